From an optimization exercise on the open Yosys and OpenROAD flow, aimed at small area; shortcuts taken in it are not production practice. At most, simulation tests tie the RTL to the original design; equivalence was not proved. Runs are listed by start time; runs that overlapped did not see each other's results, and the first one shown may already differ from the original design. Some runs may be left out. An edit can pass the tests and still lose a function that they never use. No functional check of the RTL was part of runs 4 to 8, 16 and 23.

### config.mk
export PLATFORM = sky130hd
export DESIGN_NAME = MatchingGame
export DESIGN_NICKNAME = MatchingGame
export VERILOG_FILES = /design/flow/design.v
export SDC_FILE = /design/flow/constraint.sdc
export NUM_CORES = 4
export LEC_CHECK = 0
export CAP_MARGIN = 20
export CORE_MARGIN = 2
export CORE_UTILIZATION = 40
export SLEW_MARGIN = 20
### design.v
`timescale 1ns / 1ps
module RNG(
    input clk,
    input changeNum,
	 input reset,
	 input seedReset,
    output reg [31:0] randNum
    );
reg [31:0] seed;
reg isSeeded;
always @ (posedge clk) begin
    if (seedReset) begin
        seed <= 1;
    end
    else
        seed <= seed + 1;
end
always @ (posedge clk) begin
	if(reset) begin
			isSeeded <= 0;
			randNum <= 1;
	end
	else if (changeNum) begin
		if(isSeeded == 0) begin
			randNum <= seed;
			isSeeded <= 1;
		end
		else begin
			randNum <= (16_807 * randNum) % 2_147_483_647;
		end
	end
end
endmodule
`timescale 1ns / 1ps
module MapGen(
    input clk,
	input reset,
	input seedReset,
	output reg finishedGen,
    output reg [4 * 4 * 3 - 1:0] logicMap
    );
reg randSig;
wire [31:0] randNum;
reg [3 - 1:0] colorVal;
RNG rng(.clk(clk), .changeNum(~randSig), .reset(reset), .seedReset(seedReset), .randNum(randNum));
reg [4:0] curIndex;
reg [3:0] indexCount [0:7];
always @ (posedge clk) begin
	if(reset) begin
		logicMap <= 0;
		finishedGen <= 0;
		randSig <= 0;
		curIndex <= 0;
		colorVal <= 0;
		indexCount[6] <= 4'b0010;
		indexCount[1] <= 4'b0010;
		indexCount[2] <= 4'b0010;
		indexCount[3] <= 4'b0010;
		indexCount[4] <= 4'b0100;
		indexCount[5] <= 4'b0100;
		indexCount[0] <= 4'b0000;
		indexCount[7] <= 4'b0000;
	end
	else begin
		randSig <= !randSig;
		if(randSig) begin
			colorVal <= randNum % 6 + 1;
			if(indexCount[colorVal] != 0) begin
				indexCount[colorVal] <= indexCount[colorVal] - 1;
				logicMap[(curIndex * 3)+: 3] <= colorVal;
				curIndex <= curIndex + 1;
			end
			else if (curIndex > 4 * 4 - 1) begin
				finishedGen <= 1;
			end
		end
	end
end
endmodule
`timescale 1ns / 1ps
module FSM(
    input clk,
	input reset,
	output reg mapReset,
    input btnU,
    input btnD,
    input btnL,
    input btnR,
    input btnS,
    input [4 * 4 * 3 - 1:0] inputMap,
	input finishedGen,
    output reg [4 * 4 * 3 - 1:0] logicMap,
    output reg [3:0] cursor,
    output reg [7:0] selected,
	output reg [1:0] selectedCount,
	output reg [4:0] removedCards
    );	
wire [8:0] clk_dv_inc;
reg [7:0] clk_dv;
assign clk_dv_inc = clk_dv + 1;
reg clk_en;
reg clk_en_d;
reg [2:0] step_L;
reg [2:0] step_R;
reg [2:0] step_U;
reg [2:0] step_D;
reg [2:0] step_S;
reg buttonL;
reg buttonR;
reg buttonU;
reg buttonD;
reg buttonS;
always @ (posedge clk) begin
	if (reset) begin
		clk_dv   <= 0;
		clk_en   <= 1'b0;
      clk_en_d <= 1'b0;
	end
	else begin
		clk_dv   <= clk_dv_inc[7:0];
		clk_en   <= clk_dv_inc[8];
		clk_en_d <= clk_en;
	end
end   
always @ (posedge clk) begin
	if(reset) begin
		step_L <= 3'b000;
		step_R <= 3'b000;
		step_U <= 3'b000;
		step_D <= 3'b000;
		step_S <= 3'b000;
	end
   else if (clk_en) begin
      step_L[2:0]  <= {btnL, step_L[2:1]};
		step_R[2:0]  <= {btnR, step_R[2:1]};
		step_U[2:0]  <= {btnU, step_U[2:1]};
		step_D[2:0]  <= {btnD, step_D[2:1]};
		step_S[2:0]  <= {btnS, step_S[2:1]};
   end
end
always @ (posedge clk) begin
	if (reset) begin
		buttonL <= 1'b0;
		buttonR <= 1'b0;
		buttonU <= 1'b0;
		buttonD <= 1'b0;
		buttonS <= 1'b0;
	end
	else begin
        buttonL <= ~step_L[0] & step_L[1] & clk_en_d;
		buttonR <= ~step_R[0] & step_R[1] & clk_en_d;
		buttonU <= ~step_U[0] & step_U[1] & clk_en_d;
		buttonD <= ~step_D[0] & step_D[1] & clk_en_d;
		buttonS <= ~step_S[0] & step_S[1] & clk_en_d;
	end
end
reg [3:0] cur_state;
reg [3:0] next_state;
reg [31:0] revealTimer;
always @ (posedge clk) begin
	if(reset) begin
		revealTimer <= 0;
		removedCards <= 0;
		selected <= 0;
		selectedCount <= 0;
		mapReset <= 0;
		cursor <= 0;
	end
	else begin
		case(cur_state)
			0: begin  
				if(finishedGen) begin
					logicMap <= inputMap;
					removedCards <= 0;
				end
			end
			1: begin  
				if(buttonU) begin
					cursor <= ((cursor - 4) + (4 * 4)) 
						% (4 * 4);
				end
				else if(buttonD) begin
					cursor <= (cursor + 4) % (4 * 4);
				end
				else if(buttonL) begin
					cursor <= (cursor / 4) * 4 + ((cursor - 1) % 4);
				end
				else if(buttonR) begin
					cursor <= (cursor / 4) * 4 + ((cursor + 1) % 4);
				end
			end
			2: begin  
				if(logicMap[(cursor * 3)+:3] == 3'b000 || 
						(cursor == selected[3:0] && selectedCount == 1))
					begin
					end
				else begin
					selected[(selectedCount * 4)+:4] <= cursor;
					selectedCount <= selectedCount + 1;
				end
			end
			3: begin  
				if(revealTimer == 40_000) begin
					revealTimer <= 0;
				end
				else begin
					revealTimer <= revealTimer + 1;
				end
			end
			4: begin  
				if(logicMap[(selected[3:0] * 3)+:3] == 
						logicMap[(selected[7:4] * 3)+:3]) begin
					logicMap[(selected[3:0] * 3)+:3] <= 3'b000;  
					logicMap[(selected[7:4] * 3)+:3] <= 3'b000;  
					selectedCount <= 0;
					removedCards <= removedCards + 2;
				end
				else begin
					selectedCount <= 0;
				end
			end
			5: begin  
				if(revealTimer == 400_000) begin
					revealTimer <= 0;
					mapReset <= 0;
				end
				else begin
					revealTimer <= revealTimer + 1;
					mapReset <= 1;
				end
			end
		endcase
	end
end
always @ (*) begin
	next_state = cur_state;
	case(cur_state)
	0: begin
		if(finishedGen)
			next_state = 1;
	end
	1: begin
		if(buttonS)
			next_state = 2;
	end
	2: begin
		if(logicMap[(cursor * 3)+:3] == 3'b000 || 
						(cursor == selected[3:0] && selectedCount == 1))
					next_state = 1;
		else if (selectedCount  == 0)
			next_state = 1;
		else if (selectedCount == 1)
			next_state = 3;
	end
	3: begin
		if(revealTimer == 40_000) 
			next_state = 4;
		else
			next_state = 3;
	end
	4: begin
		if(logicMap[(selected[3:0] * 3)+:3] == 
						logicMap[(selected[7:4] * 3)+:3]) begin
								next_state = (removedCards == 4 * 4 - 2) ? 5 : 1;
		end
		else
			next_state = 1;
	end
	5: begin
		if(revealTimer == 400_000) 
			next_state = 0;
		else
			next_state = 5;
	end
	endcase
end
always @(posedge clk) begin
	if(reset)
		cur_state <= 0;
	else
		cur_state <= next_state;
end
endmodule
`timescale 1ns / 1ps
module vga(
	 input wire clk,
	 input wire reset,
	 input wire [3:0] cursor,
	 input wire [7:0] selected,
	 input wire [1:0] selectedCount,
	 input wire [(3*4*4)-1:0] vid_mem,
    output reg [7:0] rgb,
    output wire hsync,
    output wire vsync
    );
	reg [1:0] pixel_clk;
	wire pixel_clk_en = (pixel_clk == 2'd3);
	always @ (posedge clk) begin
		if (reset)
			pixel_clk <= 0;
		else
			pixel_clk <= pixel_clk + 1;
	end
	reg [9:0] counter_x;
	reg [9:0] counter_y;
	wire [9:0] cursor_x = (cursor % 4)*60 + (((640 - (4 * 60)) / 2)) + (60 / 3);
	wire [9:0] cursor_y = (cursor / 4)*60 + (((480 - (4 * 60)) / 2)) + (60 / 3);
	wire [9:0] card1_x = (selected[3:0] % 4)*60 + (((640 - (4 * 60)) / 2));
	wire [9:0] card1_y = (selected[3:0] / 4)*60 + (((480 - (4 * 60)) / 2));
	wire [9:0] card2_x = (selected[7:4] % 4)*60 + (((640 - (4 * 60)) / 2));
	wire [9:0] card2_y = (selected[7:4] / 4)*60 + (((480 - (4 * 60)) / 2));
	assign hsync = ~(counter_x >= (640 + 16) &&
	                 counter_x < (640 + 16 + 96));
	assign vsync = ~(counter_y >= (480 + 10) &&
	                 counter_y < (480 + 10 + 2));
	reg [9:0] current_block_index;
	reg [2:0] current_vid_mem;
	always @ (posedge clk) begin
		if (reset) begin
			current_block_index <= 0;
			current_vid_mem <= 0;
			rgb <= 8'b00000000;
		end
		else if (pixel_clk_en) begin
		if (counter_x >= (((640 - (4 * 60)) / 2)) && counter_y >= (((480 - (4 * 60)) / 2)) &&
		    counter_x < (((640 - (4 * 60)) / 2)) + (4 * 60) && counter_y < (((480 - (4 * 60)) / 2)) + (4 * 60)) begin
			current_block_index <= ((counter_x-(((640 - (4 * 60)) / 2))+2) /60) + (((counter_y-(((480 - (4 * 60)) / 2)))/60)*4);
			current_vid_mem <= vid_mem[current_block_index * 3 +:3];
			if (counter_x == (((640 - (4 * 60)) / 2)) || counter_x == (((640 - (4 * 60)) / 2)) + (4 * 60) - 1 ||
				counter_y == (((480 - (4 * 60)) / 2)) || counter_y == (((480 - (4 * 60)) / 2)) + (4 * 60) - 1 ||
				counter_x == (((640 - (4 * 60)) / 2)) + 1 || counter_x == (((640 - (4 * 60)) / 2)) + (4 * 60) - 2
 ) begin
				rgb <= 8'b11111111;
			end
			else if (counter_x >= cursor_x && counter_y >= cursor_y &&
					 counter_x < cursor_x + (60 / 3) && counter_y < cursor_y + (60 / 3)) begin
				rgb <= 8'b11111111;
			end
			else if (selectedCount == 2'b01 &&
						counter_x >= card1_x && counter_y >= card1_y &&
						counter_x < card1_x + 60 && counter_y < card1_y + 60) begin
				case (current_vid_mem[2:0])
					3'b000: rgb <= 8'b00000000;
					3'b001: rgb <= 8'b11110000;
					3'b010: rgb <= 8'b00111111;
					3'b011: rgb <= 8'b11000111;
					3'b100: rgb <= 8'b00111000;
					3'b101: rgb <= 8'b00000111;
					3'b110: rgb <= 8'b11000000;
					3'b111: rgb <= 8'b00011111;
				endcase			
			end
			else if (selectedCount == 2'b10 &&
						((counter_x >= card1_x && counter_y >= card1_y &&
						counter_x < card1_x + 60 && counter_y < card1_y + 60)
						||
						(counter_x >= card2_x && counter_y >= card2_y &&
						counter_x < card2_x + 60 && counter_y < card2_y + 60))) begin
				case (current_vid_mem[2:0])
					3'b000: rgb <= 8'b00000000;
					3'b001: rgb <= 8'b11110000;
					3'b010: rgb <= 8'b00111111;
					3'b011: rgb <= 8'b11000111;
					3'b100: rgb <= 8'b00111000;
					3'b101: rgb <= 8'b00000111;
					3'b110: rgb <= 8'b11000000;
					3'b111: rgb <= 8'b00011111;
				endcase			
			end
			else begin
				if (current_vid_mem[2:0] == 3'b000)
					rgb <= 8'b00000000;
				else
					rgb <= 8'b10100100;
			end
		end else begin
			current_block_index <= 0;
			current_vid_mem <= 0;
			rgb <= 8'b00000000;
		end
		end
	end
	always @ (posedge clk) begin
		if (reset) begin
			counter_x <= 0;
			counter_y <= 0;
		end
		else if (pixel_clk_en) begin
		if (counter_x >= 640 + 16 + 96 + 48) begin
			counter_x <= 0;
			if (counter_y >= 480 + 10 + 2 + 33) begin
				counter_y <= 0;
			end else begin
				counter_y <= counter_y + 1;
			end
		end else begin
			counter_x <= counter_x + 1;
		end
		end
	end
endmodule
`timescale 1ns / 1ps
module SevenSeg(
    input clk,
	 input reset,
	 input [4:0] removedCards,
    output reg[7:0] C,   
    output reg[3:0] AN   
    );
reg [1:0] digit;
reg [5:0] value;
reg [15:0] clock;
wire clk_en = (clock == 16'hFFFF);
always @ (posedge clk)
	if (reset)
		clock <= 0;
	else
		clock <= clock + 1;
always @ (posedge clk) begin
	if (reset) begin
		digit <= 0;
		value <= 0;
		AN <= 4'b1111;
		C <= 8'b11111111;
	end
	else if (clk_en) begin
	digit <= digit + 1;
	if (removedCards == 5'b10000) begin
			case(digit)
			0: begin
				AN <= 4'b1011;
				C <= 8'b11000000;
			end
			1: begin
				AN <= 4'b1101;
				C <= 8'b10001000;
			end
			2: begin
				AN <= 4'b1110;
				C <= 8'b11000111;
			end
			3: begin
				AN <= 4'b0111;
				C <= 8'b11000010;
			end
		endcase
	end
	else begin
		case(digit)
			0: begin
				AN <= 4'b0111;
				value <= removedCards % 10;
				case(value)
					0: C <= 8'b11000000;
					1: C <= 8'b11111001;
					2: C <= 8'b10100100;
					3: C <= 8'b10110000;
					4: C <= 8'b10011001;
					5: C <= 8'b10010010;
					6: C <= 8'b10000010;
					7: C <= 8'b11111000;
					8: C <= 8'b10000000;
					9: C <= 8'b10010000;
				endcase
			end
			1: begin
				AN <= 4'b1011;
				value <= removedCards / 10;
				case(value)
					0: C <= 8'b11000000;
					1: C <= 8'b11111001;
					2: C <= 8'b10100100;
					3: C <= 8'b10110000;
					4: C <= 8'b10011001;
					5: C <= 8'b10010010;
					6: C <= 8'b10000010;
					7: C <= 8'b11111000;
					8: C <= 8'b10000000;
					9: C <= 8'b10010000;
				endcase
			end
			2: begin
				AN <= 4'b1101;
				C <= 8'b11111111;
			end
			3: begin
				AN <= 4'b1110;
				C <= 8'b11111111;
			end
		endcase
	end
	end
end
endmodule
`timescale 1ns / 1ps
module MatchingGame(
    input clk,
    input rst,
    input btnU,
    input btnD,
    input btnL,
    input btnR,
    input btnS,
	output [7:0] rgb,
	output hsync,
	output vsync,
	output [7:0] C,   
    output [3:0] AN   
    );
wire arst_i;
reg [1:0] arst_ff;
assign arst_i = rst;
wire reset;
assign reset = arst_ff[0];
always @ (posedge clk)
	if (arst_i)
		arst_ff <= 2'b11;
	else
		arst_ff <= {1'b0, arst_ff[1]}; 
wire mapReset;
wire resetSum;
assign resetSum = mapReset | rst;
wire [4 * 4 * 3 - 1:0] inputMap;
wire [4 * 4 * 3 - 1:0] logicMap;
wire finishedGen;
wire [3:0] cursor;
wire [7:0] selected;
wire [1:0] selectedCount;
wire [4:0] removedCards;
FSM fsm(.clk(clk), .reset(reset), .mapReset(mapReset), .btnU(btnU), .btnD(btnD), .btnL(btnL), .btnR(btnR), .btnS(btnS), .inputMap(inputMap), 
	.finishedGen(finishedGen), .logicMap(logicMap), .cursor(cursor), .selected(selected), .selectedCount(selectedCount), .removedCards(removedCards));
MapGen mapgen(.clk(clk), .reset(resetSum), .seedReset(rst), .finishedGen(finishedGen), .logicMap(inputMap));
vga VGA(.clk(clk), .reset(reset), .cursor(cursor), .vid_mem(logicMap), .rgb(rgb), .hsync(hsync), .vsync(vsync), 
	.selected(selected), .selectedCount(selectedCount));
SevenSeg sevenseg(.clk(clk), .reset(reset), .removedCards(removedCards), .C(C), .AN(AN));
endmodule
### run.sh
#!/bin/bash
# synth_recipe.tcl (not shown) runs the flow's synth.tcl, then flattens the netlist and writes it again
# the make line also repeats each setting of config.mk as NAME=value (left out here)
make -C /OpenROAD-flow-scripts/flow DESIGN_CONFIG=/design/flow/config.mk WORK_HOME=/design/flow/orfs CLKGATE_MAP_FILE= SYNTH_SCRIPT=/design/flow/synth_recipe.tcl finish
### constraint.sdc
create_clock -name core_clock -period 50.0 [get_ports {clk}]
set_input_delay 10.0000 -clock core_clock [delete_from_list [all_inputs] [get_ports {clk}]]
set_output_delay 10.0000 -clock core_clock [all_outputs]
set_load 0.01 [all_outputs]
==> run notes, run 1 <==
The run finished with no timing, DRC or antenna violations. The starting density of the core came out at 40.2%. The post-synthesis share of cell area spent on and, or, nand and nor gates is 29.1%. The cell type of the slowest stage on the worst timing path is sky130_fd_sc_hd__a2111oi_4.

The final layout contains 8658 nets. The DRC marker count from the first detailed-route iteration came out at 6454. The number of max-cap violations came out at 0. The sum of buffers and inverters on the critical path came out at 18. The count of boundary I/O pins came out at 29. The adder-cell area share of the yosys netlist is between 10% and 20%. The total global routing overflow is 0.

The count of vias placed by the detailed router is 64.6k. The compound-cell area share of the yosys netlist came out at around a quarter. Among all flip-flop cells after synthesis, the most frequent one is sky130_fd_sc_hd__dfxtp_1.

In the synthesized netlist, mux cells make up 4.89% of the area. Timing would allow up to 21.2 MHz. The tightest min-delay check is of the flop to flop type. The layout cell share with drive strength beyond 1 came out at under 10%. The H-tree level count is 2.

Global routing used 25.7% of the available tracks. The number of cell rows is 145. 0 antenna diodes ended up in the layout.

The number of distinct standard cells referenced by the synthesized netlist is around 150. In this run, synthesis produced a sequential element count of 370. The worst clock skew is 0.0400 ns. By area, the combinational part of the netlist is dominated by simple AND/OR/NAND/NOR gates.

The relative slew slack came out at 21.2%. The number of global-route vias before repair was 59.7k. The routed length per placed instance came out at 21.1 um.

The share of the clock period used by the worst path is between 90 and 100%. The remaining number of nets flagged by the antenna check after routing came out at 0. The wire length of the first global-routing pass is 337 mm. Setup total negative slack on the finished layout was measured at 0 ns. Data on the critical path arrives at its endpoint at between 40 and 50 ns. The chip height came out at 400 um. The library cells used most frequently in the layout, excluding fill and tap cells, are 894 x sky130_fd_sc_hd__nor2_1, 713 x sky130_fd_sc_hd__nand2_1, 585 x sky130_fd_sc_hd__xnor2_1. The area of the core came out at 0.156 sq mm. The via-per-instance ratio is 6.29. The final hold violation count came out at 0. Counting the buffers created by CTS gives 43.

After clock tree synthesis, the clock-pin slew on the worst setup and hold paths is 0.06 ns. The actual transition at the worst max-transition pin came out at about 1.2 ns. The die covers 0.160 sq mm. In this run the worst path has a maximum fanout of 22.

Hold repair after CTS inserted 0 buffers. The summed instance area of the synthesized netlist is 0.0626 sq mm. Clock tree synthesis selected as its root buffer the cell sky130_fd_sc_hd__clkbuf_16. The number of warnings issued by yosys is 6.

Broken down by cell family, the worst path's largest delay share belongs to simple AND/OR/NAND/NOR gates. The chip width is 400 um. The number of slew-limit violations in the final report came out at 0. The pin count of the biggest net entering global routing is 70. For this run, the register share of the synthesized area comes to a little over an eighth. The maximum root-to-sink buffer count is 3.

The final routed wirelength across all metal layers is 216 mm. For this run, the slowest stage of the critical path takes 0.71 ns. The category of the most critical setup path is flop to flop. TritonCTS built the clock tree. The detailed placer's ending HPWL is 170 mm.

The tightest hold margin is 0.404 ns. After technology mapping, the gate count stands at ~8.3k. The number of fill cells came out at 15.8k. The critical path required time came out at 50.48 ns. The first detailed-routing pass took 8 iterations.

The share of the core filled with cells in the final layout is 43.0%. The area share of the leading cell type in the synthesized netlist is roughly 9.3%. The worst setup path is captured at a flop. The leading cell type in the layout, fill and taps excluded is sky130_fd_sc_hd__nor2_1.

The number of cells on the worst reg-to-reg path is 135. The clock latency on the worst-skew pair came out at 0.61 ns. The weighted congestion reported at the end of routability-driven placement came out at around 0.96. The count of flip-flops with a built-in enable after synthesis came out at 80. The count of input and output buffers came out at 27.

The post-layout minimum cycle time is 47.27 ns. The fraction of registers with async set or reset after synthesis is 0%. The cell occurring most often along the worst timing path is sky130_fd_sc_hd__buf_4. Setup violations remaining at the end of the flow were counted as 0.

The DRC violations left came out at 0. STA classifies the critical path startpoint as a flop. The xor/xnor cell area share of the yosys netlist is 12.6%. Yosys attributes the largest share of cell area to sky130_fd_sc_hd__dfxtp_1 9.3%, sky130_fd_sc_hd__xnor2_1 8.3%, sky130_fd_sc_hd__ha_1 7.3%. The number of antenna violations at the first check in global routing was 1.

The depth of the critical timing path with buffers and inverters included came out at 135. The number of instances on the worst hold path is 1. In this run the mean area of a mapped cell was 7.56 sq um. The largest total area in the synthesized netlist belongs to sky130_fd_sc_hd__dfxtp_1. The sink count of the clock tree came out at 370.

The layout overhead on the synthesized area is 7.11%.
## timing repair
action,in CTS,in global routing
setup endpoints to repair,0,4
hold endpoints to repair,0,0
setup buffers,0,33
gates resized for setup,0,48
## cells in the mapped netlist, types with 60 or more instances
master                      instances
sky130_fd_sc_hd__nand4_1          154
sky130_fd_sc_hd__edfxtp_1          80
sky130_fd_sc_hd__clkbuf_1         223
sky130_fd_sc_hd__a21o_1            70
sky130_fd_sc_hd__nor2b_1           77
sky130_fd_sc_hd__nor3_1           323
sky130_fd_sc_hd__o31ai_1           61
sky130_fd_sc_hd__or2_2             60
sky130_fd_sc_hd__mux2i_1          140
sky130_fd_sc_hd__o2111ai_1         61
sky130_fd_sc_hd__inv_1            342
sky130_fd_sc_hd__and2_1           136
sky130_fd_sc_hd__nand2b_1          87
sky130_fd_sc_hd__and3_1           129
sky130_fd_sc_hd__nor4_1           131
sky130_fd_sc_hd__nor2_1           898
sky130_fd_sc_hd__fa_1             114
sky130_fd_sc_hd__nand2_1          714
sky130_fd_sc_hd__xor2_1           290
sky130_fd_sc_hd__dfxtp_1          290
sky130_fd_sc_hd__ha_1             365
sky130_fd_sc_hd__or3_1            112
sky130_fd_sc_hd__o21ai_0          269
sky130_fd_sc_hd__a211oi_1         124
sky130_fd_sc_hd__a21oi_1          394
sky130_fd_sc_hd__xnor2_1          594
sky130_fd_sc_hd__nand3_1          322
sky130_fd_sc_hd__a31oi_1          105
sky130_fd_sc_hd__buf_2             86
## per-layer routing
layer  wire (um)  GRT usage [%]  share of wire [%]  vias to the layer above
li1            -              -                  -                    30700
met1       97300           35.4                 45                    31100
met2       99100           42.3                 46                     2368
met3       12500           2.13                5.8                      387
met4        7200           8.22                3.3                        0
met5           0              0                  0                        -
## sequential cells by signal, summed over array words and instances, names as in the netlist, 10 cells and up, named ones only
name / cells
VGA.counter_y: 10
sevenseg.clock: 16
mapgen.rng.seed: 32
mapgen.indexCount: 32
mapgen.logicMap: 48
fsm.revealTimer: 32
fsm.logicMap: 48
VGA.counter_x: 10
mapgen.rng.randNum: 32
## cell type report
type | instances | area [sq um] | share of cell area [%]
multi-input cells | 7196 | 51800 | 77.3
inverters | 349 | 1310 | 1.96
clock buffers | 52 | 1160 | 1.73
repair buffers | 212 | 1680 | 2.50
flip-flops and latches | 370 | 8220 | 12.3
well taps | 2058 | 2570 | 3.84
clock inverters | 27 | 307 | 0.457
## metrics by stage
step / cell area (sq um) / setup slack (ns) / std cells
3_3_place_gp: 64900 / 1.65 / 10200
6_report: 67000 / 2.73 / 10300
4_1_cts: 66400 / 0.796 / 10200
2_1_floorplan: 62600 / 10.41 / 8285
3_5_place_dp: 65000 / 1.05 / 10200
5_1_grt: 67000 / -0.00110 / 10300
## worst reg2reg max path, delay by kind of cell, from the launching register on
family	cells	cell delay, ns
buffers and inverters	18	4.70
XOR/XNOR	11	2.77
AO/OA/AOI/OAI	49	18.31
flip-flops	1	0.62
multiplexers	5	1.72
adder cells (fa/ha/maj)	2	0.53
AND/OR/NAND/NOR	50	18.52
## cells by family (layout without fill, tap and decap cells)
group                      Yosys count  in the layout
AOI/OAI and AO/OA                 2063           2063
xor gates and xnor gates           891            891
adders and majority gates          494            494
buffers and inverters              719            640
DFF                                370            370
muxes                              233            233
other                                2              5
and+or+nand+nor                   3510           3510
## worst paths after layout
kind	start	end	slack, ns
setup / recovery	mapgen.rng.randNum[7]	flop	2.73
hold / removal	arst_ff[1]	arst_ff[0]	0.40
setup reg to reg	mapgen.rng.randNum[7]	flop	2.73
hold reg to reg	arst_ff[1]	arst_ff[0]	0.40
Power of run 1 is left out: the tool's default activity adds up to more than one toggle a clock period on the data nets, which glitch-free logic cannot reach.
==> run 2, diff against run 1 <==
==> design.v (replaced) <==
`timescale 1ns / 1ps
module RNG(
    input clk,
    input seedReset,
    input reset,
    input randSig,
    output reg [31:0] seed,
    output [2:0] color       
    );
always @ (posedge clk)
	if (seedReset)
		seed <= 32'd1;
	else
		seed <= seed + 32'd1;
reg [31:0] r;
reg isSeeded;
wire [31:0] m7   = {r[28:0], 3'b000} - r;
wire [31:0] m49  = {m7[28:0], 3'b000} - m7;
wire [31:0] m343 = {m49[28:0], 3'b000} - m49;
wire [31:0] s = {1'b0, m343[30:0]} + {31'd0, m343[31]};
wire [30:0] red = (s[30:0] == 31'h7FFFFFFF) ? 31'd0 : s[30:0];
wire [31:0] nxt = {1'b0, red[30:1], red[0] | s[31]};
always @ (posedge clk)
	if (randSig)
		r <= m49;
	else if (!isSeeded)
		r <= seed;
	else
		r <= nxt;
always @ (posedge clk)
	if (reset)
		isSeeded <= 1'b0;
	else if (!randSig)
		isSeeded <= 1'b1;
function [1:0] add3;
	input [1:0] a;
	input [1:0] b;
	reg [2:0] t;
	begin
		t = a + b;
		add3 = (t >= 3'd3) ? t - 3'd3 : t[1:0];
	end
endfunction
reg [1:0] m3;
integer i;
always @ (*) begin
	m3 = 2'd0;
	for (i = 0; i < 16; i = i + 1)
		m3 = add3(m3, (r[2*i +: 2] == 2'd3) ? 2'd0 : r[2*i +: 2]);
end
assign color = r[0] ? ((m3 == 2'd1) ? 3'd2 : (m3 == 2'd0) ? 3'd4 : 3'd6)
                    : ((m3 == 2'd0) ? 3'd1 : (m3 == 2'd2) ? 3'd3 : 3'd5);
endmodule
`timescale 1ns / 1ps
module MapGen(
    input clk,
	input reset,
	input [2:0] color,
	input [15:0] clr,
	output reg randSig,
	output reg finishedGen,
    output reg [47:0] logicMap
    );
reg [2:0] colorVal;
reg [1:0] c1, c2, c3, c6;
reg [2:0] c4, c5;
reg nz;
always @ (*)
	case (colorVal)
		3'd1: nz = |c1;
		3'd2: nz = |c2;
		3'd3: nz = |c3;
		3'd4: nz = |c4;
		3'd5: nz = |c5;
		3'd6: nz = |c6;
		default: nz = 1'b0;
	endcase
wire allzero = ~|{c1, c2, c3, c4, c5, c6};
wire place = randSig & nz;
always @ (posedge clk) begin
	if (reset) begin
		randSig <= 1'b0;
		finishedGen <= 1'b0;
		colorVal <= 3'd0;
		c1 <= 2'd2; c2 <= 2'd2; c3 <= 2'd2; c6 <= 2'd2;
		c4 <= 3'd4; c5 <= 3'd4;
	end
	else begin
		randSig <= !randSig;
		if (randSig) begin
			colorVal <= color;
			if (nz) begin
				case (colorVal)
					3'd1: c1 <= c1 - 2'd1;
					3'd2: c2 <= c2 - 2'd1;
					3'd3: c3 <= c3 - 2'd1;
					3'd4: c4 <= c4 - 3'd1;
					3'd5: c5 <= c5 - 3'd1;
					3'd6: c6 <= c6 - 2'd1;
					default: ;
				endcase
			end
			else if (allzero)
				finishedGen <= 1'b1;
		end
	end
end
integer k;
always @ (posedge clk) begin
	if (reset)
		logicMap <= 48'd0;
	else if (place)
		logicMap <= {colorVal, logicMap[47:3]};
	else
		for (k = 0; k < 16; k = k + 1)
			if (clr[k])
				logicMap[3*k +: 3] <= 3'd0;
end
endmodule
`timescale 1ns / 1ps
module FSM(
    input clk,
	input reset,
	input [7:0] tick,
    input btnU,
    input btnD,
    input btnL,
    input btnR,
    input btnS,
	input finishedGen,
	input [2:0] rd,             
	output reg mapReset,
	output [15:0] clr,          
	output reg [2:0] state,
    output reg [3:0] cursor,
	output reg [3:0] sel0,
	output reg [3:0] sel1,
	output reg s1,
	output reg [3:0] pairs      
    );
localparam [18:0] REVEAL_T = 19'h5337d;
localparam [18:0] FINISH_T = 19'h1f7e3;
reg clk_en;
reg [2:0] step_L, step_R, step_U, step_D, step_S;
always @ (posedge clk)
	clk_en <= ~reset & (tick == 8'd2);
always @ (posedge clk) begin
	if (reset) begin
		step_L <= 3'b000;
		step_R <= 3'b000;
		step_U <= 3'b000;
		step_D <= 3'b000;
		step_S <= 3'b000;
	end
	else if (clk_en) begin
		step_L <= {btnL, step_L[2:1]};
		step_R <= {btnR, step_R[2:1]};
		step_U <= {btnU, step_U[2:1]};
		step_D <= {btnD, step_D[2:1]};
		step_S <= {btnS, step_S[2:1]};
	end
end
wire bs = (tick == 8'd5);
wire buttonL = ~step_L[0] & step_L[1] & bs;
wire buttonR = ~step_R[0] & step_R[1] & bs;
wire buttonU = ~step_U[0] & step_U[1] & bs;
wire buttonD = ~step_D[0] & step_D[1] & bs;
wire buttonS = ~step_S[0] & step_S[1] & bs;
reg [18:0] timer;
wire [18:0] timer_n = {timer[17:0], ~(timer[18] ^ timer[17])};
wire t3 = (timer == REVEAL_T);
wire t5 = (timer == FINISH_T);
reg [2:0] col1;
reg mt;
wire invalid = (rd == 3'd0) | ((cursor == sel0) & s1);
always @ (posedge clk) begin
	if (reset) begin
		state <= 3'd0;
		timer <= 19'd0;
		pairs <= 4'd0;
		s1 <= 1'b0;
		cursor <= 4'd0;
		mapReset <= 1'b0;
	end
	else begin
		mapReset <= (state == 3'd5) & ~t5;
		timer <= (((state == 3'd3) & ~t3) | ((state == 3'd5) & ~t5)) ? timer_n : 19'd0;
		case (state)
			3'd0: if (finishedGen) begin
				pairs <= 4'd0;
				state <= 3'd1;
			end
			3'd1: begin
				if (buttonU)
					cursor <= cursor - 4'd4;
				else if (buttonD)
					cursor <= cursor + 4'd4;
				else if (buttonL)
					cursor <= {cursor[3:2], cursor[1:0] - 2'd1};
				else if (buttonR)
					cursor <= {cursor[3:2], cursor[1:0] + 2'd1};
				if (buttonS)
					state <= 3'd2;
			end
			3'd2: begin
				if (!invalid)
					s1 <= ~s1;
				state <= (!invalid && s1) ? 3'd3 : 3'd1;
			end
			3'd3: if (t3) state <= 3'd4;
			3'd4: begin
				if (mt)
					pairs <= pairs + 4'd1;
				state <= (mt && pairs == 4'd7) ? 3'd5 : 3'd1;
			end
			3'd5: if (t5) state <= 3'd0;
			default: ;
		endcase
	end
end
always @ (posedge clk)
	if (!reset && state == 3'd2 && !invalid) begin
		if (!s1) begin
			sel0 <= cursor;
			col1 <= rd;
		end
		else begin
			sel1 <= cursor;
			mt <= (rd == col1);
		end
	end
wire clrEn = (state == 3'd4) & mt;
assign clr = clrEn ? ((16'd1 << sel0) | (16'd1 << sel1)) : 16'd0;
endmodule
`timescale 1ns / 1ps
module vga(
	input wire clk,
	input wire reset,
	input wire [1:0] phase,
	input wire [3:0] cursor,
	input wire [3:0] sel0,
	input wire [3:0] sel1,
	input wire cnt1,
	input wire cnt2,
	input wire gate,           
	input wire [2:0] rd,
	output wire [3:0] idx,
    output reg [7:0] rgb,
    output wire hsync,
    output wire vsync
    );
	wire en   = (phase == 2'd2);
	wire samp = (phase == 2'd3);
	reg [3:0] qx, qy;
	reg [5:0] rx, ry;
	always @ (posedge clk) begin
		if (reset) begin
			qx <= 4'd0;
			rx <= 6'd40;
			qy <= 4'd2;
			ry <= 6'd0;
		end
		else if (en) begin
			if (qx == 4'd14) begin
				qx <= 4'd0;
				rx <= 6'd40;
				if (qy == 4'd10 && ry == 6'd45) begin
					qy <= 4'd2;
					ry <= 6'd0;
				end
				else if (ry == 6'd59) begin
					ry <= 6'd0;
					qy <= qy + 4'd1;
				end
				else
					ry <= ry + 6'd1;
			end
			else if (rx == 6'd59) begin
				rx <= 6'd0;
				qx <= qx + 4'd1;
			end
			else
				rx <= rx + 6'd1;
		end
	end
	assign hsync = ~((qx == 4'd11 && rx >= 6'd36) || qx == 4'd12 || (qx == 4'd13 && rx < 6'd12));
	assign vsync = ~(qy == 4'd10 && (ry == 6'd10 || ry == 6'd11));
	assign idx = {qy[1:0], qx[1:0]};
	reg [2:0] vid;
	always @ (posedge clk)
		if (samp)
			vid <= gate ? 3'd0 : rd;
	wire inb   = (qx[3:2] == 2'b01) && (qy[3:2] == 2'b01);
	wire edgeb = (qx == 4'd4 && rx < 6'd2) || (qx == 4'd7 && rx >= 6'd58) ||
	             (qy == 4'd4 && ry == 6'd0) || (qy == 4'd7 && ry == 6'd59);
	wire curs  = (qx[1:0] == cursor[1:0]) && (qy[1:0] == cursor[3:2]) &&
	             rx >= 6'd20 && rx < 6'd40 && ry >= 6'd20 && ry < 6'd40;
	wire card1 = (qx[1:0] == sel0[1:0]) && (qy[1:0] == sel0[3:2]);
	wire card2 = (qx[1:0] == sel1[1:0]) && (qy[1:0] == sel1[3:2]);
	wire showc = (cnt1 & card1) | (cnt2 & (card1 | card2));
	reg [3:0] code;
	always @ (posedge clk)
		if (reset)
			code <= 4'd0;
		else if (en) begin
			if (!inb)
				code <= 4'd0;
			else if (edgeb || curs)
				code <= 4'b1001;
			else if (showc)
				code <= {1'b0, vid};
			else if (vid == 3'd0)
				code <= 4'd0;
			else
				code <= 4'b1000;
		end
	always @ (*)
		if (code[3])
			rgb = code[0] ? 8'b11111111 : 8'b10100100;
		else
			case (code[2:0])
				3'b000: rgb = 8'b00000000;
				3'b001: rgb = 8'b11110000;
				3'b010: rgb = 8'b00111111;
				3'b011: rgb = 8'b11000111;
				3'b100: rgb = 8'b00111000;
				3'b101: rgb = 8'b00000111;
				3'b110: rgb = 8'b11000000;
				default: rgb = 8'b00011111;
			endcase
endmodule
`timescale 1ns / 1ps
module SevenSeg(
    input clk,
	input reset,
	input [17:0] tick,
	input [3:0] pairs,
    output reg [7:0] C,   
    output reg [3:0] AN   
    );
wire upd = (tick[15:0] == 16'd2);
wire [1:0] d = tick[17:16] - 2'd1;
wire goal = (pairs == 4'd8);
reg started, gl;
reg [1:0] dl;
reg [2:0] vcode, ccode;
always @ (posedge clk) begin
	if (reset) begin
		started <= 1'b0;
		vcode <= 3'd0;
	end
	else if (upd) begin
		started <= 1'b1;
		if (!goal && !d[1])
			vcode <= d[0] ? ((pairs >= 4'd5) ? 3'd5 : 3'd0)
			              : ((pairs >= 4'd5) ? pairs[2:0] - 3'd5 : pairs[2:0]);
	end
end
always @ (posedge clk)
	if (!reset && upd) begin
		gl <= goal;
		dl <= d;
		if (!goal && !d[1])
			ccode <= vcode;
	end
wire [1:0] an_d = gl ? dl + 2'd1 : dl;
always @ (*) begin
	if (!started) begin
		AN = 4'b1111;
		C = 8'b11111111;
	end
	else begin
		case (an_d)
			2'd0: AN = 4'b0111;
			2'd1: AN = 4'b1011;
			2'd2: AN = 4'b1101;
			default: AN = 4'b1110;
		endcase
		if (gl)
			case (dl)
				2'd0: C = 8'b11000000;
				2'd1: C = 8'b10001000;
				2'd2: C = 8'b11000111;
				default: C = 8'b11000010;
			endcase
		else if (dl[1])
			C = 8'b11111111;
		else
			case (ccode)
				3'd0: C = 8'b11000000;
				3'd1: C = 8'b10100100;
				3'd2: C = 8'b10011001;
				3'd3: C = 8'b10000010;
				3'd4: C = 8'b10000000;
				default: C = 8'b11111001;
			endcase
	end
end
endmodule
`timescale 1ns / 1ps
module MatchingGame(
    input clk,
    input rst,
    input btnU,
    input btnD,
    input btnL,
    input btnR,
    input btnS,
	output [7:0] rgb,
	output hsync,
	output vsync,
	output [7:0] C,   
    output [3:0] AN   
    );
reg [1:0] arst_ff;
wire reset = arst_ff[0];
always @ (posedge clk)
	if (rst)
		arst_ff <= 2'b11;
	else
		arst_ff <= {1'b0, arst_ff[1]};
wire mapReset;
wire resetSum = mapReset | rst;
wire [31:0] seed;
wire [2:0] color;
wire randSig;
wire finishedGen;
wire [47:0] map;
wire [15:0] clr;
wire [2:0] state;
wire [3:0] cursor, sel0, sel1;
wire s1;
wire [3:0] pairs;
wire [3:0] vgaIdx;
wire [3:0] idx = (state == 3'd2) ? cursor : vgaIdx;
wire [2:0] rd = map[idx * 3 +: 3];
reg gate_d;
always @ (posedge clk)
	gate_d <= (state == 3'd0);
RNG rng(.clk(clk), .seedReset(rst), .reset(resetSum), .randSig(randSig), .seed(seed), .color(color));
MapGen mapgen(.clk(clk), .reset(resetSum), .color(color), .clr(clr), .randSig(randSig),
	.finishedGen(finishedGen), .logicMap(map));
FSM fsm(.clk(clk), .reset(reset), .tick(seed[7:0]), .btnU(btnU), .btnD(btnD), .btnL(btnL), .btnR(btnR), .btnS(btnS),
	.finishedGen(finishedGen), .rd(rd), .mapReset(mapReset), .clr(clr), .state(state), .cursor(cursor),
	.sel0(sel0), .sel1(sel1), .s1(s1), .pairs(pairs));
vga VGA(.clk(clk), .reset(reset), .phase(seed[1:0]), .cursor(cursor), .sel0(sel0), .sel1(sel1),
	.cnt1(s1), .cnt2(state == 3'd3 || state == 3'd4), .gate(gate_d), .rd(rd), .idx(vgaIdx),
	.rgb(rgb), .hsync(hsync), .vsync(vsync));
SevenSeg sevenseg(.clk(clk), .reset(reset), .tick(seed[17:0]), .pairs(pairs), .C(C), .AN(AN));
endmodule
==> run 2 against run 1 <==
Wire length down 77%. Maximum frequency up 130%. Utilization up 1.2 points. Area after synthesis down 70%. Critical path type unchanged. Via count down 74%. Setup slack better by 26 ns. Die area down 70%. Critical path depth down 53.
==> run notes, run 2 <==
The highest layer touched by signal routing is met4. The wire length on met1 came out at 23.7 mm. The category of the most critical setup path is flop to flop. The final-layout setup total negative slack is 0 ns.

The cell sitting at the root of the clock tree is a sky130_fd_sc_hd__clkbuf_16. The weighted congestion reported at the end of routability-driven placement came out at 0.885. The cell type of the slowest stage on the worst timing path is sky130_fd_sc_hd__dfxtp_1.

The relative slew slack came out at 32.3%. Sorting the synthesized cells by area gives the leading types as sky130_fd_sc_hd__dfxtp_1 23%, sky130_fd_sc_hd__ha_1 9.9%, sky130_fd_sc_hd__nor2_1 5.5%. The biggest area consumer among synthesized cells is sky130_fd_sc_hd__dfxtp_1.

The core region is 0.0455 sq mm. The worst clock skew is around 0.023 ns. In the synthesized netlist the dominant register cell turns out to be sky130_fd_sc_hd__dfxtp_1.

Counting stages on the worst path, the most repeated cell is sky130_fd_sc_hd__ha_1. The pin count of the biggest net entering global routing is slightly below 70. The buffers inserted during post-CTS setup optimization is 0. The via-per-instance ratio came out at 5.76. The mux contribution to synthesized area is 1.55%. After the first detailed-routing iteration, the DRC count stood at approximately 1.2k. By instance count, the leading cell after synthesis is sky130_fd_sc_hd__nor2_1. The number of cell rows is 78.

The die footprint came out at between 0.04 and 0.05 sq mm. After synthesis the cells add up to 0.0185 sq mm. The count of vias placed by the detailed router is 16.8k. Summing the areas of all xor and xnor instances in the mapped netlist gives 8.85% of the synthesized area.

In the synthesized netlist, the cells that appear most often are 270 x sky130_fd_sc_hd__nor2_1, 210 x sky130_fd_sc_hd__dfxtp_1, 170 x sky130_fd_sc_hd__a21oi_1. The count of input and output buffers is 27. The number of warnings issued by yosys came out at 6.

The maximum clock frequency is 47.8 MHz. The net count of the finished layout is 2469. The post-CTS resize count is 0. The actual transition at the worst max-transition pin came out at 0.989 ns. Setup repair after global routing left no endpoint under its margin. Once placement finished, the instance area stood at 0.0191 sq mm.

The sequential area share after synthesis came out at between 20% and 30%. In this run the number of H-tree levels came out at 1. The compound-cell area share of the yosys netlist is 23.6%.

STA puts the critical path data required time at 50.51 ns. Wire segments on met3 add up to 2.32 mm in the final route. The remaining number of nets flagged by the antenna check after routing is 0. The adder-cell area share of the yosys netlist came out at between 10% and 20%. Counting flops and latches in the post-synthesis netlist gives 232. 0 antenna diodes ended up in the layout. The worst setup path is captured at a flop.

The DRC violations left came out at 0. The largest registers in the layout are mapgen.logicMap (48), rng.r (32), rng.seed (32). For this configuration, the core starts out at a cell density of 40.7%.

After synthesis, the largest family of logic cells by area is compound AO/OA/AOI/OAI gates. The mean post-synth cell area came out at just under 8 sq um. The number of max-cap violations came out at 0. The wire length of the first global-routing pass is 82.0 mm. The final routed wirelength across all metal layers is 50.4 mm.

The number of clock buffers inserted by TritonCTS is 28. The layout overhead on the synthesized area came out at 8.72%. The flip-flop count of the largest register after layout is 48. The final hold violation count is 0. Of the cells placed in the final design, the portion with a size suffix greater than 1 is 3.92%. At the later pin of the worst-skew pair, clock insertion delay measures approximately 0.58 ns. The first detailed-routing pass took 5 iterations. The path class of the tightest hold or removal check is flop to flop. TritonCTS built the clock tree. The worst path uses 41.8% of the clock period. The number of slew-limit violations in the final report came to 0. The run finished with no timing, DRC or antenna violations. Detailed routing placed a total of 22.9 mm of wire on met2. The maximum fanout encountered on the critical timing path is 20. The count of flip-flops with a built-in enable after synthesis came out at 22. Detailed placement ended at an HPWL of 38.5 mm. The finished cells cover 0.0201 sq mm.

Setup violations remaining at the end of the flow were counted as 0. The number of antenna violations at the first check in global routing came out at 1. The number of global-route vias before repair came to 16.0k.

Counting every sink on the clock net gives 232. In this design, the stage delay of the slowest critical-path cell is 0.75 ns. The maximum root-to-sink buffer count came out at 3. The routed length per placed instance is 17.2 um. The cell count after synthesis came out at 2353. From left edge to right edge, the die measures 219 um. The fraction of registers with async set or reset after synthesis came out at 0%.

The post-layout minimum cycle time is approximately 21 ns. The clock slew seen by the registers of the worst setup and hold paths is approximately 0.06 ns. At the worst endpoint, the arrival time is 21.43 ns. The worst setup path is launched from a flop. The count of boundary I/O pins came out at 29. More flip-flops sit in one register than any other, and that register is mapgen.logicMap. The leading cell type in the layout, fill and taps excluded is sky130_fd_sc_hd__nor2_1.

The post-synthesis share of cell area spent on and, or, nand and nor gates came out at between 20% and 30%. The area share of the leading cell type in the synthesized netlist came out at around 23%. The number of distinct standard cells referenced by the synthesized netlist is 88. The total global routing track utilization is 20.7%.

The top cell types in the final layout, fill and taps aside, are 269 x sky130_fd_sc_hd__nor2_1, 209 x sky130_fd_sc_hd__dfxtp_1, 170 x sky130_fd_sc_hd__a21oi_1. The chip height is 219 um. The number of hold buffers added after cts is 0. For this run the aggregate overflow at the end of global routing stands at 0.
==> run 2: cell count changes after synthesis, sizes merged, moves of 123 or more <==
cell | before | now
a21oi | 396 | 170
buf | 146 | 23
clkbuf | 223 | 98
ha | 365 | 146
inv | 346 | 143
nand2 | 717 | 161
nand3 | 325 | 50
nor2 | 900 | 270
nor3 | 339 | 59
nor4 | 151 | 14
o21ai | 326 | 88
xnor2 | 599 | 86
xor2 | 291 | 93
==> run 2: final timing paths <==
path | to | depth (start not counted) | start | slack [ns]
hold reg to reg | arst_ff[0] | 1 | arst_ff[1] | 0.43
setup reg to reg | mapgen.colorVal[1] | 82 | rng.r[2] | 29.08
hold / removal | arst_ff[0] | 1 | arst_ff[1] | 0.43
setup / recovery | mapgen.colorVal[1] | 82 | rng.r[2] | 29.08
==> run 2: stage by stage <==
step / hold slack [ns] / setup slack [ns] / utilization (%) / cells
3_5_place_dp: 0.417 / 29.02 / 42.1 / 2871
2_1_floorplan: 0.389 / 30.26 / - / 2353
5_1_grt: 0.434 / 27.64 / 44.2 / 2923
3_3_place_gp: 0.405 / 29.38 / 42.1 / 2871
4_1_cts: 0.431 / 28.97 / 44.2 / 2923
6_report: 0.434 / 29.08 / 44.2 / 2923
==> run 2: cell type report <==
class | count | area (sq um)
fill | 4542 | 25400
multi-input combinational | 1856 | 12600
sequential | 232 | 4870
tap | 600 | 751
clock buffer | 32 | 726
inverter | 144 | 541
timing repair buffer | 39 | 360
clock inverter | 20 | 250
==> run 2: routing by layer <==
| metal | track usage [%] | up-vias |
|---|---|---|
| li1 | - | 8397 |
| met1 | 28.2 | 8022 |
| met2 | 34.1 | 333 |
| met3 | 2.79 | 79 |
| met4 | 6.17 | 0 |
| met5 | 0 | - |
==> run 2: logic make-up (layout without fill, tap and decap cells) <==
logic type / count (synthesis) / count (layout)
and+or+nand+nor: 832 / 832
AOI/OAI and AO/OA: 652 / 652
buffers and inverters: 265 / 235
DFF: 232 / 232
xor gates and xnor gates: 182 / 182
adders and majority gates: 161 / 161
muxes: 28 / 28
other: 1 / 1
==> run 2: critical path: cells and delay by family (launching register included) <==
| family | cells | cell delay [ns] |
|---|---|---|
| flip-flops | 1 | 0.75 |
| adder cells (fa/ha/maj) | 45 | 12.30 |
| AO/OA/AOI/OAI | 16 | 2.40 |
| buffers and inverters | 1 | 0.22 |
| AND/OR/NAND/NOR | 20 | 5.17 |
Power of run 2 is left out for the same reason.
==> run 3, diff against run 2 <==
--- a/design.v
+++ b/design.v
@@ -16,6 +16,45 @@
 reg isSeeded;
-wire [31:0] m7   = {r[28:0], 3'b000} - r;
-wire [31:0] m49  = {m7[28:0], 3'b000} - m7;
-wire [31:0] m343 = {m49[28:0], 3'b000} - m49;
-wire [31:0] s = {1'b0, m343[30:0]} + {31'd0, m343[31]};
+function [31:0] add32;
+	input [31:0] a;
+	input [31:0] b;
+	reg c;
+	integer j;
+	begin
+		c = 1'b0;
+		for (j = 0; j < 32; j = j + 1) begin
+			add32[j] = a[j] ^ b[j] ^ c;
+			c = (a[j] & b[j]) | (c & (a[j] ^ b[j]));
+		end
+	end
+endfunction
+function [31:0] times7;
+	input [31:0] x;
+	reg c;
+	reg a;
+	reg b;
+	integer j;
+	begin
+		c = 1'b1;
+		for (j = 0; j < 32; j = j + 1) begin
+			a = (j >= 3) ? x[j-3] : 1'b0;
+			b = ~x[j];
+			times7[j] = a ^ b ^ c;
+			c = (a & b) | (c & (a ^ b));
+		end
+	end
+endfunction
+wire [31:0] m3r  = add32({r[30:0], 1'b0}, r);
+wire [31:0] m49  = add32({m3r[27:0], 4'b0000}, r);
+wire [31:0] m343 = times7(m49);
+reg [31:0] s;
+reg cc;
+integer j2;
+always @ (*) begin
+	cc = m343[31];
+	for (j2 = 0; j2 < 31; j2 = j2 + 1) begin
+		s[j2] = m343[j2] ^ cc;
+		cc = m343[j2] & cc;
+	end
+	s[31] = cc;
+end
 wire [30:0] red = (s[30:0] == 31'h7FFFFFFF) ? 31'd0 : s[30:0];
@@ -107,13 +146,11 @@
 end
-integer k;
-always @ (posedge clk) begin
-	if (reset)
-		logicMap <= 48'd0;
-	else if (place)
-		logicMap <= {colorVal, logicMap[47:3]};
-	else
-		for (k = 0; k < 16; k = k + 1)
-			if (clr[k])
-				logicMap[3*k +: 3] <= 3'd0;
-end
+genvar k;
+generate
+	for (k = 0; k < 16; k = k + 1) begin : card
+		wire keep = ~(place | clr[k]);
+		always @ (posedge clk)
+			logicMap[3*k +: 3] <= ({3{place}} & ((k == 15) ? colorVal : logicMap[3*k+3 +: 3]))
+			                    | ({3{keep}} & logicMap[3*k +: 3]);
+	end
+endgenerate
 endmodule
@@ -231,4 +268,8 @@
 	end
-wire clrEn = (state == 3'd4) & mt;
-assign clr = clrEn ? ((16'd1 << sel0) | (16'd1 << sel1)) : 16'd0;
+reg clr2;
+always @ (posedge clk)
+	clr2 <= ~reset & (state == 3'd4) & mt;
+wire clrEn = ((state == 3'd4) & mt) | clr2;
+wire [3:0] clrIdx = clr2 ? sel1 : sel0;
+assign clr = clrEn ? (16'd1 << clrIdx) : 16'd0;
 endmodule
==> run 3 against run 2 <==
Critical path type unchanged. Sequential cell count rose by 1. Still clean. Largest cell class unchanged. Maximum frequency rose by 0.77%. First-iteration DRC count fell by 48%. Sequential share of layout area rose by 5.4 points. Wire length fell by 36%.
==> run notes, run 3 <==
The run finished with no timing, DRC or antenna violations. The number of different library cells used by synthesis comes to 72. The detailed router finished its first iteration with 596 violations. The root buffer cell is sky130_fd_sc_hd__clkbuf_16. The number of clock buffers inserted by TritonCTS came out at 27.

The repair_antennas step left the layout with diodes totalling 0. Summing the sequential cell areas from Yosys gives 32.6% of the chip area. The total global routing overflow came out at 0. Entering global routing, the biggest net connects 71 pins. From synthesis to final layout, the design area changed by 10.4%. The number of global-route vias before repair was around 11k. The most frequently used cell type in the post-synthesis netlist is sky130_fd_sc_hd__dfxtp_1. In the post-synthesis netlist, the biggest area contributors are sky130_fd_sc_hd__dfxtp_1 28%, sky130_fd_sc_hd__fa_1 12%, sky130_fd_sc_hd__ha_1 10%. mapgen.logicMap holds more flip-flops than any other register. Counting instances, the worst hold path has a depth of 1. The detailed placer's ending HPWL is between 20 and 25 mm. The net count of the finished layout came out at around 1.8k. The launch point of the worst reg-to-reg path is rng.r[0]. The wire length of the first global-routing pass came out at 55.1 mm. The number of hold buffers added after cts is 0.

The number of cell rows is 71. The worst hold path begins at arst_ff[1]. The number of warnings issued by yosys is 6.

The endpoint arrival time on the critical path is 21.16 ns. The weighted congestion reported at the end of routability-driven placement came out at around 0.82. Setup repair after global routing left no endpoint under its margin. The critical path starts at rng.r[0]. The maximum root-to-sink buffer count came out at 3. The die is ~200 um wide.

The library cell used most frequently in the layout, excluding fill and tap cells, is sky130_fd_sc_hd__dfxtp_1. Counting instances in the post-synthesis netlist gives the leading cell types as 208 x sky130_fd_sc_hd__dfxtp_1, 158 x sky130_fd_sc_hd__nor2_1, 139 x sky130_fd_sc_hd__inv_1. The via-per-instance ratio is ~5.3.

The maximum fanout encountered on the critical timing path came out at 14. The count of flip-flops with a built-in enable after synthesis is 25. The clock reaches the later pin of the worst-skew pair after ~0.53 ns.

The worst setup path is launched from a flop. The storage element area came out at 0.00492 sq mm. The final-layout setup total negative slack is 0 ns.

The largest individual stage delay along the critical path comes from the cell sky130_fd_sc_hd__fa_1. Among the stages of the critical path, the cell type that occurs most often is sky130_fd_sc_hd__ha_1. The count of input and output buffers is 27. The class of the tightest hold or removal check is flop to flop.

The commonest register cell after synthesis is sky130_fd_sc_hd__dfxtp_1. For this configuration, the core starts out at a cell density of approximately two fifths. The synthesized design devotes to its leading area cell type between 20% and 30% of total area. Dividing the detail-routed wire length by the instance count gives 15.7 um. The largest registers in the layout are mapgen.logicMap (48), rng.r (32), rng.seed (32).

Grouping stages by cell kind, the critical path spends the most delay in adder cells. The category of the most critical setup path is flop to flop. The depth of the critical timing path with buffers and inverters included is between 70 and 80. The DRC violations left is 0. The sink count of the clock tree came out at 233. The CTS tree is yes. The final routed wirelength across all metal layers is 32.3 mm. The share of the clock period used by the worst path came out at 41.5%. The region available for standard cell placement spans ~0.037 sq mm. The buffers inserted during post-CTS setup optimization is 0. The worst clock skew is 0.0195 ns. Global routing consumed, over all layers together, 17.0% of the routing resources. The critical path required time is 50.40 ns. The mean post-synth cell area came out at 9.77 sq um.

Counting the fill cells in the layout gives 3604. The top cell types in the final layout, fill and taps aside, are 205 x sky130_fd_sc_hd__dfxtp_1, 158 x sky130_fd_sc_hd__nor2_1, 139 x sky130_fd_sc_hd__inv_1. The relative slew slack came out at 29.7%.

The cell count after synthesis is 1542. The H-tree level count is 1. The layout cell share with drive strength beyond 1 is under 10%. The fraction of registers with async set or reset after synthesis came out at 0%. 29 I/O pins were placed. The post-CTS resize count is 0.

STA classifies the critical path endpoint as a flop. The sum of buffers and inverters on the critical path is 6. The cell count of the worst reg-to-reg path came out at between 70 and 80. The clock slew seen by the registers of the worst setup and hold paths came out at 0.06 ns.

Once detail routing completed, the nets flagged for antenna violations numbered 0. The tightest hold margin is 0.412 ns. After synthesis the netlist holds a flip-flop and latch count of approximately 230.

The biggest area contributor in the post-synthesis netlist is sky130_fd_sc_hd__dfxtp_1. For this run, the top clock speed supported by timing is 48.2 MHz. The actual transition at the worst max-transition pin is 1.05 ns. The number of antenna violations at the first check in global routing is 0.

The chip height is 198 um. The die covers 0.0392 sq mm. The length of the first detailed-routing pass in iterations is 5.

The number of slew-limit violations in the final report came to 0. The largest stage delay on the critical path is 0.58 ns. The number of max-cap violations is 0.

The area occupied by multi-input gates is about 0.0093 sq mm. For the finished layout, the period the worst path requires is 20.76 ns. The register with the most flip-flops in the layout has 48 of them. The count of vias placed by the detailed router came out at 10.9k. Setup violations remaining at the end of the flow were counted as 0.

The final hold violation count came out at 0. The summed instance area of the synthesized netlist came out at 0.0151 sq mm.
[run 3: cell types whose count changed in the layout (fill, tap and decap cells not counted), sizes merged, moves of 48 or more]
| cell | previous run | this run |
|---|---|---|
| a21oi | 170 | 57 |
| nor2 | 270 | 158 |
| nand2 | 161 | 65 |
| fa | 15 | 94 |
| a22oi | 78 | 8 |
| xnor2 | 86 | 32 |
| a22o | 2 | 50 |
[run 3: layer usage]
layer	vias up	wire (um)	track usage, %
li1	5395	-	-
met1	5344	15200	22.7
met2	170	15400	29.6
met3	34	1210	2.01
met4	0	443	3.31
met5	-	0	0
[run 3: cell type report]
type	count	share of cell area [%]
flip-flops and latches	233	29.6
clock buffers	32	4.36
inverters	139	3.14
clock inverters	17	1.13
well taps	511	3.85
multi-input cells	1093	55.9
repair buffers	35	2.06
[run 3: worst paths after layout]
kind	endpoint	slack (ns)
worst min register to register	arst_ff[0]	0.41
worst max-delay path	rng.r[17]	29.24
worst max register to register	rng.r[17]	29.24
worst min-delay path	arst_ff[0]	0.41
[run 3: worst reg2reg max path, delay by kind of cell, from the launching register on]
family,cells,cell delay (ns)
AOI/OAI and AO/OA,3,0.67
xor gates and xnor gates,2,0.37
adders and majority gates,59,17.93
buffers and inverters,6,0.61
DFF,1,0.57
and+or+nand+nor,2,0.51
[run 3: kinds of logic (layout without fill, tap and decap cells)]
logic type                 after synthesis  count (layout)  share of synthesized area, %
DFF                                    233             233                          32.6
AOI/OAI and AO/OA                      283             283                          13.1
adders and majority gates              215             215                          22.6
xor gates and xnor gates                78              78                          4.54
buffers and inverters                  216             223                          5.76
and+or+nand+nor                        471             471                          16.4
other                                    1               1                        0.0249
muxes                                   45              45                          4.99
[run 3: metrics by stage]
step,instances,worst slack [ns],instance area [sq um],utilization (%)
after global routing,2060,28.30,16600,44.4
final,2060,29.24,16600,44.4
after CTS,2059,29.09,16600,44.4
after detailed placement,2010,29.14,15700,41.9
after floorplan,1542,30.37,15100,-
after global placement,2010,29.50,15700,41.9
Power of run 3 is left out for the same reason.
==> run 4, diff against run 3 <==
--- a/design.v
+++ b/design.v
@@ -6,3 +6,6 @@
     input randSig,
+    input tmode,
+    input [18:0] timerNext,
     output reg [31:0] seed,
+    output [18:0] timer,
     output [2:0] color       
@@ -63,7 +66,8 @@
 	if (randSig)
-		r <= m49;
+		r <= tmode ? {m49[31:19], timerNext} : m49;
 	else if (!isSeeded)
-		r <= seed;
+		r <= tmode ? {seed[31:19], timerNext} : seed;
 	else
-		r <= nxt;
+		r <= tmode ? {nxt[31:19], timerNext} : nxt;
+assign timer = r[18:0];
 always @ (posedge clk)
@@ -168,2 +172,5 @@
 	input [2:0] rd,             
+	input [18:0] timer,         
+	output tmode,               
+	output [18:0] timerNext,
 	output reg mapReset,
@@ -205,3 +212,3 @@
 wire buttonS = ~step_S[0] & step_S[1] & bs;
-reg [18:0] timer;
+assign tmode = ~reset & (state != 3'd0);
 wire [18:0] timer_n = {timer[17:0], ~(timer[18] ^ timer[17])};
@@ -211,2 +218,3 @@
 reg mt;
+assign timerNext = (((state == 3'd3) & ~t3) | ((state == 3'd5) & ~t5)) ? timer_n : 19'd0;
 wire invalid = (rd == 3'd0) | ((cursor == sel0) & s1);
@@ -215,3 +223,2 @@
 		state <= 3'd0;
-		timer <= 19'd0;
 		pairs <= 4'd0;
@@ -223,3 +230,2 @@
 		mapReset <= (state == 3'd5) & ~t5;
-		timer <= (((state == 3'd3) & ~t3) | ((state == 3'd5) & ~t5)) ? timer_n : 19'd0;
 		case (state)
@@ -480,3 +486,6 @@
 	gate_d <= (state == 3'd0);
-RNG rng(.clk(clk), .seedReset(rst), .reset(resetSum), .randSig(randSig), .seed(seed), .color(color));
+wire tmode;
+wire [18:0] timer, timerNext;
+RNG rng(.clk(clk), .seedReset(rst), .reset(resetSum), .randSig(randSig), .tmode(tmode), .timerNext(timerNext),
+	.seed(seed), .timer(timer), .color(color));
 MapGen mapgen(.clk(clk), .reset(resetSum), .color(color), .clr(clr), .randSig(randSig),
@@ -484,3 +493,3 @@
 FSM fsm(.clk(clk), .reset(reset), .tick(seed[7:0]), .btnU(btnU), .btnD(btnD), .btnL(btnL), .btnR(btnR), .btnS(btnS),
-	.finishedGen(finishedGen), .rd(rd), .mapReset(mapReset), .clr(clr), .state(state), .cursor(cursor),
+	.finishedGen(finishedGen), .rd(rd), .timer(timer), .tmode(tmode), .timerNext(timerNext), .mapReset(mapReset), .clr(clr), .state(state), .cursor(cursor),
 	.sel0(sel0), .sel1(sel1), .s1(s1), .pairs(pairs));
--- a/config.mk
+++ b/config.mk
@@ -9,3 +9,3 @@
 export CORE_MARGIN = 2
-export CORE_UTILIZATION = 40
+export CORE_UTILIZATION = 70
 export SLEW_MARGIN = 20
==> run 4 against run 3 <==
Still clean. Utilization grew 32 points. Sequential cell count shrank 19. Clock skew fell by 0.0037 ns. Area after synthesis decreased by 1.3%. Wire length up 2.5%. First-iteration DRC count increased by 12%. Setup slack got worse by 0.033 ns. Critical endpoint is now rng.r[14]. Highest routed layer unchanged.
==> run notes, run 4 <==
The maximum clock frequency is 48.1 MHz. The critical path required time came out at 50.37 ns. The wire length on met1 came out at 14.1 mm. The actual transition at the worst max-transition pin is 0.985 ns.

Row generation in the floorplan step produced 53 rows. Setup repair after global routing left no endpoint under its margin. The final hold violation count came out at 0. After synthesis, the cell types taking the most area are sky130_fd_sc_hd__dfxtp_1 25%, sky130_fd_sc_hd__fa_1 13%, sky130_fd_sc_hd__ha_1 11%. After routing, the total negative slack on setup checks comes to 0 ns. The critical path is of the flop to flop type. The number of hold buffers added after cts came out at 0.

The number of instances on the worst hold path came out at 1. The startpoint kind of the worst setup timing path is a flop. The number of distinct standard cells referenced by the synthesized netlist came out at 75.

The root buffer cell is sky130_fd_sc_hd__clkbuf_16. The cell count of the worst reg-to-reg path is 72. Summing the areas of all compound-gate instances in the mapped netlist gives between 10% and 20% of the synthesized area.

The remaining number of nets flagged by the antenna check after routing is 0. The highest routing layer actually used is met4. The detailed router finished its first iteration with 667 violations. The routed length per placed instance is between 15 and 20 um. The total global routing overflow is 0. The total global routing track utilization came out at 29.6%. The chip width came out at 150 um. The chip height came out at 150 um. The adder-cell area share of the yosys netlist came out at around a quarter. The cell count after synthesis is 1594. Ranked by flip-flop count, first place goes to mapgen.logicMap.

The relative slew slack is 33.9%. The sequential area share after synthesis is between 30 and 40%. The final routed wirelength across all metal layers is 33.1 mm. Routability-driven placement finished with a final weighted congestion of 0.897.

No sink is reached through more buffers than the 3 on the longest clock path. The fraction of registers with async set or reset after synthesis is 0%. The number of slew-limit violations in the final report is 0. The DRC violations left is 0. After synthesis, the largest family of logic cells by area is adder cells. In the final layout, the registers with the most flip-flops are mapgen.logicMap (48), rng.r (32), rng.seed (32). The mux contribution to synthesized area is 3.19%.

The cell occurring most often along the worst timing path is sky130_fd_sc_hd__ha_1. Entering global routing, the biggest net connects 70 pins. The run finished with no timing, DRC or antenna violations. The count of vias placed by the detailed router is 11.4k. In this run, CTS created clock tree buffers numbering 24.

The worst clock skew is 0.0158 ns. In the layout the commonest cells are 187 x sky130_fd_sc_hd__dfxtp_1, 174 x sky130_fd_sc_hd__nor2_1, 149 x sky130_fd_sc_hd__inv_1. The post-synthesis share of cell area spent on and, or, nand and nor gates is 16.7%. After clock tree synthesis, the clock-pin slew on the worst setup and hold paths is 0.06 ns.

The largest stage delay on the critical path came out at 0.59 ns. The biggest area consumer among synthesized cells is sky130_fd_sc_hd__dfxtp_1. The starting density of the core came out at just over 70%. The total length of routed met2 wires came out at 16.4 mm. The mean post-synth cell area is 9.32 sq um. The wire length of the first global-routing pass is ~54 mm. The count of boundary I/O pins came out at 29. The count of antenna diodes in the layout came out at 0.

The number of global-route vias before repair is 11.1k. The share of the clock period used by the worst path came out at 41.6%. The die footprint is 0.0224 sq mm. The area of the core is 0.0210 sq mm.

Using the TritonRoute via totals, the vias-per-cell ratio works out to 6.13. The summed instance area of the synthesized netlist is about 0.015 sq mm. Counting instances in the post-synthesis netlist gives the leading cell types as 189 x sky130_fd_sc_hd__dfxtp_1, 175 x sky130_fd_sc_hd__nor2_1, 149 x sky130_fd_sc_hd__inv_1. The count of final setup violators is 0. The endpoint arrival time on the critical path is 21.16 ns. The cell type of the slowest stage on the worst timing path is sky130_fd_sc_hd__fa_1. The number of max-cap violations came out at 0. The worst path needs 20.79 ns of the cycle, external delays included. The kind of capture point of the worst setup path is a flop. The length of the first detailed-routing pass in iterations came out at 5. The detailed placer's ending HPWL came out at 24.4 mm.

The count of input and output buffers is 27. The post-route netlist has 4.79% of its cells at a drive strength greater than 1. The tightest min-delay check is of the flop to flop type. The flip-flop count of the largest register after layout came out at 48.

The maximum fanout encountered on the critical timing path is 23. The clock net in this run drives a total of 214 sinks. CTS built an H-tree with a depth of 1.

The met3 routed wirelength is 1.39 mm. sky130_fd_sc_hd__dfxtp_1 is the most common cell in the netlist. The layout overhead on the synthesized area came out at 7.75%. The CTS tree is yes. After clock tree synthesis, the repair step resized 0 gates. The clock reaches the later pin of the worst-skew pair after just over 0.5 ns. The number of setup buffers added after CTS is 0. The leading cell type in the layout, fill and taps excluded is sky130_fd_sc_hd__dfxtp_1. Counting flops and latches in the post-synthesis netlist gives ~210. The commonest register cell after synthesis is sky130_fd_sc_hd__dfxtp_1.

The count of flip-flops with a built-in enable after synthesis came out at 25. The area share of the leading cell type in the synthesized netlist is between 20% and 30%. The number of warnings issued by yosys is 6.

The net count of the finished layout came out at between 1.5k and 2k. The xor/xnor cell area share of the yosys netlist came out at 4.78%. The number of antenna violations at the first check in global routing came to 0.
[run 4: kinds of logic after synthesis]
logic type | Yosys count
adder cells (fa/ha/maj) | 226
other | 1
multiplexers | 38
AND/OR/NAND/NOR | 490
AO/OA/AOI/OAI | 307
flip-flops | 214
buffers and inverters | 237
XOR/XNOR | 81
[run 4: stage by stage]
| step | setup slack, ns | util [%] | cell area [sq um] | hold slack, ns | instances |
|---|---|---|---|---|---|
| CTS | 28.79 | 76.2 | 16000 | 0.409 | 1861 |
| detailed placement | 28.84 | 72.5 | 15200 | 0.394 | 1817 |
| global route | 28.36 | 76.4 | 16000 | 0.438 | 1862 |
| floorplan | 30.48 | - | 14900 | 0.389 | 1594 |
| global placement | 29.12 | 72.5 | 15200 | 0.391 | 1817 |
| finish | 29.21 | 76.4 | 16000 | 0.409 | 1862 |
[run 4: layout make-up]
type,count,area [sq um]
Multi-Input combinational cell,1143,9410
Inverter,150,564
Sequential cell,214,4540
Clock buffer,31,668
Tap cell,275,344
Timing Repair Buffer,36,358
Fill cell,1515,4950
Clock inverter,13,125
[run 4: path summary, 6_finish.rpt]
check        slack, ns       start    endpoint
max              29.21    rng.r[0]   rng.r[14]
min               0.41  arst_ff[1]  arst_ff[0]
max reg2reg      29.21    rng.r[0]   rng.r[14]
min reg2reg       0.41  arst_ff[1]  arst_ff[0]
[run 4: critical path: cells and delay by family, from the launching register on]
kind | cells | cell delay [ns]
fa+ha+maj | 59 | 18.14
simple gates | 3 | 0.60
xor+xnor | 2 | 0.31
compound gates | 2 | 0.46
flops | 1 | 0.55
buf+inv | 6 | 0.60
[run 4: routing by layer]
layer / up-vias / global-route usage (%)
met3: 81 / 3.38
li1: 5527 / -
met4: 0 / 11.3
met5: - / 0
met1: 5491 / 37.9
met2: 311 / 51.6
Power of run 4 is left out for the same reason.
==> run 5, diff against run 4 <==
--- a/design.v
+++ b/design.v
@@ -12,10 +12,25 @@
     );
+function [1:0] add3;
+	input [1:0] a;
+	input [1:0] b;
+	reg [2:0] t;
+	begin
+		t = a + b;
+		add3 = (t >= 3'd6) ? t - 3'd6 : (t >= 3'd3) ? t - 3'd3 : t[1:0];
+	end
+endfunction
+reg [1:0] sig;
 always @ (posedge clk)
-	if (seedReset)
+	if (seedReset) begin
 		seed <= 32'd1;
-	else
+		sig <= 2'd1;
+	end
+	else begin
 		seed <= seed + 32'd1;
+		sig <= (sig == 2'd2) ? 2'd0 : sig + 2'd1;
+	end
 reg [31:0] r;
+reg [1:0] rho;               
 reg isSeeded;
-function [31:0] add32;
+function [32:0] add32;
 	input [31:0] a;
@@ -30,5 +45,6 @@
 		end
+		add32[32] = c;
 	end
 endfunction
-function [31:0] times7;
+function [32:0] times7;
 	input [31:0] x;
@@ -46,7 +62,8 @@
 		end
+		times7[32] = c;
 	end
 endfunction
-wire [31:0] m3r  = add32({r[30:0], 1'b0}, r);
-wire [31:0] m49  = add32({m3r[27:0], 4'b0000}, r);
-wire [31:0] m343 = times7(m49);
+wire [32:0] m3r  = add32({r[30:0], 1'b0}, r);
+wire [32:0] m49  = add32({m3r[27:0], 4'b0000}, r);
+wire [32:0] m343 = times7(m49[31:0]);
 reg [31:0] s;
@@ -62,11 +79,25 @@
 end
-wire [30:0] red = (s[30:0] == 31'h7FFFFFFF) ? 31'd0 : s[30:0];
+wire allOnes = (s[30:0] == 31'h7FFFFFFF);
+wire [30:0] red = allOnes ? 31'd0 : s[30:0];
 wire [31:0] nxt = {1'b0, red[30:1], red[0] | s[31]};
+wire [1:0] hx = add3(m3r[31:30], m3r[29:28]);    
+wire [1:0] neg49 = add3(add3(hx, {1'b0, r[31]}), {1'b0, m3r[32]} + {1'b0, m49[32]});
+wire [1:0] rho49 = add3(rho, (neg49 == 2'd0) ? 2'd0 : 2'd3 - neg49);
+wire [1:0] hh = add3({1'b0, m49[31]}, m49[30:29]);        
+wire k = allOnes | s[31];
+wire [1:0] neg343 = add3(add3(hh, {1'b0, m343[32]}), {1'b0, m343[31]} + {1'b0, k});
+wire [1:0] rhoNxt = add3(add3(rho49, 2'd1), (neg343 == 2'd0) ? 2'd0 : 2'd3 - neg343);
 always @ (posedge clk)
-	if (randSig)
-		r <= tmode ? {m49[31:19], timerNext} : m49;
-	else if (!isSeeded)
+	if (randSig) begin
+		r <= tmode ? {m49[31:19], timerNext} : m49[31:0];
+		rho <= rho49;
+	end
+	else if (!isSeeded) begin
 		r <= tmode ? {seed[31:19], timerNext} : seed;
-	else
+		rho <= sig;
+	end
+	else begin
 		r <= tmode ? {nxt[31:19], timerNext} : nxt;
+		rho <= rhoNxt;
+	end
 assign timer = r[18:0];
@@ -77,20 +108,4 @@
 		isSeeded <= 1'b1;
-function [1:0] add3;
-	input [1:0] a;
-	input [1:0] b;
-	reg [2:0] t;
-	begin
-		t = a + b;
-		add3 = (t >= 3'd3) ? t - 3'd3 : t[1:0];
-	end
-endfunction
-reg [1:0] m3;
-integer i;
-always @ (*) begin
-	m3 = 2'd0;
-	for (i = 0; i < 16; i = i + 1)
-		m3 = add3(m3, (r[2*i +: 2] == 2'd3) ? 2'd0 : r[2*i +: 2]);
-end
-assign color = r[0] ? ((m3 == 2'd1) ? 3'd2 : (m3 == 2'd0) ? 3'd4 : 3'd6)
-                    : ((m3 == 2'd0) ? 3'd1 : (m3 == 2'd2) ? 3'd3 : 3'd5);
+assign color = r[0] ? ((rho == 2'd1) ? 3'd2 : (rho == 2'd0) ? 3'd4 : 3'd6)
+                    : ((rho == 2'd0) ? 3'd1 : (rho == 2'd2) ? 3'd3 : 3'd5);
 endmodule
--- a/config.mk
+++ b/config.mk
@@ -10,2 +10,4 @@
 export CORE_UTILIZATION = 70
+export CTS_BUF_LIST = sky130_fd_sc_hd__clkbuf_4
+export CTS_CLUSTER_SIZE = 10
 export SLEW_MARGIN = 20
==> run 5 against run 4 <==
Still clean on timing, DRC and antenna. Area after synthesis down 1.2%. Global-route usage grew 0.68 points. Register-to-register slack got worse by 3.4 ns. Critical path depth increased by 9. Clock skew is 0.062 ns higher. Critical endpoint is now rng.rho[1].
==> run notes, run 5 <==
The register-to-register setup slack is between 20 and 30 ns. The final routed wirelength across all metal layers is roughly 33 mm. Setup repair after global routing left no endpoint under its margin. The sum of buffers and inverters on the critical path came out at 6. The number of clock buffers inserted by TritonCTS is just under 60.

The detailed placer's ending HPWL is 24.0 mm. The actual transition at the worst max-transition pin is 1.07 ns. Counting the fill cells in the layout gives 1454. For this run, the slowest stage of the critical path takes between 0.6 and 0.7 ns. The share of the clock period used by the worst path came out at 48.3%. The maximum fanout encountered on the critical timing path is 10. The number of slew-limit violations in the final report was 0. Of all cell types, the one taking the most synthesized area is sky130_fd_sc_hd__dfxtp_1.

The sink count of the clock tree is 218. The number of warnings issued by yosys came out at 6. The core region is a little over 0.02 sq mm. The leading cell type in the layout, fill and taps excluded is sky130_fd_sc_hd__dfxtp_1.

The commonest register cell after synthesis is sky130_fd_sc_hd__dfxtp_1. The class of the tightest hold or removal check is flop to flop. Across every metal layer, demand over resource in global routing totals 30.3%. The critical path required time came out at around 51 ns. Setup total negative slack on the finished layout was measured at 0 ns. For this block, the via count after detailed routing is roughly 12k. The cell type of the slowest stage on the worst timing path is sky130_fd_sc_hd__fa_1. The critical register-to-register path endpoint is rng.rho[1]. The floorplan step defined a die boundary enclosing 0.0221 sq mm. The area occupied by multi-input gates came out at 0.00906 sq mm. The netlist uses 72 different library cells.

The number of antenna violations at the first check in global routing came to 1. The register with the most flip-flops in the layout has 48 of them. The relative slew slack came out at 28.3%. The number of hold buffers added after cts came out at 0.

The chip height came out at 149 um. The remaining number of nets flagged by the antenna check after routing is 0. STA classifies the critical path endpoint as a flop. The category of the most critical setup path is flop to flop.

Leaving out fill and tap cells, the most frequent cells in the layout are 191 x sky130_fd_sc_hd__dfxtp_1, 170 x sky130_fd_sc_hd__inv_1, 157 x sky130_fd_sc_hd__nor2_1. The net count of the finished layout is 1757. The storage element area came out at 0.00462 sq mm.

The worst setup path is launched from a flop. The chip width came out at 149 um. Dividing the detail-routed wire length by the instance count gives 17.7 um. The startpoint identified for the worst hold timing path is arst_ff[1]. The register ranked first by flip-flop count is mapgen.logicMap. The length of the first detailed-routing pass in iterations came out at 5. The count of boundary I/O pins is 29. The cell occurring most often along the worst timing path is sky130_fd_sc_hd__ha_1. The layout cell share with drive strength beyond 1 is roughly a tenth. The fraction of registers with async set or reset after synthesis is 0%. The root buffer cell is sky130_fd_sc_hd__clkbuf_4.

The maximum clock frequency came out at 41.4 MHz. The cell area that synthesis handed to floorplanning was between 0.01 and 0.015 sq mm. The H-tree level count is 2. Subtracting the final worst setup slack from the clock period gives ~24 ns. The starting density of the core is 71.9%. The wire length of the first global-routing pass is 54.5 mm.

The endpoint arrival time on the critical path is between 20 and 25 ns. The largest registers in the layout are mapgen.logicMap (48), rng.r (32), rng.seed (32). The congestion estimate from routability-driven global placement came to 0.917. The clock slew seen by the registers of the worst setup and hold paths is 0.07 ns. The cell count of the worst reg-to-reg path came out at approximately 80. The buffers inserted during post-CTS setup optimization is 0. Gates resized during post-CTS repair numbered 0. The maximum root-to-sink buffer count is 3.

Sorting the synthesized cells by how often they occur yields 193 x sky130_fd_sc_hd__dfxtp_1, 170 x sky130_fd_sc_hd__inv_1, 157 x sky130_fd_sc_hd__nor2_1. The cell count after synthesis is 1537. Entering global routing, the biggest net connects 67 pins. Row generation in the floorplan step produced 52 rows.

For this run, design rule violations remaining after detail routing come to 0. For hold timing, the worst endpoint is arst_ff[0]. The flow ran to the end and the layout has no timing, DRC or antenna violations.

During placement, the flow inserted port buffers numbering 27. The post-synthesis sequential element count came out at 218. In the post-synthesis netlist, the biggest area contributors are sky130_fd_sc_hd__dfxtp_1 26%, sky130_fd_sc_hd__fa_1 13%, sky130_fd_sc_hd__ha_1 8.8%. The count of final setup violators is 0. The total global routing overflow came out at 0. In this run, the number of DRC markers left after iteration 0 of detailed routing was 717.

The via-per-instance ratio came out at 6.16. sky130_fd_sc_hd__dfxtp_1 is the most common cell in the netlist. The cell family contributing the most delay on the critical path is adder cells.

The number of instances on the worst hold path came out at 1. The CTS tree is yes. The number of global-route vias before repair is around 11k. Of the post-synthesis cell area, the dominant cell type holds a little over a quarter. The launch point of the worst reg-to-reg path is rng.r[0]. The mean post-synth cell area came out at 9.55 sq um. The count of flip-flops with a built-in enable after synthesis is 25. The final hold violation count was 0. The layout overhead on the synthesized area came out at 8.01%. The number of max-cap violations is 0.

The clock latency on the worst-skew pair came out at 0.73 ns. The worst clock skew is approximately 0.077 ns. For this run, the register share of the synthesized area comes to between 30% and 40%.
-- run 5: cell types whose count changed after synthesis, sizes merged, moves of 14 or more --
cell / delta
inv: +21
a221oi: +27
nand2: -14
nor2: -18
nand3: +15
mux4: +18
a311oi: -25
nor2b: -24
ha: -29
-- run 5: metal layers --
layer | up-vias | share of wire [%] | global-route usage [%]
met5 | - | 0 | 0
met4 | 0 | 3.2 | 11.6
met3 | 91 | 5.0 | 4.80
met2 | 353 | 51 | 53.5
met1 | 5602 | 41 | 37.4
li1 | 5462 | - | -
-- run 5: worst register-to-register path, delay by kind of cell (launching register included) --
| family | cells | cell delay (ns) |
|---|---|---|
| buffers and inverters | 6 | 0.46 |
| AOI/OAI and AO/OA | 7 | 1.20 |
| adders and majority gates | 65 | 21.05 |
| and+or+nand+nor | 3 | 0.78 |
| DFF | 1 | 0.56 |
-- run 5: kinds of logic after synthesis --
logic type / synth area share, %
buf+inv: 6.90
simple gates: 14.9
xor+xnor: 4.47
compound gates: 14.8
flops: 31.4
other cells: 0.0255
fa+ha+maj: 22.1
mux: 5.33
-- run 5: final cells by class --
type / count / area share [%]
inverters: 171 / 4.05
diodes: 1 / 0.0158
repair buffers: 39 / 2.27
multi-input cells: 1061 / 57.1
well taps: 270 / 2.13
clock buffers: 89 / 4.21
flip-flops and latches: 218 / 29.1
clock inverters: 20 / 1.07
-- run 5: stage by stage --
step,setup WS [ns],area [sq um],hold WS [ns],utilization [%],cells
5_1_grt,24.91,15900,0.433,77.6,1869
3_3_place_gp,26.70,15000,0.391,73.5,1759
2_1_floorplan,27.51,14700,0.389,-,1537
3_5_place_dp,26.04,15000,0.400,73.5,1759
4_1_cts,25.94,15900,0.415,77.6,1868
6_report,25.84,15900,0.410,77.6,1869
-- run 5: how the worst max path moves through the flow --
stage,startpoint,end,slack [ns],cells past startpoint
6_report,rng.r[0],rng.rho[1],25.84,81
5_1_grt,rng.r[0],rng.rho[1],24.91,81
4_1_cts,rng.r[0],rng.rho[1],25.94,81
3_5_place_dp,rng.r[0],rng.rho[1],26.04,81
3_3_place_gp,rng.r[0],rng.rho[1],26.70,81
2_1_floorplan,rng.r[0],rng.rho[1],27.51,81
Power of run 5 is left out for the same reason.
==> run 6, diff against run 5 <==
--- a/config.mk
+++ b/config.mk
@@ -10,4 +10,4 @@
 export CORE_UTILIZATION = 70
-export CTS_BUF_LIST = sky130_fd_sc_hd__clkbuf_4
-export CTS_CLUSTER_SIZE = 10
+export CTS_BUF_LIST = sky130_fd_sc_hd__clkbuf_8
+export CTS_CLUSTER_SIZE = 20
 export SLEW_MARGIN = 20
==> run 6 against run 5 <==
Critical path depth stayed put. Die area stayed put. Sequential share of layout area is 0.21 points higher. Largest cell class unchanged. Setup slack better by 0.081 ns. Still clean on timing, DRC and antenna. Sequential cell count stayed put. Area after synthesis stayed put. Critical path type unchanged. Register-to-register slack better by 0.08 ns.
==> run notes, run 6 <==
At the pin with the least slew margin, the transition time is 1.09 ns. By instance count, the cell type seen most on the critical path is sky130_fd_sc_hd__ha_1. The most critical setup path has its startpoint at rng.r[0].

The worst hold path begins at arst_ff[1]. The net count of the finished layout came out at 1737. After detailed routing, the average wire length per cell comes to 17.8 um. For this block, the initial DRC count from the detailed router was about 740. The wire length of the first global-routing pass is between 50 and 60 mm.

The post-layout minimum cycle time is 24.08 ns. The weighted congestion reported at the end of routability-driven placement is 0.917. The number of slew-limit violations in the final report is 0.

The buffers inserted during post-CTS setup optimization came out at 0. STA classifies the critical path endpoint as a flop. Counting buffers and inverters, the worst setup path is 81 cells deep. The post-route netlist has 6.55% of its cells at a drive strength greater than 1. The worst clock skew is 0.0313 ns. In this run the worst hold path is classified as flop to flop. The largest stage delay on the critical path is 0.62 ns.

Setup repair after global routing left no endpoint under its margin. The via-per-instance ratio is 6.21. The area share of the leading cell type in the synthesized netlist is 26.3%. The fraction of registers with async set or reset after synthesis came out at 0%. The final routed wirelength across all metal layers came out at 32.6 mm. The worst setup path is launched from a flop. The root buffer cell is sky130_fd_sc_hd__clkbuf_8.

The number of warnings issued by yosys came out at 6. The post-synthesis sequential element count is 218. By startpoint and endpoint, the worst setup path is classified as flop to flop. The count of final setup violators came out at 0.

The library cell used most frequently in the layout, excluding fill and tap cells, is sky130_fd_sc_hd__dfxtp_1. The tightest hold margin came out at 0.408 ns. The run finished with no timing, DRC or antenna violations. The compound-cell area share of the yosys netlist is 14.8%. The clock reaches the later pin of the worst-skew pair after 0.55 ns. Based on the critical path, the design can be clocked at up to 41.5 MHz. In the routed design, unresolved DRC markers number 0.

Measured in cells, the most critical reg-to-reg path has a length of 81. The number of gates resized after CTS was 0. The number of cell rows is 52.

The die footprint is roughly 0.022 sq mm. For this run, the total global-route usage over all layers was measured as 29.9%. The endpoint arrival time on the critical path is 24.49 ns. In this run the vertical extent of the chip is 149 um. The number of antenna violations at the first check in global routing is 0.

The tool flagged a number of max-cap violations equal to 0. The final hold violation count was 0. The summed instance area of the synthesized netlist came out at 0.0147 sq mm. The family with the most delay on the worst path is adder cells. The commonest register cell after synthesis is sky130_fd_sc_hd__dfxtp_1. The pin count of the biggest net entering global routing came out at 67.

The number of hold buffers added after cts came out at 0. Port buffering added 27 buffers. In the final layout, the registers with the most flip-flops are mapgen.logicMap (48), rng.r (32), rng.seed (32).

In this run, placement finished with an instance count of approximately 1.8k. In the finished design, the share of the clock period the worst path needs comes to around 48%. The mux contribution to synthesized area is 5.33%. The final-layout setup total negative slack came out at 0 ns. The clock net in this run drives a total of 218 sinks.

The startpoint identified for the worst register-to-register timing path is rng.r[0]. The sequential area share after synthesis is a little under a third. TritonCTS built the clock tree. The count of vias placed by the detailed router is 11.3k. Counting the buffers created by CTS gives 38. By area, the combinational part of the netlist is dominated by adder cells.

Yosys attributes the largest share of cell area to sky130_fd_sc_hd__dfxtp_1 26%, sky130_fd_sc_hd__fa_1 13%, sky130_fd_sc_hd__ha_1 8.8%. The starting density of the core came out at 71.9%. The relative slew slack is approximately 28%.

The register-to-register setup slack is 25.92 ns. The post-synthesis share of cell area spent on and, or, nand and nor gates is 14.9%. The register with the most flip-flops in the final layout is mapgen.logicMap. During I/O placement, the number of pins put on the boundary was 29. The clock slew seen by the registers of the worst setup and hold paths is 0.07 ns. The most common cell in the synthesized netlist is sky130_fd_sc_hd__dfxtp_1. The synthesized design spends more area on one cell type than any other, namely sky130_fd_sc_hd__dfxtp_1. The clock tree synthesis step divided the H-tree into 2 levels. The count of antenna diodes in the layout came out at 0. The xor/xnor cell area share of the yosys netlist came out at 4.47%. The sum of buffers and inverters on the critical path is 6. Ranked by instance count, the synthesized netlist is headed by 193 x sky130_fd_sc_hd__dfxtp_1, 170 x sky130_fd_sc_hd__inv_1, 157 x sky130_fd_sc_hd__nor2_1. The maximum root-to-sink buffer count came out at 3. Once detailed placement completed, the half-perimeter wirelength came to 24.0 mm. Of all nets on the critical path, the largest fanout is 10. The cell type of the slowest stage on the worst timing path is sky130_fd_sc_hd__fa_1. The cell count after synthesis came out at 1537. The number of global-route vias before repair is 11.2k.

The layout overhead on the synthesized area is 7.24%. The length of the first detailed-routing pass in iterations is 5. The number of non-filler instances in the completed layout is around 1.8k.

The number of distinct standard cells referenced by the synthesized netlist is slightly above 70. The area of the core is between 0.02 and 0.025 sq mm. Leaving out fill and tap cells, the most frequent cells in the layout are 191 x sky130_fd_sc_hd__dfxtp_1, 188 x sky130_fd_sc_hd__inv_1, 157 x sky130_fd_sc_hd__nor2_1. The mean post-synth cell area is 9.55 sq um. The flip-flop count of the largest register after layout is 48. For this run the aggregate overflow at the end of global routing stands at 0. The number of instances on the worst hold path is 1. The remaining number of nets flagged by the antenna check after routing came out at 0.

The critical path required time came out at 50.41 ns. The chip width came out at 149 um. The count of flip-flops with a built-in enable after synthesis is 25. The synthesized netlist devotes 22.1% of its cell area to adder and majority cells.
run 6: worst reg2reg max path: cells and delay by family (launching register included):
family | cells | cell delay (ns)
fa+ha+maj | 65 | 20.99
compound gates | 7 | 1.19
simple gates | 3 | 0.75
flops | 1 | 0.56
buf+inv | 6 | 0.44
run 6: worst paths after layout:
kind | end
worst min-delay path | arst_ff[0]
worst max register to register | rng.rho[1]
worst max-delay path | rng.rho[1]
worst min register to register | arst_ff[0]
run 6: area by class of cell:
cell class	instances	area [sq um]
Multi-Input combinational cell	1061	9060
Clock buffer	46	633
Fill cell	1439	4690
Sequential cell	218	4620
Clock inverter	22	93.8
Tap cell	270	338
Timing Repair Buffer	39	360
Inverter	171	642
run 6: cell families (layout without fill, tap and decap cells):
family | Yosys count | after routing
AND/OR/NAND/NOR | 433 | 433
AO/OA/AOI/OAI | 305 | 305
buffers and inverters | 258 | 278
flip-flops | 218 | 218
adder cells (fa/ha/maj) | 201 | 201
XOR/XNOR | 75 | 75
multiplexers | 46 | 46
other | 1 | 1
run 6: routing by layer:
layer,part of all wire (%),up-vias,global-route usage [%]
met5,0,-,0
met4,2.6,0,10.3
met3,4.4,70,4.10
met2,51,310,53.1
met1,42,5566,37.8
li1,-,5395,-
run 6: per-stage QoR:
stage	area, sq um	worst slack, ns	utilization [%]
after floorplan	14700	27.51	-
after global placement	15000	26.70	73.5
after detailed placement	15000	26.04	73.5
after CTS	15700	25.95	77.1
after global routing	15700	24.95	77.1
final	15700	25.92	77.1
Power of run 6 is left out for the same reason.
==> run 7, diff against run 6 <==
--- a/design.v
+++ b/design.v
@@ -191,3 +191,3 @@
 	output reg mapReset,
-	output [15:0] clr,          
+	output clrEn,               
 	output reg [2:0] state,
@@ -292,5 +292,3 @@
 	clr2 <= ~reset & (state == 3'd4) & mt;
-wire clrEn = ((state == 3'd4) & mt) | clr2;
-wire [3:0] clrIdx = clr2 ? sel1 : sel0;
-assign clr = clrEn ? (16'd1 << clrIdx) : 16'd0;
+assign clrEn = ((state == 3'd4) & mt) | clr2;
 endmodule
@@ -496,4 +494,20 @@
 wire [3:0] vgaIdx;
-wire [3:0] idx = (state == 3'd2) ? cursor : vgaIdx;
-wire [2:0] rd = map[idx * 3 +: 3];
+reg [3:0] idx;
+always @ (*)
+	case (seed[1:0])
+		2'd0: idx = sel0;
+		2'd1: idx = sel1;
+		2'd2: idx = cursor;
+		default: idx = vgaIdx;
+	endcase
+wire [15:0] dec = 16'd1 << idx;
+wire clrEn;
+assign clr = clrEn ? dec : 16'd0;
+reg [2:0] rd;
+integer k;
+always @ (*) begin
+	rd = 3'd0;
+	for (k = 0; k < 16; k = k + 1)
+		rd = rd | ({3{dec[k]}} & map[3*k +: 3]);
+end
 reg gate_d;
@@ -508,3 +522,3 @@
 FSM fsm(.clk(clk), .reset(reset), .tick(seed[7:0]), .btnU(btnU), .btnD(btnD), .btnL(btnL), .btnR(btnR), .btnS(btnS),
-	.finishedGen(finishedGen), .rd(rd), .timer(timer), .tmode(tmode), .timerNext(timerNext), .mapReset(mapReset), .clr(clr), .state(state), .cursor(cursor),
+	.finishedGen(finishedGen), .rd(rd), .timer(timer), .tmode(tmode), .timerNext(timerNext), .mapReset(mapReset), .clrEn(clrEn), .state(state), .cursor(cursor),
 	.sel0(sel0), .sel1(sel1), .s1(s1), .pairs(pairs));
--- a/config.mk
+++ b/config.mk
@@ -10,4 +10,5 @@
 export CORE_UTILIZATION = 70
-export CTS_BUF_LIST = sky130_fd_sc_hd__clkbuf_8
-export CTS_CLUSTER_SIZE = 20
+export CTS_BUF_LIST = sky130_fd_sc_hd__clkbuf_16
+export CTS_CLUSTER_DIAMETER = 120
+export CTS_CLUSTER_SIZE = 24
 export SLEW_MARGIN = 20
==> run 7 against run 6 <==
First-iteration DRC count down 5.8%. Cell count up 1.0%. Maximum frequency up 4.0%. Register-to-register slack better by 0.93 ns. Synthesized cell count up 4.0%. Sequential share of layout area up 1.1 points. Area after synthesis down 1.6%. Highest routed layer unchanged. Clock skew about the same. Worst hold slack better by 0.038 ns. Still clean.
==> run notes, run 7 <==
The endpoint arrival time on the critical path came out at 23.53 ns. The detailed placer's ending HPWL came out at between 20 and 25 mm. The weighted congestion reported at the end of routability-driven placement came out at 0.961. STA classifies the critical path startpoint as a flop.

Leaving out fill and tap cells, the most frequent cell in the layout is sky130_fd_sc_hd__dfxtp_1. The maximum fanout encountered on the critical timing path is 10. Wires add up to 31.0 mm.

The register ranked first by flip-flop count is mapgen.logicMap. The final hold violation count is 0. In this run the tightest slew margin relative to its limit is 34.2%. The routed layout has 11.2k vias. In this run the worst setup path terminates at rng.rho[1]. The kind of capture point of the worst setup path is a flop.

The run finished with no timing, DRC or antenna violations. The class of the tightest hold or removal check is flop to flop. The met3 layer usage reported by global route is between 4 and 5%.

The total global routing overflow came out at 0. The number of antenna violations at the first check in global routing is 0. The startpoint identified for the worst register-to-register timing path is rng.r[0]. Synthesis inferred 218 register bits.

Counting instances in the post-synthesis netlist gives the leading cell types as 193 x sky130_fd_sc_hd__dfxtp_1, 168 x sky130_fd_sc_hd__inv_1, 158 x sky130_fd_sc_hd__nor2_1. Ranked by total cell area, the synthesized netlist is headed by sky130_fd_sc_hd__dfxtp_1 27%, sky130_fd_sc_hd__fa_1 14%, sky130_fd_sc_hd__ha_1 9.0%. The number of fill cells came out at 1502.

Post-CTS repair changed the size of 0 cells. The number of cell rows is 52. The critical path launch point is rng.r[0].

Summed over all failing endpoints, the final setup total negative slack is 0 ns. The share of the clock period used by the worst path came out at 46.3%. The critical path required time is 50.38 ns.

The count of flip-flops with a built-in enable after synthesis came out at 25. CTS saw 218 sinks. The worst path in the final design needs a cycle of 23.15 ns, including I/O delays and setup. The count of antenna diodes in the layout came out at 0.

The mapped netlist covers 0.0145 sq mm. The critical register-to-register path endpoint is rng.rho[1]. The most congested layer reported by global routing is met2. In the routed layout, each cell is associated on average with a via count of 6.05. The cell count of the worst reg-to-reg path came out at 81.

The area share of the leading cell type in the synthesized netlist came out at about a quarter. The buffers inserted during post-CTS setup optimization is 0. The sequential area share after synthesis is 31.9%. The library cells used most frequently in the layout, excluding fill and tap cells, are 191 x sky130_fd_sc_hd__dfxtp_1, 173 x sky130_fd_sc_hd__inv_1, 158 x sky130_fd_sc_hd__nor2_1.

The chip width came out at about 150 um. The global-route track usage on met2 is 47.0%. The biggest area consumer among synthesized cells is sky130_fd_sc_hd__dfxtp_1.

The worst clock skew is 0.0311 ns. The fraction of registers with async set or reset after synthesis is 0%. The most frequently used cell type in the post-synthesis netlist is sky130_fd_sc_hd__dfxtp_1. Static timing analysis puts the maximum clock frequency at about 43 MHz.

Clock latency on the worst-skew pair, taken at its later pin, is roughly 0.50 ns. The layout overhead on the synthesized area is 4.98%. The DRC marker count from the first detailed-route iteration is roughly 700. The layout cell share with drive strength beyond 1 came out at 3.05%. The number of max-cap violations came out at 0. The starting density of the core came out at between 70% and 80%. The number of global-route vias before repair came out at about 11k. The clock passes through at most 3 buffers. Clock-pin slew was measured on the worst setup and hold paths at 0.10 ns. The register-to-register setup slack came out at about 27 ns. During synthesis, Yosys emitted a total of 6 warnings. The die footprint came out at between 0.02 and 0.025 sq mm. The net count of the finished layout is 1779. The commonest register cell after synthesis is sky130_fd_sc_hd__dfxtp_1. The cell occurring most often along the worst timing path is sky130_fd_sc_hd__ha_1. The chip height came out at 148 um. In the final routed layout, each cell accounts on average for about 17 um.

The count of boundary I/O pins is 29. The H-tree level count is 1. In the final layout, the registers with the most flip-flops are mapgen.logicMap (48), rng.r (32), rng.seed (32).

Input and output buffers added on the ports amount to 27. The length of the first detailed-routing pass in iterations is 5. The root buffer cell is sky130_fd_sc_hd__clkbuf_16. The pin count of the biggest net entering global routing came out at slightly below 70.

Setup repair after global routing left no endpoint under its margin. The DRC violations left is 0. The area of the core is 0.0202 sq mm. The cell count after synthesis came out at ~1.6k.

The slowest stage of the critical path belongs to the cell sky130_fd_sc_hd__edfxtp_1. The actual transition at the worst max-transition pin is 0.985 ns. The number of clock buffers added by TritonCTS is 13. The number of hold buffers added after CTS was 0. For met1 alone, demand over resource in global routing was 42.2%. The number of distinct standard cells referenced by the synthesized netlist is 75.

The category of the most critical setup path is flop to flop. The remaining number of nets flagged by the antenna check after routing is 0. The mean post-synth cell area is 9.04 sq um. The number of slew-limit violations in the final report came out at 0. The register with the most flip-flops in the layout has 48 of them. The largest single stage delay on the critical path is between 0.6 and 0.7 ns.

TritonCTS built the clock tree. Setup violations remaining at the end of the flow were counted as 0. The wire length of the first global-routing pass is 53.2 mm. The total global routing track utilization is 29.4%.
run 7: final cells by class:
cell class                      instances  area (sq um)  area share, %
Clock inverter                          8          52.6          0.346
Sequential cell                       218          4620           30.4
Tap cell                              270           338           2.23
Clock buffer                           13           325           2.14
Multi-Input combinational cell       1136          8890           58.6
Inverter                              169           634           4.18
Timing Repair Buffer                   32           308           2.03
run 7: per-layer routing:
layer,routed length (um),vias to the layer above,part of all wire [%]
met5,0,-,0
met4,604,0,2.0
met3,1960,51,6.3
met2,14200,343,46
met1,14200,5341,46
li1,-,5425,-
run 7: per-stage QoR:
step | hold slack [ns] | setup slack [ns] | instances | area (sq um) | util (%)
2_1_floorplan | 0.389 | 28.34 | 1598 | 14500 | -
3_3_place_gp | 0.392 | 27.46 | 1825 | 14800 | 73.1
3_5_place_dp | 0.422 | 27.01 | 1825 | 14800 | 73.1
4_1_cts | 0.453 | 26.92 | 1846 | 15200 | 75.0
5_1_grt | 0.459 | 25.70 | 1846 | 15200 | 75.0
6_report | 0.446 | 26.85 | 1846 | 15200 | 75.0
run 7: logic make-up (layout without fill, tap and decap cells):
kind of cell	after synthesis	in the layout	share of synthesized area, %
AO/OA/AOI/OAI	336	336	15.5
XOR/XNOR	79	79	4.79
adder cells (fa/ha/maj)	202	202	22.6
buffers and inverters	244	222	6.61
flip-flops	218	218	31.9
multiplexers	35	35	2.55
other	1	1	0.0259
AND/OR/NAND/NOR	483	483	16.0
run 7: how the worst min path moves through the flow:
stage	from	endpoint	slack, ns	cells after the start
after global placement	arst_ff[1]	arst_ff[0]	0.39	1
after CTS	sevenseg.vcode[0]	sevenseg.ccode[0]	0.45	0
after detailed placement	arst_ff[1]	arst_ff[0]	0.42	1
after floorplan	arst_ff[1]	arst_ff[0]	0.39	1
final	arst_ff[1]	arst_ff[0]	0.45	1
after global routing	sevenseg.vcode[0]	sevenseg.ccode[0]	0.46	0
run 7: critical path: cells and delay by family, from the launching register on:
kind | cells | cell delay (ns)
adder cells (fa/ha/maj) | 65 | 20.37
buffers and inverters | 5 | 0.45
AO/OA/AOI/OAI | 6 | 0.86
flip-flops | 1 | 0.63
AND/OR/NAND/NOR | 5 | 0.68
Power of run 7 is left out for the same reason.
==> run 8, diff against run 7 <==
--- a/config.mk
+++ b/config.mk
@@ -10,5 +10,5 @@
 export CORE_UTILIZATION = 70
-export CTS_BUF_LIST = sky130_fd_sc_hd__clkbuf_16
-export CTS_CLUSTER_DIAMETER = 120
-export CTS_CLUSTER_SIZE = 24
+export CTS_BUF_LIST = sky130_fd_sc_hd__clkbuf_8
+export CTS_CLUSTER_DIAMETER = 100
+export CTS_CLUSTER_SIZE = 12
 export SLEW_MARGIN = 20
==> run 8 against run 7 <==
Still clean. Design area down 0.12%. Synthesized cell count unchanged. Critical path depth is the same. Clock skew shrank 0.0080 ns. Setup slack improved by 0.037 ns. Worst hold slack got worse by 0.012 ns. Global-route usage about the same. Area after synthesis unchanged. Die area unchanged. Clock-buffer cell count is 9 higher. Maximum frequency grew 0.16%. Cell count up 0.70%. Largest cell class unchanged.
==> run notes, run 8 <==
The run finished with no timing, DRC or antenna violations. The pin count of the biggest net entering global routing came out at around 70. Setup repair after global routing left no endpoint under its margin. The register ranked first by flip-flop count is mapgen.logicMap. After floorplanning, the core was divided into 52 placement rows. The endpoint arrival time on the critical path is 23.53 ns. In this run the number of H-tree levels came out at 1. The largest stage delay on the critical path is 0.62 ns.

The number of slew-limit violations in the final report came out at 0. Timing would allow up to 43.3 MHz. The routed length per placed instance came out at ~17 um. The family with the most delay on the worst path is adder cells. The share of the core filled with cells in the final layout is approximately 75%. The library cells used most frequently in the layout, excluding fill and tap cells, are 191 x sky130_fd_sc_hd__dfxtp_1, 178 x sky130_fd_sc_hd__inv_1, 158 x sky130_fd_sc_hd__nor2_1. The share of the clock period used by the worst path is 46.2%.

In this run, synthesis produced a sequential element count of 218. The total global routing overflow came out at 0. The final hold violation count came out at 0. The register with the most flip-flops in the layout has 48 of them. The number of distinct standard cells referenced by the synthesized netlist is between 70 and 80. The highest routing layer actually used is met4. The count of vias placed by the detailed router is 11.2k. The tightest hold margin is 0.435 ns. The floorplan step defined a core boundary enclosing 0.0202 sq mm. Yosys attributes the largest share of cell area to sky130_fd_sc_hd__dfxtp_1 27%, sky130_fd_sc_hd__fa_1 14%, sky130_fd_sc_hd__ha_1 9.0%. The starting density of the core is 71.4%.

The summed instance area of the synthesized netlist came out at 0.0145 sq mm. The chip width came out at about 150 um. The die footprint is around 0.022 sq mm. The sink count of the clock tree is 218. In this run the tightest slew margin relative to its limit is 33.2%. The DRC marker count from the first detailed-route iteration is around 740. For this run, the leading register cell type out of synthesis is sky130_fd_sc_hd__dfxtp_1. The length of the first detailed-routing pass in iterations came out at 5.

The fraction of registers with async set or reset after synthesis came out at 0%. The clock passes through at most 3 buffers. The worst clock skew is around 0.023 ns.

The cell type of the slowest stage on the worst timing path is sky130_fd_sc_hd__edfxtp_1. Max-cap violations in this run came to 0. Yosys instantiated no cell more often than sky130_fd_sc_hd__dfxtp_1. The post-layout minimum cycle time is 23.11 ns. The chip height is 148 um.

The area share of the leading cell type in the synthesized netlist came out at a little over a quarter. The worst hold path belongs to the class flop to flop. For this run, the number of Yosys warnings is 6. The count of antenna diodes in the layout came out at 0.

The worst setup path is captured at a flop. The routed design uses 14.3 mm of met2 wire. Global routing consumed, over all layers together, a little under 30% of the routing resources. The wire length of the first global-routing pass is 53.1 mm. For the pin with the worst max-slew slack, the measured transition is 1.00 ns. The layout overhead on the synthesized area came out at 4.86%. Routability-driven placement finished with a final weighted congestion of 0.961. The DRC violations left is 0. The remaining number of nets flagged by the antenna check after routing came out at 0. After the flow finishes, the layout carries non-filler instances totaling 1859. The count of flip-flops with a built-in enable after synthesis is 25.

In this run the worst path has a maximum fanout of 10. The sum of buffers and inverters on the critical path came out at 5. Setup violations remaining at the end of the flow were counted as 0. Clock-pin slew was measured on the worst setup and hold paths at 0.09 ns. The number of hold buffers added after cts is 0. The startpoint kind of the worst setup timing path is a flop. The final layout contains 1788 nets. In the synthesized netlist, the cells that appear most often are 193 x sky130_fd_sc_hd__dfxtp_1, 168 x sky130_fd_sc_hd__inv_1, 158 x sky130_fd_sc_hd__nor2_1. The post-CTS resize count came out at 0. The routed design uses about 2.2 mm of met3 wire. Synthesis produced a netlist whose cell count is 1598. At the later pin of the worst-skew pair, clock insertion delay measures around 0.55 ns. The via-per-instance ratio is 6.02. The layout cell share with drive strength beyond 1 came out at 3.52%.

The CTS tree is yes. By startpoint and endpoint, the worst setup path is classified as flop to flop. In the final timing run, aggregate negative setup slack is 0 ns. The count of boundary I/O pins is 29. Leaving out fill and tap cells, the most frequent cell in the layout is sky130_fd_sc_hd__dfxtp_1. The number of antenna violations at the first check in global routing came to 0.

The number of global-route vias before repair came out at 10.8k. The critical path required time came out at around 50 ns. The final routed wirelength across all metal layers is roughly 31 mm.

In the final layout, the registers with the most flip-flops are mapgen.logicMap (48), rng.r (32), rng.seed (32). After synthesis, flip-flops and latches occupy about a third of the total area. The mean post-synth cell area is 9.04 sq um. The count of input and output buffers is 27. Buffers inserted during clock tree synthesis total 22. The detailed placer's ending HPWL came out at around 23 mm. The cell count after placement is about 1.8k. The biggest area contributor in the post-synthesis netlist is sky130_fd_sc_hd__dfxtp_1. The wire length on met1 came out at 14.2 mm.

The tree is rooted in a sky130_fd_sc_hd__clkbuf_8. The buffers inserted during post-CTS setup optimization came out at 0. Counting stages on the worst path, the most repeated cell is sky130_fd_sc_hd__ha_1.
[run 8: cell types whose count changed in the layout (fill, tap and decap cells not counted), sizes merged]
cell / change
clkbuf: +9
inv: +4
[run 8: path summary, 6_finish.rpt]
path / from / to / slack [ns] / depth (start not counted)
worst max register to register: rng.r[0] / rng.rho[1] / 26.89 / 81
worst min register to register: arst_ff[1] / arst_ff[0] / 0.43 / 1
worst max-delay path: rng.r[0] / rng.rho[1] / 26.89 / 81
worst min-delay path: arst_ff[1] / arst_ff[0] / 0.43 / 1
[run 8: cell families after synthesis]
| group | count (synthesis) | synth area share [%] |
|---|---|---|
| compound gates | 336 | 15.5 |
| xor+xnor | 79 | 4.79 |
| fa+ha+maj | 202 | 22.6 |
| buf+inv | 244 | 6.61 |
| flops | 218 | 31.9 |
| mux | 35 | 2.55 |
| other cells | 1 | 0.0259 |
| simple gates | 483 | 16.0 |
[run 8: metrics by stage]
step | instance area, sq um | setup slack, ns
after floorplan | 14500 | 28.34
after global placement | 14800 | 27.46
after detailed placement | 14800 | 27.01
after CTS | 15200 | 26.96
after global routing | 15200 | 25.79
final | 15200 | 26.89
[run 8: layout make-up]
type / instances / area (sq um)
flip-flops and latches: 218 / 4620
clock buffers: 22 / 303
fillers: 1529 / 5080
inverters: 169 / 634
well taps: 270 / 338
repair buffers: 32 / 308
multi-input cells: 1136 / 8890
clock inverters: 12 / 57.6
[run 8: per-layer routing]
| metal | GRT usage (%) | up-vias |
|---|---|---|
| met5 | 0 | - |
| met4 | 6.88 | 0 |
| met3 | 4.60 | 49 |
| met2 | 46.8 | 373 |
| met1 | 42.7 | 5327 |
| li1 | - | 5446 |
Power of run 8 is left out for the same reason.
==> run 9, diff against run 8 <==
--- a/design.v
+++ b/design.v
@@ -33,2 +33,3 @@
 reg [1:0] rho;               
+reg pend;
 reg isSeeded;
@@ -37,2 +38,3 @@
 	input [31:0] b;
+	input ci;
 	reg c;
@@ -40,3 +42,3 @@
 	begin
-		c = 1'b0;
+		c = ci;
 		for (j = 0; j < 32; j = j + 1) begin
@@ -50,2 +52,3 @@
 	input [31:0] x;
+	input p;
 	reg c;
@@ -57,3 +60,3 @@
 		for (j = 0; j < 32; j = j + 1) begin
-			a = (j >= 3) ? x[j-3] : 1'b0;
+			a = (j >= 3) ? x[j-3] : p;
 			b = ~x[j];
@@ -65,19 +68,9 @@
 endfunction
-wire [32:0] m3r  = add32({r[30:0], 1'b0}, r);
-wire [32:0] m49  = add32({m3r[27:0], 4'b0000}, r);
-wire [32:0] m343 = times7(m49[31:0]);
-reg [31:0] s;
-reg cc;
-integer j2;
-always @ (*) begin
-	cc = m343[31];
-	for (j2 = 0; j2 < 31; j2 = j2 + 1) begin
-		s[j2] = m343[j2] ^ cc;
-		cc = m343[j2] & cc;
-	end
-	s[31] = cc;
-end
-wire allOnes = (s[30:0] == 31'h7FFFFFFF);
-wire [30:0] red = allOnes ? 31'd0 : s[30:0];
-wire [31:0] nxt = {1'b0, red[30:1], red[0] | s[31]};
+wire [32:0] m3r  = add32({r[30:0], pend}, r, pend);
+wire [32:0] m49  = add32({m3r[27:0], {4{pend}}}, r, pend);
+wire [32:0] m343 = times7(m49[31:0], pend);
+wire bOnes = &m343[30:1];
+wire k = bOnes & (m343[0] | m343[31]);
+wire [31:0] nxt = k ? 32'd0 : {1'b0, m343[30:0]};
+wire nxtPend = k ? (m343[31] & m343[0]) : m343[31];
 wire [1:0] hx = add3(m3r[31:30], m3r[29:28]);    
@@ -86,3 +79,2 @@
 wire [1:0] hh = add3({1'b0, m49[31]}, m49[30:29]);        
-wire k = allOnes | s[31];
 wire [1:0] neg343 = add3(add3(hh, {1'b0, m343[32]}), {1'b0, m343[31]} + {1'b0, k});
@@ -97,2 +89,3 @@
 		rho <= sig;
+		pend <= 1'b0;
 	end
@@ -101,2 +94,3 @@
 		rho <= rhoNxt;
+		pend <= nxtPend;
 	end
@@ -108,3 +102,4 @@
 		isSeeded <= 1'b1;
-assign color = r[0] ? ((rho == 2'd1) ? 3'd2 : (rho == 2'd0) ? 3'd4 : 3'd6)
+wire par = r[0] ^ pend;
+assign color = par ? ((rho == 2'd1) ? 3'd2 : (rho == 2'd0) ? 3'd4 : 3'd6)
                     : ((rho == 2'd0) ? 3'd1 : (rho == 2'd2) ? 3'd3 : 3'd5);
==> run 9 against run 8 <==
Worst hold slack worse by 0.022 ns. Clock-buffer cell count is 1 higher. Register-to-register slack better by 0.71 ns. Critical path type unchanged. Design area is 3.0% lower.
==> run notes, run 9 <==
The detailed placer's ending HPWL came out at 22.1 mm. The count of vias placed by the detailed router is approximately 11k. The net count of the finished layout came out at 1689.

The wire length of the first global-routing pass came out at 50.7 mm. The number of slew-limit violations in the final report came out at 0. The count of antenna diodes in the layout came out at 0. The layout overhead on the synthesized area came out at 5.22%. The DRC marker count from the first detailed-route iteration came out at 790. TritonCTS built the clock tree. The final-layout setup total negative slack is 0 ns. Setup violations remaining at the end of the flow were counted as 0. The cell type of the slowest stage on the worst timing path is sky130_fd_sc_hd__fa_1. In the post-synthesis netlist, the biggest area contributors are sky130_fd_sc_hd__dfxtp_1 28%, sky130_fd_sc_hd__fa_1 15%, sky130_fd_sc_hd__ha_1 6.5%. The routed length per placed instance came out at 16.8 um. The post-layout minimum cycle time is 22.40 ns. The sequential area share after synthesis came out at between 30 and 40%.

The chip height came out at 145 um. In the layout the commonest cells are 196 x sky130_fd_sc_hd__dfxtp_1, 183 x sky130_fd_sc_hd__inv_1, 162 x sky130_fd_sc_hd__nor2_1. The tree is rooted in a sky130_fd_sc_hd__clkbuf_8.

The number of distinct standard cells referenced by the synthesized netlist came out at 77. The final hold violation count is 0. The die footprint came out at 0.0211 sq mm. The category of the most critical setup path is flop to flop. The remaining number of nets flagged by the antenna check after routing came out at 0. The commonest cells after synthesis are 197 x sky130_fd_sc_hd__dfxtp_1, 174 x sky130_fd_sc_hd__inv_1, 164 x sky130_fd_sc_hd__nor2_1. The library cell used most frequently in the layout, excluding fill and tap cells, is sky130_fd_sc_hd__dfxtp_1.

The starting density of the core came out at 71.6%. The core region is 0.0195 sq mm. The worst clock skew is 0.0188 ns. CTS built an H-tree with a depth of 1. The worst setup timing slack at the placement stage is 27.57 ns. The area share of the leading cell type in the synthesized netlist came out at 28.2%.

The count of boundary I/O pins came out at 29. The length of the first detailed-routing pass in iterations came out at 7. The number of hold buffers added after cts is 0.

The final routed wirelength across all metal layers is 29.9 mm. Setup repair after global routing left no endpoint under its margin. The worst hold path belongs to the class flop to flop. The final critical path takes up 44.8% of the cycle. For this run, the leading register cell type out of synthesis is sky130_fd_sc_hd__dfxtp_1. The cell count after synthesis is between 1.5k and 2k.

The register with the most flip-flops in the layout has between 40 and 50 of them. The worst setup path is captured at a flop. STA classifies the critical path startpoint as a flop. The sink count of the clock tree came out at 219.

The maximum fanout encountered on the critical timing path came out at 7. The cell count after placement came out at around 1.7k. The fraction of registers with async set or reset after synthesis is 0%. The register-to-register setup slack came out at 27.60 ns. For the worst-skew pair, the clock arrives at the later sink with an insertion delay of 0.54 ns. The cell area after layout came out at 0.0147 sq mm.

The most common cell in the synthesized netlist is sky130_fd_sc_hd__dfxtp_1. Synthesis inferred about 220 register bits. The clock slew seen by the registers of the worst setup and hold paths is 0.08 ns. mapgen.logicMap holds more flip-flops than any other register. The summed instance area of the synthesized netlist is around 0.014 sq mm.

The critical path required time came out at 50.42 ns. The DRC violations left came out at 0. Row generation in the floorplan step produced 51 rows.

The largest stage delay on the critical path is between 0.6 and 0.7 ns. The Yosys step of the flow raised 6 warnings. The worst-case setup margin in the final layout came out at 27.60 ns. The count of input and output buffers came out at 27.

The via-per-instance ratio came out at ~6. The post-CTS resize count is 0. The mean post-synth cell area came out at approximately 9.2 sq um. The number of antenna violations at the first check in global routing came out at 0. The total global routing overflow is 0. Counting stages on the worst path, the most repeated cell is sky130_fd_sc_hd__fa_1. The number of non-filler instances in the completed layout is 1780.

The flow ran to the end and the layout has no timing, DRC or antenna violations. The weighted congestion reported at the end of routability-driven placement came out at 0.887. The endpoint arrival time on the critical path came out at 22.82 ns. The biggest area consumer among synthesized cells is sky130_fd_sc_hd__dfxtp_1. The buffers inserted during post-CTS setup optimization came out at 0.

The number of global-route vias before repair is 10.3k. The maximum clock frequency is between 40 and 50 MHz. The instance area after placement is 0.0143 sq mm.

The pin count of the biggest net entering global routing is 71. The largest registers in the layout are mapgen.logicMap (48), rng.r (32), rng.seed (32). The number of max-cap violations came out at 0. The count of flip-flops with a built-in enable after synthesis came out at 22.

Measured along the x axis, the die boundary spans 145 um. The number of clock buffers inserted by TritonCTS is 22. The relative slew slack is around 28%.

The actual transition at the worst max-transition pin came out at around 1.1 ns. The layout cell share with drive strength beyond 1 is a little under 4%. The maximum root-to-sink buffer count is 3. Global routing consumed, over all layers together, 28.6% of the routing resources.
==> run 9: layout make-up <==
class                           count  area, sq um
Clock buffer                       23          317
Fill cell                        1538         4820
Timing Repair Buffer               36          338
Sequential cell                   219         4610
Multi-Input combinational cell   1051         8400
Clock inverter                     10         45.0
Inverter                          176          663
Tap cell                          265          332
==> run 9: per-stage QoR <==
stage          util [%]  hold slack [ns]
2_1_floorplan         -            0.389
3_3_place_gp       73.4            0.393
3_5_place_dp       73.4            0.397
4_1_cts            75.3            0.416
5_1_grt            75.3            0.430
6_report           75.3            0.412
==> run 9: path summary, 6_finish.rpt <==
path / startpoint / end / cells after the start
worst min register to register: arst_ff[1] / arst_ff[0] / 1
worst max-delay path: rng.r[0] / rng.rho[0] / 76
worst max register to register: rng.r[0] / rng.rho[0] / 76
worst min-delay path: arst_ff[1] / arst_ff[0] / 1
==> run 9: kinds of logic (layout without fill, tap and decap cells) <==
kind of cell	Yosys count	count (layout)	share of synthesized area, %
flip-flops	219	219	33.0
adder cells (fa/ha/maj)	176	176	21.3
multiplexers	39	39	2.88
AND/OR/NAND/NOR	449	449	15.4
AO/OA/AOI/OAI	308	308	15.6
other	1	1	0.0268
XOR/XNOR	78	78	4.89
buffers and inverters	252	245	7.04
==> run 9: per-layer routing <==
metal / global-route usage [%] / up-vias / part of all wire [%]
li1: - / 5201 / -
met4: 7.60 / 0 / 2.1
met1: 42.5 / 5213 / 46
met5: 0 / - / 0
met2: 44.6 / 401 / 45
met3: 3.40 / 52 / 6.9
==> run 9: critical path, delay by kind of cell, from the launching register on <==
family | cells | cell delay, ns
multiplexers | 2 | 0.55
AND/OR/NAND/NOR | 6 | 0.54
buffers and inverters | 13 | 1.14
adder cells (fa/ha/maj) | 46 | 18.22
AO/OA/AOI/OAI | 9 | 1.47
flip-flops | 1 | 0.36
Power of run 9 is left out for the same reason.
==> run 10, diff against run 9 <==
--- a/config.mk
+++ b/config.mk
@@ -7,2 +7,3 @@
 export LEC_CHECK = 0
+export ABC_AREA = 1
 export CAP_MARGIN = 20
==> run 10 against run 9 <==
Still clean on timing, DRC and antenna. Cell count increased by 15%. Via count increased by 7.7%. First-iteration DRC count decreased by 0.76%. Synthesized cell count increased by 16%. Wire length increased by 5.3%. Sequential cell count unchanged. Largest cell class unchanged.
==> run notes, run 10 <==
The post-layout minimum cycle time is roughly 22 ns. The mean post-synth cell area came out at 8.06 sq um. Buffers inserted to repair hold after CTS numbered 0. The fraction of registers with async set or reset after synthesis is 0%. The post-CTS resize count came out at 0. The sink count of the clock tree came out at 219. After synthesis, the cell types taking the most area are sky130_fd_sc_hd__dfxtp_1 28%, sky130_fd_sc_hd__fa_1 15%, sky130_fd_sc_hd__inv_1 9.0%.

The number of global-route vias before repair was 11.7k. The number of clock buffers inserted by TritonCTS came out at 22. The worst setup path is launched from a flop. The clock slew seen by the registers of the worst setup and hold paths is approximately 0.09 ns. The worst setup path is of the flop to flop kind.

The final routed wirelength across all metal layers is 31.5 mm. The area share of the leading cell type in the synthesized netlist is between 20% and 30%. The chip width came out at 146 um. The final hold violation count is 0. The largest stage delay on the critical path is 0.57 ns. Post-CTS timing repair inserted 0 buffers for setup. The number of placed instances, taps included, is approximately 2k.

The pre-antenna-repair detailed-routing pass consisted of 5 iterations. The chip height is about 150 um. The count of flip-flops with a built-in enable after synthesis is 22. The top cell types in the final layout, fill and taps aside, are 346 x sky130_fd_sc_hd__inv_1, 252 x sky130_fd_sc_hd__nand2_1, 197 x sky130_fd_sc_hd__dfxtp_1. The net count of the finished layout came out at 1947. By count the netlist is led by 339 x sky130_fd_sc_hd__inv_1, 252 x sky130_fd_sc_hd__nand2_1, 197 x sky130_fd_sc_hd__dfxtp_1.

The leading cell type in the layout, fill and taps excluded is sky130_fd_sc_hd__inv_1. The first global-routing pass estimated 54.1 mm of wire. The layout cell share with drive strength beyond 1 came out at 4.29%. In this run the cell area of the synthesized design comes to 0.0142 sq mm. In this run the critical register-to-register path is launched from rng.r[0].

The tightest min-delay check is of the flop to flop type. The area of the core came out at 0.0200 sq mm. Dividing the detail-routed wire length by the instance count gives 15.4 um. Once detailed placement completed, the half-perimeter wirelength came to 23.7 mm. Synthesis handed over a netlist of about 1.8k instances.

The H-tree level count came out at 1. The largest individual stage delay along the critical path comes from the cell sky130_fd_sc_hd__fa_1. The die covers 0.0214 sq mm. The sum of buffers and inverters on the critical path came out at 13.

The cell count of the worst reg-to-reg path came out at 80. The DRC violations left came out at 0. The maximum root-to-sink buffer count came out at 3.

The critical path crosses 80 cells after its start point. STA classifies the critical path endpoint as a flop. The most frequently used cell type in the post-synthesis netlist is sky130_fd_sc_hd__inv_1. The critical path required time came out at 50.43 ns. Setup total negative slack on the finished layout was measured at 0 ns. The number of slew-limit violations in the final report is 0. The sequential area share after synthesis came out at 32.4%. The total global routing track utilization is a little under a third. The worst hold path endpoint is arst_ff[0].

The root buffer cell chosen for the clock tree is sky130_fd_sc_hd__clkbuf_8. The biggest area consumer among synthesized cells is sky130_fd_sc_hd__dfxtp_1. In this run the critical register-to-register path is captured at rng.rho[0]. The count of final setup violators came out at 0. The relative slew slack is around 27%.

The number of non-filler instances in the completed layout came out at around 2.0k. Compared with the post-synthesis result, the final layout area differs by 5.46%. Counting instances, the worst hold path has a depth of 1. Setup repair after global routing left no endpoint under its margin. The largest registers in the layout are mapgen.logicMap (48), rng.r (32), rng.seed (32). The number of antenna diodes in the final layout is 0. Of all nets on the critical path, the largest fanout is 6. The count of input and output buffers came out at 27. The register with the most flip-flops in the final layout is mapgen.logicMap. The synthesized design contains 219 register bits. The number of antenna violations at the first check in global routing came out at 0. STA puts the critical path data arrival time at between 20 and 25 ns. The setup check on the worst reg-to-reg path leaves a slack of 27.80 ns. The Yosys step of the flow raised 6 warnings. The worst clock skew came out at about 0.024 ns.

The number of distinct standard cells referenced by the synthesized netlist is 59. For this run, the top clock speed supported by timing is about 45 MHz. The clock latency on the worst-skew pair came out at 0.55 ns. The actual transition at the worst max-transition pin came out at roughly 1.1 ns. Fill cells in the final layout number 1621. The via-per-instance ratio came out at 5.73. The weighted congestion reported at the end of routability-driven placement is 0.882. The worst hold path begins at arst_ff[1]. The most used flip-flop cell after synthesis is sky130_fd_sc_hd__dfxtp_1. The starting density of the core is between 70% and 80%.

The cell occurring most often along the worst timing path is sky130_fd_sc_hd__fa_1. The number of max-cap violations is 0. The pin count of the biggest net entering global routing is 67.

The count of vias placed by the detailed router came out at 11.7k. The DRC marker count from the first detailed-route iteration came out at 784. The flow ran to the end and the layout has no timing, DRC or antenna violations. The count of boundary I/O pins is 29. The flip-flop count of the largest register after layout is 48. The share of the clock period used by the worst path is 44.4%.

The remaining number of nets flagged by the antenna check after routing came out at 0. TritonCTS built the clock tree. The total global routing overflow is 0. The number of cell rows came out at 52. The family with the most delay on the worst path is adder cells.
[run 10: kinds of logic (layout without fill, tap and decap cells)]
kind of cell / Yosys count / in the layout / share of synthesized area [%]
other: 1 / 1 / 0.0264
buffers and inverters: 403 / 412 / 11.1
adder cells (fa/ha/maj): 176 / 176 / 21.0
multiplexers: 2 / 2 / 0.141
AO/OA/AOI/OAI: 330 / 330 / 13.9
XOR/XNOR: 36 / 36 / 2.22
AND/OR/NAND/NOR: 596 / 596 / 19.2
flip-flops: 219 / 219 / 32.4
[run 10: how the worst max path moves through the flow]
stage	startpoint	end	slack (ns)
finish	rng.r[0]	rng.rho[0]	27.80
floorplan	rng.r[0]	rng.rho[0]	29.05
global placement	rng.r[0]	rng.rho[0]	28.59
detailed placement	rng.r[0]	rng.rho[0]	27.71
CTS	rng.r[0]	rng.rho[0]	27.68
global route	rng.r[0]	rng.rho[0]	26.50
[run 10: final cells by class]
class | count | area [sq um] | share of cell area, %
Inverter | 344 | 1290 | 8.62
Sequential cell | 219 | 4600 | 30.7
Clock inverter | 8 | 35.0 | 0.234
Multi-Input combinational cell | 1141 | 8040 | 53.7
Timing Repair Buffer | 36 | 338 | 2.26
Clock buffer | 24 | 330 | 2.21
Tap cell | 270 | 338 | 2.26
[run 10: routing by layer]
layer  track usage, %  wire, um
met1             38.8     13500
met2             52.6     15400
met3             3.75      1520
met4             10.8      1050
met5                0         0
[run 10: stage by stage]
step	setup WS (ns)	hold WS (ns)	area [sq um]	utilization, %
CTS	27.68	0.432	15000	74.7
detailed placement	27.71	0.413	14600	72.9
global route	26.50	0.442	15000	74.7
global placement	28.59	0.391	14600	72.9
finish	27.80	0.421	15000	74.7
floorplan	29.05	0.389	14200	-
Power of run 10 is left out for the same reason.
==> run 11, diff against run 10 <==
==> flow/run.sh (new file) <==
#!/bin/bash
# Standard layout, with the port buffers made from the smallest buffer cell.
set -euo pipefail
export BUFFER_PORTS_ARGS="-buffer_cell sky130_fd_sc_hd__buf_1"
bash standard.sh > standard.log 2>&1
==> standard.sh (new file) <==
#!/bin/bash
# synth_recipe.tcl (not shown) runs the flow's synth.tcl, then flattens the netlist and writes it again
# the make line also repeats each setting of config.mk as NAME=value (left out here)
make -C /OpenROAD-flow-scripts/flow DESIGN_CONFIG=/design/flow/config.mk WORK_HOME=/design/flow/orfs CLKGATE_MAP_FILE= SYNTH_SCRIPT=/design/flow/synth_recipe.tcl "${@:-finish}"
removed: run.sh
==> run 11 against run 10 <==
Utilization fell by 0.91 points. Worst hold slack improved by 0.0036 ns. Setup slack improved by 0.084 ns. Cell count barely moved. Critical path depth did not move. Synthesized cell count did not move. Largest cell class unchanged. Highest routed layer unchanged.
==> run notes, run 11 <==
The flow ran to the end and the layout has no timing, DRC or antenna violations. TritonCTS built the clock tree. The remaining number of nets flagged by the antenna check after routing is 0. The number of non-filler instances in the completed layout came out at between 2k and 2.5k. The count of input and output buffers came out at 27. The number of warnings issued by yosys is 6.

The largest registers in the layout are mapgen.logicMap (48), rng.r (32), rng.seed (32). The repair_antennas step left the layout with diodes totalling 0. The H-tree level count came out at 1. The chip width is 146 um. The largest stage delay on the critical path came out at 0.58 ns. The class of the tightest hold or removal check is flop to flop. sky130_fd_sc_hd__dfxtp_1 takes more of the synthesized area than any other cell. The count of flip-flops with a built-in enable after synthesis came out at 22. The smallest clock period supported by the final layout is computed as 22.12 ns.

The area of the core came out at around 0.02 sq mm. Of all nets on the critical path, the largest fanout is 6. The total global routing track utilization is 29.5%. Compared with the post-synthesis result, the final layout area differs by 4.18%. Summed over all nets, the half-perimeter wirelength after detailed placement is 23.2 mm. The chip height is around 150 um. The maximum root-to-sink buffer count came out at 3. The clock slew seen by the registers of the worst setup and hold paths came out at 0.09 ns. The sequential area share after synthesis is 32.4%. The number of instances on the worst hold path is 0. After synthesis, the netlist uses 59 different library cells. After routing the design area is 0.0148 sq mm. The category of the most critical setup path is flop to flop. The DRC marker count from the first detailed-route iteration came out at 718. The worst setup path is captured at a flop. Clock tree synthesis selected as its root buffer the cell sky130_fd_sc_hd__clkbuf_8. The die covers approximately 0.021 sq mm. CTS saw ~220 sinks. Summed over its instances, the top area cell type makes up about 28% of the synthesized netlist area.

The pin count of the biggest net entering global routing is 67. The routed length per placed instance came out at 15.2 um. The final critical path takes up between 40% and 50% of the cycle. The count of final setup violators came out at 0. Measured on the finished design, the core utilization comes to 73.8%. The endpoint arrival time on the critical path came out at 22.57 ns.

The first detailed-routing pass ran for 5 iterations. The number of clock buffers inserted by TritonCTS came out at 22. The cell count of the worst reg-to-reg path came out at 80.

The number of global-route vias before repair is 11.6k. The commonest register cell after synthesis is sky130_fd_sc_hd__dfxtp_1. The buffers inserted during post-CTS setup optimization came out at 0. The startpoint kind of the worst setup timing path is a flop. By instance count, the leading cell after synthesis is sky130_fd_sc_hd__inv_1. The count of boundary I/O pins is 29. The worst pin sits at a relative slew slack of 27.4%. The final routed wirelength across all metal layers is between 30 and 40 mm. For flop-to-flop paths, the worst setup slack is 27.88 ns. The number of fill cells came out at 1599. Counting stages on the worst path, the most repeated cell is sky130_fd_sc_hd__fa_1.

Ranked by total cell area, the synthesized netlist is headed by sky130_fd_sc_hd__dfxtp_1 28%, sky130_fd_sc_hd__fa_1 15%, sky130_fd_sc_hd__inv_1 9.0%. Of the cells placed in the final design, the portion with a size suffix greater than 1 is 4.29%. After detailed routing, the number of vias per cell comes to 5.67.

The number of hold buffers added after cts came out at 0. By count the netlist is led by 339 x sky130_fd_sc_hd__inv_1, 252 x sky130_fd_sc_hd__nand2_1, 197 x sky130_fd_sc_hd__dfxtp_1. The count of vias placed by the detailed router is approximately 12k. The net count of the finished layout is about 1.9k. The synthesized netlist occupies a cell area of approximately 0.014 sq mm. The number of cell rows came out at 52.

The number of slew-limit violations in the final report is 0. The critical path required time is around 50 ns. The first global-routing pass estimated about 53 mm of wire. The register with the most flip-flops in the layout has 48 of them.

Across the run, the number of max-cap violations was 0. At the pin with the least slew margin, the transition time is 1.09 ns. The maximum clock frequency came out at 45.2 MHz. The fraction of registers with async set or reset after synthesis came out at 0%. Counting flops per register, the top entry is mapgen.logicMap. Post-CTS repair changed the size of 0 cells. The number of antenna violations at the first check in global routing came out at 0. The weighted congestion reported at the end of routability-driven placement came out at 0.858. The cell count after synthesis is approximately 1.8k. Among all stages on the critical path, the largest delay is contributed by sky130_fd_sc_hd__fa_1.

The final hold violation count is 0. The mean post-synth cell area came out at approximately 8.1 sq um. The worst clock skew is 0.0295 ns. Setup repair after global routing left no endpoint under its margin. The initial utilization of the core area, before any placement, comes to 70.9%. The final-layout setup total negative slack came out at 0 ns. At the later pin of the worst-skew pair, clock insertion delay measures ~0.55 ns. The instance area after placement is 0.0144 sq mm. The post-synthesis sequential element count is between 200 and 250.

The DRC violations left came out at 0. The top cell types in the final layout, fill and taps aside, are 347 x sky130_fd_sc_hd__inv_1, 252 x sky130_fd_sc_hd__nand2_1, 197 x sky130_fd_sc_hd__dfxtp_1. Leaving out fill and tap cells, the most frequent cell in the layout is sky130_fd_sc_hd__inv_1.

Including well taps, the total number of placed cells is 2011. The total global routing overflow is 0.
run 11: layout make-up:
| type | instances | area [sq um] | share of cell area [%] |
|---|---|---|---|
| multi-input cells | 1141 | 8030 | 54.3 |
| well taps | 270 | 338 | 2.28 |
| flip-flops and latches | 219 | 4600 | 31.1 |
| inverters | 344 | 1290 | 8.73 |
| repair buffers | 37 | 176 | 1.19 |
| clock inverters | 10 | 50.0 | 0.338 |
| clock buffers | 22 | 303 | 2.05 |
run 11: through the flow:
stage | hold slack (ns) | setup WS (ns)
2_1_floorplan | 0.389 | 29.05
3_3_place_gp | 0.391 | 28.58
3_5_place_dp | 0.409 | 27.82
4_1_cts | 0.425 | 27.81
5_1_grt | 0.433 | 26.59
6_report | 0.425 | 27.88
run 11: final timing paths:
check	start	end
max	rng.r[0]	rng.rho[0]
max reg2reg	rng.r[0]	rng.rho[0]
min	sevenseg.vcode[0]	sevenseg.ccode[0]
min reg2reg	sevenseg.vcode[0]	sevenseg.ccode[0]
run 11: per-layer routing:
metal	routed length [um]	vias to the layer above	GRT usage [%]
li1	-	5763	-
met1	13600	5468	38.0
met2	15300	295	52.5
met3	1400	49	3.56
met4	675	0	8.79
met5	0	-	0
run 11: critical path, delay by kind of cell (launching register included):
kind / cells / cell delay, ns
AO/OA/AOI/OAI: 10 / 1.79
XOR/XNOR: 3 / 0.44
adder cells (fa/ha/maj): 47 / 17.57
buffers and inverters: 13 / 1.18
flip-flops: 1 / 0.38
AND/OR/NAND/NOR: 7 / 0.66
run 11: cells by family (layout without fill, tap and decap cells):
logic type      count (synthesis)  count (layout)  synth area share [%]
simple gates                  596             596                  19.2
buf+inv                       403             413                  11.1
compound gates                330             330                  13.9
flops                         219             219                  32.4
fa+ha+maj                     176             176                  21.0
xor+xnor                       36              36                  2.22
mux                             2               2                 0.141
other cells                     1               1                0.0264
Power of run 11 is left out for the same reason.
==> run 12, diff against run 11 <==
==> flow/run.sh (replaced) <==
#!/bin/bash
# The standard layout, with two changes to how it is made:
#  - the port buffers are the smallest buffer cell;
#  - after floorplanning, every logic cell that synthesis gave a stronger drive
#    than it needs is put back to the smallest cell of its kind (the design has
#    lots of slack); placement's own repair then resizes whatever still needs it.
set -euo pipefail
export BUFFER_PORTS_ARGS="-buffer_cell sky130_fd_sc_hd__buf_1"
bash standard.sh floorplan > standard_floorplan.log 2>&1
openroad -no_init -exit flow/downsize.tcl > downsize.log 2>&1
bash standard.sh > standard.log 2>&1
==> flow/downsize.tcl (new file) <==
# Swap each logic cell for the smallest cell of the same kind (same function and
# pins, drive strength _0/_1/_2), in the floorplan database, before placement.
set odb_file orfs/results/sky130hd/MatchingGame/base/2_floorplan.odb
read_db $odb_file
set db [ord::get_db]
set block [ord::get_db_block]
set n 0
set saved 0
foreach inst [$block getInsts] {
  set m [$inst getMaster]
  set name [$m getName]
  if {![regexp {^(sky130_fd_sc_hd__[a-z0-9]+)_([0-9]+)$} $name -> base drive]} { continue }
  if {[regexp {clk|dly|tap|fill|decap|conb|df|dl|sdf|probe|lpflow|diode} $base]} { continue }
  set bestM $m
  set bestA [expr {[$m getWidth] * [$m getHeight]}]
  set a0 $bestA
  foreach d {0 1 2} {
    set c [$db findMaster ${base}_$d]
    if {$c eq "NULL" || $c eq ""} { continue }
    set a [expr {[$c getWidth] * [$c getHeight]}]
    if {$a < $bestA} {
      set bestM $c
      set bestA $a
    }
  }
  if {$bestM ne $m} {
    $inst swapMaster $bestM
    incr n
    set saved [expr {$saved + $a0 - $bestA}]
  }
}
puts "downsized $n instances, [expr {$saved / 1e6}] um2"
write_db $odb_file
==> run 12 against run 11 <==
Design area down 0.90%. Non-clock buffer count unchanged. Critical path depth unchanged. Clock skew up 0.0071 ns. Via count up 0.32%. Clock-buffer cell count unchanged. Sequential cell count unchanged. Utilization down 0.67 points. First-iteration DRC count down 2.6%. Still clean on timing, DRC and antenna. Setup slack worse by 0.020 ns. Synthesized cell count unchanged. Maximum frequency about the same.
==> run notes, run 12 <==
The fraction of registers with async set or reset after synthesis came out at 0%. The wire length of the first global-routing pass came out at about 54 mm. The critical path is of the flop to flop type. The layout cell share with drive strength beyond 1 came out at ~2.6%.

Ranked by total cell area, the synthesized netlist is headed by sky130_fd_sc_hd__dfxtp_1 28%, sky130_fd_sc_hd__fa_1 15%, sky130_fd_sc_hd__inv_1 9.0%. The path with the worst hold slack has its endpoint at sevenseg.ccode[0]. The count of vias placed by the detailed router is 11.6k. The register with the most flip-flops in the layout has 48 of them. The floorplan step defined a die boundary enclosing 0.0214 sq mm. The cell occurring most often along the worst timing path is sky130_fd_sc_hd__fa_1.

The post-CTS resize count is 0. The final-layout setup total negative slack came out at 0 ns. By instance count, the leading cell after synthesis is sky130_fd_sc_hd__inv_1.

The post-synthesis sequential element count came out at between 200 and 250. The number of instances on the worst hold path came out at 0. In this run the vertical extent of the chip is 146 um. The initial utilization of the core area, before any placement, comes to 70.9%. For the pin with the worst max-slew slack, the measured transition is between 1 and 1.5 ns.

In the final routed layout, each cell accounts on average for 15.4 um. The flow ran to the end and the layout has no timing, DRC or antenna violations. Entering global routing, the biggest net connects 67 pins. The post-layout minimum cycle time came out at roughly 22 ns. The final hold violation count came out at 0.

The count of final setup violators is 0. The leading cell type in the layout, fill and taps excluded is sky130_fd_sc_hd__inv_1. The total global routing track utilization is 30.3%. The length of the first detailed-routing pass in iterations is 5. The summed instance area of the synthesized netlist came out at 0.0142 sq mm. The detail route stage leaves a number of antenna-violating nets equal to 0. The commonest cells after synthesis are 339 x sky130_fd_sc_hd__inv_1, 252 x sky130_fd_sc_hd__nand2_1, 197 x sky130_fd_sc_hd__dfxtp_1. The kind of capture point of the worst setup path is a flop. The count of input and output buffers came out at 27. The count of boundary I/O pins came out at 29. The worst clock skew came out at around 0.037 ns.

The number of max-cap violations came out at 0. 0 antenna diodes ended up in the layout. The CTS tree is yes. The final routed wirelength across all metal layers is 31.4 mm. The largest stage delay on the critical path came out at 0.57 ns.

The top cell types in the final layout, fill and taps aside, are 348 x sky130_fd_sc_hd__inv_1, 255 x sky130_fd_sc_hd__nand2_1, 197 x sky130_fd_sc_hd__dfxtp_1. The maximum root-to-sink buffer count is 3. The total global routing overflow is 0. For the worst-skew pair, the clock arrives at the later sink with an insertion delay of 0.56 ns. The H-tree level count is 1. The sink count of the clock tree came out at 219.

The number of slew-limit violations in the final report is 0. The clock slew seen by the registers of the worst setup and hold paths is 0.09 ns. The finished cells cover 0.0147 sq mm. The DRC marker count from the first detailed-route iteration is 699. Setup repair after global routing left no endpoint under its margin. The endpoint identified for the worst register-to-register timing path is rng.rho[0]. For the worst setup path, the data required time is 50.44 ns. The startpoint identified for the worst hold timing path is sevenseg.vcode[0]. Dividing the synthesized area by the synthesized cell count gives 8.06 sq um. The sequential area share after synthesis came out at 32.4%.

The relative slew slack came out at 27.8%. The tightest min-delay check is of the flop to flop type. The number of clock buffers inserted by TritonCTS came out at 22. The count of flip-flops with a built-in enable after synthesis is 22. The number of distinct standard cells referenced by the synthesized netlist came out at 59. The register ranked first by flip-flop count is mapgen.logicMap. The number of global-route vias before repair is 11.6k.

The weighted congestion reported at the end of routability-driven placement is 0.882. After detailed routing, the number of remaining DRC violations is 0. The commonest register cell after synthesis is sky130_fd_sc_hd__dfxtp_1.

Counting cells, the worst reg-to-reg path comes to 80. The endpoint arrival time on the critical path is 22.58 ns. The area of the core came out at 0.0200 sq mm. The layout overhead on the synthesized area came out at 3.24%. The register-to-register setup slack came out at 27.86 ns. The number of setup buffers added after CTS is 0.

The cell count after synthesis came out at 1763. Of all cell types, the one taking the most synthesized area is sky130_fd_sc_hd__dfxtp_1. For this design, the slowest cell found on the critical path is sky130_fd_sc_hd__fa_1.

The maximum clock frequency is 45.2 MHz. The area share of the leading cell type in the synthesized netlist came out at ~28%. The die is 146 um wide.

The share of the clock period used by the worst path is 44.3%. The number of warnings issued by yosys came out at 6. The net count of the finished layout is 1948.

The root buffer cell chosen for the clock tree is sky130_fd_sc_hd__clkbuf_8. The maximum fanout encountered on the critical timing path is 6. The launch point of the worst reg-to-reg path is rng.r[0]. The via-per-instance ratio came out at roughly 5.7. The number of cell rows came out at 52.

The tightest hold margin came out at 0.438 ns. In this run, post-CTS hold repair placed 0 buffers. In the final layout, the registers with the most flip-flops are mapgen.logicMap (48), rng.r (32), rng.seed (32). The detailed placer's ending HPWL is 23.5 mm. The number of antenna violations at the first check in global routing was 0. The instance area after placement came out at 0.0143 sq mm. The worst setup path is launched from a flop.
run 12: kinds of logic (layout without fill, tap and decap cells):
family / Yosys count / after routing / synth area share (%)
buf+inv: 403 / 414 / 11.1
other cells: 1 / 1 / 0.0264
xor+xnor: 36 / 36 / 2.22
compound gates: 330 / 330 / 13.9
mux: 2 / 2 / 0.141
flops: 219 / 219 / 32.4
fa+ha+maj: 176 / 176 / 21.0
simple gates: 596 / 596 / 19.2
run 12: through the flow:
| stage | util, % | setup slack (ns) | instances |
|---|---|---|---|
| finish | 73.2 | 27.86 | 2044 |
| detailed placement | 71.4 | 27.74 | 2011 |
| global route | 73.2 | 26.45 | 2044 |
| global placement | 71.4 | 28.58 | 2011 |
| floorplan | - | 29.05 | 1763 |
| CTS | 73.2 | 27.73 | 2044 |
run 12: metal layers:
layer | track usage [%] | vias up | routed length, um
met5 | 0 | - | 0
met4 | 8.45 | 0 | 815
met3 | 3.81 | 64 | 1660
met2 | 54.0 | 337 | 15600
met1 | 38.9 | 5435 | 13400
li1 | - | 5776 | -
run 12: worst max path at each step:
| stage | slack (ns) | cells after the start | from | endpoint |
|---|---|---|---|---|
| after detailed placement | 27.74 | 80 | rng.r[0] | rng.rho[0] |
| after floorplan | 29.05 | 79 | rng.r[0] | rng.rho[0] |
| after CTS | 27.73 | 80 | rng.r[0] | rng.rho[0] |
| final | 27.86 | 80 | rng.r[0] | rng.rho[0] |
| after global routing | 26.45 | 80 | rng.r[0] | rng.rho[0] |
| after global placement | 28.58 | 79 | rng.r[0] | rng.rho[0] |
run 12: critical path: cells and delay by family, from the launching register on:
| kind | cells | cell delay [ns] |
|---|---|---|
| adder cells (fa/ha/maj) | 47 | 17.59 |
| AO/OA/AOI/OAI | 10 | 1.80 |
| buffers and inverters | 13 | 1.18 |
| AND/OR/NAND/NOR | 7 | 0.63 |
| XOR/XNOR | 3 | 0.43 |
| flip-flops | 1 | 0.38 |
run 12: layout make-up:
class	instances	area (sq um)
inverters	344	1290
multi-input cells	1141	7900
clock buffers	22	303
well taps	270	338
flip-flops and latches	219	4600
clock inverters	11	53.8
fillers	1664	5380
repair buffers	37	176
Power of run 12 is left out for the same reason.
==> run 13, diff against run 12 <==
--- a/config.mk
+++ b/config.mk
@@ -7,4 +7,3 @@
 export LEC_CHECK = 0
-export ABC_AREA = 1
-export CAP_MARGIN = 20
+export CAP_MARGIN = 0
 export CORE_MARGIN = 2
@@ -14,2 +13,2 @@
 export CTS_CLUSTER_SIZE = 12
-export SLEW_MARGIN = 20
+export SLEW_MARGIN = 0
==> run 13 against run 12 <==
Still clean. Wire length decreased by 4.2%. Design area down 1.0%. Clock-buffer cell count is 1 higher. First-iteration DRC count up 29%. Sequential cell count unchanged. Non-clock buffer count grew 1. Setup slack worse by 0.21 ns. Synthesized cell count fell by 14%. Clock skew fell by 0.020 ns. Global-route usage shrank 1.4 points. Critical path type unchanged. Critical endpoint unchanged. Largest cell class unchanged.
==> run notes, run 13 <==
The run finished with no timing, DRC or antenna violations. Relative to the synthesized area, the layout overhead comes to 3.84%. The worst setup path is captured at a flop. More flip-flops sit in one register than any other, and that register is mapgen.logicMap. Clock skew on the completed layout was measured at 0.0169 ns. The mean post-synth cell area is between 9 and 10 sq um. The area share of the leading cell type in the synthesized netlist came out at 28.2%.

The die is 145 um wide. The chip height came out at roughly 150 um. The most frequently used cell type in the post-synthesis netlist is sky130_fd_sc_hd__dfxtp_1. In this run the worst hold path is classified as flop to flop. The biggest area consumer among synthesized cells is sky130_fd_sc_hd__dfxtp_1.

By startpoint and endpoint, the worst setup path is classified as flop to flop. After synthesis, the most frequently instantiated cells are 197 x sky130_fd_sc_hd__dfxtp_1, 174 x sky130_fd_sc_hd__inv_1, 164 x sky130_fd_sc_hd__nor2_1. Setup repair after global routing left no endpoint under its margin. The layout cell share with drive strength beyond 1 is 3.43%. For this run, the number of Yosys warnings is 6. The buffers inserted during post-CTS setup optimization is 0. CTS built an H-tree with a depth of 1. The count of antenna diodes in the layout came out at 0. STA puts the critical path data required time at a little over 50 ns.

The worst setup timing slack at the placement stage is 27.57 ns. The clock latency on the worst-skew pair is 0.54 ns. The die footprint is ~0.021 sq mm. The launch point of the worst reg-to-reg path is rng.r[0]. Across the whole layout, storage elements account for ~0.0046 sq mm. The number of slew-limit violations in the final report is 0. The critical register-to-register path endpoint is rng.rho[0].

The count of flip-flops with a built-in enable after synthesis is 22. STA classifies the critical path startpoint as a flop. The core region is ~0.020 sq mm. At the end of routability-driven placement, the weighted congestion stood at 0.903. Clock tree synthesis found a total of 219 sinks. The DRC marker count from the first detailed-route iteration came out at 900. The wire length of the first global-routing pass came out at 51.3 mm. The relative slew slack is 20.4%. TritonCTS built the clock tree. After detailed routing, the number of remaining DRC violations is 0. In this run, synthesis produced a sequential element count of 219. Summed over all layers, the global routing overflow is 0. After synthesis, flip-flops and latches occupy roughly a third of the total area. The placed instances occupy a cell area of 0.0142 sq mm. Summing all multi-input logic gate instances after layout gives 0.00837 sq mm. The most critical setup path has its startpoint at rng.r[0]. In the finished design, the share of the clock period the worst path needs comes to 44.7%.

Of all flip-flops after synthesis, the portion carrying an async set or reset was 0%. Summed over all layers, the routed wires come to 30.1 mm. Clock-pin slew was measured on the worst setup and hold paths at 0.10 ns. The maximum fanout encountered on the critical timing path is 7. The pin count of the biggest net entering global routing is 71. The number of antenna violations at the first check in global routing came out at 0.

The number of clock buffers added by TritonCTS is 22. Setup violations remaining at the end of the flow were counted as 0. The post-CTS resize count is 0. For the worst setup path, the data arrival time is 22.77 ns.

The count of input and output buffers is 27. The routed length per placed instance came out at around 17 um. The length of the first detailed-routing pass in iterations came out at 7. The number of global-route vias before repair came out at 10.5k.

The count of boundary I/O pins is 29. The most numerous cell type found on the critical path is sky130_fd_sc_hd__fa_1. The routed design could run at a clock period as short as between 20 and 25 ns. The count of vias placed by the detailed router came out at 10.8k.

At the end of the flow the core is filled with cells to 74.3%. The register with the most flip-flops in the layout has 48 of them. In the routed layout, each cell is associated on average with a via count of 6.07. Leaving out fill and tap cells, the most frequent cell in the layout is sky130_fd_sc_hd__dfxtp_1. Once routing completed, OpenROAD measured the worst setup slack at around 28 ns. The root buffer cell is sky130_fd_sc_hd__clkbuf_8. The maximum root-to-sink buffer count is 3. The number of max-cap violations came out at 0.

In the final layout, the registers with the most flip-flops are mapgen.logicMap (48), rng.r (32), rng.seed (32). The detail route stage leaves a number of antenna-violating nets equal to 0. The detailed placer's ending HPWL is ~22 mm. The maximum clock frequency is 44.7 MHz.

The filler cells instantiated in the layout total between 1.5k and 2k. Row generation in the floorplan step produced 51 rows. The actual transition at the worst max-transition pin is roughly 1.2 ns. For the worst flop-to-flop path, the logic depth is 76. The number of distinct standard cells referenced by the synthesized netlist came out at 77. The starting density of the core came out at 71.6%. The register-to-register setup slack came out at 27.65 ns. Summing all non-filler instances in the final layout gives an area of between 0.01 and 0.015 sq mm.

In the post-synthesis netlist, the biggest area contributors are sky130_fd_sc_hd__dfxtp_1 28%, sky130_fd_sc_hd__fa_1 15%, sky130_fd_sc_hd__ha_1 6.5%. The final hold violation count came out at 0. The total global routing track utilization is approximately 29%. Counting every instance in the synthesized netlist gives 1522. The commonest register cell after synthesis is sky130_fd_sc_hd__dfxtp_1.

The most critical setup path has its endpoint at rng.rho[0]. The mapped netlist covers 0.0140 sq mm. The number of hold buffers added after cts is 0. The largest stage delay on the critical path is between 0.6 and 0.7 ns.

The cell type of the slowest stage on the worst timing path is sky130_fd_sc_hd__fa_1. The net count of the finished layout is 1691. The library cells used most frequently in the layout, excluding fill and tap cells, are 196 x sky130_fd_sc_hd__dfxtp_1, 183 x sky130_fd_sc_hd__inv_1, 163 x sky130_fd_sc_hd__nor2_1. The final-layout setup total negative slack is 0 ns.
## run 13: cell count changes after synthesis, sizes merged, moves of 26 or more
| cell | change |
|---|---|
| mux2i | +30 |
| a22o | +49 |
| nand3 | -32 |
| o21ai | -60 |
| inv | -165 |
| nand4 | -37 |
| nand2 | -166 |
| xnor2 | +26 |
| a21oi | -30 |
| o221ai | -28 |
## run 13: layout make-up
type,count,area share (%)
clock buffers,23,2.18
clock inverters,9,0.285
inverters,176,4.55
multi-input cells,1051,57.7
flip-flops and latches,219,31.7
well taps,265,2.29
repair buffers,38,1.27
## run 13: kinds of logic (layout without fill, tap and decap cells)
family / count (synthesis) / count (layout) / synth area share, %
AO/OA/AOI/OAI: 308 / 308 / 15.6
adder cells (fa/ha/maj): 176 / 176 / 21.3
buffers and inverters: 252 / 246 / 7.04
flip-flops: 219 / 219 / 33.0
multiplexers: 39 / 39 / 2.88
other: 1 / 1 / 0.0268
XOR/XNOR: 78 / 78 / 4.89
AND/OR/NAND/NOR: 449 / 449 / 15.4
## run 13: worst max-delay path: cells and delay by family, from the launching register on
family          cells  cell delay, ns
compound gates      9            1.42
fa+ha+maj          46           18.18
buf+inv            13            1.18
flops               1            0.37
mux                 2            0.54
simple gates        6            0.53
## run 13: routing by layer
layer	vias to the layer above	global-route usage [%]	part of all wire (%)
li1	5213	-	-
met1	5208	42.3	47
met2	342	46.1	46
met3	42	3.96	5.7
met4	0	6.37	1.9
met5	-	0	0
## run 13: stage by stage
stage / cells / hold slack [ns]
3_3_place_gp: 1749 / 0.391
6_report: 1781 / 0.414
2_1_floorplan: 1522 / 0.389
3_5_place_dp: 1749 / 0.395
4_1_cts: 1781 / 0.414
5_1_grt: 1781 / 0.439
## run 13: how the worst min path moves through the flow
stage | to | from | cells after the start | slack, ns
after floorplan | arst_ff[0] | arst_ff[1] | 1 | 0.39
after global placement | arst_ff[0] | arst_ff[1] | 1 | 0.39
after detailed placement | arst_ff[0] | arst_ff[1] | 1 | 0.39
after CTS | arst_ff[0] | arst_ff[1] | 1 | 0.41
after global routing | arst_ff[0] | arst_ff[1] | 1 | 0.44
final | arst_ff[0] | arst_ff[1] | 1 | 0.41
Power of run 13 is left out for the same reason.
==> run 14, diff against run 13 <==
--- a/config.mk
+++ b/config.mk
@@ -7,3 +7,3 @@
 export LEC_CHECK = 0
-export CAP_MARGIN = 0
+export CAP_MARGIN = 20
 export CORE_MARGIN = 2
@@ -13,2 +13,2 @@
 export CTS_CLUSTER_SIZE = 12
-export SLEW_MARGIN = 0
+export SLEW_MARGIN = 20
==> run 14 against run 13 <==
Area after synthesis is the same. Critical path depth shrank 1. Synthesized cell count is the same. Cell count is the same. Setup slack lost 0.021 ns. Maximum frequency is essentially flat. Sequential cell count is the same. Wire length shrank 0.22%. Critical endpoint unchanged. Highest routed layer unchanged.
==> run notes, run 14 <==
The run finished with no timing, DRC or antenna violations. Yosys attributes the largest share of cell area to sky130_fd_sc_hd__dfxtp_1 28%, sky130_fd_sc_hd__fa_1 15%, sky130_fd_sc_hd__ha_1 6.5%. The DRC marker count from the first detailed-route iteration came out at 942. The clock latency on the worst-skew pair is around 0.54 ns.

For this run the aggregate overflow at the end of global routing stands at 0. The count of input and output buffers came out at 27. The category of the most critical setup path is flop to flop.

The wire length of the first global-routing pass came out at 51.7 mm. Global routing used 46.2% of the available met2 tracks. The path class of the tightest hold or removal check is flop to flop. The number of clock buffers inserted by TritonCTS is 22. The post-CTS resize count is 0. The length of the first detailed-routing pass in iterations came out at 8. The share of the clock period used by the worst path is between 40 and 50%.

At the end of routability-driven placement, the weighted congestion stood at approximately 0.9. Yosys mapped the design onto 77 distinct sky130hd cell types. Compared with the post-synthesis result, the final layout area differs by 3.84%.

For this design, the slowest cell found on the critical path is sky130_fd_sc_hd__fa_1. The launch point of the worst reg-to-reg path is rng.r[0]. The remaining number of nets flagged by the antenna check after routing is 0. The die footprint came out at 0.0211 sq mm. The starting density of the core is 71.6%. In this run the clock root is driven by a sky130_fd_sc_hd__clkbuf_8.

Among all flip-flop cells after synthesis, the most frequent one is sky130_fd_sc_hd__dfxtp_1. Of all flip-flops after synthesis, the portion carrying an async set or reset was 0%. The CTS tree is yes. The final routed wirelength across all metal layers came out at roughly 30 mm. Measured along the y axis, the die boundary spans 145 um. The number of slew-limit violations in the final report is 0. In the layout the commonest cells are 196 x sky130_fd_sc_hd__dfxtp_1, 183 x sky130_fd_sc_hd__inv_1, 163 x sky130_fd_sc_hd__nor2_1. The sink count of the clock tree came out at 219. The number of antenna violations at the first check in global routing is 0. For the final database, setup skew stands at 0.0226 ns. The startpoint identified for the worst hold timing path is arst_ff[1].

Adding up every negative setup slack in the final design gives 0 ns. The count of boundary I/O pins came out at 29. The count of final setup violators came out at 0. The sequential area share after synthesis is 33.0%. The via-per-instance ratio is 6.08. The number of warnings issued by yosys came out at 6. The detailed placer's ending HPWL is ~22 mm. The die is 145 um wide.

The H-tree level count is 1. Leaving out fill and tap cells, the most frequent cell in the layout is sky130_fd_sc_hd__dfxtp_1. The count of antenna diodes in the layout is 0. The total global routing track utilization is between 20 and 30%. The flip-flop count of the largest register after layout came out at 48.

The met3 layer usage reported by global route is 3.99%. The net count of the finished layout came out at 1691. The critical path required time is 50.41 ns.

In this run the most used layer during global routing was met2. The relative slew slack came out at 27.4%. In this design, the critical path's most frequently occurring cell is sky130_fd_sc_hd__fa_1. At the pin with the least slew margin, the transition time is around 1.1 ns. The number of fill cells is 1531. The summed instance area of the synthesized netlist is about 0.014 sq mm.

The post-synthesis sequential element count is between 200 and 250. The clock passes through at most 3 buffers. The met1 capacity usage during global routing came out at 42.5%. The buffers inserted during post-CTS setup optimization came out at 0. After detailed routing, the number of remaining DRC violations is 0. In the post-synthesis netlist, the cell with the most instances is sky130_fd_sc_hd__dfxtp_1.

By count the netlist is led by 197 x sky130_fd_sc_hd__dfxtp_1, 174 x sky130_fd_sc_hd__inv_1, 164 x sky130_fd_sc_hd__nor2_1. Max-cap violations in this run came to 0. The number of global-route vias before repair is 10.6k. The cell count after synthesis is 1522.

Of all cell types, the one taking the most synthesized area is sky130_fd_sc_hd__dfxtp_1. The count of vias placed by the detailed router came out at 10.8k. Setup repair after global routing left no endpoint under its margin. The number of cell rows came out at 51. The area of the core came out at approximately 0.020 sq mm. The synthesized design contains 22 enable-type register cells. The post-layout minimum cycle time is around 22 ns. For this run, the top clock speed supported by timing is 44.7 MHz. The layout cell share with drive strength beyond 1 is approximately 3.4%. The number of hold buffers added after cts came out at 0. The register with the most flip-flops in the final layout is mapgen.logicMap. The endpoint arrival time on the critical path is between 20 and 25 ns. The routed length per placed instance is 16.9 um.

The largest stage delay on the critical path came out at around 0.65 ns. The final hold violation count came out at 0. The most critical setup path has its startpoint at rng.r[0]. The area share of the leading cell type in the synthesized netlist came out at approximately 28%. STA classifies the critical path startpoint as a flop. In this run the worst path has a maximum fanout of 7.

After clock tree synthesis, the clock-pin slew on the worst setup and hold paths is 0.09 ns. Entering global routing, the biggest net connects 71 pins. The worst setup path is captured at a flop. The mean post-synth cell area came out at 9.18 sq um. The largest registers in the layout are mapgen.logicMap (48), rng.r (32), rng.seed (32).
-- run 14: cell families (layout without fill, tap and decap cells) --
| kind of cell | Yosys count | after routing | share of synthesized area (%) |
|---|---|---|---|
| adder cells (fa/ha/maj) | 176 | 176 | 21.3 |
| multiplexers | 39 | 39 | 2.88 |
| other | 1 | 1 | 0.0268 |
| buffers and inverters | 252 | 246 | 7.04 |
| flip-flops | 219 | 219 | 33.0 |
| AO/OA/AOI/OAI | 308 | 308 | 15.6 |
| AND/OR/NAND/NOR | 449 | 449 | 15.4 |
| XOR/XNOR | 78 | 78 | 4.89 |
-- run 14: area by class of cell --
cell class                 instances  area, sq um  share of cell area (%)
clock buffer                      23          317                    2.18
clock inverter                     9         41.3                   0.285
inverter                         176          661                    4.55
multi-input combinational       1051         8370                    57.7
sequential                       219         4610                    31.7
tap                              265          332                    2.29
timing repair buffer              38          184                    1.27
-- run 14: per-layer routing --
layer / up-vias / share of wire (%) / wire (um)
met5: - / 0 / 0
met4: 0 / 2.0 / 602
met3: 50 / 5.8 / 1730
met2: 352 / 46 / 13800
met1: 5216 / 46 / 14000
li1: 5205 / - / -
-- run 14: worst paths after layout --
check                                   to  slack, ns  cells past startpoint
worst max-delay path            rng.rho[0]      27.63                     75
worst min-delay path            arst_ff[0]       0.41                      1
worst max register to register  rng.rho[0]      27.63                     75
worst min register to register  arst_ff[0]       0.41                      1
-- run 14: critical path: cells and delay by family, from the launching register on --
| family | cells | cell delay [ns] |
|---|---|---|
| AOI/OAI and AO/OA | 9 | 1.43 |
| muxes | 2 | 0.54 |
| buffers and inverters | 12 | 1.14 |
| adders and majority gates | 45 | 18.03 |
| DFF | 1 | 0.37 |
| and+or+nand+nor | 7 | 0.77 |
-- run 14: per-stage QoR --
stage / setup slack [ns] / hold slack [ns] / util [%] / cell area (sq um) / std cells
after global placement: 28.24 / 0.391 / 72.5 / 14200 / 1749
after floorplan: 28.76 / 0.389 / - / 14000 / 1522
after detailed placement: 27.60 / 0.395 / 72.5 / 14200 / 1749
after CTS: 27.53 / 0.414 / 74.3 / 14500 / 1781
after global routing: 26.36 / 0.439 / 74.3 / 14500 / 1781
final: 27.63 / 0.414 / 74.3 / 14500 / 1781
Power of run 14 is left out for the same reason.
==> run 15, diff against run 14 <==
--- a/config.mk
+++ b/config.mk
@@ -9,3 +9,3 @@
 export CORE_MARGIN = 2
-export CORE_UTILIZATION = 70
+export CORE_UTILIZATION = 85
 export CTS_BUF_LIST = sky130_fd_sc_hd__clkbuf_8
==> run 15 against run 14 <==
Critical path type unchanged. Sequential cell count did not move. Design area fell by 0.40%. Global-route usage rose by 11 points. Critical endpoint unchanged. Register-to-register slack got worse by 0.50 ns. Critical path depth rose by 2. Clock skew rose by 0.0035 ns.
==> run notes, run 15 <==
The final-layout setup total negative slack came out at 0 ns. Compared with the post-synthesis result, the final layout area differs by 3.43%. The net count of the finished layout came out at 1691. The count of vias placed by the detailed router is between 10k and 15k. Setup violations remaining at the end of the flow were counted as 0. Ranked by flip-flop count, first place goes to mapgen.logicMap.

0 antenna diodes ended up in the layout. During synthesis, Yosys emitted a total of 6 warnings. The die is 132 um wide. The buffers inserted during post-CTS setup optimization came out at 0. Counting instances in the post-synthesis netlist gives the leading cell types as 197 x sky130_fd_sc_hd__dfxtp_1, 174 x sky130_fd_sc_hd__inv_1, 164 x sky130_fd_sc_hd__nor2_1. The layout cell share with drive strength beyond 1 is 3.36%.

The largest registers in the layout are mapgen.logicMap (48), rng.r (32), rng.seed (32). The critical path required time came out at 50.41 ns. The final hold violation count is 0.

The number of hold buffers added after cts came out at 0. The kind of capture point of the worst setup path is a flop. The DRC marker count from the first detailed-route iteration is between 1.5k and 2k. The clock reaches the later pin of the worst-skew pair after 0.54 ns. The clock slew seen by the registers of the worst setup and hold paths is 0.09 ns. The relative slew slack came out at 20.4%.

The remaining number of nets flagged by the antenna check after routing is 0. The DRC violations left is 0. The post-layout minimum cycle time came out at 22.88 ns.

The total global routing track utilization is between 40% and 50%. The met3 routed wirelength is between 3 and 4 mm. For the worst setup path, the data arrival time is 23.29 ns.

The worst clock skew is ~0.026 ns. In this design, the critical path's most frequently occurring cell is sky130_fd_sc_hd__fa_1. The sink count of the clock tree is 219. The maximum fanout encountered on the critical timing path is 7. The synthesized design contains between 200 and 250 register bits. The detailed placer's ending HPWL came out at between 20 and 25 mm.

The largest stage delay on the critical path came out at between 0.6 and 0.7 ns. The number of distinct standard cells referenced by the synthesized netlist is 77. The run finished with no timing, DRC or antenna violations. After detailed routing, the wire length on met1 is 13.2 mm. On the critical path the largest part of the delay comes from adder cells. The highest routing layer actually used is met4. At the end of routability-driven placement, the weighted congestion stood at 0.959.

The fraction of registers with async set or reset after synthesis came out at 0%. Setup repair after global routing left no endpoint under its margin. The actual transition at the worst max-transition pin is 1.18 ns.

The path class of the tightest hold or removal check is flop to flop. The number of slew-limit violations in the final report came out at 0. Leaving out fill and tap cells, the most frequent cells in the layout are 196 x sky130_fd_sc_hd__dfxtp_1, 185 x sky130_fd_sc_hd__inv_1, 163 x sky130_fd_sc_hd__nor2_1. The pin count of the biggest net entering global routing is 54. The summed instance area of the synthesized netlist is ~0.014 sq mm. The sequential area share after synthesis came out at 33.0%. The category of the most critical setup path is flop to flop.

The biggest area contributor in the post-synthesis netlist is sky130_fd_sc_hd__dfxtp_1. The via-per-instance ratio is 6.84. The number of max-cap violations is 0.

The most frequently used cell type in the post-synthesis netlist is sky130_fd_sc_hd__dfxtp_1. The cell count after synthesis is between 1.5k and 2k. The total overflow left after global routing is 0.

STA classifies the critical path startpoint as a flop. The routed length per placed instance came out at 20.1 um. The total length of routed met2 wires is 16.4 mm. The final routed wirelength across all metal layers came out at 34.9 mm.

The mean post-synth cell area is around 9 sq um. The chip height came out at 132 um. The share of the clock period used by the worst path is 45.8%. In the post-synthesis netlist, the biggest area contributors are sky130_fd_sc_hd__dfxtp_1 28%, sky130_fd_sc_hd__fa_1 15%, sky130_fd_sc_hd__ha_1 6.5%. The wire length of the first global-routing pass is 57.7 mm. The number of clock buffers inserted by TritonCTS is 22. The die footprint is around 0.017 sq mm. In the synthesized netlist the dominant register cell turns out to be sky130_fd_sc_hd__dfxtp_1.

The number of global-route vias before repair is roughly 12k. The count of input and output buffers came out at 27. The count of flip-flops with a built-in enable after synthesis came out at 22.

The starting density of the core is 87.3%. The number of cell rows came out at 46. The CTS tree is yes. On the critical path, the stage with the largest delay is an instance of sky130_fd_sc_hd__fa_1. The number of fill cells is 707. The maximum root-to-sink buffer count is 3. The flip-flop count of the largest register after layout is 48. In this run, post-CTS repair resized a total of 0 instances. The share of the core filled with cells in the final layout came out at roughly nine tenths. The area of the core came out at 0.0160 sq mm. The H-tree level count came out at 1.

The leading cell type in the layout, fill and taps excluded is sky130_fd_sc_hd__dfxtp_1. The maximum clock frequency came out at 43.7 MHz. After synthesis, the largest area contributor takes up 28.2% of total cell area. The count of boundary I/O pins came out at 29.

The length of the first detailed-routing pass in iterations is 10. The number of antenna violations at the first check in global routing is 0. The sum of buffers and inverters on the critical path is 13.

CTS placed an instance of sky130_fd_sc_hd__clkbuf_8 at the clock tree root.
==> run 15: cell counts after synthesis <==
Identical to the previous run, type by type.
==> run 15: worst paths after layout <==
kind / endpoint / depth (start not counted) / start / slack [ns]
worst max register to register: rng.rho[0] / 77 / rng.r[0] / 27.12
worst min-delay path: arst_ff[0] / 1 / arst_ff[1] / 0.41
worst min register to register: arst_ff[0] / 1 / arst_ff[1] / 0.41
worst max-delay path: rng.rho[0] / 77 / rng.r[0] / 27.12
==> run 15: metrics by stage <==
step	instances	hold WS (ns)	area, sq um	worst slack, ns
after global placement	1700	0.393	14100	28.28
after CTS	1734	0.412	14500	27.21
after detailed placement	1700	0.393	14100	27.35
final	1734	0.413	14500	27.12
after floorplan	1522	0.389	14000	28.76
after global routing	1734	0.432	14500	26.10
==> run 15: area by class of cell <==
cell class / instances / area, sq um / area share (%)
multi-input cells: 1051 / 8370 / 57.9
clock inverters: 11 / 48.8 / 0.338
inverters: 176 / 661 / 4.57
repair buffers: 38 / 184 / 1.27
flip-flops and latches: 219 / 4610 / 31.9
clock buffers: 23 / 317 / 2.19
well taps: 216 / 270 / 1.87
==> run 15: worst register-to-register path, delay by kind of cell (launching register included) <==
family | cells | cell delay [ns]
fa+ha+maj | 46 | 18.49
simple gates | 6 | 0.61
compound gates | 10 | 1.52
flops | 1 | 0.37
mux | 2 | 0.57
buf+inv | 13 | 1.18
==> run 15: logic make-up (layout without fill, tap and decap cells) <==
group | after synthesis | after routing | synth area share (%)
compound gates | 308 | 308 | 15.6
xor+xnor | 78 | 78 | 4.89
fa+ha+maj | 176 | 176 | 21.3
buf+inv | 252 | 248 | 7.04
flops | 219 | 219 | 33.0
mux | 39 | 39 | 2.88
other cells | 1 | 1 | 0.0268
simple gates | 449 | 449 | 15.4
==> run 15: layer usage <==
metal  global-route usage (%)  up-vias
met5                        0        -
met4                     18.5        0
met3                     7.65      211
met2                     66.0      877
met1                     51.9     5549
li1                         -     5220
Power of run 15 is left out for the same reason.
==> run 16, diff against run 15 <==
--- a/design.v
+++ b/design.v
@@ -310,2 +310,7 @@
 	reg [5:0] rx, ry;
+	wire lineEnd = qx[3] & qx[2] & qx[1];                         
+	wire rxLast  = rx[5] & rx[4] & rx[3] & rx[1] & rx[0];          
+	wire ryLast  = ry[5] & ry[4] & ry[3] & ry[1] & ry[0];          
+	wire qy10    = qy[3] & qy[1];                                  
+	wire frameEnd = qy10 & ry[5] & ry[3] & ry[2] & ry[0];          
 	always @ (posedge clk) begin
@@ -318,6 +323,6 @@
 		else if (en) begin
-			if (qx == 4'd14) begin
+			if (lineEnd) begin
 				qx <= 4'd0;
 				rx <= 6'd40;
-				if (qy == 4'd10 && ry == 6'd45) begin
+				if (frameEnd) begin
 					qy <= 4'd2;
@@ -325,3 +330,3 @@
 				end
-				else if (ry == 6'd59) begin
+				else if (ryLast) begin
 					ry <= 6'd0;
@@ -332,3 +337,3 @@
 			end
-			else if (rx == 6'd59) begin
+			else if (rxLast) begin
 				rx <= 6'd0;
@@ -341,3 +346,3 @@
 	assign hsync = ~((qx == 4'd11 && rx >= 6'd36) || qx == 4'd12 || (qx == 4'd13 && rx < 6'd12));
-	assign vsync = ~(qy == 4'd10 && (ry == 6'd10 || ry == 6'd11));
+	assign vsync = ~(qy10 && ry[5:1] == 5'b00101);
 	assign idx = {qy[1:0], qx[1:0]};
@@ -348,4 +353,4 @@
 	wire inb   = (qx[3:2] == 2'b01) && (qy[3:2] == 2'b01);
-	wire edgeb = (qx == 4'd4 && rx < 6'd2) || (qx == 4'd7 && rx >= 6'd58) ||
-	             (qy == 4'd4 && ry == 6'd0) || (qy == 4'd7 && ry == 6'd59);
+	wire edgeb = (qx[1:0] == 2'd0 && rx[5:1] == 5'd0) || (qx[1:0] == 2'd3 && rx[5:1] == 5'b11101) ||
+	             (qy[1:0] == 2'd0 && ry == 6'd0) || (qy[1:0] == 2'd3 && ryLast);
 	wire curs  = (qx[1:0] == cursor[1:0]) && (qy[1:0] == cursor[3:2]) &&
@@ -396,7 +401,16 @@
 wire upd = (tick[15:0] == 16'd2);
-wire [1:0] d = tick[17:16] - 2'd1;
+wire [1:0] t = tick[17:16];
 wire goal = (pairs == 4'd8);
 reg started, gl;
-reg [1:0] dl;
+reg [1:0] tl;               
 reg [2:0] vcode, ccode;
+reg [2:0] mod10;            
+always @ (*)
+	case (pairs[2:0])
+		3'd5: mod10 = 3'd0;
+		3'd6: mod10 = 3'd1;
+		3'd7: mod10 = 3'd2;
+		default: mod10 = pairs[2:0];
+	endcase
+wire low = (t == 2'd1) || (t == 2'd2);     
 always @ (posedge clk) begin
@@ -408,5 +422,4 @@
 		started <= 1'b1;
-		if (!goal && !d[1])
-			vcode <= d[0] ? ((pairs >= 4'd5) ? 3'd5 : 3'd0)
-			              : ((pairs >= 4'd5) ? pairs[2:0] - 3'd5 : pairs[2:0]);
+		if (!goal && low)
+			vcode <= (t == 2'd2) ? ((pairs >= 4'd5) ? 3'd5 : 3'd0) : mod10;
 	end
@@ -416,7 +429,6 @@
 		gl <= goal;
-		dl <= d;
-		if (!goal && !d[1])
+		tl <= t;
+		if (!goal && low)
 			ccode <= vcode;
 	end
-wire [1:0] an_d = gl ? dl + 2'd1 : dl;
 always @ (*) begin
@@ -427,16 +439,16 @@
 	else begin
-		case (an_d)
-			2'd0: AN = 4'b0111;
-			2'd1: AN = 4'b1011;
-			2'd2: AN = 4'b1101;
-			default: AN = 4'b1110;
+		case ({gl, tl})
+			3'b001, 3'b100: AN = 4'b0111;
+			3'b010, 3'b101: AN = 4'b1011;
+			3'b011, 3'b110: AN = 4'b1101;
+			default:        AN = 4'b1110;
 		endcase
 		if (gl)
-			case (dl)
-				2'd0: C = 8'b11000000;
-				2'd1: C = 8'b10001000;
-				2'd2: C = 8'b11000111;
+			case (tl)
+				2'd1: C = 8'b11000000;
+				2'd2: C = 8'b10001000;
+				2'd3: C = 8'b11000111;
 				default: C = 8'b11000010;
 			endcase
-		else if (dl[1])
+		else if (tl == 2'd3 || tl == 2'd0)
 			C = 8'b11111111;
--- a/config.mk
+++ b/config.mk
@@ -9,3 +9,3 @@
 export CORE_MARGIN = 2
-export CORE_UTILIZATION = 85
+export CORE_UTILIZATION = 70
 export CTS_BUF_LIST = sky130_fd_sc_hd__clkbuf_8
==> run 16 against run 15 <==
Critical path depth decreased by 3. Wire length decreased by 14%. Sequential share of layout area decreased by 0.22 points. Maximum frequency increased by 15%. Die area increased by 21%.
==> run notes, run 16 <==
The flow ran to the end and the layout has no timing, DRC or antenna violations. The length of the first detailed-routing pass in iterations came out at 6. The largest registers in the layout are mapgen.logicMap (48), rng.r (32), rng.seed (32). The total global routing overflow came out at 0. For this block, the via count after detailed routing is between 10k and 15k. The number of global-route vias before repair is 10.4k.

After layout, the minimum clock period comes to 19.97 ns. The clock latency on the worst-skew pair is around 0.56 ns. The fraction of registers with async set or reset after synthesis came out at 0%. For this run, the leading register cell type out of synthesis is sky130_fd_sc_hd__dfxtp_1.

Summed over all instances, the cell type with the most area after synthesis is sky130_fd_sc_hd__dfxtp_1. The summed instance area of the synthesized netlist came out at 0.0140 sq mm. The cell occurring most often along the worst timing path is sky130_fd_sc_hd__fa_1. The post-CTS resize count is 0.

The cell count after synthesis is 1528. The detailed placer's ending HPWL came out at 22.0 mm. The area share of the leading cell type in the synthesized netlist is 28.1%. For the worst setup path, the data required time is 50.43 ns.

The maximum root-to-sink buffer count is 3. The worst clock skew is 0.0285 ns. The number of warnings issued by yosys is 6. 29 I/O pins were placed. The wire length of the first global-routing pass came out at 50.7 mm. STA classifies the critical path startpoint as a flop. The pin count of the biggest net entering global routing came out at 69. The number of antenna violations at the first check in global routing is 0. The area of the core came out at 0.0195 sq mm. The maximum clock frequency came out at 50.1 MHz.

The critical path is of the flop to flop type. The net count of the finished layout is approximately 1.7k. Data on the critical path arrives at its endpoint at 20.41 ns. The share of the clock period used by the worst path is between 30% and 40%.

The largest individual stage delay along the critical path comes from the cell sky130_fd_sc_hd__fa_1. The final-layout setup total negative slack is 0 ns. In the post-synthesis netlist, the cell with the most instances is sky130_fd_sc_hd__dfxtp_1. The layout cell share with drive strength beyond 1 is 3.15%. Sequential elements use 32.9% of the synthesized area. The final layout contains routed wiring with a total length of 30.1 mm. CTS built an H-tree with a depth of 1. Measured along the y axis, the die boundary spans between 100 and 150 um. CTS saw 219 sinks. The worst setup path is captured at a flop. The leading cell type in the layout, fill and taps excluded is sky130_fd_sc_hd__dfxtp_1. Yosys mapped a number of flops with a built-in enable equal to 22. The remaining number of nets flagged by the antenna check after routing came out at 0.

The clock slew seen by the registers of the worst setup and hold paths is 0.09 ns. The relative slew slack is 36.3%. The top cell types in the final layout, fill and taps aside, are 195 x sky130_fd_sc_hd__dfxtp_1, 187 x sky130_fd_sc_hd__inv_1, 129 x sky130_fd_sc_hd__nor2_1. The layout overhead on the synthesized area came out at 3.87%.

The commonest cells after synthesis are 197 x sky130_fd_sc_hd__dfxtp_1, 178 x sky130_fd_sc_hd__inv_1, 130 x sky130_fd_sc_hd__nor2_1. In the global route stage, overall resource usage came out at 28.5%. The number of max-cap violations came out at 0.

The number of slew-limit violations in the final report was 0. The filler cells instantiated in the layout total 1453. Setup repair after global routing left no endpoint under its margin.

The number of distinct standard cells referenced by the synthesized netlist came out at 72. The final hold violation count is 0. In the routed design, unresolved DRC markers number 0.

Buffers inserted during clock tree synthesis total 22. The weighted congestion reported at the end of routability-driven placement came out at roughly 0.87. The buffers inserted during post-CTS setup optimization came out at 0.

The class of the tightest hold or removal check is flop to flop. Clock tree synthesis selected as its root buffer the cell sky130_fd_sc_hd__clkbuf_8. Sorting the synthesized cells by area gives the leading types as sky130_fd_sc_hd__dfxtp_1 28%, sky130_fd_sc_hd__fa_1 15%, sky130_fd_sc_hd__ha_1 6.9%. After detailed routing, the average wire length per cell comes to 16.8 um.

For this block, the initial DRC count from the detailed router was 1017. The register with the most flip-flops in the layout has 48 of them. On the final layout, the worst hold slack is between 0.4 and 0.5 ns. The via-per-instance ratio is roughly 6.1. The post-synthesis sequential element count is 219. TritonCTS built the clock tree. The number of hold buffers added after cts came out at 0. The mean post-synth cell area is 9.17 sq um. Setup violations remaining at the end of the flow were counted as 0. The largest single stage delay on the critical path is 0.62 ns.

The die covers about 0.021 sq mm. The actual transition at the worst max-transition pin came out at 0.956 ns. The number of antenna diodes in the final layout is 0. The starting density of the core came out at 71.8%. The die is 145 um wide. The number of cell rows is 51. The count of input and output buffers is 27. The maximum fanout encountered on the critical timing path is 6. mapgen.logicMap holds more flip-flops than any other register.
-- run 16: path summary, 6_finish.rpt --
path	to	cells after the start	from	slack [ns]
worst min-delay path	arst_ff[0]	1	arst_ff[1]	0.42
worst min register to register	arst_ff[0]	1	arst_ff[1]	0.42
worst max register to register	rng.rho[1]	74	rng.r[0]	30.03
worst max-delay path	rng.rho[1]	74	rng.r[0]	30.03
-- run 16: through the flow --
step                      util, %  instance area (sq um)  setup WS, ns  cells
after floorplan                 -                  14000         31.33   1528
after global placement       72.6                  14200         30.83   1753
after detailed placement     72.6                  14200         30.14   1753
after CTS                    74.4                  14500         30.12   1786
after global routing         74.5                  14600         29.05   1787
final                        74.5                  14600         30.03   1787
-- run 16: cell families after synthesis --
logic type                 share of synthesized area [%]
and+or+nand+nor                                     15.1
AOI/OAI and AO/OA                                   16.3
buffers and inverters                               6.98
DFF                                                 32.9
adders and majority gates                           21.6
xor gates and xnor gates                            4.25
muxes                                               2.91
other                                             0.0268
-- run 16: cell type report --
class / instances / area (sq um) / share of cell area [%]
Multi-Input combinational cell: 1056 / 8410 / 57.8
Timing Repair Buffer: 36 / 181 / 1.25
Tap cell: 265 / 332 / 2.28
Sequential cell: 219 / 4610 / 31.7
Inverter: 178 / 668 / 4.59
Clock buffer: 22 / 303 / 2.08
Clock inverter: 11 / 51.3 / 0.352
-- run 16: worst max-delay path: cells and delay by family, from the launching register on --
kind	cells	cell delay [ns]
flops	1	0.37
buf+inv	11	0.97
simple gates	6	0.55
mux	1	0.14
compound gates	10	1.61
fa+ha+maj	46	16.22
-- run 16: routing by layer --
metal / part of all wire, % / wire length (um) / vias up / GRT usage (%)
li1: - / - / 5264 / -
met1: 47 / 14200 / 5300 / 42.9
met2: 44 / 13200 / 354 / 43.3
met3: 6.8 / 2040 / 48 / 4.48
met4: 2.1 / 646 / 0 / 7.79
met5: 0 / 0 / - / 0
Power of run 16 is left out for the same reason.
==> run 17, diff against run 16 <==
--- a/design.v
+++ b/design.v
@@ -50,2 +50,17 @@
 endfunction
+function [28:0] add28;
+	input [27:0] a;
+	input [27:0] b;
+	input ci;
+	reg c;
+	integer j;
+	begin
+		c = ci;
+		for (j = 0; j < 28; j = j + 1) begin
+			add28[j] = a[j] ^ b[j] ^ c;
+			c = (a[j] & b[j]) | (c & (a[j] ^ b[j]));
+		end
+		add28[28] = c;
+	end
+endfunction
 function [32:0] times7;
@@ -68,3 +83,3 @@
 endfunction
-wire [32:0] m3r  = add32({r[30:0], pend}, r, pend);
+wire [28:0] m3r  = add28({r[26:0], pend}, r[27:0], pend);
 wire [32:0] m49  = add32({m3r[27:0], {4{pend}}}, r, pend);
@@ -75,4 +90,3 @@
 wire nxtPend = k ? (m343[31] & m343[0]) : m343[31];
-wire [1:0] hx = add3(m3r[31:30], m3r[29:28]);    
-wire [1:0] neg49 = add3(add3(hx, {1'b0, r[31]}), {1'b0, m3r[32]} + {1'b0, m49[32]});
+wire [1:0] neg49 = add3({1'b0, r[27]}, {1'b0, m3r[28]} + {1'b0, m49[32]});
 wire [1:0] rho49 = add3(rho, (neg49 == 2'd0) ? 2'd0 : 2'd3 - neg49);
@@ -310,7 +324,2 @@
 	reg [5:0] rx, ry;
-	wire lineEnd = qx[3] & qx[2] & qx[1];                         
-	wire rxLast  = rx[5] & rx[4] & rx[3] & rx[1] & rx[0];          
-	wire ryLast  = ry[5] & ry[4] & ry[3] & ry[1] & ry[0];          
-	wire qy10    = qy[3] & qy[1];                                  
-	wire frameEnd = qy10 & ry[5] & ry[3] & ry[2] & ry[0];          
 	always @ (posedge clk) begin
@@ -323,6 +332,6 @@
 		else if (en) begin
-			if (lineEnd) begin
+			if (qx == 4'd14) begin
 				qx <= 4'd0;
 				rx <= 6'd40;
-				if (frameEnd) begin
+				if (qy == 4'd10 && ry == 6'd45) begin
 					qy <= 4'd2;
@@ -330,3 +339,3 @@
 				end
-				else if (ryLast) begin
+				else if (ry == 6'd59) begin
 					ry <= 6'd0;
@@ -337,3 +346,3 @@
 			end
-			else if (rxLast) begin
+			else if (rx == 6'd59) begin
 				rx <= 6'd0;
@@ -346,3 +355,3 @@
 	assign hsync = ~((qx == 4'd11 && rx >= 6'd36) || qx == 4'd12 || (qx == 4'd13 && rx < 6'd12));
-	assign vsync = ~(qy10 && ry[5:1] == 5'b00101);
+	assign vsync = ~(qy == 4'd10 && (ry == 6'd10 || ry == 6'd11));
 	assign idx = {qy[1:0], qx[1:0]};
@@ -353,4 +362,4 @@
 	wire inb   = (qx[3:2] == 2'b01) && (qy[3:2] == 2'b01);
-	wire edgeb = (qx[1:0] == 2'd0 && rx[5:1] == 5'd0) || (qx[1:0] == 2'd3 && rx[5:1] == 5'b11101) ||
-	             (qy[1:0] == 2'd0 && ry == 6'd0) || (qy[1:0] == 2'd3 && ryLast);
+	wire edgeb = (qx == 4'd4 && rx < 6'd2) || (qx == 4'd7 && rx >= 6'd58) ||
+	             (qy == 4'd4 && ry == 6'd0) || (qy == 4'd7 && ry == 6'd59);
 	wire curs  = (qx[1:0] == cursor[1:0]) && (qy[1:0] == cursor[3:2]) &&
@@ -401,16 +410,7 @@
 wire upd = (tick[15:0] == 16'd2);
-wire [1:0] t = tick[17:16];
+wire [1:0] d = tick[17:16] - 2'd1;
 wire goal = (pairs == 4'd8);
 reg started, gl;
-reg [1:0] tl;               
+reg [1:0] dl;
 reg [2:0] vcode, ccode;
-reg [2:0] mod10;            
-always @ (*)
-	case (pairs[2:0])
-		3'd5: mod10 = 3'd0;
-		3'd6: mod10 = 3'd1;
-		3'd7: mod10 = 3'd2;
-		default: mod10 = pairs[2:0];
-	endcase
-wire low = (t == 2'd1) || (t == 2'd2);     
 always @ (posedge clk) begin
@@ -422,4 +422,5 @@
 		started <= 1'b1;
-		if (!goal && low)
-			vcode <= (t == 2'd2) ? ((pairs >= 4'd5) ? 3'd5 : 3'd0) : mod10;
+		if (!goal && !d[1])
+			vcode <= d[0] ? ((pairs >= 4'd5) ? 3'd5 : 3'd0)
+			              : ((pairs >= 4'd5) ? pairs[2:0] - 3'd5 : pairs[2:0]);
 	end
@@ -429,6 +430,7 @@
 		gl <= goal;
-		tl <= t;
-		if (!goal && low)
+		dl <= d;
+		if (!goal && !d[1])
 			ccode <= vcode;
 	end
+wire [1:0] an_d = gl ? dl + 2'd1 : dl;
 always @ (*) begin
@@ -439,16 +441,16 @@
 	else begin
-		case ({gl, tl})
-			3'b001, 3'b100: AN = 4'b0111;
-			3'b010, 3'b101: AN = 4'b1011;
-			3'b011, 3'b110: AN = 4'b1101;
-			default:        AN = 4'b1110;
+		case (an_d)
+			2'd0: AN = 4'b0111;
+			2'd1: AN = 4'b1011;
+			2'd2: AN = 4'b1101;
+			default: AN = 4'b1110;
 		endcase
 		if (gl)
-			case (tl)
-				2'd1: C = 8'b11000000;
-				2'd2: C = 8'b10001000;
-				2'd3: C = 8'b11000111;
+			case (dl)
+				2'd0: C = 8'b11000000;
+				2'd1: C = 8'b10001000;
+				2'd2: C = 8'b11000111;
 				default: C = 8'b11000010;
 			endcase
-		else if (tl == 2'd3 || tl == 2'd0)
+		else if (dl[1])
 			C = 8'b11111111;
==> run 17 against run 16 <==
Still clean on timing, DRC and antenna. Via count shrank 3.9%. Setup slack improved by 0.32 ns. Non-clock buffer count up 3. Wire length is 2.9% lower. Global-route usage decreased by 0.053 points. Register-to-register slack better by 0.32 ns. Clock skew is 0.0032 ns lower. Area after synthesis is 1.6% lower. Maximum frequency is 1.6% higher. Synthesized cell count decreased by 1.2%. Largest cell class unchanged.
==> run notes, run 17 <==
The layout cell share with drive strength beyond 1 is 3.47%. The endpoint arrival time on the critical path is 20.07 ns. The remaining number of nets flagged by the antenna check after routing is 0. The actual transition at the worst max-transition pin is 1.06 ns. The count of flip-flops with a built-in enable after synthesis is 22.

The layout overhead on the synthesized area came out at 3.52%. The mean post-synth cell area is 9.13 sq um. The cell count after synthesis is 1510. The area share of the leading cell type in the synthesized netlist came out at 28.6%. The count of boundary I/O pins came out at 29. The number of hold buffers added after cts came out at 0. The routed design could run at a clock period as short as 19.65 ns.

The final hold violation count came out at 0. The count of vias placed by the detailed router came out at 10.5k. The register with the most flip-flops in the layout has 48 of them. The run finished with no timing, DRC or antenna violations. The summed instance area of the synthesized netlist came out at between 0.01 and 0.015 sq mm. The most frequently used cell type in the post-synthesis netlist is sky130_fd_sc_hd__dfxtp_1.

From bottom edge to top edge, the die measures around 140 um. The congestion estimate from routability-driven global placement came to 0.875. The number of setup buffers added after CTS is 0. The root buffer cell is sky130_fd_sc_hd__clkbuf_8. The number of cell rows is 51.

The total global routing track utilization is 28.5%. By area the synthesized netlist is led by sky130_fd_sc_hd__dfxtp_1 29%, sky130_fd_sc_hd__fa_1 14%, sky130_fd_sc_hd__ha_1 6.0%. The count of antenna diodes in the layout is 0. In this design, the stage delay of the slowest critical-path cell is 0.65 ns. For this run, asynchronously set or reset flops after synthesis account for 0%.

The maximum fanout encountered on the critical timing path is 6. Dividing the detail-routed wire length by the instance count gives 16.5 um. In this run the number of H-tree levels came out at 1. Setup violations remaining at the end of the flow were counted as 0. TritonCTS built the clock tree. By count the netlist is led by 197 x sky130_fd_sc_hd__dfxtp_1, 160 x sky130_fd_sc_hd__nor2_1, 156 x sky130_fd_sc_hd__inv_1.

The maximum clock frequency is 50.9 MHz. The final-layout setup total negative slack is 0 ns. The starting density of the core is between 70% and 80%. The clock slew seen by the registers of the worst setup and hold paths is about 0.09 ns. The relative slew slack came out at 29.5%.

The tool flagged a number of max-cap violations equal to 0. The biggest area consumer among synthesized cells is sky130_fd_sc_hd__dfxtp_1. Setup repair after global routing left no endpoint under its margin. At the later pin of the worst-skew pair, clock insertion delay measures between 0.5 and 0.6 ns. The number of slew-limit violations in the final report was 0.

The detailed placer's ending HPWL is 21.5 mm. Of the available clock period, the critical path in the final layout requires 39.3%. The DRC marker count from the first detailed-route iteration came out at 725.

The worst clock skew came out at 0.0252 ns. In the routed design, unresolved DRC markers number 0. The share of the core filled with cells in the final layout is ~74%. The sink count of the clock tree came out at 219. The pin count of the biggest net entering global routing is 70.

The post-CTS resize count is 0. The post-synthesis sequential element count is 219. The cell occurring most often along the worst timing path is sky130_fd_sc_hd__fa_1. The largest registers in the layout are mapgen.logicMap (48), rng.r (32), rng.seed (32). The routed design has just under 30 mm of wire. The die covers 0.0208 sq mm. STA classifies the critical path endpoint as a flop.

mapgen.logicMap holds more flip-flops than any other register. The number of warnings issued by yosys is 6. The count of input and output buffers came out at 27. Clock tree synthesis inserted a total of 22 buffers. The leading cell type in the layout, fill and taps excluded is sky130_fd_sc_hd__dfxtp_1. The number of distinct standard cells referenced by the synthesized netlist came out at 79. Dividing the detail-routed via count by the number of cells gives 5.97. STA classifies the critical path startpoint as a flop. The length of the first detailed-routing pass in iterations is 9. At the end of the flow, the number of nets in the layout was 1659. The number of antenna violations at the first check in global routing came to 0. The commonest register cell after synthesis is sky130_fd_sc_hd__dfxtp_1.

The cell type of the slowest stage on the worst timing path is sky130_fd_sc_hd__fa_1. The sequential area share after synthesis came out at 33.4%. Summed over all layers, the global routing overflow is 0. The category of the most critical setup path is flop to flop. Leaving out fill and tap cells, the most frequent cells in the layout are 195 x sky130_fd_sc_hd__dfxtp_1, 164 x sky130_fd_sc_hd__inv_1, 158 x sky130_fd_sc_hd__nor2_1. The chip width came out at 144 um. The critical path required time is 50.42 ns. The clock passes through at most 3 buffers. The number of global-route vias before repair came out at 9980. The area of the core is 0.0194 sq mm. The wire length of the first global-routing pass came out at 48.5 mm. The class of the tightest hold or removal check is flop to flop.
[run 17: final cells by class]
cell class,instances,area (sq um)
multi-input combinational,1053,8200
clock inverter,9,41.3
fill,1524,5130
inverter,157,589
sequential,219,4610
tap,265,332
clock buffer,23,317
timing repair buffer,39,189
[run 17: path summary, 6_finish.rpt]
| path | end | from | slack [ns] | cells after the start |
|---|---|---|---|---|
| min | arst_ff[0] | arst_ff[1] | 0.41 | 1 |
| max reg2reg | rng.rho[1] | rng.r[0] | 30.35 | 67 |
| max | rng.rho[1] | rng.r[0] | 30.35 | 67 |
| min reg2reg | arst_ff[0] | arst_ff[1] | 0.41 | 1 |
[run 17: cells by family (layout without fill, tap and decap cells)]
family | count (synthesis) | count (layout) | synth area share (%)
compound gates | 300 | 300 | 15.6
simple gates | 483 | 483 | 17.1
buf+inv | 238 | 228 | 6.93
flops | 219 | 219 | 33.4
mux | 34 | 34 | 2.49
fa+ha+maj | 160 | 160 | 19.6
xor+xnor | 75 | 75 | 4.77
other cells | 1 | 1 | 0.0272
[run 17: worst max-delay path, delay by kind of cell, from the launching register on]
kind	cells	cell delay, ns
compound gates	11	1.43
xor+xnor	1	0.32
fa+ha+maj	40	15.83
buf+inv	8	0.79
flops	1	0.43
mux	1	0.08
simple gates	6	0.64
[run 17: through the flow]
| stage | hold slack, ns | setup WS, ns | instances | area, sq um |
|---|---|---|---|---|
| CTS | 0.413 | 30.35 | 1764 | 14300 |
| global placement | 0.390 | 30.98 | 1732 | 13900 |
| detailed placement | 0.394 | 30.40 | 1732 | 13900 |
| floorplan | 0.389 | 31.54 | 1510 | 13800 |
| finish | 0.413 | 30.35 | 1765 | 14300 |
| global route | 0.437 | 29.22 | 1765 | 14300 |
[run 17: per-layer routing]
metal | track usage [%] | vias to the layer above | part of all wire [%]
met5 | 0 | - | 0
met4 | 7.87 | 0 | 2.2
met3 | 3.84 | 49 | 4.9
met2 | 47.8 | 287 | 48
met1 | 39.1 | 5042 | 45
li1 | - | 5161 | -
Power of run 17 is left out for the same reason.
==> run 18, diff against run 17 <==
--- a/config.mk
+++ b/config.mk
@@ -11,4 +11,4 @@
 export CTS_BUF_LIST = sky130_fd_sc_hd__clkbuf_8
-export CTS_CLUSTER_DIAMETER = 100
-export CTS_CLUSTER_SIZE = 12
+export CTS_CLUSTER_DIAMETER = 110
+export CTS_CLUSTER_SIZE = 14
 export SLEW_MARGIN = 20
==> run 18 against run 17 <==
Still clean. Synthesized cell count is the same. Wire length is 0.31% lower. Global-route usage down 0.17 points. Setup slack improved by 0.0023 ns. Critical path depth stayed put. First-iteration DRC count is 8.0% lower. Maximum frequency about the same. Non-clock buffer count unchanged. Utilization is 0.25 points lower. Design area shrank 0.33%. Critical path type unchanged. Highest routed layer unchanged.
==> run notes, run 18 <==
In the routed design, unresolved DRC markers number 0. The count of antenna diodes in the layout is 0. The die footprint is 0.0208 sq mm. The first global-routing pass estimated 48.2 mm of wire. The cell area after layout came out at 0.0142 sq mm.

Counting instances, the worst hold path has a depth of 1. Setup repair after global routing left no endpoint under its margin. The number of cell rows came out at 51. The relative slew slack came out at 30.2%. The number of fill cells came out at 1542. The flip-flop count of the largest register after layout came out at 48. The count of nets left with antenna violations once routing finished came out at 0. The number of distinct standard cells referenced by the synthesized netlist is 79. The DRC marker count from the first detailed-route iteration came out at approximately 670. By count the netlist is led by 197 x sky130_fd_sc_hd__dfxtp_1, 160 x sky130_fd_sc_hd__nor2_1, 156 x sky130_fd_sc_hd__inv_1. The worst-case setup margin in the final layout came out at 30.35 ns. The final routed wirelength across all metal layers is approximately 29 mm. The chip width came out at 144 um. The instance area after placement came out at 0.0139 sq mm. The run finished with no timing, DRC or antenna violations.

The area share of the leading cell type in the synthesized netlist came out at 28.6%. In the layout the commonest cells are 195 x sky130_fd_sc_hd__dfxtp_1, 165 x sky130_fd_sc_hd__inv_1, 158 x sky130_fd_sc_hd__nor2_1. The number of antenna violations at the first check in global routing is 0. Sorting the synthesized cells by area gives the leading types as sky130_fd_sc_hd__dfxtp_1 29%, sky130_fd_sc_hd__fa_1 14%, sky130_fd_sc_hd__ha_1 6.0%. The endpoint arrival time on the critical path is about 20 ns. The tightest hold margin came out at 0.415 ns. The final-layout setup total negative slack is 0 ns.

The maximum clock frequency is 50.9 MHz. The mean post-synth cell area is between 9 and 10 sq um. The count of boundary I/O pins is 29. The worst register-to-register path has a setup slack of ~30 ns.

The layout cell share with drive strength beyond 1 came out at under 10%. For this design, the CTS-stage hold fixing added 0 buffers. The path class of the tightest hold or removal check is flop to flop. For this run the aggregate overflow at the end of global routing stands at 0. The via-per-instance ratio came out at between 5 and 6. The number of max-cap violations is 0.

The detailed placer's ending HPWL came out at 21.5 mm. The clock slew seen by the registers of the worst setup and hold paths came out at 0.10 ns. For the final database, setup skew stands at 0.0144 ns.

The final hold violation count is 0. Of the synthesized area, sequential elements account for 33.4%. The count of flip-flops with a built-in enable after synthesis came out at 22. The net count of the finished layout came out at 1656.

At the worst endpoint, the required time is 50.40 ns. The detailed router placed 10.5k vias in this run. The most numerous cell type found on the critical path is sky130_fd_sc_hd__fa_1. The maximum fanout encountered on the critical timing path is 6.

Dividing the detail-routed wire length by the instance count gives 16.5 um. The post-layout minimum cycle time is 19.65 ns. TritonCTS built the clock tree.

For the worst-skew pair, the clock arrives at the later sink with an insertion delay of 0.53 ns. The actual transition at the worst max-transition pin came out at between 1 and 1.5 ns. The count of final setup violators is 0.

Counting every instance in the synthesized netlist gives 1510. The most used flip-flop cell after synthesis is sky130_fd_sc_hd__dfxtp_1. The sink count of the clock tree is 219. The summed instance area of the synthesized netlist is 0.0138 sq mm. The share of the clock period used by the worst path is a little under 40%. The number of warnings issued by yosys came out at 6. The first TritonRoute pass finished after 6 iterations.

In this run the most critical hold path is launched from arst_ff[1]. The launch point of the worst reg-to-reg path is rng.r[0]. The worst setup path is launched from a flop. The post-synthesis sequential element count came out at 219. The number of global-route vias before repair came out at 9943. Of all flip-flops after synthesis, the portion carrying an async set or reset was 0%. The post-CTS resize count came out at 0.

The total global routing track utilization is 28.3%. The count of input and output buffers is 27. The chip height is 144 um. The largest registers in the layout are mapgen.logicMap (48), rng.r (32), rng.seed (32). The worst setup path is of the flop to flop kind. sky130_fd_sc_hd__dfxtp_1 is the most common cell in the netlist.

Leaving out fill and tap cells, the most frequent cell in the layout is sky130_fd_sc_hd__dfxtp_1. The number of clock buffers inserted by TritonCTS is 19. The starting density of the core is 71.1%. The congestion estimate from routability-driven global placement came to 0.875. The number of slew-limit violations in the final report came to 0. The maximum root-to-sink buffer count came out at 3. The worst setup timing slack at the placement stage came out at about 30 ns. The register ranked first by flip-flop count is mapgen.logicMap. The largest total area in the synthesized netlist belongs to sky130_fd_sc_hd__dfxtp_1. For hold timing, the worst endpoint is arst_ff[0].

Among all stages on the critical path, the largest delay is contributed by sky130_fd_sc_hd__fa_1. The tree is rooted in a sky130_fd_sc_hd__clkbuf_8. STA classifies the critical path endpoint as a flop. The pin count of the biggest net entering global routing is 70.

The largest stage delay on the critical path came out at ~0.65 ns. The endpoint identified for the worst register-to-register timing path is rng.rho[1]. The area of the core is between 0.015 and 0.02 sq mm. The cell count of the worst reg-to-reg path came out at 67. The H-tree level count is 1. The layout overhead on the synthesized area came out at 3.18%. The buffers inserted during post-CTS setup optimization came out at 0.
-- run 18: changes by cell type in the layout (fill, tap and decap cells not counted), sizes merged --
cell and delta:
clkbuf -4, clkinvlp +2
-- run 18: layout make-up --
class / count / area, sq um / area share, %
multi-input combinational: 1053 / 8200 / 57.6
sequential: 219 / 4610 / 32.4
inverter: 157 / 589 / 4.14
tap: 265 / 332 / 2.33
clock buffer: 19 / 262 / 1.84
timing repair buffer: 39 / 189 / 1.33
clock inverter: 11 / 48.8 / 0.343
-- run 18: cells by family (layout without fill, tap and decap cells) --
group | count (synthesis) | after routing | synth area share (%)
flip-flops | 219 | 219 | 33.4
XOR/XNOR | 75 | 75 | 4.77
adder cells (fa/ha/maj) | 160 | 160 | 19.6
buffers and inverters | 238 | 226 | 6.93
multiplexers | 34 | 34 | 2.49
AND/OR/NAND/NOR | 483 | 483 | 17.1
AO/OA/AOI/OAI | 300 | 300 | 15.6
other | 1 | 1 | 0.0272
-- run 18: worst max path at each step --
stage | start | endpoint | slack (ns) | cells past startpoint
after global placement | rng.r[0] | rng.rho[1] | 30.98 | 65
after detailed placement | rng.r[0] | rng.rho[1] | 30.40 | 68
after floorplan | rng.r[0] | rng.rho[1] | 31.54 | 65
after CTS | rng.r[0] | rng.rho[1] | 30.34 | 67
final | rng.r[0] | rng.rho[1] | 30.35 | 67
after global routing | rng.r[0] | rng.rho[1] | 29.22 | 68
-- run 18: routing by layer --
metal | global-route usage (%) | vias to the layer above | wire [um]
met2 | 47.6 | 247 | 14000
met5 | 0 | - | 0
li1 | - | 5160 | -
met4 | 7.10 | 0 | 589
met3 | 3.58 | 47 | 1270
met1 | 39.2 | 5058 | 13300
-- run 18: metrics by stage --
stage                     std cells  util [%]
after floorplan                1510         -
after global routing           1763      73.3
final                          1763      73.3
after detailed placement       1732      71.7
after global placement         1732      71.7
after CTS                      1762      73.3
-- run 18: critical path: cells and delay by family, from the launching register on --
kind | cells | cell delay [ns]
buffers and inverters | 8 | 0.78
and+or+nand+nor | 6 | 0.64
AOI/OAI and AO/OA | 11 | 1.41
adders and majority gates | 40 | 15.82
xor gates and xnor gates | 1 | 0.32
muxes | 1 | 0.08
DFF | 1 | 0.44
Power of run 18 is left out for the same reason.
==> run 19, diff against run 18 <==
--- a/config.mk
+++ b/config.mk
@@ -13,2 +13,3 @@
 export CTS_CLUSTER_SIZE = 14
+export GPL_TIMING_DRIVEN = 0
 export SLEW_MARGIN = 20
==> run 19 against run 18 <==
First-iteration DRC count increased by 25%. Register-to-register slack got worse by 0.09 ns. Synthesized cell count stayed put. Highest routed layer unchanged. Clock skew rose by 0.012 ns. Design area up 1.4%. Wire length increased by 6.0%. Non-clock buffer count rose by 69. Utilization up 1.0 points. Setup slack lost 0.094 ns.
==> run notes, run 19 <==
The run finished with no timing, DRC or antenna violations. After detailed routing, the number of vias per cell comes to 5.99. The count of flip-flops with a built-in enable after synthesis is 22.

The mean post-synth cell area is 9.13 sq um. The number of cell rows is 51. The area occupied by multi-input gates is 0.00819 sq mm. The cell count after synthesis came out at between 1.5k and 2k. Yosys printed 6 warnings. The total global routing overflow came out at 0. Setup violations remaining at the end of the flow were counted as 0. The endpoint arrival time on the critical path came out at 20.17 ns.

After detailed routing, the total wire length is about 30 mm. The area growth from synthesis to layout is 4.63%. The number of gates resized after CTS was 0. The number of fill cells came out at 1527. The detailed placer's ending HPWL came out at about 23 mm. Entering global routing, the biggest net connects 16 pins. The largest registers in the layout are mapgen.logicMap (48), rng.r (32), rng.seed (32). The actual transition at the worst max-transition pin came out at 1.09 ns.

The starting density of the core came out at 71.1%. The commonest register cell after synthesis is sky130_fd_sc_hd__dfxtp_1. In the final design database the tool counted 1725 nets. Among the stages of the critical path, the cell type that occurs most often is sky130_fd_sc_hd__fa_1. The die covers 0.0208 sq mm. The first detailed-routing pass ran for 7 iterations.

The maximum fanout encountered on the critical timing path came out at 6. The commonest cells after synthesis are 197 x sky130_fd_sc_hd__dfxtp_1, 160 x sky130_fd_sc_hd__nor2_1, 156 x sky130_fd_sc_hd__inv_1. The area share of the leading cell type in the synthesized netlist is 28.6%. The number of slew-limit violations in the final report is 0.

Ranked by total cell area, the synthesized netlist is headed by sky130_fd_sc_hd__dfxtp_1 29%, sky130_fd_sc_hd__fa_1 14%, sky130_fd_sc_hd__ha_1 6.0%. The library cells used most frequently in the layout, excluding fill and tap cells, are 197 x sky130_fd_sc_hd__dfxtp_1, 164 x sky130_fd_sc_hd__inv_1, 160 x sky130_fd_sc_hd__nor2_1. Setup repair after global routing left no endpoint under its margin.

For the final database, setup skew stands at 0.0265 ns. The largest individual stage delay along the critical path comes from the cell sky130_fd_sc_hd__fa_1. Buffers added to address setup during post-CTS repair amount to 0. The maximum clock frequency is 50.6 MHz. The post-synthesis sequential element count is between 200 and 250. The summed instance area of the synthesized netlist came out at 0.0138 sq mm. Max-cap violations in this run came to 0. The H-tree level count is 1. The critical path is of the flop to flop type.

The sequential area share after synthesis came out at between 30% and 40%. The number of hold buffers added after cts is 0. STA puts the critical path data required time at 50.43 ns.

The count of input and output buffers came out at 27. The number of distinct standard cells referenced by the synthesized netlist is 79. The count of boundary I/O pins came out at 29. The number of antenna violations at the first check in global routing is 0.

STA classifies the critical path endpoint as a flop. The register-to-register setup slack is ~30 ns. The library cell used most frequently in the layout, excluding fill and tap cells, is sky130_fd_sc_hd__dfxtp_1. After clock tree synthesis, the clock-pin slew on the worst setup and hold paths is roughly 0.10 ns. The chip height is between 100 and 150 um.

The DRC marker count from the first detailed-route iteration is 835. The share of the clock period used by the worst path is 39.5%. The count of vias placed by the detailed router is ~11k.

The final hold violation count is 0. The number of global-route vias before repair is 10.2k. The count of nets left with antenna violations once routing finished came out at 0. The chip width is 144 um. The repair_antennas step left the layout with diodes totalling 0.

Subtracting the final worst setup slack from the clock period gives just under 20 ns. The relative slew slack is between 20% and 30%. The class of the tightest hold or removal check is flop to flop. The fraction of registers with async set or reset after synthesis is 0%. The largest stage delay on the critical path came out at 0.50 ns. The DRC violations left is 0.

STA classifies the critical path startpoint as a flop. The wire length of the first global-routing pass is 49.6 mm. The clock drives 219 sinks. The most frequently used cell type in the post-synthesis netlist is sky130_fd_sc_hd__dfxtp_1. TritonCTS built the clock tree. The root buffer cell is sky130_fd_sc_hd__clkbuf_8. The total global routing track utilization is about 30%.

After routing, the total negative slack on setup checks comes to 0 ns. The area of the core is 0.0194 sq mm. The maximum root-to-sink buffer count is 3. Routability-driven placement finished with a final weighted congestion of 0.942. The register with the most flip-flops in the final layout is mapgen.logicMap. The storage element area is 0.00460 sq mm.

The post-route netlist has between 2 and 2.5% of its cells at a drive strength greater than 1. The biggest area consumer among synthesized cells is sky130_fd_sc_hd__dfxtp_1. The later pin in the worst-skew pair is clocked with a latency of 0.55 ns. The register with the most flip-flops in the layout has 48 of them.

Counting the buffers created by CTS gives 19. After detailed routing, the average wire length per cell comes to 16.9 um.
run 19: cell counts after synthesis:
Identical to the previous run, type by type.
run 19: critical path: cells and delay by family, from the launching register on:
family,cells,cell delay (ns)
buffers and inverters,8,0.83
adders and majority gates,42,15.84
DFF,1,0.48
and+or+nand+nor,5,0.59
xor gates and xnor gates,1,0.33
muxes,1,0.08
AOI/OAI and AO/OA,10,1.46
run 19: cell families (layout without fill, tap and decap cells):
family	count (synthesis)	in the layout	synth area share [%]
AO/OA/AOI/OAI	300	300	15.6
XOR/XNOR	75	75	4.77
adder cells (fa/ha/maj)	160	160	19.6
buffers and inverters	238	294	6.93
flip-flops	219	219	33.4
multiplexers	34	34	2.49
other	1	1	0.0272
AND/OR/NAND/NOR	483	483	17.1
run 19: routing by layer:
| metal | global-route usage [%] | wire, um |
|---|---|---|
| met5 | 0 | 0 |
| met4 | 9.20 | 927 |
| met3 | 2.88 | 1310 |
| met2 | 51.0 | 15100 |
| met1 | 40.2 | 13500 |
run 19: path summary, 6_finish.rpt:
| path | start | end | depth (start not counted) |
|---|---|---|---|
| max | rng.r[0] | rng.rho[1] | 67 |
| min | arst_ff[1] | arst_ff[0] | 1 |
| max reg2reg | rng.r[0] | rng.rho[1] | 67 |
| min reg2reg | arst_ff[1] | arst_ff[0] | 1 |
run 19: metrics by stage:
stage | cell area (sq um) | cells | util, % | setup slack (ns) | hold slack (ns)
2_1_floorplan | 13800 | 1510 | - | 31.54 | 0.389
3_3_place_gp | 14100 | 1802 | 72.7 | 30.58 | 0.402
3_5_place_dp | 14100 | 1802 | 72.8 | 30.26 | 0.397
4_1_cts | 14400 | 1831 | 74.3 | 30.24 | 0.418
5_1_grt | 14400 | 1831 | 74.3 | 29.17 | 0.442
6_report | 14400 | 1831 | 74.3 | 30.26 | 0.417
run 19: cell type report:
| type | instances | area share [%] |
|---|---|---|
| flip-flops and latches | 219 | 31.9 |
| inverters | 157 | 4.09 |
| repair buffers | 27 | 0.703 |
| clock buffers | 19 | 1.81 |
| plain buffers | 81 | 2.11 |
| clock inverters | 10 | 0.312 |
| multi-input cells | 1053 | 56.8 |
| well taps | 265 | 2.30 |
Power of run 19 is left out for the same reason.
==> run 20, diff against run 19 <==
--- a/config.mk
+++ b/config.mk
@@ -10,6 +10,5 @@
 export CORE_UTILIZATION = 70
-export CTS_BUF_LIST = sky130_fd_sc_hd__clkbuf_8
-export CTS_CLUSTER_DIAMETER = 110
-export CTS_CLUSTER_SIZE = 14
-export GPL_TIMING_DRIVEN = 0
+export CTS_BUF_LIST = sky130_fd_sc_hd__clkbuf_16
+export CTS_CLUSTER_DIAMETER = 130
+export CTS_CLUSTER_SIZE = 28
 export SLEW_MARGIN = 20
==> run 20 against run 19 <==
Still clean. Critical path depth unchanged. Die area stayed put. Sequential share of layout area is 0.50 points higher. Maximum frequency is 0.61% higher. Critical path type unchanged.
==> run notes, run 20 <==
The run finished with no timing, DRC or antenna violations. In this run the worst path has a maximum fanout of 6. The chip height is 144 um. Dividing the final minimum period by the clock period gives 39.2%. Among all flip-flop cells after synthesis, the most frequent one is sky130_fd_sc_hd__dfxtp_1. The actual transition at the worst max-transition pin came out at between 1 and 1.5 ns.

The library cells used most frequently in the layout, excluding fill and tap cells, are 195 x sky130_fd_sc_hd__dfxtp_1, 160 x sky130_fd_sc_hd__inv_1, 158 x sky130_fd_sc_hd__nor2_1. The CTS tree is yes. The finished cells cover 0.0142 sq mm. The number of cell rows came out at 51. In this run the worst hold path is classified as flop to flop. The DRC marker count from the first detailed-route iteration is 755.

The clock latency on the worst-skew pair came out at roughly 0.47 ns. The remaining number of nets flagged by the antenna check after routing is 0. Among all stages on the critical path, the largest delay is contributed by sky130_fd_sc_hd__fa_1. The chip width came out at 144 um. The flip-flop count of the largest register after layout is 48. The number of global-route vias before repair is 9928. The biggest area contributor in the post-synthesis netlist is sky130_fd_sc_hd__dfxtp_1. By count the netlist is led by 197 x sky130_fd_sc_hd__dfxtp_1, 160 x sky130_fd_sc_hd__nor2_1, 156 x sky130_fd_sc_hd__inv_1. The leading cell type in the layout, fill and taps excluded is sky130_fd_sc_hd__dfxtp_1. The pin count of the biggest net entering global routing is 70. The maximum clock frequency came out at 51.0 MHz. The wire length of the first global-routing pass is between 40 and 50 mm. The layout has about 1.5k filler cells. The area of the core came out at about 0.019 sq mm.

In this design, the critical path's most frequently occurring cell is sky130_fd_sc_hd__fa_1. The die footprint is 0.0208 sq mm. The final hold violation count came to 0. The fraction of registers with async set or reset after synthesis came out at 0%.

The final routed wirelength across all metal layers came out at 28.9 mm. The number of gates resized after CTS was 0. After legalization and detailed placement, the total HPWL measured 21.5 mm. In the post-synthesis netlist, the biggest area contributors are sky130_fd_sc_hd__dfxtp_1 29%, sky130_fd_sc_hd__fa_1 14%, sky130_fd_sc_hd__ha_1 6.0%.

The buffers inserted during post-CTS setup optimization is 0. The count of input and output buffers is 27. More flip-flops sit in one register than any other, and that register is mapgen.logicMap. The smallest clock period supported by the final layout is computed as 19.62 ns. CTS saw 219 sinks. The largest registers in the layout are mapgen.logicMap (48), rng.r (32), rng.seed (32). Setup violations remaining at the end of the flow were counted as 0.

The number of distinct standard cells referenced by the synthesized netlist is between 70 and 80. The count of boundary I/O pins is 29. After detailed routing, the number of vias per cell comes to 5.98. The DRC violations left came out at 0. The relative slew slack is between 30% and 40%.

Setup repair after global routing left no endpoint under its margin. The storage element area came out at 0.00461 sq mm. For this run, the slowest stage of the critical path takes 0.64 ns. The worst setup path is captured at a flop. The final layout contains around 1.6k nets. The total global routing track utilization is between 20% and 30%.

The critical path required time came out at between 50 and 60 ns. The count of flip-flops with a built-in enable after synthesis is 22. The starting density of the core is between 70 and 80%.

The instance area after placement is 0.0139 sq mm. The number of slew-limit violations in the final report came out at 0. The routed length per placed instance came out at about 17 um. The area occupied by multi-input gates is 0.00820 sq mm. Of the cells placed in the final design, the portion with a size suffix greater than 1 is 2.70%. 0 antenna diodes ended up in the layout. Summed over all failing endpoints, the final setup total negative slack is 0 ns. In this run the mean area of a mapped cell was a little over 9 sq um. The count of vias placed by the detailed router came out at approximately 10k.

The layout overhead on the synthesized area came out at 3.09%. The cell count after synthesis came out at 1510. The setup path with the least slack is of type flop to flop.

In this run the deepest clock path goes through 3 buffers. The endpoint arrival time on the critical path is 19.98 ns. The number of hold buffers added after cts came out at 0.

Clock tree synthesis selected as its root buffer the cell sky130_fd_sc_hd__clkbuf_16. The startpoint kind of the worst setup timing path is a flop. The weighted congestion reported at the end of routability-driven placement is between 0.8 and 0.9. In this run the number of H-tree levels came out at 1.

The sequential area share after synthesis came out at ~33%. The share of synthesized area in the top cell type comes to 28.6%. The post-synthesis sequential element count is 219. Global routing finished with a remaining overflow of 0. The number of clock buffers inserted by TritonCTS came out at 11. During synthesis, Yosys emitted a total of 6 warnings.

The summed instance area of the synthesized netlist is approximately 0.014 sq mm. The number of max-cap violations came out at 0. The number of antenna violations at the first check in global routing is 0.

For this run, the detailed router's first-pass iteration total came to 8. Yosys instantiated no cell more often than sky130_fd_sc_hd__dfxtp_1. The clock slew seen by the registers of the worst setup and hold paths is 0.11 ns. The worst clock skew is 0.0123 ns.
-- run 20: cell counts after synthesis --
No cell type changed its count.
-- run 20: worst paths after layout --
check | startpoint | end | slack, ns | cells past startpoint
worst max-delay path | rng.r[0] | rng.rho[1] | 30.38 | 67
worst min-delay path | arst_ff[1] | arst_ff[0] | 0.42 | 1
worst max register to register | rng.r[0] | rng.rho[1] | 30.38 | 67
worst min register to register | arst_ff[1] | arst_ff[0] | 0.42 | 1
-- run 20: cell families (layout without fill, tap and decap cells) --
group / after synthesis / count (layout) / synth area share (%)
simple gates: 483 / 483 / 17.1
compound gates: 300 / 300 / 15.6
buf+inv: 238 / 212 / 6.93
flops: 219 / 219 / 33.4
fa+ha+maj: 160 / 160 / 19.6
xor+xnor: 75 / 75 / 4.77
mux: 34 / 34 / 2.49
other cells: 1 / 1 / 0.0272
-- run 20: cell type report --
| type | instances | area share, % |
|---|---|---|
| multi-input cells | 1053 | 57.7 |
| flip-flops and latches | 219 | 32.4 |
| inverters | 157 | 4.15 |
| well taps | 265 | 2.33 |
| clock buffers | 11 | 1.94 |
| repair buffers | 39 | 1.33 |
| clock inverters | 5 | 0.158 |
-- run 20: stage by stage --
step | std cells | utilization [%] | hold slack [ns] | setup slack [ns]
after floorplan | 1510 | - | 0.389 | 31.54
after global placement | 1732 | 71.7 | 0.390 | 30.98
after detailed placement | 1732 | 71.7 | 0.394 | 30.40
after CTS | 1748 | 73.2 | 0.419 | 30.35
after global routing | 1749 | 73.3 | 0.443 | 29.23
final | 1749 | 73.3 | 0.418 | 30.38
-- run 20: worst max-delay path: cells and delay by family (launching register included) --
kind,cells,cell delay (ns)
AOI/OAI and AO/OA,11,1.42
xor gates and xnor gates,1,0.32
adders and majority gates,40,15.82
buffers and inverters,8,0.79
DFF,1,0.45
muxes,1,0.08
and+or+nand+nor,6,0.64
-- run 20: per-layer routing --
metal	vias up	wire length (um)	track usage, %
met3	44	1250	3.34
met5	-	0	0
met2	276	13900	48.2
met4	0	629	7.05
li1	5141	-	-
met1	5001	13200	39.2
Power of run 20 is left out for the same reason.
==> run 21, diff against run 20 <==
--- a/config.mk
+++ b/config.mk
@@ -10,5 +10,5 @@
 export CORE_UTILIZATION = 70
-export CTS_BUF_LIST = sky130_fd_sc_hd__clkbuf_16
-export CTS_CLUSTER_DIAMETER = 130
-export CTS_CLUSTER_SIZE = 28
+export CTS_BUF_LIST = sky130_fd_sc_hd__clkbuf_8
+export CTS_CLUSTER_DIAMETER = 110
+export CTS_CLUSTER_SIZE = 16
 export SLEW_MARGIN = 20
==> run 21 against run 20 <==
Still clean on timing, DRC and antenna. Clock-buffer cell count up 6. First-iteration DRC count down 6.0%. Cell count up 0.57%. Sequential share of layout area up 0.051 points. Wire length up 0.52%. Via count up 1.1%. Design area down 0.16%. Non-clock buffer count unchanged. Utilization down 0.12 points. Die area unchanged.
==> run notes, run 21 <==
The flow ran to the end and the layout has no timing, DRC or antenna violations. The die footprint is 0.0208 sq mm. The area share of the leading cell type in the synthesized netlist came out at about 29%.

The post-CTS resize count came out at 0. The final-layout setup total negative slack came out at 0 ns. The commonest cells after synthesis are 197 x sky130_fd_sc_hd__dfxtp_1, 160 x sky130_fd_sc_hd__nor2_1, 156 x sky130_fd_sc_hd__inv_1. The class of the tightest hold or removal check is flop to flop. In the post-synthesis netlist, the cell with the most instances is sky130_fd_sc_hd__dfxtp_1. Sorting the synthesized cells by area gives the leading types as sky130_fd_sc_hd__dfxtp_1 29%, sky130_fd_sc_hd__fa_1 14%, sky130_fd_sc_hd__ha_1 6.0%.

In the layout the commonest cells are 195 x sky130_fd_sc_hd__dfxtp_1, 163 x sky130_fd_sc_hd__inv_1, 158 x sky130_fd_sc_hd__nor2_1. The mean post-synth cell area is 9.13 sq um. Data on the critical path arrives at its endpoint at about 20 ns. The post-route netlist has 3.15% of its cells at a drive strength greater than 1. After clock tree synthesis, the setup repair step added 0 buffers. The largest individual stage delay along the critical path comes from the cell sky130_fd_sc_hd__fa_1.

The worst setup path is captured at a flop. Counting stages on the worst path, the most repeated cell is sky130_fd_sc_hd__fa_1. The total global routing overflow came out at 0.

The register with the most flip-flops in the layout has 48 of them. The count of flip-flops with a built-in enable after synthesis is 22. The post-layout minimum cycle time came out at 19.65 ns. The worst clock skew came out at 0.0355 ns. More flip-flops sit in one register than any other, and that register is mapgen.logicMap. The via-per-instance ratio is roughly 6. The number of slew-limit violations in the final report is 0. The number of global-route vias before repair was 9999. The count of input and output buffers is 27.

The final hold violation count was 0. The count of final setup violators came out at 0. The largest registers in the layout are mapgen.logicMap (48), rng.r (32), rng.seed (32).

The sink count of the clock tree came out at 219. The DRC violations left is 0. For this run, asynchronously set or reset flops after synthesis account for 0%.

After synthesis the netlist holds a flip-flop and latch count of about 220. The cell count after synthesis came out at 1510. The H-tree level count came out at 1. The category of the most critical setup path is flop to flop. For this block, the via count after detailed routing is 10.6k. The number of hold buffers added after CTS was 0. The Yosys step of the flow raised 6 warnings. The starting density of the core is 71.1%. The number of antenna violations at the first check in global routing came out at 0. After synthesis, the netlist uses 79 different library cells. Summed over all nets, the half-perimeter wirelength after detailed placement is 21.5 mm.

Row generation in the floorplan step produced 51 rows. STA classifies the critical path startpoint as a flop. Setup repair after global routing left no endpoint under its margin. The CTS tree is yes.

The relative slew slack is 31.3%. Global routing used 28.4% of the available tracks across all layers. The first global-routing pass estimated about 48 mm of wire. The pin count of the biggest net entering global routing is 70. The final routed wirelength across all metal layers came out at 29.1 mm.

The critical path required time came out at around 50 ns. The DRC marker count from the first detailed-route iteration is 710. The count of antenna diodes in the layout is 0.

The clock passes through at most 3 buffers. In the synthesized netlist the dominant register cell turns out to be sky130_fd_sc_hd__dfxtp_1. The clock slew seen by the registers of the worst setup and hold paths is approximately 0.11 ns. For the worst-skew pair, the clock arrives at the later sink with an insertion delay of 0.54 ns.

After synthesis the cells add up to 0.0138 sq mm. The number of max-cap violations came out at 0. The actual transition at the worst max-transition pin is 1.03 ns.

The net count of the finished layout came out at roughly 1.7k. In the final routed layout, each cell accounts on average for roughly 17 um. The largest stage delay on the critical path is between 0.5 and 0.6 ns.

The maximum clock frequency is 50.9 MHz. The pre-antenna-repair detailed-routing pass consisted of 7 iterations. The area of the core came out at 0.0194 sq mm. The synthesized design spends more area on one cell type than any other, namely sky130_fd_sc_hd__dfxtp_1. The tree is rooted in a sky130_fd_sc_hd__clkbuf_8. Fill cells in the final layout number 1546.

The maximum fanout encountered on the critical timing path is 6. The number of clock buffers inserted by TritonCTS came out at 17. The sequential area share after synthesis is 33.4%.

The floorplan step set the die width to 144 um. The library cell used most frequently in the layout, excluding fill and tap cells, is sky130_fd_sc_hd__dfxtp_1. The layout overhead on the synthesized area is 2.92%.

The detail route stage leaves a number of antenna-violating nets equal to 0. Measured along the y axis, the die boundary spans 144 um. The worst path uses 39.3% of the clock period. The weighted congestion reported at the end of routability-driven placement came out at 0.875. In this run the count of I/O pins placed on the die edge is 29.
## run 21: area by class of cell
class / instances / area (sq um) / share of cell area [%]
clock inverter: 9 / 41.3 / 0.291
inverter: 157 / 589 / 4.15
clock buffer: 17 / 234 / 1.65
multi-input combinational: 1053 / 8200 / 57.8
sequential: 219 / 4610 / 32.5
tap: 265 / 332 / 2.34
timing repair buffer: 39 / 189 / 1.33
## run 21: final timing paths
kind	startpoint	endpoint	cells past startpoint	slack, ns
hold / removal	arst_ff[1]	arst_ff[0]	1	0.41
setup / recovery	rng.r[0]	rng.rho[1]	68	30.35
hold reg to reg	arst_ff[1]	arst_ff[0]	1	0.41
setup reg to reg	rng.r[0]	rng.rho[1]	68	30.35
## run 21: kinds of logic after synthesis
group | share of synthesized area [%]
fa+ha+maj | 19.6
simple gates | 17.1
xor+xnor | 4.77
flops | 33.4
other cells | 0.0272
compound gates | 15.6
buf+inv | 6.93
mux | 2.49
## run 21: through the flow
stage          instance area [sq um]  hold slack, ns  worst slack [ns]  cells  utilization (%)
2_1_floorplan                  13800           0.389             31.54   1510                -
3_3_place_gp                   13900           0.390             30.98   1732             71.7
3_5_place_dp                   13900           0.394             30.40   1732             71.7
4_1_cts                        14200           0.415             30.38   1758             73.1
5_1_grt                        14200           0.438             29.24   1759             73.1
6_report                       14200           0.412             30.35   1759             73.1
## run 21: metal layers
metal,global-route usage (%),routed length (um)
met5,0,0
met4,8.28,649
met3,3.21,1280
met2,47.6,13900
met1,39.2,13200
## run 21: critical path, delay by kind of cell, from the launching register on
| family | cells | cell delay [ns] |
|---|---|---|
| simple gates | 7 | 0.74 |
| fa+ha+maj | 42 | 15.76 |
| xor+xnor | 1 | 0.32 |
| mux | 1 | 0.15 |
| buf+inv | 7 | 0.65 |
| flops | 1 | 0.44 |
| compound gates | 10 | 1.50 |
Power of run 21 is left out for the same reason.
==> run 22, diff against run 21 <==
--- a/design.v
+++ b/design.v
@@ -22,2 +22,12 @@
 reg [1:0] sig;
+reg [31:0] seedInc;
+reg sc;
+integer i1;
+always @ (*) begin
+	sc = 1'b1;
+	for (i1 = 0; i1 < 32; i1 = i1 + 1) begin
+		seedInc[i1] = seed[i1] ^ sc;
+		sc = seed[i1] & sc;
+	end
+end
 always @ (posedge clk)
@@ -28,3 +38,3 @@
 	else begin
-		seed <= seed + 32'd1;
+		seed <= seedInc;
 		sig <= (sig == 2'd2) ? 2'd0 : sig + 2'd1;
--- a/config.mk
+++ b/config.mk
@@ -10,5 +10,5 @@
 export CORE_UTILIZATION = 70
-export CTS_BUF_LIST = sky130_fd_sc_hd__clkbuf_8
-export CTS_CLUSTER_DIAMETER = 110
-export CTS_CLUSTER_SIZE = 16
+export CTS_BUF_LIST = sky130_fd_sc_hd__clkbuf_16
+export CTS_CLUSTER_DIAMETER = 130
+export CTS_CLUSTER_SIZE = 28
 export SLEW_MARGIN = 20
==> run 22 against run 21 <==
Still clean on timing, DRC and antenna. Design area fell by 1.0%. Global-route usage fell by 0.76 points. Via count down 5.2%. Non-clock buffer count down 1. Worst hold slack gained 0.0087 ns. Highest routed layer unchanged.
==> run notes, run 22 <==
The run finished with no timing, DRC or antenna violations. The number of antenna violations at the first check in global routing is 0. The number of slew-limit violations in the final report is 0. After synthesis, the netlist uses 83 different library cells. Before CTS, the worst setup slack after placement is 31.91 ns. The number of global-route vias before repair came out at between 9k and 10k.

The number of max-cap violations is 0. The first detailed-routing pass took 6 iterations. The largest stage delay on the critical path came out at 0.50 ns. Adding up every negative setup slack in the final design gives 0 ns. Routability-driven placement finished with a final weighted congestion of about 0.91. Sorting the synthesized cells by how often they occur yields 197 x sky130_fd_sc_hd__dfxtp_1, 152 x sky130_fd_sc_hd__inv_1, 122 x sky130_fd_sc_hd__nor2_1.

The worst clock skew came out at 0.0115 ns. The post-CTS resize count came out at 0. The register with the most flip-flops in the layout has between 40 and 50 of them.

TritonCTS built the clock tree. The tree is rooted in a sky130_fd_sc_hd__clkbuf_16. The final routed wirelength across all metal layers came out at roughly 28 mm. The actual transition at the worst max-transition pin came out at 0.960 ns. The number of clock buffers inserted by TritonCTS is 11. The die footprint came out at 0.0207 sq mm. The layout overhead on the synthesized area came out at 2.61%.

Registers take approximately 0.0046 sq mm. Setup repair after global routing left no endpoint under its margin. After synthesis the netlist holds a flip-flop and latch count of roughly 220. The maximum fanout encountered on the critical timing path is 6. The cell type of the slowest stage on the worst timing path is sky130_fd_sc_hd__fa_1.

The buffers inserted during post-CTS setup optimization came out at 0. In this run the worst hold path is classified as flop to flop. The detailed placer's ending HPWL is ~21 mm. Grouping stages by cell kind, the critical path spends the most delay in adder cells. After clock tree synthesis, the clock-pin slew on the worst setup and hold paths is around 0.1 ns. Entering global routing, the biggest net connects 68 pins. The count of flip-flops with a built-in enable after synthesis is 22.

The worst setup path is of the flop to flop kind. In this design, the critical path's most frequently occurring cell is sky130_fd_sc_hd__fa_1. Once routing completed, OpenROAD measured the worst setup slack at 31.83 ns.

The maximum root-to-sink buffer count came out at 3. The share of the clock period used by the worst path is 36.3%. The count of antenna diodes in the layout came out at 0. The area share of the leading cell type in the synthesized netlist came out at 28.8%.

The top cell types in the final layout, fill and taps aside, are 195 x sky130_fd_sc_hd__dfxtp_1, 157 x sky130_fd_sc_hd__inv_1, 123 x sky130_fd_sc_hd__nor2_1. The maximum clock frequency came out at 55.0 MHz. The wire length of the first global-routing pass is about 46 mm. The count of final setup violators came out at 0. The DRC marker count from the first detailed-route iteration is ~600. The number of cell rows is 51.

The H-tree level count came out at 1. The endpoint arrival time on the critical path is between 15 and 20 ns. In the post-synthesis netlist, the cell with the most instances is sky130_fd_sc_hd__dfxtp_1.

The post-layout minimum cycle time came out at 18.17 ns. The leading cell type in the layout, fill and taps excluded is sky130_fd_sc_hd__dfxtp_1. The final hold violation count is 0.

The mean post-synth cell area is roughly 9.5 sq um. Port buffering added 27 buffers. The sink count of the clock tree came out at ~220. The startpoint kind of the worst setup timing path is a flop. The fraction of registers with async set or reset after synthesis is 0%.

The number of hold buffers added after cts came out at 0. The sum of buffers and inverters on the critical path came out at 8. Dividing the detail-routed wire length by the instance count gives between 15 and 20 um. The area of the core came out at 0.0193 sq mm. The critical path required time is 50.34 ns.

The number of warnings issued by yosys is 6. The chip height is 144 um. The total global routing track utilization is 27.6%.

Cells with a size suffix above 1 make up approximately 2.9% of the layout. Global routing finished with a remaining overflow of 0. The DRC violations left came out at 0.

The multi-input combinational cells in the finished layout cover a total of between 0.008 and 0.009 sq mm. By area the synthesized netlist is led by sky130_fd_sc_hd__dfxtp_1 29%, sky130_fd_sc_hd__fa_1 14%, sky130_fd_sc_hd__ha_1 8.7%. For this block, the via count after detailed routing is 10.0k.

The clock latency on the worst-skew pair is 0.46 ns. The number of fill cells came out at about 1.5k. The remaining number of nets flagged by the antenna check after routing is 0.

Of the synthesized area, sequential elements account for 33.6%. In the synthesized netlist the dominant register cell turns out to be sky130_fd_sc_hd__dfxtp_1. The starting density of the core came out at just over 70%.

Using the TritonRoute via totals, the vias-per-cell ratio works out to 5.97. The count of boundary I/O pins is 29. The net count of the finished layout is 1608. The register ranked first by flip-flop count is mapgen.logicMap. The largest registers in the layout are mapgen.logicMap (48), rng.r (32), rng.seed (32). The worst setup path is captured at a flop.

Headroom to the max-slew limit came out at 35.9%. The synthesized design spends more area on one cell type than any other, namely sky130_fd_sc_hd__dfxtp_1. The chip width is between 100 and 150 um. The summed instance area of the synthesized netlist is between 0.01 and 0.015 sq mm.

The cell count after synthesis is 1436.
[run 22: changes by cell type in the layout (fill, tap and decap cells not counted), moves of 6 or more]
cell,change
sky130_fd_sc_hd__and3_1,-13
sky130_fd_sc_hd__nor2_1,-35
sky130_fd_sc_hd__nand3_1,-13
sky130_fd_sc_hd__xor2_1,-20
sky130_fd_sc_hd__clkbuf_8,-17
sky130_fd_sc_hd__clkbuf_16,+11
sky130_fd_sc_hd__nand2_1,-15
sky130_fd_sc_hd__a31oi_1,+10
sky130_fd_sc_hd__nor2b_1,+23
sky130_fd_sc_hd__inv_1,-6
sky130_fd_sc_hd__mux2i_1,+6
sky130_fd_sc_hd__a21oi_1,-10
sky130_fd_sc_hd__ha_1,+29
sky130_fd_sc_hd__nor3_1,+7
[run 22: through the flow]
stage	hold WS, ns	cells	util, %	cell area [sq um]
detailed placement	0.397	1664	71.1	13700
global placement	0.392	1664	71.1	13700
finish	0.420	1681	72.6	14000
CTS	0.423	1681	72.6	14000
floorplan	0.389	1436	-	13700
global route	0.451	1681	72.6	14000
[run 22: cell type report]
cell class | instances | area share, %
Timing Repair Buffer | 38 | 1.31
Tap cell | 265 | 2.36
Clock inverter | 6 | 0.187
Inverter | 155 | 4.14
Multi-Input combinational cell | 987 | 57.2
Clock buffer | 11 | 1.96
Sequential cell | 219 | 32.8
[run 22: cell families after synthesis]
kind of cell               count (synthesis)  synth area share, %
adders and majority gates                189                 22.4
DFF                                      219                 33.6
buffers and inverters                    230                 6.76
other                                      1               0.0274
xor gates and xnor gates                  51                 3.26
and+or+nand+nor                          418                 15.2
muxes                                     45                 3.38
AOI/OAI and AO/OA                        283                 15.2
[run 22: per-layer routing]
layer,track usage [%],wire [um],vias up
met3,3.57,1250,45
met1,35.7,12300,4833
met5,0,0,-
met2,49.0,14000,244
met4,7.59,641,0
li1,-,-,4907
[run 22: final timing paths]
check / from / endpoint / slack [ns] / cells past startpoint
worst max register to register: rng.r[0] / rng.rho[1] / 31.83 / 69
worst min-delay path: arst_ff[1] / arst_ff[0] / 0.42 / 1
worst min register to register: arst_ff[1] / arst_ff[0] / 0.42 / 1
worst max-delay path: rng.r[0] / rng.rho[1] / 31.83 / 69
[run 22: worst register-to-register path, delay by kind of cell, from the launching register on]
kind	cells	cell delay [ns]
AND/OR/NAND/NOR	7	0.71
buffers and inverters	8	0.74
AO/OA/AOI/OAI	9	1.51
adder cells (fa/ha/maj)	42	13.97
XOR/XNOR	2	0.56
multiplexers	1	0.16
flip-flops	1	0.44
Power of run 22 is left out for the same reason.
==> run 23, diff against run 22 <==
--- a/design.v
+++ b/design.v
@@ -334,2 +334,26 @@
 	reg [5:0] rx, ry;
+	function [5:0] inc6;
+		input [5:0] v;
+		reg c;
+		integer j;
+		begin
+			c = 1'b1;
+			for (j = 0; j < 6; j = j + 1) begin
+				inc6[j] = v[j] ^ c;
+				c = v[j] & c;
+			end
+		end
+	endfunction
+	function [3:0] inc4;
+		input [3:0] v;
+		reg c;
+		integer j;
+		begin
+			c = 1'b1;
+			for (j = 0; j < 4; j = j + 1) begin
+				inc4[j] = v[j] ^ c;
+				c = v[j] & c;
+			end
+		end
+	endfunction
 	always @ (posedge clk) begin
@@ -351,6 +375,6 @@
 					ry <= 6'd0;
-					qy <= qy + 4'd1;
+					qy <= inc4(qy);
 				end
 				else
-					ry <= ry + 6'd1;
+					ry <= inc6(ry);
 			end
@@ -358,6 +382,6 @@
 				rx <= 6'd0;
-				qx <= qx + 4'd1;
+				qx <= inc4(qx);
 			end
 			else
-				rx <= rx + 6'd1;
+				rx <= inc6(rx);
 		end
--- a/config.mk
+++ b/config.mk
@@ -10,5 +10,5 @@
 export CORE_UTILIZATION = 70
-export CTS_BUF_LIST = sky130_fd_sc_hd__clkbuf_16
-export CTS_CLUSTER_DIAMETER = 130
-export CTS_CLUSTER_SIZE = 28
+export CTS_BUF_LIST = sky130_fd_sc_hd__clkbuf_8
+export CTS_CLUSTER_DIAMETER = 110
+export CTS_CLUSTER_SIZE = 16
 export SLEW_MARGIN = 20
==> run 23 against run 22 <==
Still clean. Worst hold slack worse by 0.0013 ns. Area after synthesis down 0.85%. Cell count up 1.2%. Global-route usage up 0.47 points. Sequential share of layout area about the same. Critical path type unchanged. Largest cell class unchanged.
==> run notes, run 23 <==
The run finished with no timing, DRC or antenna violations. The detailed placer's ending HPWL came out at between 20 and 25 mm. The clock drives 219 sinks.

The post-synthesis sequential element count came out at 219. The number of max-cap violations came out at 0. Counting buffers and inverters, the worst setup path is 59 cells deep.

After routing, the total negative slack on setup checks comes to 0 ns. The register ranked first by flip-flop count is mapgen.logicMap. Once the floorplan was initialized, standard cells occupied a little under three quarters of the core. The final hold violation count is 0. The category of the most critical setup path is flop to flop. TritonCTS built the clock tree.

By instance count, the cell type seen most on the critical path is sky130_fd_sc_hd__fa_1. Clock latency on the worst-skew pair, taken at its later pin, is 0.53 ns. The post-CTS resize count is 0.

After clock tree synthesis, the flow added hold-fix buffers numbering 0. The worst setup path is launched from a flop. Measured against its own limit, the worst slew margin works out to 29.0%. The first detailed-routing pass took 5 iterations. The maximum clock frequency came out at 55.1 MHz. The actual transition at the worst max-transition pin is 1.06 ns. The largest single stage delay on the critical path is 0.58 ns. Counting the buffers created by CTS gives 17. The area share of the leading cell type in the synthesized netlist came out at 29.1%. Global routing consumed, over all layers together, 28.1% of the routing resources. The number of global-route vias before repair came out at 9760.

The number of antenna violations at the first check in global routing is 0. The hold path startpoint is arst_ff[1]. The share of the clock period used by the worst path came out at between 30% and 40%. For the worst setup path, the data required time is 50.39 ns.

The routed length per placed instance came out at 16.3 um. The cell count after synthesis came out at 1453. In the synthesized netlist the dominant register cell turns out to be sky130_fd_sc_hd__dfxtp_1. By area the synthesized netlist is led by sky130_fd_sc_hd__dfxtp_1 29%, sky130_fd_sc_hd__fa_1 14%, sky130_fd_sc_hd__ha_1 9.4%.

The cell type of the slowest stage on the worst timing path is sky130_fd_sc_hd__fa_1. The pin count of the biggest net entering global routing is 75. Among all cell types in the netlist, the one instantiated most often is sky130_fd_sc_hd__dfxtp_1. The buffers inserted during post-CTS setup optimization is 0.

On the critical path the largest part of the delay comes from adder cells. The layout cell share with drive strength beyond 1 is roughly 3.2%. The worst setup path is captured at a flop.

Setup repair after global routing left no endpoint under its margin. The layout overhead on the synthesized area is 3.41%. The chip height came out at about 140 um. Yosys mapped a number of flops with a built-in enable equal to 22. The total global routing overflow came out at 0. The launch point of the worst reg-to-reg path is rng.r[0].

The via-per-instance ratio is 6.01. In this run, distinct cell masters in the synthesized netlist total 73. The net count of the finished layout came out at around 1.6k. The count of input and output buffers came out at 27. For this run, design rule violations remaining after detail routing come to 0.

The die footprint is 0.0205 sq mm. Of the synthesized area, sequential elements account for 33.9%. The maximum fanout encountered on the critical timing path came out at 6. The area of the core is ~0.019 sq mm. The number of slew-limit violations in the final report came out at 0.

The H-tree level count is 1. The critical path starts at rng.r[0]. The weighted congestion reported at the end of routability-driven placement is 0.924.

The number of warnings issued by yosys is 6. The number of instances on the worst hold path came out at 1. The count of final setup violators came out at 0. The maximum root-to-sink buffer count is 3. The biggest area consumer among synthesized cells is sky130_fd_sc_hd__dfxtp_1. The number of antenna diodes in the final layout is 0. The first global-routing pass estimated 47.2 mm of wire. The leading cell type in the layout, fill and taps excluded is sky130_fd_sc_hd__dfxtp_1. Clock-pin slew was measured on the worst setup and hold paths at 0.10 ns. In this run the clock root is driven by a sky130_fd_sc_hd__clkbuf_8. The number of cell rows is 50.

The library cells used most frequently in the layout, excluding fill and tap cells, are 195 x sky130_fd_sc_hd__dfxtp_1, 160 x sky130_fd_sc_hd__inv_1, 116 x sky130_fd_sc_hd__nor2_1. The count of boundary I/O pins is 29. The worst clock skew is between 0.02 and 0.025 ns. The sum of buffers and inverters on the critical path is 4. The DRC marker count from the first detailed-route iteration is 1000. The remaining number of nets flagged by the antenna check after routing is 0. In the synthesized netlist, the cells that appear most often are 197 x sky130_fd_sc_hd__dfxtp_1, 153 x sky130_fd_sc_hd__inv_1, 117 x sky130_fd_sc_hd__nor2_1. Counting flops with an async set or reset pin after synthesis yields a share of 0%. The flip-flop count of the largest register after layout is 48. The summed instance area of the synthesized netlist came out at 0.0136 sq mm.

The mean post-synth cell area is 9.34 sq um. The chip width is 143 um. The largest registers in the layout are mapgen.logicMap (48), rng.r (32), rng.seed (32).

The tightest min-delay check is of the flop to flop type. The post-layout minimum cycle time is 18.16 ns. At the worst endpoint, the arrival time is between 15 and 20 ns. The final routed wirelength across all metal layers came out at 27.7 mm. The detailed router placed 10.2k vias in this run. The cell count of the worst reg-to-reg path came out at a little under 60.
[run 23: cell count changes after synthesis, sizes merged, moves of 6 or more]
cell    previous run  this run
a22o              50        44
o21ai             45        57
clkbuf            52        59
nand2             92       106
a21oi             51        72
a31oi             16         8
ha                95       102
buf               23        15
nor2             124       117
xor2              30        23
[run 23: metal layers]
layer,track usage (%),up-vias,share of wire (%)
met1,41.1,4945,47
li1,-,4977,-
met3,3.29,38,5.1
met2,45.0,270,46
met4,6.91,0,2.1
met5,0,-,0
[run 23: metrics by stage]
stage	hold slack [ns]	util [%]	setup WS, ns	instances	instance area [sq um]
floorplan	0.389	-	32.83	1453	13600
global placement	0.391	72.8	32.39	1675	13800
detailed placement	0.401	72.8	31.89	1675	13800
CTS	0.425	74.3	31.87	1701	14000
global route	0.439	74.3	30.92	1701	14000
finish	0.419	74.3	31.84	1701	14000
[run 23: cell families after synthesis]
family / after synthesis / synth area share (%)
simple gates: 427 / 15.4
flops: 219 / 33.9
other cells: 1 / 0.0276
mux: 40 / 3.03
compound gates: 300 / 15.1
xor+xnor: 42 / 2.71
buf+inv: 228 / 6.47
fa+ha+maj: 196 / 23.3
[run 23: final timing paths]
check | to | slack [ns]
worst max-delay path | rng.rho[1] | 31.84
worst min-delay path | arst_ff[0] | 0.42
worst max register to register | rng.rho[1] | 31.84
worst min register to register | arst_ff[0] | 0.42
[run 23: cell type report]
cell class                      instances  area, sq um
Multi-Input combinational cell       1006         8080
Fill cell                            1428         4860
Sequential cell                       219         4610
Inverter                              154          578
Tap cell                              260          325
Clock buffer                           17          234
Timing Repair Buffer                   36          170
Clock inverter                          9         41.3
Power of run 23 is left out for the same reason.
==> run 24, diff against run 23 <==
--- a/design.v
+++ b/design.v
@@ -334,26 +334,7 @@
 	reg [5:0] rx, ry;
-	function [5:0] inc6;
-		input [5:0] v;
-		reg c;
-		integer j;
-		begin
-			c = 1'b1;
-			for (j = 0; j < 6; j = j + 1) begin
-				inc6[j] = v[j] ^ c;
-				c = v[j] & c;
-			end
-		end
-	endfunction
-	function [3:0] inc4;
-		input [3:0] v;
-		reg c;
-		integer j;
-		begin
-			c = 1'b1;
-			for (j = 0; j < 4; j = j + 1) begin
-				inc4[j] = v[j] ^ c;
-				c = v[j] & c;
-			end
-		end
-	endfunction
+	wire lineEnd = qx[3] & qx[2] & qx[1];                         
+	wire rxLast  = rx[5] & rx[4] & rx[3] & rx[1] & rx[0];          
+	wire ryLast  = ry[5] & ry[4] & ry[3] & ry[1] & ry[0];          
+	wire qy10    = qy[3] & qy[1];                                  
+	wire frameEnd = qy10 & ry[5] & ry[3] & ry[2] & ry[0];          
 	always @ (posedge clk) begin
@@ -366,6 +347,6 @@
 		else if (en) begin
-			if (qx == 4'd14) begin
+			if (lineEnd) begin
 				qx <= 4'd0;
 				rx <= 6'd40;
-				if (qy == 4'd10 && ry == 6'd45) begin
+				if (frameEnd) begin
 					qy <= 4'd2;
@@ -373,15 +354,15 @@
 				end
-				else if (ry == 6'd59) begin
+				else if (ryLast) begin
 					ry <= 6'd0;
-					qy <= inc4(qy);
+					qy <= qy + 4'd1;
 				end
 				else
-					ry <= inc6(ry);
+					ry <= ry + 6'd1;
 			end
-			else if (rx == 6'd59) begin
+			else if (rxLast) begin
 				rx <= 6'd0;
-				qx <= inc4(qx);
+				qx <= qx + 4'd1;
 			end
 			else
-				rx <= inc6(rx);
+				rx <= rx + 6'd1;
 		end
@@ -389,3 +370,3 @@
 	assign hsync = ~((qx == 4'd11 && rx >= 6'd36) || qx == 4'd12 || (qx == 4'd13 && rx < 6'd12));
-	assign vsync = ~(qy == 4'd10 && (ry == 6'd10 || ry == 6'd11));
+	assign vsync = ~(qy10 && ry[5:1] == 5'b00101);
 	assign idx = {qy[1:0], qx[1:0]};
@@ -396,4 +377,4 @@
 	wire inb   = (qx[3:2] == 2'b01) && (qy[3:2] == 2'b01);
-	wire edgeb = (qx == 4'd4 && rx < 6'd2) || (qx == 4'd7 && rx >= 6'd58) ||
-	             (qy == 4'd4 && ry == 6'd0) || (qy == 4'd7 && ry == 6'd59);
+	wire edgeb = (qx[1:0] == 2'd0 && rx[5:1] == 5'd0) || (qx[1:0] == 2'd3 && rx[5:1] == 5'b11101) ||
+	             (qy[1:0] == 2'd0 && ry == 6'd0) || (qy[1:0] == 2'd3 && ryLast);
 	wire curs  = (qx[1:0] == cursor[1:0]) && (qy[1:0] == cursor[3:2]) &&
@@ -444,7 +425,16 @@
 wire upd = (tick[15:0] == 16'd2);
-wire [1:0] d = tick[17:16] - 2'd1;
+wire [1:0] t = tick[17:16];
 wire goal = (pairs == 4'd8);
 reg started, gl;
-reg [1:0] dl;
+reg [1:0] tl;               
 reg [2:0] vcode, ccode;
+reg [2:0] mod10;            
+always @ (*)
+	case (pairs[2:0])
+		3'd5: mod10 = 3'd0;
+		3'd6: mod10 = 3'd1;
+		3'd7: mod10 = 3'd2;
+		default: mod10 = pairs[2:0];
+	endcase
+wire low = (t == 2'd1) || (t == 2'd2);     
 always @ (posedge clk) begin
@@ -456,5 +446,4 @@
 		started <= 1'b1;
-		if (!goal && !d[1])
-			vcode <= d[0] ? ((pairs >= 4'd5) ? 3'd5 : 3'd0)
-			              : ((pairs >= 4'd5) ? pairs[2:0] - 3'd5 : pairs[2:0]);
+		if (!goal && low)
+			vcode <= (t == 2'd2) ? ((pairs >= 4'd5) ? 3'd5 : 3'd0) : mod10;
 	end
@@ -464,7 +453,6 @@
 		gl <= goal;
-		dl <= d;
-		if (!goal && !d[1])
+		tl <= t;
+		if (!goal && low)
 			ccode <= vcode;
 	end
-wire [1:0] an_d = gl ? dl + 2'd1 : dl;
 always @ (*) begin
@@ -475,16 +463,16 @@
 	else begin
-		case (an_d)
-			2'd0: AN = 4'b0111;
-			2'd1: AN = 4'b1011;
-			2'd2: AN = 4'b1101;
-			default: AN = 4'b1110;
+		case ({gl, tl})
+			3'b001, 3'b100: AN = 4'b0111;
+			3'b010, 3'b101: AN = 4'b1011;
+			3'b011, 3'b110: AN = 4'b1101;
+			default:        AN = 4'b1110;
 		endcase
 		if (gl)
-			case (dl)
-				2'd0: C = 8'b11000000;
-				2'd1: C = 8'b10001000;
-				2'd2: C = 8'b11000111;
+			case (tl)
+				2'd1: C = 8'b11000000;
+				2'd2: C = 8'b10001000;
+				2'd3: C = 8'b11000111;
 				default: C = 8'b11000010;
 			endcase
-		else if (dl[1])
+		else if (tl == 2'd3 || tl == 2'd0)
 			C = 8'b11111111;
==> run 24 against run 23 <==
Largest cell class unchanged. Area after synthesis barely moved. Register-to-register slack lost 0.37 ns. Clock-buffer cell count stayed put. Sequential share of layout area rose by 0.12 points. Die area about the same. Critical path depth increased by 8. Via count fell by 0.65%.
==> run notes, run 24 <==
In this run the core area contains 50 standard-cell rows. Sequential cells were found to cover roughly 34% of the synthesized design area. The class of the tightest hold or removal check is flop to flop. The area share of the leading cell type in the synthesized netlist is a little under 30%. The critical path required time came out at 50.37 ns.

The count of vias placed by the detailed router came out at 10.2k. The CTS tree is yes. The maximum root-to-sink buffer count came out at 3. The number of slew-limit violations in the final report was 0. Entering global routing, the biggest net connects 75 pins. The flip-flop count of the largest register after layout is 48. The maximum clock frequency came out at 54.0 MHz.

The sink count of the clock tree is 219. The starting density of the core came out at 72.0%. At the end of routability-driven placement, the weighted congestion stood at 0.910. The count of final setup violators came out at 0. By area the synthesized netlist is led by sky130_fd_sc_hd__dfxtp_1 29%, sky130_fd_sc_hd__fa_1 14%, sky130_fd_sc_hd__ha_1 9.1%.

The count of input and output buffers is 27. In this run the critical register-to-register path is captured at rng.rho[1]. After detailed routing, the number of vias per cell comes to just over 6. The number of distinct standard cells referenced by the synthesized netlist is 73. More flip-flops sit in one register than any other, and that register is mapgen.logicMap. The share of the clock period used by the worst path came out at a little under two fifths. After synthesis, the share of flip-flops with an asynchronous set or reset is 0%.

The routed length per placed instance is 16.8 um. After layout, the worst setup slack is 31.47 ns. After synthesis, the most frequently instantiated cells are 197 x sky130_fd_sc_hd__dfxtp_1, 153 x sky130_fd_sc_hd__inv_1, 119 x sky130_fd_sc_hd__nor2_1. The detailed placer's ending HPWL came out at 21.0 mm. The first detailed-routing pass took 8 iterations. The startpoint kind of the worst setup timing path is a flop.

The largest stage delay on the critical path came out at about 0.58 ns. The root buffer cell is sky130_fd_sc_hd__clkbuf_8. At the placement stage, the worst setup path has a slack of 31.55 ns. The number of max-cap violations came out at 0.

The number of clock buffers inserted by TritonCTS is 17. The count of antenna diodes in the layout is 0. In this run, synthesis inferred 22 flip-flops with an integrated enable. The register-to-register setup slack came out at 31.47 ns. The largest registers in the layout are mapgen.logicMap (48), rng.r (32), rng.seed (32). The area of the core is between 0.015 and 0.02 sq mm. Setup repair after global routing left no endpoint under its margin. Summed over all layers, the routed wires come to about 28 mm. The summed instance area of the synthesized netlist is 0.0136 sq mm. The buffers inserted during post-CTS setup optimization came out at 0. The net count of the finished layout came out at between 1.5k and 2k. The clock latency on the worst-skew pair is about 0.53 ns.

The slowest stage of the critical path belongs to the cell sky130_fd_sc_hd__fa_1. Of the cells placed in the final design, the portion with a size suffix greater than 1 is around 2.7%. The cell count after synthesis came out at 1437. The DRC violations left came out at 0. Of all cell types, the one taking the most synthesized area is sky130_fd_sc_hd__dfxtp_1. After clock tree synthesis, the repair step resized 0 gates. Data on the critical path arrives at its endpoint at 18.90 ns. The maximum fanout encountered on the critical timing path came out at 6. The final hold violation count came out at 0. In this run the tightest slew margin relative to its limit is 30.5%. The remaining number of nets flagged by the antenna check after routing is 0. The flow ran to the end and the layout has no timing, DRC or antenna violations. The Yosys step of the flow raised 6 warnings. The kind of capture point of the worst setup path is a flop.

The worst hold path begins at arst_ff[1]. Measured along the y axis, the die boundary spans 143 um. The mean post-synth cell area is between 9 and 10 sq um. The area growth from synthesis to layout is 3.11%. The number of antenna violations at the first check in global routing is 0.

Across the routed clock network, the largest skew measured is 0.0241 ns. The cell count of the worst reg-to-reg path is 67. The final-layout setup total negative slack is 0 ns. The number of global-route vias before repair came out at 9957.

For hold timing, the worst endpoint is arst_ff[0]. The first routing iteration left 705 violations. The clock slew seen by the registers of the worst setup and hold paths is 0.11 ns. The die footprint is 0.0205 sq mm. The total global routing track utilization is 28.4%. The smallest clock period supported by the final layout is computed as between 15 and 20 ns. The worst register-to-register path begins at rng.r[0].

The actual transition at the worst max-transition pin came out at about 1.0 ns. The category of the most critical setup path is flop to flop. The number of hold buffers added after cts came out at 0. The chip width is 143 um. Among all flip-flop cells after synthesis, the most frequent one is sky130_fd_sc_hd__dfxtp_1. After synthesis the netlist holds a flip-flop and latch count of 219. In the layout the commonest cells are 195 x sky130_fd_sc_hd__dfxtp_1, 160 x sky130_fd_sc_hd__inv_1, 117 x sky130_fd_sc_hd__nor2_1. During I/O placement, the number of pins put on the boundary was 29.

By instance count, the cell type seen most on the critical path is sky130_fd_sc_hd__fa_1. Leaving out fill and tap cells, the most frequent cell in the layout is sky130_fd_sc_hd__dfxtp_1. The H-tree level count is 1.

The total global routing overflow came out at 0. sky130_fd_sc_hd__dfxtp_1 is the most common cell in the netlist. The number of instances on the worst hold path came out at 1. The wire length of the first global-routing pass is 47.9 mm.
run 24: changes by cell type after synthesis, moves of 4 or more:
cell	change
sky130_fd_sc_hd__nand2_1	-17
sky130_fd_sc_hd__o21ai_0	-9
sky130_fd_sc_hd__nor3_1	-7
sky130_fd_sc_hd__buf_2	+6
sky130_fd_sc_hd__nand2b_1	+6
sky130_fd_sc_hd__nand3b_1	+5
sky130_fd_sc_hd__mux2_2	-4
run 24: worst max path at each step:
| stage | from | to | slack, ns |
|---|---|---|---|
| after floorplan | rng.r[0] | rng.rho[1] | 32.71 |
| after detailed placement | rng.r[0] | rng.rho[1] | 31.55 |
| after global placement | rng.r[0] | rng.rho[1] | 32.17 |
| after global routing | rng.r[0] | rng.rho[1] | 30.48 |
| after CTS | rng.r[0] | rng.rho[1] | 31.49 |
| final | rng.r[0] | rng.rho[1] | 31.47 |
run 24: worst max-delay path: cells and delay by family (launching register included):
family / cells / cell delay (ns)
AOI/OAI and AO/OA: 8 / 1.24
xor gates and xnor gates: 1 / 0.39
adders and majority gates: 39 / 14.57
buffers and inverters: 8 / 0.79
DFF: 1 / 0.38
muxes: 1 / 0.13
and+or+nand+nor: 10 / 0.80
run 24: stage by stage:
stage,hold slack (ns),util [%],std cells,area [sq um]
after floorplan,0.389,-,1437,13600
after detailed placement,0.395,72.8,1656,13700
final,0.416,74.3,1682,14000
after global routing,0.446,74.3,1682,14000
after CTS,0.419,74.3,1682,14000
after global placement,0.391,72.8,1656,13700
run 24: cell type report:
class	count	area, sq um
multi-input combinational	989	8040
fill	1395	4850
sequential	219	4610
inverter	153	574
tap	260	325
clock buffer	17	234
timing repair buffer	35	161
clock inverter	9	41.3
run 24: metal layers:
layer  track usage (%)  vias to the layer above  wire, um
met1              37.1                     4904     12300
met4              8.34                        0       744
met3              4.12                       59      1330
met2              49.2                      289     13900
met5                 0                        -         0
li1                  -                     4911         -
run 24: cell families after synthesis:
| kind of cell | Yosys count | synth area share (%) |
|---|---|---|
| and+or+nand+nor | 415 | 15.4 |
| AOI/OAI and AO/OA | 299 | 15.3 |
| buffers and inverters | 229 | 6.63 |
| DFF | 219 | 34.0 |
| adders and majority gates | 193 | 23.0 |
| xor gates and xnor gates | 46 | 2.97 |
| muxes | 35 | 2.74 |
| other | 1 | 0.0277 |
Power of run 24 is left out for the same reason.

==> what the ideal ports hide <==
The flow's constraints put no driver on any port. The routed layouts listed below were extracted and timed again, unchanged, in two steps. Step 1 (the two cells are an assumption about what drives the block):
set clk [get_ports {clk}]
set_driving_cell -lib_cell sky130_fd_sc_hd__clkbuf_16 $clk
set_driving_cell -lib_cell sky130_fd_sc_hd__buf_2 [delete_from_list [all_inputs] $clk]
Step 2 also shifts input and output timing later by t, the mid clock arrival at the registers, as if the neighbouring blocks saw the same clock. a / b / c = ideal / step 1 / step 2; a / b = the first two.
run | t, ns | setup WS [ns] | hold slack, ns | worst register clock-pin slew, ns
run 1 | 0.648 | 2.735 / 2.735 / 2.735 | 0.404 / 0.404 / 0.404 | 0.07 / 0.07
run 2 | 0.625 | 29.078 / 29.078 / 29.078 | 0.434 / 0.434 / 0.434 | 0.06 / 0.06
run 3 | 0.570 | 29.238 / 29.238 / 29.238 | 0.412 / 0.412 / 0.412 | 0.06 / 0.06
run 4 | 0.553 | 29.206 / 29.206 / 29.206 | 0.409 / 0.409 / 0.409 | 0.06 / 0.06
run 5 | 0.732 | 25.839 / 25.839 / 25.839 | 0.410 / 0.410 / 0.410 | 0.08 / 0.08
run 6 | 0.578 | 25.920 / 25.920 / 25.920 | 0.408 / 0.408 / 0.408 | 0.07 / 0.07
run 7 | 0.532 | 26.849 / 26.849 / 26.849 | 0.446 / 0.446 / 0.446 | 0.11 / 0.11
run 8 | 0.582 | 26.886 / 26.886 / 26.886 | 0.435 / 0.435 / 0.435 | 0.10 / 0.10
run 9 | 0.578 | 27.598 / 27.598 / 27.598 | 0.412 / 0.412 / 0.412 | 0.09 / 0.09
run 10 | 0.584 | 27.796 / 27.796 / 27.796 | 0.421 / 0.421 / 0.421 | 0.09 / 0.09
run 11 | 0.583 | 27.880 / 27.880 / 27.880 | 0.425 / 0.425 / 0.425 | 0.09 / 0.09
run 12 | 0.591 | 27.860 / 27.860 / 27.860 | 0.438 / 0.438 / 0.438 | 0.09 / 0.09
run 13 | 0.571 | 27.647 / 27.647 / 27.647 | 0.414 / 0.414 / 0.414 | 0.10 / 0.10
run 14 | 0.573 | 27.626 / 27.626 / 27.626 | 0.414 / 0.414 / 0.414 | 0.09 / 0.09
run 15 | 0.566 | 27.122 / 27.122 / 27.122 | 0.413 / 0.413 / 0.413 | 0.09 / 0.09
run 16 | 0.595 | 30.025 / 30.025 / 30.025 | 0.419 / 0.419 / 0.419 | 0.10 / 0.10
run 17 | 0.585 | 30.348 / 30.348 / 30.348 | 0.413 / 0.413 / 0.413 | 0.10 / 0.10
run 18 | 0.567 | 30.350 / 30.350 / 30.350 | 0.415 / 0.415 / 0.415 | 0.10 / 0.10
run 19 | 0.575 | 30.256 / 30.256 / 30.256 | 0.417 / 0.417 / 0.417 | 0.10 / 0.10
run 20 | 0.516 | 30.376 / 30.376 / 30.376 | 0.418 / 0.418 / 0.418 | 0.11 / 0.11
run 21 | 0.573 | 30.353 / 30.353 / 30.353 | 0.412 / 0.412 / 0.412 | 0.11 / 0.11
run 22 | 0.509 | 31.829 / 31.829 / 31.829 | 0.420 / 0.420 / 0.420 | 0.11 / 0.11
run 23 | 0.569 | 31.836 / 31.836 / 31.836 | 0.419 / 0.419 / 0.419 | 0.11 / 0.11
run 24 | 0.569 | 31.469 / 31.469 / 31.469 | 0.416 / 0.416 / 0.416 | 0.11 / 0.11
After both steps every run listed still meets setup and hold.
